Background: an optimization exercise with open tools, aiming at small area. Do not read the settings as production practice. Only simulation tests tie the RTL to the original design; equivalence was not proved. The runs stand in the order in which they began. Some may have run side by side, so a run need not build on the results above it, and the first need not be the original design. The series may have gaps, and a smaller design here may also do less where the tests do not look. Power figures rest on the tool's default switching activity, not on a simulated workload.

File: run.sh
#!/bin/bash
# synth_recipe.tcl (not shown) runs the flow's synth.tcl, then flattens the netlist and writes it again
# the make line also repeats each setting of config.mk as NAME=value (left out here)
make -C /OpenROAD-flow-scripts/flow DESIGN_CONFIG=/design/flow/config.mk WORK_HOME=/design/flow/orfs CLKGATE_MAP_FILE= SYNTH_SCRIPT=/design/flow/synth_recipe.tcl finish
File: config.mk
export PLATFORM = sky130hd
export DESIGN_NAME = tt_um_htfab_caterpillar
export DESIGN_NICKNAME = tt_um_htfab_caterpillar
export VERILOG_FILES = /design/flow/design.v
export SDC_FILE = /design/flow/constraint.sdc
export NUM_CORES = 4
export LEC_CHECK = 0
export ABC_AREA = 1
export CAP_MARGIN = 20
export CORE_MARGIN = 2
export CORE_UTILIZATION = 40
export SLEW_MARGIN = 20
File: constraint.sdc
create_clock -name core_clock -period 15.0 [get_ports {clk}]
set_input_delay 3.0000 -clock core_clock [delete_from_list [all_inputs] [get_ports {clk}]]
set_output_delay 3.0000 -clock core_clock [all_outputs]
set_load 0.01 [all_outputs]
File: design.v
`default_nettype none
module tt_um_htfab_caterpillar(ui_in, uo_out, uio_in, uio_out, uio_oe, ena, clk, rst_n);
  input [7:0] ui_in;
  wire [7:0] ui_in;
  output [7:0] uo_out;
  wire [7:0] uo_out;
  input [7:0] uio_in;
  wire [7:0] uio_in;
  output [7:0] uio_out;
  wire [7:0] uio_out;
  output [7:0] uio_oe;
  wire [7:0] uio_oe;
  input ena;
  wire ena;
  input clk;
  wire clk;
  input rst_n;
  wire rst_n;
  wire [6:0] n0000;
  wire n0001;
  wire n0002;
  wire n0003;
  wire n0004;
  wire n0005;
  wire n0006;
  wire n0007;
  wire n0008;
  wire n0009;
  wire n0010;
  wire n0011;
  wire n0012;
  wire n0013;
  wire n0014;
  wire n0015;
  wire n0016;
  wire n0017;
  wire n0018;
  wire n0019;
  wire n0020;
  wire n0021;
  wire n0022;
  wire n0023;
  wire n0024;
  wire n0025;
  wire n0026;
  wire n0027;
  wire n0028;
  wire n0029;
  wire n0030;
  wire n0031;
  wire n0032;
  wire n0033;
  reg n0034;
  reg n0035;
  reg n0036;
  reg n0037;
  reg n0038;
  reg n0039;
  reg n0040;
  wire n0041;
  wire n0042;
  wire n0043;
  wire n0044;
  wire n0045;
  wire n0046;
  wire n0047;
  wire n0048;
  wire n0049;
  wire n0050;
  wire n0051;
  wire n0052;
  wire n0053;
  wire n0054;
  wire n0055;
  wire n0056;
  wire n0057;
  wire n0058;
  wire n0059;
  wire n0060;
  wire n0061;
  wire n0062;
  wire n0063;
  wire n0064;
  wire n0065;
  wire n0066;
  wire n0067;
  wire n0068;
  wire n0069;
  wire n0070;
  wire n0071;
  wire n0072;
  wire n0073;
  wire n0074;
  wire n0075;
  wire n0076;
  wire n0077;
  wire n0078;
  wire n0079;
  wire n0080;
  wire n0081;
  wire n0082;
  wire n0083;
  wire n0084;
  wire n0085;
  wire n0086;
  wire n0087;
  wire n0088;
  wire n0089;
  wire n0090;
  wire n0091;
  wire n0092;
  wire n0093;
  wire n0094;
  wire n0095;
  wire n0096;
  wire n0097;
  wire n0098;
  wire n0099;
  wire n0100;
  wire n0101;
  wire n0102;
  wire n0103;
  wire n0104;
  wire n0105;
  wire n0106;
  wire n0107;
  wire n0108;
  wire n0109;
  wire n0110;
  wire n0111;
  wire n0112;
  wire n0113;
  wire n0114;
  wire n0115;
  wire n0116;
  wire n0117;
  wire n0118;
  wire n0119;
  wire n0120;
  wire n0121;
  wire n0122;
  wire n0123;
  wire n0124;
  wire n0125;
  wire n0126;
  wire n0127;
  wire n0128;
  wire n0129;
  wire n0130;
  wire n0131;
  wire n0132;
  wire n0133;
  wire n0134;
  wire n0135;
  wire n0136;
  wire n0137;
  wire n0138;
  wire n0139;
  wire n0140;
  wire n0141;
  wire n0142;
  wire n0143;
  wire n0144;
  wire n0145;
  wire n0146;
  wire n0147;
  wire n0148;
  wire n0149;
  wire n0150;
  wire n0151;
  wire n0152;
  wire n0153;
  wire n0154;
  wire n0155;
  wire n0156;
  wire n0157;
  wire n0158;
  wire n0159;
  wire n0160;
  wire n0161;
  wire n0162;
  wire n0163;
  wire n0164;
  wire n0165;
  wire n0166;
  wire n0167;
  wire n0168;
  wire n0169;
  wire n0170;
  wire n0171;
  wire n0172;
  wire n0173;
  wire n0174;
  wire n0175;
  wire n0176;
  wire n0177;
  wire n0178;
  wire n0179;
  wire n0180;
  wire n0181;
  wire n0182;
  wire n0183;
  wire n0184;
  wire n0185;
  wire n0186;
  wire n0187;
  wire n0188;
  wire n0189;
  wire n0190;
  wire n0191;
  wire n0192;
  wire n0193;
  wire n0194;
  wire n0195;
  wire n0196;
  wire n0197;
  wire n0198;
  wire n0199;
  wire n0200;
  wire n0201;
  wire n0202;
  wire n0203;
  wire n0204;
  wire n0205;
  wire n0206;
  wire n0207;
  wire n0208;
  wire n0209;
  wire n0210;
  wire n0211;
  wire n0212;
  wire n0213;
  wire n0214;
  wire n0215;
  wire n0216;
  wire n0217;
  wire n0218;
  wire n0219;
  wire n0220;
  wire n0221;
  wire n0222;
  wire n0223;
  wire n0224;
  wire n0225;
  wire n0226;
  wire n0227;
  wire n0228;
  wire n0229;
  wire n0230;
  wire n0231;
  wire n0232;
  wire n0233;
  wire n0234;
  wire n0235;
  wire n0236;
  wire n0237;
  wire n0238;
  wire n0239;
  wire n0240;
  wire n0241;
  wire n0242;
  wire n0243;
  wire n0244;
  wire n0245;
  wire n0246;
  wire n0247;
  wire n0248;
  wire n0249;
  wire n0250;
  wire n0251;
  wire n0252;
  wire n0253;
  wire n0254;
  wire n0255;
  wire n0256;
  wire n0257;
  wire n0258;
  wire n0259;
  wire n0260;
  wire n0261;
  wire n0262;
  wire n0263;
  wire n0264;
  wire n0265;
  wire n0266;
  wire n0267;
  wire n0268;
  wire n0269;
  wire n0270;
  wire n0271;
  wire n0272;
  wire n0273;
  wire n0274;
  wire n0275;
  wire n0276;
  wire n0277;
  wire n0278;
  wire n0279;
  wire n0280;
  wire n0281;
  wire n0282;
  wire n0283;
  wire n0284;
  wire n0285;
  wire n0286;
  wire n0287;
  wire n0288;
  wire n0289;
  wire n0290;
  wire n0291;
  wire n0292;
  wire n0293;
  wire n0294;
  wire n0295;
  wire n0296;
  wire n0297;
  wire n0298;
  wire n0299;
  wire n0300;
  wire n0301;
  wire n0302;
  wire n0303;
  wire n0304;
  wire n0305;
  wire n0306;
  wire n0307;
  wire n0308;
  wire n0309;
  wire n0310;
  wire n0311;
  wire n0312;
  wire n0313;
  wire n0314;
  wire n0315;
  wire n0316;
  wire n0317;
  wire n0318;
  wire n0319;
  wire n0320;
  wire n0321;
  wire n0322;
  wire n0323;
  wire n0324;
  wire n0325;
  wire n0326;
  wire n0327;
  wire n0328;
  wire n0329;
  wire n0330;
  wire n0331;
  wire n0332;
  wire n0333;
  wire n0334;
  wire n0335;
  wire n0336;
  wire n0337;
  wire n0338;
  wire n0339;
  wire n0340;
  wire n0341;
  wire n0342;
  wire n0343;
  wire n0344;
  wire n0345;
  wire n0346;
  wire n0347;
  wire n0348;
  wire n0349;
  wire n0350;
  wire n0351;
  wire n0352;
  wire n0353;
  wire n0354;
  wire n0355;
  wire n0356;
  wire n0357;
  wire n0358;
  wire n0359;
  wire n0360;
  wire n0361;
  wire n0362;
  wire n0363;
  wire n0364;
  wire n0365;
  wire n0366;
  wire n0367;
  wire n0368;
  wire n0369;
  wire n0370;
  wire n0371;
  wire n0372;
  wire n0373;
  wire n0374;
  wire n0375;
  wire n0376;
  wire n0377;
  wire n0378;
  wire n0379;
  wire n0380;
  wire n0381;
  wire n0382;
  wire n0383;
  wire n0384;
  wire n0385;
  wire n0386;
  wire n0387;
  wire n0388;
  wire n0389;
  wire n0390;
  wire n0391;
  wire n0392;
  wire n0393;
  wire n0394;
  wire n0395;
  wire n0396;
  wire n0397;
  wire n0398;
  wire n0399;
  wire n0400;
  wire n0401;
  wire n0402;
  wire n0403;
  wire n0404;
  wire n0405;
  wire n0406;
  wire n0407;
  wire n0408;
  wire n0409;
  wire n0410;
  wire n0411;
  wire n0412;
  wire n0413;
  wire n0414;
  wire n0415;
  wire n0416;
  wire n0417;
  wire n0418;
  wire n0419;
  wire n0420;
  wire n0421;
  wire n0422;
  wire n0423;
  wire n0424;
  wire n0425;
  wire n0426;
  wire n0427;
  wire n0428;
  wire n0429;
  wire n0430;
  wire n0431;
  wire n0432;
  wire n0433;
  wire n0434;
  wire n0435;
  wire n0436;
  wire n0437;
  wire n0438;
  wire n0439;
  wire n0440;
  wire n0441;
  wire n0442;
  wire n0443;
  wire n0444;
  wire n0445;
  wire n0446;
  wire n0447;
  wire n0448;
  wire n0449;
  wire n0450;
  wire n0451;
  wire n0452;
  wire n0453;
  wire n0454;
  wire n0455;
  wire n0456;
  wire n0457;
  wire n0458;
  wire n0459;
  wire n0460;
  wire n0461;
  wire n0462;
  wire n0463;
  wire n0464;
  wire n0465;
  wire n0466;
  wire n0467;
  wire n0468;
  wire n0469;
  wire n0470;
  wire n0471;
  wire n0472;
  wire n0473;
  wire n0474;
  wire n0475;
  wire n0476;
  wire n0477;
  wire n0478;
  wire n0479;
  wire n0480;
  wire n0481;
  wire n0482;
  wire n0483;
  wire n0484;
  wire n0485;
  wire n0486;
  wire n0487;
  wire n0488;
  wire n0489;
  wire n0490;
  wire n0491;
  wire n0492;
  wire n0493;
  wire n0494;
  wire n0495;
  wire n0496;
  wire n0497;
  wire n0498;
  wire n0499;
  wire n0500;
  wire n0501;
  wire n0502;
  wire n0503;
  wire n0504;
  wire n0505;
  wire n0506;
  wire n0507;
  wire n0508;
  wire n0509;
  wire n0510;
  wire n0511;
  wire n0512;
  wire n0513;
  wire n0514;
  wire n0515;
  wire n0516;
  wire n0517;
  wire n0518;
  wire n0519;
  wire n0520;
  wire n0521;
  wire n0522;
  wire n0523;
  wire n0524;
  wire n0525;
  wire n0526;
  wire n0527;
  wire n0528;
  wire n0529;
  wire n0530;
  wire n0531;
  wire n0532;
  wire n0533;
  wire n0534;
  wire n0535;
  wire n0536;
  wire n0537;
  wire n0538;
  wire n0539;
  wire n0540;
  wire n0541;
  wire n0542;
  wire n0543;
  wire n0544;
  wire n0545;
  wire n0546;
  wire n0547;
  wire n0548;
  wire n0549;
  wire n0550;
  wire n0551;
  wire n0552;
  wire n0553;
  wire n0554;
  wire n0555;
  wire n0556;
  wire n0557;
  wire n0558;
  wire n0559;
  wire n0560;
  wire n0561;
  wire n0562;
  wire n0563;
  wire n0564;
  wire n0565;
  wire n0566;
  wire n0567;
  wire n0568;
  wire n0569;
  wire n0570;
  wire n0571;
  wire n0572;
  wire n0573;
  wire n0574;
  wire n0575;
  wire n0576;
  wire n0577;
  wire n0578;
  wire n0579;
  wire n0580;
  wire n0581;
  wire n0582;
  wire n0583;
  wire n0584;
  wire n0585;
  wire n0586;
  wire n0587;
  wire n0588;
  wire n0589;
  wire n0590;
  wire n0591;
  wire n0592;
  wire n0593;
  wire n0594;
  wire n0595;
  wire n0596;
  wire n0597;
  wire n0598;
  wire n0599;
  wire n0600;
  wire n0601;
  wire n0602;
  wire n0603;
  wire n0604;
  wire n0605;
  wire n0606;
  wire n0607;
  wire n0608;
  wire n0609;
  wire n0610;
  wire n0611;
  wire n0612;
  wire n0613;
  wire n0614;
  wire n0615;
  wire n0616;
  wire n0617;
  wire n0618;
  wire n0619;
  wire n0620;
  wire n0621;
  wire n0622;
  wire n0623;
  wire n0624;
  wire n0625;
  wire n0626;
  wire n0627;
  wire n0628;
  wire n0629;
  wire n0630;
  wire n0631;
  wire n0632;
  wire n0633;
  wire n0634;
  wire n0635;
  wire n0636;
  wire n0637;
  wire n0638;
  wire n0639;
  wire n0640;
  wire n0641;
  wire n0642;
  wire n0643;
  wire n0644;
  wire n0645;
  wire n0646;
  wire n0647;
  wire n0648;
  wire n0649;
  wire n0650;
  wire n0651;
  wire n0652;
  wire n0653;
  wire n0654;
  wire n0655;
  wire n0656;
  wire n0657;
  wire n0658;
  wire n0659;
  wire n0660;
  wire n0661;
  wire n0662;
  wire n0663;
  wire n0664;
  wire n0665;
  wire n0666;
  wire n0667;
  wire n0668;
  wire n0669;
  wire n0670;
  wire n0671;
  wire n0672;
  wire n0673;
  wire n0674;
  wire n0675;
  wire n0676;
  wire n0677;
  wire n0678;
  wire n0679;
  wire n0680;
  wire n0681;
  wire n0682;
  wire n0683;
  wire n0684;
  wire n0685;
  wire n0686;
  wire n0687;
  wire n0688;
  wire n0689;
  wire n0690;
  wire n0691;
  wire n0692;
  wire n0693;
  wire n0694;
  wire n0695;
  wire n0696;
  wire n0697;
  wire n0698;
  wire n0699;
  wire n0700;
  wire n0701;
  wire n0702;
  wire n0703;
  wire n0704;
  wire n0705;
  wire n0706;
  wire n0707;
  wire n0708;
  wire n0709;
  wire n0710;
  wire n0711;
  wire n0712;
  wire n0713;
  wire n0714;
  wire n0715;
  wire n0716;
  wire n0717;
  wire n0718;
  wire n0719;
  wire n0720;
  wire n0721;
  wire n0722;
  wire n0723;
  wire n0724;
  wire n0725;
  wire n0726;
  wire n0727;
  wire n0728;
  wire n0729;
  wire n0730;
  wire n0731;
  wire n0732;
  wire n0733;
  wire n0734;
  wire n0735;
  wire n0736;
  wire n0737;
  wire n0738;
  wire n0739;
  wire n0740;
  wire n0741;
  wire n0742;
  wire n0743;
  wire n0744;
  wire n0745;
  wire n0746;
  wire n0747;
  wire n0748;
  wire n0749;
  wire n0750;
  wire n0751;
  wire n0752;
  wire n0753;
  wire n0754;
  wire n0755;
  wire n0756;
  wire n0757;
  wire n0758;
  wire n0759;
  wire n0760;
  wire n0761;
  wire n0762;
  wire n0763;
  wire n0764;
  wire n0765;
  wire n0766;
  wire n0767;
  wire n0768;
  wire n0769;
  wire n0770;
  wire n0771;
  wire n0772;
  wire n0773;
  wire n0774;
  wire n0775;
  wire n0776;
  wire n0777;
  wire n0778;
  wire n0779;
  wire n0780;
  wire n0781;
  wire n0782;
  wire n0783;
  wire n0784;
  wire n0785;
  wire n0786;
  wire n0787;
  wire n0788;
  wire n0789;
  wire n0790;
  wire n0791;
  wire n0792;
  wire n0793;
  wire n0794;
  wire n0795;
  wire n0796;
  wire n0797;
  wire n0798;
  wire n0799;
  wire n0800;
  wire n0801;
  wire n0802;
  wire n0803;
  wire n0804;
  wire n0805;
  wire n0806;
  wire n0807;
  wire n0808;
  wire n0809;
  wire n0810;
  wire n0811;
  wire n0812;
  wire n0813;
  wire n0814;
  wire n0815;
  wire n0816;
  wire n0817;
  wire n0818;
  wire n0819;
  wire n0820;
  wire n0821;
  wire n0822;
  wire n0823;
  wire n0824;
  wire n0825;
  wire n0826;
  wire n0827;
  wire n0828;
  wire n0829;
  wire n0830;
  wire n0831;
  wire n0832;
  wire n0833;
  wire n0834;
  wire n0835;
  wire n0836;
  wire n0837;
  wire n0838;
  wire n0839;
  wire n0840;
  wire n0841;
  wire n0842;
  wire n0843;
  wire n0844;
  wire n0845;
  wire n0846;
  wire n0847;
  wire n0848;
  wire n0849;
  wire n0850;
  wire n0851;
  wire n0852;
  wire n0853;
  wire n0854;
  wire n0855;
  wire n0856;
  wire n0857;
  wire n0858;
  wire n0859;
  wire n0860;
  wire n0861;
  wire n0862;
  wire n0863;
  wire n0864;
  wire n0865;
  wire n0866;
  wire n0867;
  wire n0868;
  wire n0869;
  wire n0870;
  wire n0871;
  wire n0872;
  wire n0873;
  wire n0874;
  wire n0875;
  wire n0876;
  wire n0877;
  wire n0878;
  wire n0879;
  wire n0880;
  wire n0881;
  wire n0882;
  wire n0883;
  wire n0884;
  wire n0885;
  wire n0886;
  wire n0887;
  wire n0888;
  wire n0889;
  wire n0890;
  wire n0891;
  wire n0892;
  wire n0893;
  wire n0894;
  wire n0895;
  wire n0896;
  wire n0897;
  wire n0898;
  wire n0899;
  wire n0900;
  wire n0901;
  wire n0902;
  wire n0903;
  wire n0904;
  wire n0905;
  wire n0906;
  wire n0907;
  wire n0908;
  wire n0909;
  wire n0910;
  wire n0911;
  wire n0912;
  wire n0913;
  wire n0914;
  wire n0915;
  wire n0916;
  wire n0917;
  wire n0918;
  wire n0919;
  wire n0920;
  wire n0921;
  wire n0922;
  wire n0923;
  wire n0924;
  wire n0925;
  wire n0926;
  wire n0927;
  wire n0928;
  wire n0929;
  wire n0930;
  wire n0931;
  wire n0932;
  wire n0933;
  wire n0934;
  wire n0935;
  wire n0936;
  wire n0937;
  wire n0938;
  wire n0939;
  wire n0940;
  wire n0941;
  wire n0942;
  wire n0943;
  wire n0944;
  wire n0945;
  wire n0946;
  wire n0947;
  wire n0948;
  wire n0949;
  wire n0950;
  wire n0951;
  wire n0952;
  wire n0953;
  wire n0954;
  wire n0955;
  wire n0956;
  wire n0957;
  wire n0958;
  wire n0959;
  wire n0960;
  wire n0961;
  wire n0962;
  wire n0963;
  wire n0964;
  wire n0965;
  wire n0966;
  wire n0967;
  wire n0968;
  wire n0969;
  wire n0970;
  wire n0971;
  wire n0972;
  wire n0973;
  wire n0974;
  wire n0975;
  wire n0976;
  wire n0977;
  wire n0978;
  wire n0979;
  wire n0980;
  wire n0981;
  wire n0982;
  wire n0983;
  wire n0984;
  wire n0985;
  wire n0986;
  wire n0987;
  wire n0988;
  wire n0989;
  wire n0990;
  wire n0991;
  wire n0992;
  wire n0993;
  wire n0994;
  wire n0995;
  wire n0996;
  wire n0997;
  wire n0998;
  wire n0999;
  wire n1000;
  wire n1001;
  wire n1002;
  wire n1003;
  wire n1004;
  wire n1005;
  wire n1006;
  wire n1007;
  wire n1008;
  wire n1009;
  wire n1010;
  wire n1011;
  wire n1012;
  wire n1013;
  wire n1014;
  wire n1015;
  wire n1016;
  wire n1017;
  wire n1018;
  wire n1019;
  wire n1020;
  wire n1021;
  wire n1022;
  wire n1023;
  wire n1024;
  wire n1025;
  wire n1026;
  wire n1027;
  wire n1028;
  wire n1029;
  wire n1030;
  wire n1031;
  wire n1032;
  wire n1033;
  wire n1034;
  wire n1035;
  wire n1036;
  wire n1037;
  wire n1038;
  wire n1039;
  wire n1040;
  wire n1041;
  wire n1042;
  wire n1043;
  wire n1044;
  wire n1045;
  wire n1046;
  wire n1047;
  wire n1048;
  wire n1049;
  wire n1050;
  wire n1051;
  wire n1052;
  wire n1053;
  wire n1054;
  wire n1055;
  wire n1056;
  wire n1057;
  wire n1058;
  wire n1059;
  wire n1060;
  wire n1061;
  wire n1062;
  wire n1063;
  wire n1064;
  wire n1065;
  wire n1066;
  wire n1067;
  wire n1068;
  wire n1069;
  wire n1070;
  wire n1071;
  wire n1072;
  wire n1073;
  wire n1074;
  wire n1075;
  wire n1076;
  wire n1077;
  wire n1078;
  wire n1079;
  wire n1080;
  wire n1081;
  wire n1082;
  wire n1083;
  wire n1084;
  wire n1085;
  wire n1086;
  wire n1087;
  wire n1088;
  wire n1089;
  wire n1090;
  wire n1091;
  wire n1092;
  wire n1093;
  wire n1094;
  wire n1095;
  wire n1096;
  wire n1097;
  wire n1098;
  wire n1099;
  wire n1100;
  wire n1101;
  wire n1102;
  wire n1103;
  wire n1104;
  wire n1105;
  wire n1106;
  wire n1107;
  wire n1108;
  wire n1109;
  wire n1110;
  wire n1111;
  wire n1112;
  wire n1113;
  wire n1114;
  wire n1115;
  wire n1116;
  wire n1117;
  wire n1118;
  wire n1119;
  wire n1120;
  wire n1121;
  wire n1122;
  wire n1123;
  wire n1124;
  wire n1125;
  wire n1126;
  wire n1127;
  wire n1128;
  wire n1129;
  wire n1130;
  wire n1131;
  wire n1132;
  wire n1133;
  wire n1134;
  wire n1135;
  wire n1136;
  wire n1137;
  wire n1138;
  wire n1139;
  wire n1140;
  wire n1141;
  wire n1142;
  wire n1143;
  wire n1144;
  wire n1145;
  wire n1146;
  wire n1147;
  wire n1148;
  wire n1149;
  wire n1150;
  wire n1151;
  wire n1152;
  wire n1153;
  wire n1154;
  wire n1155;
  wire n1156;
  wire n1157;
  wire n1158;
  wire n1159;
  wire n1160;
  wire n1161;
  wire n1162;
  wire n1163;
  wire n1164;
  wire n1165;
  wire n1166;
  wire n1167;
  wire n1168;
  wire n1169;
  wire n1170;
  wire n1171;
  wire n1172;
  wire n1173;
  wire n1174;
  wire n1175;
  wire n1176;
  wire n1177;
  wire n1178;
  wire n1179;
  wire n1180;
  wire n1181;
  wire n1182;
  wire n1183;
  wire n1184;
  wire n1185;
  wire n1186;
  wire n1187;
  wire n1188;
  wire n1189;
  wire n1190;
  wire n1191;
  wire n1192;
  wire n1193;
  wire n1194;
  wire n1195;
  wire n1196;
  wire n1197;
  wire n1198;
  wire n1199;
  wire n1200;
  wire n1201;
  wire n1202;
  wire n1203;
  wire n1204;
  wire n1205;
  wire n1206;
  wire n1207;
  wire n1208;
  wire n1209;
  wire n1210;
  wire n1211;
  wire n1212;
  wire n1213;
  wire n1214;
  wire n1215;
  wire n1216;
  wire n1217;
  wire n1218;
  wire n1219;
  wire n1220;
  wire n1221;
  wire n1222;
  wire n1223;
  wire n1224;
  wire n1225;
  wire n1226;
  wire n1227;
  wire n1228;
  wire n1229;
  wire n1230;
  wire n1231;
  wire n1232;
  wire n1233;
  wire n1234;
  wire n1235;
  wire n1236;
  wire n1237;
  wire n1238;
  wire n1239;
  wire n1240;
  wire n1241;
  wire n1242;
  wire n1243;
  wire n1244;
  wire n1245;
  wire n1246;
  wire n1247;
  wire n1248;
  wire n1249;
  wire n1250;
  wire n1251;
  wire n1252;
  wire n1253;
  wire n1254;
  wire n1255;
  wire n1256;
  wire n1257;
  wire n1258;
  wire n1259;
  wire n1260;
  wire n1261;
  wire n1262;
  wire n1263;
  wire n1264;
  wire n1265;
  wire n1266;
  wire n1267;
  wire n1268;
  wire n1269;
  wire n1270;
  wire n1271;
  wire n1272;
  wire n1273;
  wire n1274;
  wire n1275;
  wire n1276;
  wire n1277;
  wire n1278;
  wire n1279;
  wire n1280;
  wire n1281;
  wire n1282;
  wire n1283;
  wire n1284;
  wire n1285;
  wire n1286;
  wire n1287;
  wire n1288;
  wire n1289;
  wire n1290;
  wire n1291;
  wire n1292;
  wire n1293;
  wire n1294;
  wire n1295;
  wire n1296;
  wire n1297;
  wire n1298;
  wire n1299;
  wire n1300;
  wire n1301;
  wire n1302;
  wire n1303;
  wire n1304;
  wire n1305;
  wire n1306;
  wire n1307;
  wire n1308;
  wire n1309;
  wire n1310;
  wire n1311;
  wire n1312;
  wire n1313;
  wire n1314;
  wire n1315;
  wire n1316;
  wire n1317;
  wire n1318;
  wire n1319;
  wire n1320;
  wire n1321;
  wire n1322;
  wire n1323;
  wire n1324;
  wire n1325;
  wire n1326;
  wire n1327;
  wire n1328;
  wire n1329;
  wire n1330;
  wire n1331;
  wire n1332;
  wire n1333;
  wire n1334;
  wire n1335;
  wire n1336;
  wire n1337;
  wire n1338;
  wire n1339;
  wire n1340;
  wire n1341;
  wire n1342;
  wire n1343;
  wire n1344;
  wire n1345;
  wire n1346;
  wire n1347;
  wire n1348;
  wire n1349;
  wire n1350;
  wire n1351;
  wire n1352;
  wire n1353;
  wire n1354;
  wire n1355;
  wire n1356;
  wire n1357;
  wire n1358;
  wire n1359;
  wire n1360;
  wire n1361;
  wire n1362;
  wire n1363;
  wire n1364;
  wire n1365;
  wire n1366;
  wire n1367;
  wire n1368;
  wire n1369;
  wire n1370;
  wire n1371;
  wire n1372;
  wire n1373;
  wire n1374;
  wire n1375;
  wire n1376;
  wire n1377;
  wire n1378;
  wire n1379;
  wire n1380;
  wire n1381;
  wire n1382;
  wire n1383;
  wire n1384;
  wire n1385;
  wire n1386;
  wire n1387;
  wire n1388;
  wire n1389;
  wire n1390;
  wire n1391;
  wire n1392;
  wire n1393;
  wire n1394;
  wire n1395;
  wire n1396;
  wire n1397;
  wire n1398;
  wire n1399;
  wire n1400;
  wire n1401;
  wire n1402;
  wire n1403;
  wire n1404;
  wire n1405;
  wire n1406;
  wire n1407;
  wire n1408;
  wire n1409;
  wire n1410;
  wire n1411;
  wire n1412;
  wire n1413;
  wire n1414;
  wire n1415;
  wire n1416;
  wire n1417;
  wire n1418;
  wire n1419;
  wire n1420;
  wire n1421;
  wire n1422;
  wire n1423;
  wire n1424;
  wire n1425;
  wire n1426;
  wire n1427;
  wire n1428;
  wire n1429;
  wire n1430;
  wire n1431;
  wire n1432;
  wire n1433;
  wire n1434;
  wire n1435;
  wire n1436;
  wire n1437;
  wire n1438;
  wire n1439;
  wire n1440;
  wire n1441;
  wire n1442;
  wire n1443;
  wire n1444;
  wire n1445;
  wire n1446;
  wire n1447;
  wire n1448;
  wire n1449;
  wire n1450;
  wire n1451;
  wire n1452;
  wire n1453;
  wire n1454;
  wire n1455;
  wire n1456;
  wire n1457;
  wire n1458;
  wire n1459;
  wire n1460;
  wire n1461;
  wire n1462;
  wire n1463;
  wire n1464;
  wire n1465;
  wire n1466;
  wire n1467;
  wire n1468;
  wire n1469;
  wire n1470;
  wire n1471;
  wire n1472;
  wire n1473;
  wire n1474;
  wire n1475;
  wire n1476;
  wire n1477;
  wire n1478;
  wire n1479;
  wire n1480;
  wire n1481;
  wire n1482;
  wire n1483;
  wire n1484;
  wire n1485;
  wire n1486;
  wire n1487;
  wire n1488;
  wire n1489;
  wire n1490;
  wire n1491;
  wire n1492;
  wire n1493;
  wire n1494;
  wire n1495;
  wire n1496;
  wire n1497;
  wire n1498;
  wire n1499;
  wire n1500;
  wire n1501;
  wire n1502;
  wire n1503;
  wire n1504;
  wire n1505;
  wire n1506;
  wire n1507;
  wire n1508;
  wire n1509;
  wire n1510;
  wire n1511;
  wire n1512;
  wire n1513;
  wire n1514;
  wire n1515;
  wire n1516;
  wire n1517;
  wire n1518;
  wire n1519;
  wire n1520;
  wire n1521;
  wire n1522;
  wire n1523;
  wire n1524;
  wire n1525;
  wire n1526;
  wire n1527;
  wire n1528;
  wire n1529;
  wire n1530;
  wire n1531;
  wire n1532;
  wire n1533;
  wire n1534;
  wire n1535;
  wire n1536;
  wire n1537;
  wire n1538;
  wire n1539;
  wire n1540;
  wire n1541;
  wire n1542;
  wire n1543;
  wire n1544;
  wire n1545;
  wire n1546;
  wire n1547;
  wire n1548;
  wire n1549;
  wire n1550;
  wire n1551;
  wire n1552;
  wire n1553;
  wire n1554;
  wire n1555;
  wire n1556;
  wire n1557;
  wire n1558;
  wire n1559;
  wire n1560;
  wire n1561;
  wire n1562;
  wire n1563;
  wire n1564;
  wire n1565;
  wire n1566;
  wire n1567;
  wire n1568;
  wire n1569;
  wire n1570;
  wire n1571;
  wire n1572;
  wire n1573;
  wire n1574;
  wire n1575;
  wire n1576;
  wire n1577;
  wire n1578;
  wire n1579;
  wire n1580;
  wire n1581;
  wire n1582;
  wire n1583;
  wire n1584;
  wire n1585;
  wire n1586;
  wire n1587;
  wire n1588;
  wire n1589;
  wire n1590;
  wire n1591;
  wire n1592;
  wire n1593;
  wire n1594;
  wire n1595;
  wire n1596;
  wire n1597;
  wire n1598;
  wire n1599;
  wire n1600;
  wire n1601;
  wire n1602;
  wire n1603;
  wire n1604;
  wire n1605;
  wire n1606;
  wire n1607;
  wire n1608;
  wire n1609;
  wire n1610;
  wire n1611;
  wire n1612;
  wire n1613;
  wire n1614;
  wire n1615;
  wire n1616;
  wire n1617;
  wire n1618;
  wire n1619;
  wire n1620;
  wire n1621;
  wire n1622;
  wire n1623;
  wire n1624;
  wire n1625;
  wire n1626;
  wire n1627;
  wire n1628;
  wire n1629;
  wire n1630;
  wire n1631;
  wire n1632;
  wire n1633;
  wire n1634;
  wire n1635;
  wire n1636;
  wire n1637;
  wire n1638;
  wire n1639;
  wire n1640;
  wire n1641;
  wire n1642;
  wire n1643;
  wire n1644;
  wire n1645;
  wire n1646;
  wire n1647;
  wire n1648;
  wire n1649;
  wire n1650;
  wire n1651;
  wire n1652;
  wire n1653;
  wire n1654;
  wire n1655;
  wire n1656;
  wire n1657;
  wire n1658;
  wire n1659;
  wire n1660;
  wire n1661;
  wire n1662;
  wire n1663;
  wire n1664;
  wire n1665;
  wire n1666;
  wire n1667;
  wire n1668;
  wire n1669;
  wire n1670;
  wire n1671;
  wire [7:0] n1672;
  wire [7:0] n1673;
  wire [8:0] n1674;
  wire [0:0] n1675;
  wire [0:0] n1676;
  wire [3:0] n1677;
  wire [1:0] n1678;
  wire [2:0] n1679;
  wire [4:0] n1680;
  wire [2:0] n1681;
  wire [6:0] n1682;
  wire [3:0] n1683;
  wire [1:0] n1684;
  wire [3:0] n1685;
  reg [1:0] active_tune;
  reg [3:0] button_state;
  reg challenge_mode;
  reg [3:0] challenge_num;
  reg [5:0] change_timer;
  reg [7:0] clk_div_counter;
  reg [1:0] cmd_color;
  reg cmd_erase;
  reg cmd_reset;
  reg cmd_update;
  reg [6:0] counter;
  reg [3:0] current_event;
  reg [4:0] current_level;
  reg digit;
  reg digit_started;
  reg display_graphical;
  reg [4:0] display_value;
  reg event_pending;
  reg [3:0] fb;
  reg [2:0] fsm_len ;
  reg [2:0] fsm_read_pos ;
  reg [1:0] fsm_seq_0 ;
  reg [1:0] fsm_seq_1 ;
  reg [1:0] fsm_seq_2 ;
  reg [1:0] fsm_seq_3 ;
  reg [1:0] fsm_seq_4 ;
  reg [1:0] fsm_seq_5 ;
  reg [1:0] fsm_seq_6 ;
  reg gate_200hz;
  reg [20:0] lfsr;
  reg long_press;
  wire [3:0] new_button_state;
  reg [3:0] next_note_id;
  reg [1:0] next_note_sel;
  reg [3:0] note_id;
  reg [1:0] note_sel;
  wire [3:0] pre_next_note_id;
  wire [1:0] pre_next_note_sel;
  reg random_target;
  reg [1:0] run0;
  reg [1:0] run1;
  reg [1:0] run2;
  reg [1:0] run3;
  reg saved_target;
  reg [6:0] segments_raw;
  reg [1:0] sequencer_state;
  reg [8:0] snd_counter;
  reg sound;
  reg [2:0] sound_mode;
  reg sound_on;
  reg [13:0] state;
  reg [1:0] tune;
  reg tune_on;
  assign n1034 = 4'h8 >> { challenge_num[0], challenge_num[1] };
  assign n1035 = 4'h1 >> { challenge_num[0], challenge_num[1] };
  assign n1036 = 4'h1 >> { n1035, n1034 };
  assign n1037 = 4'h1 >> { current_event[3], current_event[0] };
  assign n1038 = 4'h2 >> { n1037, event_pending };
  assign n1039 = 4'h1 >> current_event[3:2];
  assign n1040 = 4'h1 >> { current_event[0], current_event[1] };
  assign n1041 = 4'h1 >> { n1040, n1039 };
  assign n1042 = 4'h1 >> { current_event[0], current_event[2] };
  assign n1043 = 4'h4 >> { n1042, current_event[1] };
  assign n1044 = 4'h1 >> { n1043, n1041 };
  assign n1045 = 4'h1 >> { n1044, n1037 };
  assign n1046 = 4'h4 >> { current_event[0], current_event[1] };
  assign n1047 = 4'h1 >> { n1046, n1037 };
  assign n1048 = 4'h2 >> { n1047, n1044 };
  assign n1049 = 4'h1 >> { n1048, long_press };
  assign n1050 = 4'h4 >> { n1049, n1045 };
  assign n1051 = 4'h8 >> { n1050, n1038 };
  assign n1052 = 4'h8 >> { n1051, current_event[2] };
  assign n1053 = 4'h1 >> { n1052, state[6] };
  assign n1054 = 4'h2 >> { current_event[0], current_event[1] };
  assign n1055 = 4'h8 >> { n1054, event_pending };
  assign n1056 = 4'h8 >> { n1039, long_press };
  assign n1057 = 4'h8 >> { n1056, n1055 };
  assign n0075 = 4'he >> { n1057, state[2] };
  assign n1058 = 4'h1 >> { n0075, state[6] };
  assign n1059 = 4'h8 >> { challenge_num[3], challenge_num[1] };
  assign n1060 = 4'h8 >> { n1059, challenge_num[2] };
  assign n1061 = 4'h4 >> { n1060, state[6] };
  assign n1062 = 4'h1 >> { n1061, n1058 };
  assign n1063 = 4'h4 >> { n1062, n1053 };
  assign n1064 = 4'h8 >> { n1063, n1036 };
  assign n1065 = 4'h2 >> { n1052, state[2] };
  assign n1066 = 4'h4 >> { n1065, n1036 };
  assign n1683[1] = 4'he >> { n1066, n1064 };
  assign n1067 = 4'h8 >> { run2[0], run2[1] };
  assign n1068 = 4'h2 >> { button_state[2], ui_in[2] };
  assign n1069 = 4'h4 >> { button_state[2], ui_in[2] };
  assign n1070 = 4'h1 >> { n1069, n1068 };
  assign n1071 = 4'h2 >> { n1070, n1067 };
  assign n1072 = 4'h8 >> run0;
  assign n1073 = 4'h2 >> { button_state[0], ui_in[0] };
  assign n1074 = 4'h4 >> { button_state[0], ui_in[0] };
  assign n1075 = 4'h1 >> { n1074, n1073 };
  assign n1076 = 4'h2 >> { n1075, n1072 };
  assign n1077 = 4'h1 >> { n1076, n1071 };
  assign n1078 = 4'h8 >> run3;
  assign n1079 = 4'h2 >> { button_state[3], ui_in[3] };
  assign n1080 = 4'h4 >> { button_state[3], ui_in[3] };
  assign n1081 = 4'h1 >> { n1080, n1079 };
  assign n1082 = 4'h2 >> { n1081, n1078 };
  assign n1083 = 4'h8 >> run1;
  assign n1084 = 4'h2 >> { button_state[1], ui_in[1] };
  assign n1085 = 4'h4 >> { button_state[1], ui_in[1] };
  assign n1086 = 4'h1 >> { n1085, n1084 };
  assign n1087 = 4'h2 >> { n1086, n1083 };
  assign n1088 = 4'h1 >> { n1087, n1082 };
  assign n1089 = 4'h8 >> { n1088, n1077 };
  assign n1090 = 4'h8 >> change_timer[1:0];
  assign n1091 = 4'h8 >> { n1090, change_timer[2] };
  assign n1092 = 4'h8 >> { n1091, change_timer[3] };
  assign n1093 = 4'h1 >> { n1092, change_timer[4] };
  assign n1094 = 4'h8 >> { n1092, change_timer[4] };
  assign n1095 = 4'h1 >> { n1094, n1093 };
  assign n0091 = 4'h8 >> { n1095, n1089 };
  assign n1096 = 4'h1 >> { n1091, change_timer[3] };
  assign n1097 = 4'h1 >> { n1096, n1092 };
  assign n0090 = 4'h8 >> { n1097, n1089 };
  assign n1098 = 4'h1 >> { n1090, change_timer[2] };
  assign n1099 = 4'h1 >> { n1098, n1091 };
  assign n0089 = 4'h8 >> { n1099, n1089 };
  assign n1100 = 4'h1 >> change_timer[1:0];
  assign n1101 = 4'h1 >> { n1100, n1090 };
  assign n0088 = 4'h8 >> { n1101, n1089 };
  assign n0087 = 4'h4 >> { n1089, change_timer[0] };
  assign n1102 = 4'h1 >> { n1072, button_state[0] };
  assign n1103 = 4'h4 >> { n1072, ui_in[0] };
  assign new_button_state[0] = 4'h1 >> { n1103, n1102 };
  assign n1104 = 4'h1 >> { n1083, button_state[1] };
  assign n1105 = 4'h4 >> { n1083, ui_in[1] };
  assign new_button_state[1] = 4'h1 >> { n1105, n1104 };
  assign n1106 = 4'h1 >> { n1067, button_state[2] };
  assign n1107 = 4'h4 >> { n1067, ui_in[2] };
  assign new_button_state[2] = 4'h1 >> { n1107, n1106 };
  assign n1108 = 4'h1 >> { n1078, button_state[3] };
  assign n1109 = 4'h4 >> { n1078, ui_in[3] };
  assign new_button_state[3] = 4'h1 >> { n1109, n1108 };
  assign n1110 = 4'h1 >> new_button_state[3:2];
  assign n1111 = 4'h1 >> new_button_state[1:0];
  assign n0046 = 4'h8 >> { n1111, n1110 };
  assign n1112 = 4'h1 >> button_state[3:2];
  assign n1113 = 4'h1 >> button_state[1:0];
  assign n1114 = 4'h8 >> { n1113, n1112 };
  assign n1115 = 4'h2 >> { change_timer[1], change_timer[3] };
  assign n1116 = 4'h8 >> change_timer[5:4];
  assign n1117 = 4'h8 >> { n1116, change_timer[2] };
  assign n1118 = 4'h8 >> { n1117, n1115 };
  assign n1119 = 4'h4 >> { n1118, n1114 };
  assign n1120 = 4'h8 >> { n1119, n0087 };
  assign n1121 = 4'h8 >> { n1120, long_press };
  assign n1122 = 4'h1 >> { n0046, n1089 };
  assign n1123 = 4'h1 >> { n1122, n1121 };
  assign n1124 = 4'h2 >> { n1123, gate_200hz };
  assign n1125 = 4'h1 >> { n1121, new_button_state[2] };
  assign n1126 = 4'h2 >> { n1125, n1124 };
  assign n1127 = 4'h2 >> { n1124, event_pending };
  assign n1128 = 4'h2 >> { n1127, current_event[2] };
  assign n0085 = 4'he >> { n1128, n1126 };
  assign n1129 = 4'h1 >> { n1121, new_button_state[1] };
  assign n1130 = 4'h2 >> { n1129, n1124 };
  assign n1131 = 4'h2 >> { n1127, current_event[1] };
  assign n0084 = 4'he >> { n1131, n1130 };
  assign n1132 = 4'h1 >> { n1121, new_button_state[0] };
  assign n1133 = 4'h2 >> { n1132, n1124 };
  assign n1134 = 4'h2 >> { n1127, current_event[0] };
  assign n0083 = 4'he >> { n1134, n1133 };
  assign n1135 = 4'h4 >> { fsm_len [2], fsm_read_pos [2] };
  assign n1136 = 4'h2 >> { fsm_len [2], fsm_read_pos [2] };
  assign n1137 = 4'h4 >> { fsm_len [1], fsm_read_pos [1] };
  assign n1138 = 4'h2 >> { fsm_len [1], fsm_read_pos [1] };
  assign n1139 = 4'h4 >> { fsm_len [0], fsm_read_pos [0] };
  assign n1140 = 4'h4 >> { n1139, n1138 };
  assign n1141 = 4'h1 >> { n1140, n1137 };
  assign n1142 = 4'h1 >> { n1141, n1136 };
  assign n1143 = 4'h1 >> { n1142, n1135 };
  assign n1144 = 4'h2 >> { n1143, state[4] };
  assign n1145 = 4'h8 >> counter[4:3];
  assign n1146 = 4'h8 >> { n1145, counter[2] };
  assign n1147 = 4'h1 >> { counter[0], counter[1] };
  assign n1148 = 4'h2 >> { n1147, n1145 };
  assign n1149 = 4'h1 >> { counter[5], counter[6] };
  assign n1150 = 4'h4 >> { n1149, n1148 };
  assign n1151 = 4'h4 >> { n1150, n1146 };
  assign n1152 = 4'h2 >> { n1151, n1144 };
  assign n1153 = 4'h1 >> { fsm_read_pos [0], fsm_read_pos [1] };
  assign n1154 = 4'h4 >> { n1153, fsm_seq_0 [0] };
  assign n1155 = 4'h2 >> { fsm_read_pos [0], fsm_read_pos [1] };
  assign n1156 = 4'h4 >> { n1155, fsm_seq_2 [0] };
  assign n1157 = 4'h1 >> { n1156, n1154 };
  assign n1158 = 4'h8 >> { fsm_read_pos [0], fsm_read_pos [1] };
  assign n1159 = 4'h4 >> { n1158, fsm_seq_3 [0] };
  assign n1160 = 4'h4 >> { fsm_read_pos [0], fsm_read_pos [1] };
  assign n1161 = 4'h4 >> { n1160, fsm_seq_1 [0] };
  assign n1162 = 4'h1 >> { n1161, n1159 };
  assign n1163 = 4'h8 >> { n1162, n1157 };
  assign n1164 = 4'h1 >> { n1163, fsm_read_pos [2] };
  assign n1165 = 4'h8 >> { n1153, fsm_seq_4 [0] };
  assign n1166 = 4'h8 >> { fsm_seq_5 [0], fsm_read_pos [0] };
  assign n1167 = 4'h8 >> { fsm_seq_6 [0], fsm_read_pos [1] };
  assign n1168 = 4'h1 >> { n1167, n1166 };
  assign n1169 = 4'h8 >> { n1168, fsm_read_pos [2] };
  assign n1170 = 4'h4 >> { n1169, n1165 };
  assign n1171 = 4'h1 >> { n1170, n1164 };
  assign n1172 = 4'h8 >> { n1171, n1152 };
  assign n1173 = 4'h4 >> { n1153, fsm_seq_0 [1] };
  assign n1174 = 4'h4 >> { n1158, fsm_seq_3 [1] };
  assign n1175 = 4'h1 >> { n1174, n1173 };
  assign n1176 = 4'h4 >> { n1160, fsm_seq_1 [1] };
  assign n1177 = 4'h4 >> { n1155, fsm_seq_2 [1] };
  assign n1178 = 4'h1 >> { n1177, n1176 };
  assign n1179 = 4'h8 >> { n1178, n1175 };
  assign n1180 = 4'h1 >> { n1179, fsm_read_pos [2] };
  assign n1181 = 4'h8 >> { n1153, fsm_seq_4 [1] };
  assign n1182 = 4'h8 >> { fsm_seq_5 [1], fsm_read_pos [0] };
  assign n1183 = 4'h8 >> { fsm_seq_6 [1], fsm_read_pos [1] };
  assign n1184 = 4'h1 >> { n1183, n1182 };
  assign n1185 = 4'h8 >> { n1184, fsm_read_pos [2] };
  assign n1186 = 4'h4 >> { n1185, n1181 };
  assign n1187 = 4'h1 >> { n1186, n1180 };
  assign n1188 = 4'h8 >> { n1187, n1172 };
  assign n1189 = 4'h8 >> { fsm_len [1], fsm_len [2] };
  assign n1190 = 4'h8 >> { n1189, fsm_len [0] };
  assign n1191 = 4'h8 >> { n1190, state[0] };
  assign n1685[3] = 4'he >> { n1191, n1188 };
  assign n1192 = 4'h2 >> { challenge_num[0], state[6] };
  assign n1193 = 4'h8 >> { n1192, n1060 };
  assign n1684[1] = 4'he >> { n1193, state[2] };
  assign n1194 = 4'h1 >> { current_level[0], current_level[1] };
  assign n1195 = 4'h8 >> { n1194, n1053 };
  assign n1196 = 4'h8 >> { current_level[0], current_level[1] };
  assign n1197 = 4'h4 >> { n1196, n1053 };
  assign n1198 = 4'h1 >> { n1197, n1195 };
  assign n1199 = 4'h8 >> { n1198, current_level[3] };
  assign n1200 = 4'h1 >> current_level[3:2];
  assign n1201 = 4'h8 >> { n1200, current_level[4] };
  assign n1202 = 4'h8 >> { n1201, n1195 };
  assign n1203 = 4'h8 >> current_level[3:2];
  assign n1204 = 4'h8 >> { n1203, n1053 };
  assign n1205 = 4'h2 >> current_level[3:2];
  assign n1206 = 4'h8 >> { n1205, n1196 };
  assign n1207 = 4'h4 >> current_level[3:2];
  assign n1208 = 4'h1 >> { n1207, n1206 };
  assign n1209 = 4'h1 >> { n1208, n1053 };
  assign n1210 = 4'h1 >> { n1209, n1204 };
  assign n1211 = 4'h4 >> { n1210, n1202 };
  assign n0080 = 4'hb >> { n1211, n1199 };
  assign n1212 = 4'h2 >> { n1197, current_level[4] };
  assign n1213 = 4'h1 >> { n1195, current_level[4] };
  assign n1214 = 4'h1 >> { n1213, current_level[3] };
  assign n1215 = 4'h4 >> { n1214, n1212 };
  assign n1216 = 4'h4 >> { n1198, current_level[2] };
  assign n1217 = 4'h2 >> { n1198, current_level[2] };
  assign n1218 = 4'h1 >> { n1217, n1216 };
  assign n0079 = 4'h4 >> { n1218, n1215 };
  assign n1219 = 4'h1 >> { n1196, n1194 };
  assign n1220 = 4'h1 >> { n1219, n1053 };
  assign n1221 = 4'h8 >> { n1219, n1053 };
  assign n0078 = 4'h1 >> { n1221, n1220 };
  assign n1222 = 4'h8 >> { n1034, challenge_num[2] };
  assign n1223 = 4'h2 >> { n1222, challenge_num[3] };
  assign n1224 = 4'h4 >> { n1222, challenge_num[3] };
  assign n1225 = 4'h1 >> { n1224, n1223 };
  assign n1226 = 4'h2 >> { n1225, n1063 };
  assign n1227 = 4'h4 >> { n1035, challenge_num[2] };
  assign n1228 = 4'h8 >> { n1227, challenge_num[3] };
  assign n1229 = 4'h1 >> { n1227, challenge_num[3] };
  assign n1230 = 4'h1 >> { n1229, n1228 };
  assign n1231 = 4'h8 >> { n1230, n1065 };
  assign n1683[3] = 4'he >> { n1231, n1226 };
  assign n0060 = 4'h1 >> { sequencer_state[0], sequencer_state[1] };
  assign n1232 = 4'h1 >> { fsm_len [1], fsm_len [2] };
  assign n0042 = 4'hb >> { n1232, fsm_len [0] };
  assign n1233 = 4'h8 >> { counter[0], counter[1] };
  assign n1234 = 4'h8 >> { n1233, counter[2] };
  assign n1235 = 4'h4 >> { n0060, sound_mode[2] };
  assign n1236 = 4'h2 >> { sequencer_state[0], sequencer_state[1] };
  assign n1237 = 4'h4 >> { sequencer_state[0], sequencer_state[1] };
  assign n1678[1] = 4'he >> { n1237, n1236 };
  assign n1238 = 4'h4 >> { n1678[1], gate_200hz };
  assign n1239 = 4'h1 >> { n1238, n1235 };
  assign n1240 = 4'h2 >> { current_level[0], current_level[1] };
  assign n1241 = 4'h2 >> { fsm_seq_6 [1], fsm_seq_5 [1] };
  assign n1242 = 4'h4 >> { fsm_seq_6 [1], fsm_seq_5 [1] };
  assign n1243 = 4'h1 >> { n1242, n1241 };
  assign n1244 = 4'h2 >> { fsm_seq_6 [0], fsm_seq_5 [0] };
  assign n1245 = 4'h4 >> { fsm_seq_6 [0], fsm_seq_5 [0] };
  assign n1246 = 4'h1 >> { n1245, n1244 };
  assign n1247 = 4'h8 >> { n1246, n1243 };
  assign n1248 = 4'h2 >> { n1247, n1190 };
  assign n1249 = 4'h8 >> { fsm_seq_3 [0], fsm_seq_2 [0] };
  assign n1250 = 4'h1 >> { fsm_seq_3 [0], fsm_seq_2 [0] };
  assign n1251 = 4'h1 >> { n1250, n1249 };
  assign n1252 = 4'h8 >> { fsm_seq_3 [1], fsm_seq_2 [1] };
  assign n1253 = 4'h1 >> { fsm_seq_3 [1], fsm_seq_2 [1] };
  assign n1254 = 4'h1 >> { n1253, n1252 };
  assign n1255 = 4'h1 >> { n1254, n1251 };
  assign n1256 = 4'h8 >> { n1255, fsm_len [2] };
  assign n1257 = 4'h1 >> { fsm_seq_1 [1], fsm_seq_0 [1] };
  assign n1258 = 4'h8 >> { fsm_seq_1 [1], fsm_seq_0 [1] };
  assign n1259 = 4'h1 >> { n1258, n1257 };
  assign n1260 = 4'h4 >> { fsm_seq_1 [0], fsm_seq_0 [0] };
  assign n1261 = 4'h2 >> { fsm_seq_1 [0], fsm_seq_0 [0] };
  assign n1262 = 4'h1 >> { n1261, n1260 };
  assign n1263 = 4'h4 >> { n1262, n1259 };
  assign n1264 = 4'h1 >> { n1263, n1256 };
  assign n1265 = 4'h1 >> { fsm_seq_2 [0], fsm_seq_1 [0] };
  assign n1266 = 4'h8 >> { fsm_seq_2 [0], fsm_seq_1 [0] };
  assign n1267 = 4'h1 >> { n1266, n1265 };
  assign n1268 = 4'h8 >> { fsm_seq_2 [1], fsm_seq_1 [1] };
  assign n1269 = 4'h1 >> { fsm_seq_2 [1], fsm_seq_1 [1] };
  assign n1270 = 4'h1 >> { n1269, n1268 };
  assign n1271 = 4'h1 >> { n1270, n1267 };
  assign n1272 = 4'h8 >> { fsm_len [0], fsm_len [1] };
  assign n1273 = 4'h1 >> { n1272, fsm_len [2] };
  assign n1274 = 4'h2 >> { n1273, n1271 };
  assign n1275 = 4'h4 >> { n1274, n1264 };
  assign n1276 = 4'h2 >> { fsm_seq_5 [1], fsm_seq_4 [1] };
  assign n1277 = 4'h4 >> { fsm_seq_5 [1], fsm_seq_4 [1] };
  assign n1278 = 4'h1 >> { n1277, n1276 };
  assign n1279 = 4'h2 >> { fsm_seq_5 [0], fsm_seq_4 [0] };
  assign n1280 = 4'h4 >> { fsm_seq_5 [0], fsm_seq_4 [0] };
  assign n1281 = 4'h1 >> { n1280, n1279 };
  assign n1282 = 4'h8 >> { n1281, n1278 };
  assign n1283 = 4'h8 >> { n1282, n1189 };
  assign n1284 = 4'h2 >> { n1255, fsm_len [2] };
  assign n1285 = 4'h4 >> { n1284, n1283 };
  assign n1286 = 4'h1 >> { fsm_len [0], fsm_len [1] };
  assign n1287 = 4'h1 >> { fsm_seq_4 [0], fsm_seq_3 [0] };
  assign n1288 = 4'h8 >> { fsm_seq_4 [0], fsm_seq_3 [0] };
  assign n1289 = 4'h1 >> { n1288, n1287 };
  assign n1290 = 4'h4 >> { fsm_seq_4 [1], fsm_seq_3 [1] };
  assign n1291 = 4'h2 >> { fsm_seq_4 [1], fsm_seq_3 [1] };
  assign n1292 = 4'h1 >> { n1291, n1290 };
  assign n1293 = 4'h4 >> { n1292, n1289 };
  assign n1294 = 4'h4 >> { n1293, n1286 };
  assign n1295 = 4'h8 >> { n1294, fsm_len [2] };
  assign n1296 = 4'h4 >> { n1295, n1285 };
  assign n1297 = 4'h1 >> { n1296, n1275 };
  assign n1298 = 4'h2 >> { n1282, n1189 };
  assign n1299 = 4'h2 >> { n1294, n1284 };
  assign n1300 = 4'h1 >> { n1271, n1263 };
  assign n1301 = 4'h1 >> { n1300, n1299 };
  assign n1302 = 4'h2 >> { n1301, n1298 };
  assign n1303 = 4'h4 >> { n1302, n1297 };
  assign n1304 = 4'h1 >> { n1264, n1232 };
  assign n1305 = 4'h1 >> { n1304, n1274 };
  assign n1306 = 4'h1 >> { n1305, n1275 };
  assign n1307 = 4'h2 >> { n1286, fsm_len [2] };
  assign n1308 = 4'h1 >> { n1293, n1255 };
  assign n1309 = 4'h8 >> { n1308, n1307 };
  assign n1310 = 4'h4 >> { n1309, n1306 };
  assign n1311 = 4'h4 >> { n1307, n1293 };
  assign n1312 = 4'h1 >> { n1311, n1284 };
  assign n1313 = 4'h8 >> { n1271, n1263 };
  assign n1314 = 4'h1 >> { n1300, n1298 };
  assign n1315 = 4'h1 >> { n1314, n1313 };
  assign n1316 = 4'h1 >> { n1315, n1309 };
  assign n1317 = 4'h1 >> { n1316, n1312 };
  assign n1318 = 4'h4 >> { n1317, n1302 };
  assign n1319 = 4'h4 >> { n1318, n1310 };
  assign n1320 = 4'h1 >> { n1319, n1303 };
  assign n1321 = 4'h1 >> { n1320, n1248 };
  assign n1322 = 4'h2 >> { n1295, n1263 };
  assign n1323 = 4'h8 >> { n1322, n1256 };
  assign n1324 = 4'h2 >> { n1323, n1297 };
  assign n1325 = 4'h2 >> { n1324, n1248 };
  assign n1326 = 4'h8 >> { n1325, n1320 };
  assign n1327 = 4'h1 >> { n1326, n1321 };
  assign n1328 = 4'h8 >> { n1313, n1255 };
  assign n1329 = 4'h4 >> { n1328, n1298 };
  assign n1330 = 4'h1 >> { fsm_seq_5 [1], fsm_seq_2 [1] };
  assign n1331 = 4'h8 >> { fsm_seq_5 [1], fsm_seq_2 [1] };
  assign n1332 = 4'h1 >> { n1331, n1330 };
  assign n1333 = 4'h4 >> { fsm_seq_5 [0], fsm_seq_2 [0] };
  assign n1334 = 4'h2 >> { fsm_seq_5 [0], fsm_seq_2 [0] };
  assign n1335 = 4'h1 >> { n1334, n1333 };
  assign n1336 = 4'h4 >> { n1335, n1332 };
  assign n1337 = 4'h1 >> { fsm_seq_5 [1], fsm_seq_3 [1] };
  assign n1338 = 4'h8 >> { fsm_seq_5 [1], fsm_seq_3 [1] };
  assign n1339 = 4'h1 >> { n1338, n1337 };
  assign n1340 = 4'h4 >> { fsm_seq_5 [0], fsm_seq_3 [0] };
  assign n1341 = 4'h2 >> { fsm_seq_5 [0], fsm_seq_3 [0] };
  assign n1342 = 4'h1 >> { n1341, n1340 };
  assign n1343 = 4'h4 >> { n1342, n1339 };
  assign n1344 = 4'h1 >> { fsm_seq_5 [1], fsm_seq_0 [1] };
  assign n1345 = 4'h8 >> { fsm_seq_5 [1], fsm_seq_0 [1] };
  assign n1346 = 4'h1 >> { n1345, n1344 };
  assign n1347 = 4'h4 >> { fsm_seq_5 [0], fsm_seq_0 [0] };
  assign n1348 = 4'h2 >> { fsm_seq_5 [0], fsm_seq_0 [0] };
  assign n1349 = 4'h1 >> { n1348, n1347 };
  assign n1350 = 4'h4 >> { n1349, n1346 };
  assign n1351 = 4'h1 >> { fsm_seq_5 [1], fsm_seq_1 [1] };
  assign n1352 = 4'h8 >> { fsm_seq_5 [1], fsm_seq_1 [1] };
  assign n1353 = 4'h1 >> { n1352, n1351 };
  assign n1354 = 4'h4 >> { fsm_seq_5 [0], fsm_seq_1 [0] };
  assign n1355 = 4'h2 >> { fsm_seq_5 [0], fsm_seq_1 [0] };
  assign n1356 = 4'h1 >> { n1355, n1354 };
  assign n1357 = 4'h4 >> { n1356, n1353 };
  assign n1358 = 4'h4 >> { n1357, n1350 };
  assign n1359 = 4'h1 >> { n1358, n1343 };
  assign n1360 = 4'h1 >> { n1359, n1336 };
  assign n1361 = 4'h8 >> { n1359, n1336 };
  assign n1362 = 4'h1 >> { n1361, n1350 };
  assign n1363 = 4'h1 >> { n1362, n1357 };
  assign n1364 = 4'h1 >> { n1363, n1360 };
  assign n1365 = 4'h1 >> { fsm_seq_3 [1], fsm_seq_1 [1] };
  assign n1366 = 4'h8 >> { fsm_seq_3 [1], fsm_seq_1 [1] };
  assign n1367 = 4'h1 >> { n1366, n1365 };
  assign n1368 = 4'h4 >> { fsm_seq_3 [0], fsm_seq_1 [0] };
  assign n1369 = 4'h2 >> { fsm_seq_3 [0], fsm_seq_1 [0] };
  assign n1370 = 4'h1 >> { n1369, n1368 };
  assign n1371 = 4'h4 >> { n1370, n1367 };
  assign n1372 = 4'h1 >> { fsm_seq_2 [1], fsm_seq_0 [1] };
  assign n1373 = 4'h8 >> { fsm_seq_2 [1], fsm_seq_0 [1] };
  assign n1374 = 4'h1 >> { n1373, n1372 };
  assign n1375 = 4'h4 >> { fsm_seq_2 [0], fsm_seq_0 [0] };
  assign n1376 = 4'h2 >> { fsm_seq_2 [0], fsm_seq_0 [0] };
  assign n1377 = 4'h1 >> { n1376, n1375 };
  assign n1378 = 4'h4 >> { n1377, n1374 };
  assign n1379 = 4'h1 >> { n1378, n1371 };
  assign n1380 = 4'h2 >> { n1264, fsm_len [2] };
  assign n1381 = 4'h4 >> { n1380, n1379 };
  assign n1382 = 4'h8 >> { n1357, n1336 };
  assign n1383 = 4'h8 >> { n1357, n1350 };
  assign n1384 = 4'h8 >> { n1336, n1255 };
  assign n1385 = 4'h1 >> { n1384, n1383 };
  assign n1386 = 4'h8 >> { n1385, n1382 };
  assign n1387 = 4'h1 >> { n1385, n1382 };
  assign n1388 = 4'h1 >> { n1387, n1386 };
  assign n1389 = 4'h8 >> { n1388, n1283 };
  assign n1390 = 4'h8 >> { n1389, n1381 };
  assign n1391 = 4'h4 >> { n1390, n1364 };
  assign n1392 = 4'h1 >> { n1391, n1255 };
  assign n1393 = 4'h2 >> { n1315, n1293 };
  assign n1394 = 4'h4 >> { n1393, n1392 };
  assign n1395 = 4'h1 >> { n1394, n1329 };
  assign n1396 = 4'h8 >> { n1395, n1207 };
  assign n1397 = 4'h4 >> { n1396, n1327 };
  assign n1398 = 4'h4 >> fsm_seq_3 ;
  assign n1399 = 4'h8 >> { n1398, fsm_len [2] };
  assign n1400 = 4'h4 >> fsm_seq_4 ;
  assign n1401 = 4'h8 >> { n1400, n1307 };
  assign n1402 = 4'h1 >> { n1401, n1399 };
  assign n1403 = 4'h4 >> fsm_seq_0 ;
  assign n1404 = 4'h4 >> fsm_seq_1 ;
  assign n1405 = 4'h4 >> { n1404, n1232 };
  assign n1406 = 4'h1 >> { n1405, n1403 };
  assign n1407 = 4'h4 >> fsm_seq_2 ;
  assign n1408 = 4'h1 >> { n1407, n1263 };
  assign n1409 = 4'h1 >> { n1408, n1406 };
  assign n1410 = 4'h2 >> { n1407, n1406 };
  assign n1411 = 4'h4 >> { n1189, fsm_seq_5 [0] };
  assign n1412 = 4'h8 >> { n1411, fsm_seq_5 [1] };
  assign n1413 = 4'h4 >> { n1412, n1410 };
  assign n1414 = 4'h1 >> { n1413, n1409 };
  assign n1415 = 4'h8 >> { n1414, n1402 };
  assign n1416 = 4'h4 >> { n1407, n1273 };
  assign n1417 = 4'h2 >> { n1416, n1406 };
  assign n1418 = 4'h4 >> { n1417, n1412 };
  assign n1419 = 4'h4 >> { n1418, n1294 };
  assign n1420 = 4'h1 >> { n1419, n1415 };
  assign n1421 = 4'h4 >> { fsm_len [0], fsm_seq_6 [0] };
  assign n1422 = 4'h8 >> { n1421, fsm_seq_6 [1] };
  assign n1423 = 4'h8 >> { n1422, n1189 };
  assign n1424 = 4'h1 >> { n1412, n1313 };
  assign n1425 = 4'h2 >> { n1424, n1409 };
  assign n1426 = 4'h2 >> { n1425, n1402 };
  assign n1427 = 4'h4 >> { n1414, n1293 };
  assign n1428 = 4'h1 >> { n1427, n1426 };
  assign n1429 = 4'h4 >> { n1428, n1418 };
  assign n1430 = 4'h1 >> { n1429, n1423 };
  assign n1431 = 4'h4 >> { n1430, n1420 };
  assign n1432 = 4'h8 >> fsm_seq_5 ;
  assign n1433 = 4'h8 >> { n1432, n1189 };
  assign n1434 = 4'h8 >> fsm_seq_4 ;
  assign n1435 = 4'h8 >> { n1434, n1433 };
  assign n1436 = 4'h2 >> { n1232, fsm_seq_1 [0] };
  assign n1437 = 4'h8 >> { n1436, fsm_seq_1 [1] };
  assign n1438 = 4'h8 >> fsm_seq_0 ;
  assign n1439 = 4'h1 >> { n1438, n1437 };
  assign n1440 = 4'h2 >> { n1439, n1263 };
  assign n1441 = 4'h8 >> fsm_seq_3 ;
  assign n1442 = 4'h8 >> { n1441, fsm_len [2] };
  assign n1443 = 4'h8 >> fsm_seq_2 ;
  assign n1444 = 4'h4 >> { n1443, n1273 };
  assign n1445 = 4'h1 >> { n1444, n1442 };
  assign n1446 = 4'h4 >> { n1439, n1256 };
  assign n1447 = 4'h1 >> { n1446, n1445 };
  assign n1448 = 4'h1 >> { n1447, n1440 };
  assign n1449 = 4'h4 >> { n1448, n1435 };
  assign n1450 = 4'h2 >> { n1439, n0042 };
  assign n1451 = 4'h2 >> { n1450, n1445 };
  assign n1452 = 4'h8 >> { n1434, n1307 };
  assign n1453 = 4'h1 >> { n1452, n1433 };
  assign n1454 = 4'h1 >> { n1453, n1451 };
  assign n1455 = 4'h2 >> { n1454, n1449 };
  assign n1456 = 4'h4 >> { n1455, n1431 };
  assign n1457 = 4'h2 >> { n1430, n1420 };
  assign n1458 = 4'h8 >> { n1453, n1451 };
  assign n1459 = 4'h1 >> { n1458, n1457 };
  assign n1460 = 4'h4 >> { n1459, n1456 };
  assign n1461 = 4'h2 >> { n1455, n1431 };
  assign n1462 = 4'h8 >> { n1418, n1402 };
  assign n1463 = 4'h4 >> { n1450, n1264 };
  assign n1464 = 4'h4 >> { n1463, n1445 };
  assign n1465 = 4'h1 >> { n1464, n1454 };
  assign n1466 = 4'h1 >> { n1465, n1449 };
  assign n1467 = 4'h1 >> { n1466, n1462 };
  assign n1468 = 4'h4 >> { n1467, n1461 };
  assign n1469 = 4'h2 >> { n1468, n1460 };
  assign n1470 = 4'h8 >> { fsm_len [0], fsm_seq_6 [1] };
  assign n1471 = 4'h8 >> { n1470, fsm_seq_6 [0] };
  assign n1472 = 4'h8 >> { n1471, n1189 };
  assign n1473 = 4'h8 >> { n1453, n1395 };
  assign n1474 = 4'h1 >> { n1381, n1283 };
  assign n1475 = 4'h1 >> { n1474, n1391 };
  assign n1476 = 4'h4 >> { n1475, n1448 };
  assign n1477 = 4'h4 >> { n1476, n1473 };
  assign n1478 = 4'h1 >> { n1477, n1472 };
  assign n1479 = 4'h4 >> { n1478, n1469 };
  assign n1480 = 4'h4 >> { n1467, n1460 };
  assign n1481 = 4'h2 >> { n1480, n1205 };
  assign n1482 = 4'h4 >> { n1481, n1479 };
  assign n1483 = 4'h2 >> { n1263, fsm_len [2] };
  assign n1484 = 4'h1 >> { n1483, n1299 };
  assign n1485 = 4'h4 >> { fsm_len [0], fsm_len [2] };
  assign n1486 = 4'h1 >> { n1273, n1271 };
  assign n1487 = 4'h4 >> { n1486, n1256 };
  assign n1488 = 4'h1 >> { n1487, n1485 };
  assign n1489 = 4'h8 >> { n1488, n1484 };
  assign n1490 = 4'h4 >> { n1311, n1283 };
  assign n1491 = 4'h1 >> { n1490, n1248 };
  assign n1492 = 4'h8 >> { n1491, n1489 };
  assign n1493 = 4'h8 >> { n1247, n1190 };
  assign n1494 = 4'h8 >> { n1493, n1282 };
  assign n1495 = 4'h2 >> { n1494, n1297 };
  assign n1496 = 4'h8 >> { n1283, n1271 };
  assign n1497 = 4'h1 >> { n1496, n1495 };
  assign n1498 = 4'h1 >> { n1493, n1475 };
  assign n1499 = 4'h1 >> { n1498, n1395 };
  assign n1500 = 4'h2 >> { n1493, n1311 };
  assign n1501 = 4'h8 >> { n1500, n1283 };
  assign n1502 = 4'h4 >> { n1493, n1282 };
  assign n1503 = 4'h8 >> { n1294, n1285 };
  assign n1504 = 4'h1 >> { n1503, n1502 };
  assign n1505 = 4'h4 >> { n1504, n1501 };
  assign n1506 = 4'h4 >> { n1505, n1306 };
  assign n1507 = 4'h2 >> { n1505, n1306 };
  assign n1508 = 4'h8 >> { n1503, n1493 };
  assign n1509 = 4'h4 >> { n1323, n1271 };
  assign n1510 = 4'h1 >> { n1509, n1508 };
  assign n1511 = 4'h4 >> { n1510, n1507 };
  assign n1512 = 4'h4 >> { n1511, n1506 };
  assign n1513 = 4'h1 >> { n1512, n1499 };
  assign n1514 = 4'h4 >> { n1513, n1497 };
  assign n1515 = 4'h4 >> { n1510, n1303 };
  assign n1516 = 4'h2 >> { n1515, n1507 };
  assign n1517 = 4'h1 >> { n1516, n1511 };
  assign n1518 = 4'h1 >> { n1517, n1514 };
  assign n1519 = 4'h2 >> { n1518, n1492 };
  assign n1520 = 4'h4 >> { n1486, n1263 };
  assign n1521 = 4'h1 >> { n1520, n1248 };
  assign n1522 = 4'h2 >> { n1313, n1299 };
  assign n1523 = 4'h2 >> { n1522, n1521 };
  assign n1524 = 4'h1 >> { n1523, n1489 };
  assign n1525 = 4'h2 >> { n1493, n1298 };
  assign n1526 = 4'h4 >> { n1490, n1323 };
  assign n1527 = 4'h1 >> { n1526, n1525 };
  assign n1528 = 4'h1 >> { n1527, n1492 };
  assign n1529 = 4'h1 >> { n1528, n1524 };
  assign n1530 = 4'h8 >> { n1529, current_level[4] };
  assign n1531 = 4'h4 >> { n1530, n1519 };
  assign n1532 = 4'h1 >> { n1531, n1482 };
  assign n1533 = 4'h4 >> { n1532, n1397 };
  assign n1534 = 4'h2 >> { n1533, n1240 };
  assign n1535 = 4'h2 >> { n1472, n1458 };
  assign n1536 = 4'h4 >> { n1421, fsm_seq_6 [1] };
  assign n1537 = 4'h8 >> { n1536, n1189 };
  assign n1538 = 4'h1 >> fsm_seq_4 ;
  assign n1539 = 4'h8 >> { n1538, n1307 };
  assign n1540 = 4'h1 >> fsm_seq_3 ;
  assign n1541 = 4'h8 >> { n1540, fsm_len [2] };
  assign n1542 = 4'h8 >> { n1541, n1328 };
  assign n1543 = 4'h1 >> { n1542, n1539 };
  assign n1544 = 4'h4 >> { n1543, n1537 };
  assign n1545 = 4'h1 >> fsm_seq_1 ;
  assign n1546 = 4'h4 >> { n1545, n1232 };
  assign n1547 = 4'h1 >> fsm_seq_0 ;
  assign n1548 = 4'h1 >> { n1547, n1546 };
  assign n1549 = 4'h1 >> fsm_seq_2 ;
  assign n1550 = 4'h1 >> { n1549, n1541 };
  assign n1551 = 4'h1 >> { n1550, n1273 };
  assign n1552 = 4'h2 >> { n1551, n1548 };
  assign n1553 = 4'h4 >> { n1411, fsm_seq_5 [1] };
  assign n1554 = 4'h2 >> { n1553, n1552 };
  assign n1555 = 4'h8 >> { n1554, n1544 };
  assign n1556 = 4'h1 >> { n1555, n1535 };
  assign n1557 = 4'h8 >> { n1556, n1196 };
  assign n1558 = 4'h2 >> fsm_seq_3 ;
  assign n1559 = 4'h8 >> { n1558, n1284 };
  assign n1560 = 4'h2 >> fsm_seq_2 ;
  assign n1561 = 4'h8 >> { n1560, n1486 };
  assign n1562 = 4'h1 >> { n1561, n1559 };
  assign n1563 = 4'h2 >> fsm_seq_6 ;
  assign n1564 = 4'h8 >> { n1563, n1248 };
  assign n1565 = 4'h8 >> { n1298, fsm_seq_5 [0] };
  assign n1566 = 4'h4 >> { n1565, fsm_seq_5 [1] };
  assign n1567 = 4'h1 >> { n1566, n1564 };
  assign n1568 = 4'h8 >> { n1567, n1562 };
  assign n1569 = 4'h4 >> { n1436, fsm_seq_1 [1] };
  assign n1570 = 4'h2 >> fsm_seq_0 ;
  assign n1571 = 4'h8 >> { n1570, n0042 };
  assign n1572 = 4'h1 >> { n1571, n1569 };
  assign n1573 = 4'h8 >> { n1311, fsm_seq_4 [0] };
  assign n1574 = 4'h4 >> { n1573, fsm_seq_4 [1] };
  assign n1575 = 4'h2 >> { n1574, n1572 };
  assign n1576 = 4'h8 >> { n1575, n1568 };
  assign n1577 = 4'h8 >> { n1576, n1240 };
  assign n1578 = 4'h1 >> { n1577, n1557 };
  assign n1579 = 4'h8 >> { n1485, fsm_seq_2 [0] };
  assign n1580 = 4'h1 >> { fsm_len [0], fsm_len [2] };
  assign n1581 = 4'h8 >> { n1580, fsm_seq_1 [0] };
  assign n1582 = 4'h1 >> { n1581, n1579 };
  assign n1583 = 4'h4 >> { n1272, fsm_seq_6 [0] };
  assign n1584 = 4'h4 >> { fsm_len [0], fsm_len [1] };
  assign n1585 = 4'h4 >> { n1584, fsm_seq_4 [0] };
  assign n1586 = 4'h1 >> { n1585, n1583 };
  assign n1587 = 4'h2 >> { fsm_len [0], fsm_len [1] };
  assign n1588 = 4'h4 >> { n1587, fsm_seq_5 [0] };
  assign n1589 = 4'h4 >> { n1286, fsm_seq_3 [0] };
  assign n1590 = 4'h1 >> { n1589, n1588 };
  assign n1591 = 4'h8 >> { n1590, fsm_len [2] };
  assign n1592 = 4'h8 >> { n1591, n1586 };
  assign n1593 = 4'h2 >> { n1592, n1582 };
  assign n1594 = 4'h8 >> { n1593, fsm_seq_0 [0] };
  assign n1595 = 4'h1 >> { n1593, fsm_seq_0 [0] };
  assign n1596 = 4'h1 >> { n1595, n1594 };
  assign n1597 = 4'h4 >> { n1286, fsm_seq_3 [1] };
  assign n1598 = 4'h2 >> { fsm_len [0], fsm_seq_5 [1] };
  assign n1599 = 4'h2 >> { n1598, n1189 };
  assign n1600 = 4'h4 >> { n1599, n1470 };
  assign n1601 = 4'h4 >> { n1584, fsm_seq_4 [1] };
  assign n1602 = 4'h4 >> { n1580, fsm_seq_1 [1] };
  assign n1603 = 4'h1 >> { n1602, n1601 };
  assign n1604 = 4'h4 >> { n1485, fsm_seq_2 [1] };
  assign n1605 = 4'h2 >> { n1604, n1603 };
  assign n1606 = 4'h4 >> { n1605, n1600 };
  assign n1607 = 4'h4 >> { n1606, n1597 };
  assign n1608 = 4'h4 >> { n1607, fsm_seq_0 [1] };
  assign n1609 = 4'h2 >> { n1607, fsm_seq_0 [1] };
  assign n1610 = 4'h1 >> { n1609, n1608 };
  assign n1611 = 4'h8 >> { n1610, n1596 };
  assign n1612 = 4'h1 >> { n1611, n1232 };
  assign n1613 = 4'h4 >> { current_level[0], current_level[1] };
  assign n1614 = 4'h4 >> { n1613, n1612 };
  assign n1615 = 4'h1 >> { n1614, current_level[4] };
  assign n1616 = 4'h8 >> { n1615, n1578 };
  assign n1617 = 4'h4 >> { n1584, fsm_len [2] };
  assign n1618 = 4'h2 >> { n1617, n1514 };
  assign n1619 = 4'h2 >> { n1618, n1194 };
  assign n1620 = 4'h2 >> { n1619, n1200 };
  assign n1621 = 4'h4 >> { n1620, n1616 };
  assign n1622 = 4'h1 >> { n1549, n1540 };
  assign n1623 = 4'h8 >> { n1622, n1548 };
  assign n1624 = 4'h2 >> { n1623, n1553 };
  assign n1625 = 4'h2 >> { n1543, n1537 };
  assign n1626 = 4'h1 >> { n1625, n1624 };
  assign n1627 = 4'h1 >> { n1622, n1548 };
  assign n1628 = 4'h8 >> { n1547, n1545 };
  assign n1629 = 4'h8 >> { n1541, n1255 };
  assign n1630 = 4'h1 >> { n1629, n1628 };
  assign n1631 = 4'h4 >> { n1630, n1627 };
  assign n1632 = 4'h8 >> { n1631, n1525 };
  assign n1633 = 4'h1 >> { n1632, n1626 };
  assign n1634 = 4'h1 >> { n1631, n1544 };
  assign n1635 = 4'h4 >> { n1625, n1623 };
  assign n1636 = 4'h1 >> { n1635, n1634 };
  assign n1637 = 4'h4 >> { n1636, n1633 };
  assign n1638 = 4'h1 >> { n1550, n1548 };
  assign n1639 = 4'h4 >> { n1638, n1630 };
  assign n1640 = 4'h8 >> { n1639, n1637 };
  assign n1641 = 4'h1 >> { n1639, n1637 };
  assign n1642 = 4'h1 >> { n1641, n1640 };
  assign n1643 = 4'h2 >> { n1636, n1633 };
  assign n1644 = 4'h4 >> { n1613, n1273 };
  assign n1645 = 4'h4 >> { n1644, n1643 };
  assign n1646 = 4'h4 >> { n1645, n1642 };
  assign n1647 = 4'h8 >> { n1555, n1535 };
  assign n1648 = 4'h1 >> { n1647, n1556 };
  assign n1649 = 4'h4 >> { n1648, n1576 };
  assign n1650 = 4'h2 >> { n1648, n1576 };
  assign n1651 = 4'h1 >> { n1650, n1649 };
  assign n1652 = 4'h4 >> { n1462, n1423 };
  assign n1653 = 4'h2 >> { n1652, n1651 };
  assign n1654 = 4'h4 >> { n1652, n1651 };
  assign n1655 = 4'h1 >> { n1654, n1653 };
  assign n1656 = 4'h1 >> { n1649, n1556 };
  assign n1657 = 4'h2 >> { n1656, n1194 };
  assign n1658 = 4'h8 >> { n1657, n1655 };
  assign n1659 = 4'h1 >> { n1658, n1646 };
  assign n1660 = 4'h1 >> { n1659, current_level[3] };
  assign n1661 = 4'h1 >> { n1660, n1200 };
  assign n1662 = 4'h4 >> { n1661, current_level[4] };
  assign n1663 = 4'h1 >> { n1662, n1621 };
  assign n1664 = 4'h8 >> { n1517, n1194 };
  assign n1665 = 4'h4 >> { n1613, n1506 };
  assign n1666 = 4'h8 >> { n1665, n1495 };
  assign n1667 = 4'h4 >> { n1283, n1255 };
  assign n1668 = 4'h2 >> { n1667, n1322 };
  assign n1669 = 4'h4 >> { n1668, n1493 };
  assign n1670 = 4'h8 >> { n1313, n1294 };
  assign n1671 = 4'h4 >> { n1263, n1255 };
  assign n0104 = 4'h1 >> { n1493, n1490 };
  assign n0105 = 4'h1 >> { n0104, n1255 };
  assign n0106 = 4'h4 >> { n1491, n1298 };
  assign n0107 = 4'h1 >> { n0106, n0105 };
  assign n0108 = 4'h1 >> { n1500, n1299 };
  assign n0109 = 4'h2 >> { n0108, n1271 };
  assign n0110 = 4'h1 >> { n0109, n0107 };
  assign n0111 = 4'h4 >> { n0110, n1671 };
  assign n0112 = 4'h1 >> { n0111, n1670 };
  assign n0113 = 4'h4 >> { n0112, n1669 };
  assign n0114 = 4'h2 >> { n0113, n1240 };
  assign n0115 = 4'h1 >> { n0114, n1666 };
  assign n0116 = 4'h4 >> { n0115, n1664 };
  assign n0117 = 4'h8 >> { n0116, current_level[2] };
  assign n0118 = 4'h2 >> { n1525, n1492 };
  assign n0119 = 4'h8 >> { n0118, n1665 };
  assign n0120 = 4'h1 >> { n1536, n1471 };
  assign n0121 = 4'h1 >> fsm_seq_5 ;
  assign n0122 = 4'h1 >> { n0121, n1432 };
  assign n0123 = 4'h1 >> { n0122, n0120 };
  assign n0124 = 4'h1 >> { n1538, n1434 };
  assign n0125 = 4'h2 >> { n0124, n0123 };
  assign n0126 = 4'h1 >> { n1560, n1407 };
  assign n0127 = 4'h8 >> { n1572, n1406 };
  assign n0128 = 4'h8 >> { n0127, n0126 };
  assign n0129 = 4'h1 >> { n1558, n1398 };
  assign n0130 = 4'h4 >> { n1548, n1450 };
  assign n0131 = 4'h1 >> { n0127, n0126 };
  assign n0132 = 4'h1 >> { n0131, n0130 };
  assign n0133 = 4'h8 >> { n0132, n0129 };
  assign n0134 = 4'h1 >> { n0133, n0128 };
  assign n0135 = 4'h4 >> { n0134, n0125 };
  assign n0136 = 4'h8 >> { n0122, n0120 };
  assign n0137 = 4'h2 >> { n0136, n1189 };
  assign n0138 = 4'h8 >> { n0129, n0128 };
  assign n0139 = 4'h1 >> { n0138, n0125 };
  assign n0140 = 4'h4 >> { n0124, n0123 };
  assign n0141 = 4'h2 >> { n0140, n0139 };
  assign n0142 = 4'h1 >> { n0141, n0134 };
  assign n0143 = 4'h2 >> { n0142, n0137 };
  assign n0144 = 4'h4 >> { n0143, n0135 };
  assign n0145 = 4'h2 >> { n0124, n1307 };
  assign n0146 = 4'h1 >> { n0145, n0137 };
  assign n0147 = 4'h2 >> { n0140, n0137 };
  assign n0148 = 4'h1 >> { n0147, n0146 };
  assign n0149 = 4'h8 >> { n0148, n0138 };
  assign n0150 = 4'h1 >> { n0149, n0144 };
  assign n0151 = 4'h4 >> { n0130, n0126 };
  assign n0152 = 4'h1 >> { n0132, n0129 };
  assign n0153 = 4'h1 >> { n0152, n0151 };
  assign n0154 = 4'h8 >> { n0153, n1194 };
  assign n0155 = 4'h4 >> { n0154, n0150 };
  assign n0156 = 4'h1 >> { n0155, n0119 };
  assign n0157 = 4'h4 >> { n1574, n1572 };
  assign n0158 = 4'h1 >> { n1567, n1562 };
  assign n0159 = 4'h1 >> { n0158, n0157 };
  assign n0160 = 4'h1 >> { n1575, n1568 };
  assign n0161 = 4'h2 >> { n0160, n0159 };
  assign n0162 = 4'h4 >> { n0160, n0159 };
  assign n0163 = 4'h2 >> { n0162, n1196 };
  assign n0164 = 4'h4 >> { n0163, n0161 };
  assign n0165 = 4'h1 >> { n0164, current_level[2] };
  assign n0166 = 4'h8 >> { n0165, n0156 };
  assign n0167 = 4'h2 >> { n0166, current_level[3] };
  assign n0168 = 4'h4 >> { n0167, n0117 };
  assign n0169 = 4'h1 >> { n0168, n1663 };
  assign n0170 = 4'h8 >> { n1613, current_level[4] };
  assign n0171 = 4'h1 >> { fsm_seq_6 [1], fsm_seq_1 [1] };
  assign n0172 = 4'h8 >> { fsm_seq_6 [1], fsm_seq_1 [1] };
  assign n0173 = 4'h1 >> { n0172, n0171 };
  assign n0174 = 4'h4 >> { fsm_seq_6 [0], fsm_seq_1 [0] };
  assign n0175 = 4'h2 >> { fsm_seq_6 [0], fsm_seq_1 [0] };
  assign n0176 = 4'h1 >> { n0175, n0174 };
  assign n0177 = 4'h4 >> { n0176, n0173 };
  assign n0178 = 4'h1 >> { n0177, n1612 };
  assign n0179 = 4'h1 >> { fsm_seq_6 [1], fsm_seq_3 [1] };
  assign n0180 = 4'h8 >> { fsm_seq_6 [1], fsm_seq_3 [1] };
  assign n0181 = 4'h1 >> { n0180, n0179 };
  assign n0182 = 4'h4 >> { fsm_seq_6 [0], fsm_seq_3 [0] };
  assign n0183 = 4'h2 >> { fsm_seq_6 [0], fsm_seq_3 [0] };
  assign n0184 = 4'h1 >> { n0183, n0182 };
  assign n0185 = 4'h4 >> { n0184, n0181 };
  assign n0186 = 4'h8 >> { n0185, n1299 };
  assign n0187 = 4'h4 >> { fsm_seq_6 [1], fsm_seq_2 [1] };
  assign n0188 = 4'h4 >> { fsm_seq_6 [0], fsm_seq_2 [0] };
  assign n0189 = 4'h2 >> { fsm_seq_6 [0], fsm_seq_2 [0] };
  assign n0190 = 4'h2 >> { fsm_seq_6 [1], fsm_seq_2 [1] };
  assign n0191 = 4'h1 >> { n0190, n0189 };
  assign n0192 = 4'h4 >> { n0191, n0188 };
  assign n0193 = 4'h4 >> { n0192, n0187 };
  assign n0194 = 4'h8 >> { n0193, n1487 };
  assign n0195 = 4'h1 >> { fsm_seq_6 [1], fsm_seq_4 [1] };
  assign n0196 = 4'h8 >> { fsm_seq_6 [1], fsm_seq_4 [1] };
  assign n0197 = 4'h1 >> { n0196, n0195 };
  assign n0198 = 4'h8 >> { fsm_seq_6 [0], fsm_seq_4 [0] };
  assign n0199 = 4'h1 >> { fsm_seq_6 [0], fsm_seq_4 [0] };
  assign n0200 = 4'h1 >> { n0199, n0198 };
  assign n0201 = 4'h1 >> { n0200, n0197 };
  assign n0202 = 4'h4 >> { n0201, n0185 };
  assign n0203 = 4'h1 >> { n0202, n0194 };
  assign n0204 = 4'h4 >> { n0203, n0186 };
  assign n0205 = 4'h4 >> { n0177, n1271 };
  assign n0206 = 4'h8 >> { n0205, n1612 };
  assign n0207 = 4'h2 >> { n0206, n0204 };
  assign n0208 = 4'h4 >> { n0207, n0178 };
  assign n0209 = 4'h2 >> { n0208, n1248 };
  assign n0210 = 4'h1 >> { fsm_seq_4 [1], fsm_seq_1 [1] };
  assign n0211 = 4'h8 >> { fsm_seq_4 [1], fsm_seq_1 [1] };
  assign n0212 = 4'h1 >> { n0211, n0210 };
  assign n0213 = 4'h4 >> { fsm_seq_4 [0], fsm_seq_1 [0] };
  assign n0214 = 4'h2 >> { fsm_seq_4 [0], fsm_seq_1 [0] };
  assign n0215 = 4'h1 >> { n0214, n0213 };
  assign n0216 = 4'h4 >> { n0215, n0212 };
  assign n0217 = 4'h1 >> { fsm_seq_4 [1], fsm_seq_0 [1] };
  assign n0218 = 4'h8 >> { fsm_seq_4 [1], fsm_seq_0 [1] };
  assign n0219 = 4'h1 >> { n0218, n0217 };
  assign n0220 = 4'h4 >> { fsm_seq_4 [0], fsm_seq_0 [0] };
  assign n0221 = 4'h2 >> { fsm_seq_4 [0], fsm_seq_0 [0] };
  assign n0222 = 4'h1 >> { n0221, n0220 };
  assign n0223 = 4'h4 >> { n0222, n0219 };
  assign n0224 = 4'h1 >> { fsm_seq_4 [1], fsm_seq_2 [1] };
  assign n0225 = 4'h8 >> { fsm_seq_4 [1], fsm_seq_2 [1] };
  assign n0226 = 4'h1 >> { n0225, n0224 };
  assign n0227 = 4'h4 >> { fsm_seq_4 [0], fsm_seq_2 [0] };
  assign n0228 = 4'h2 >> { fsm_seq_4 [0], fsm_seq_2 [0] };
  assign n0229 = 4'h1 >> { n0228, n0227 };
  assign n0230 = 4'h4 >> { n0229, n0226 };
  assign n0231 = 4'h1 >> { n0230, n0223 };
  assign n0232 = 4'h4 >> { n0231, n0216 };
  assign n0233 = 4'h2 >> { n0231, n0216 };
  assign n0234 = 4'h1 >> { n0233, n1283 };
  assign n0235 = 4'h4 >> { n0234, n0232 };
  assign n0236 = 4'h8 >> { n0233, n1283 };
  assign n0237 = 4'h8 >> { n0236, n1514 };
  assign n0238 = 4'h1 >> { n0237, n0235 };
  assign n0239 = 4'h8 >> { n0238, n1311 };
  assign n0240 = 4'h8 >> { n0239, n1328 };
  assign n0241 = 4'h8 >> { n1487, n1378 };
  assign n0242 = 4'h2 >> { n0241, n1520 };
  assign n0243 = 4'h1 >> { fsm_seq_3 [1], fsm_seq_0 [1] };
  assign n0244 = 4'h8 >> { fsm_seq_3 [1], fsm_seq_0 [1] };
  assign n0245 = 4'h1 >> { n0244, n0243 };
  assign n0246 = 4'h4 >> { fsm_seq_3 [0], fsm_seq_0 [0] };
  assign n0247 = 4'h2 >> { fsm_seq_3 [0], fsm_seq_0 [0] };
  assign n0248 = 4'h1 >> { n0247, n0246 };
  assign n0249 = 4'h4 >> { n0248, n0245 };
  assign n0250 = 4'h8 >> { n0249, n1371 };
  assign n0251 = 4'h8 >> { n0250, n1503 };
  assign n0252 = 4'h1 >> { n0249, n1371 };
  assign n0253 = 4'h2 >> { n0252, n1299 };
  assign n0254 = 4'h4 >> { n0253, n0250 };
  assign n0255 = 4'h1 >> { n0254, n0251 };
  assign n0256 = 4'h8 >> { n0255, n1284 };
  assign n0257 = 4'h4 >> { n0256, n1313 };
  assign n0258 = 4'h1 >> { n0257, n0242 };
  assign n0259 = 4'h4 >> { n0258, n1329 };
  assign n0260 = 4'h4 >> { n0259, n0239 };
  assign n0261 = 4'h1 >> { n0260, n0240 };
  assign n0262 = 4'h1 >> { n1328, n1248 };
  assign n0263 = 4'h2 >> { n0262, n0261 };
  assign n0264 = 4'h4 >> { n0263, n0209 };
  assign n0265 = 4'h2 >> { n0264, n0170 };
  assign n0266 = 4'h8 >> { n0208, n1248 };
  assign n0267 = 4'h1 >> { n0266, n0261 };
  assign n0268 = 4'h4 >> { n1502, n1388 };
  assign n0269 = 4'h4 >> { n1525, n1364 };
  assign n0270 = 4'h1 >> { n0269, n0268 };
  assign n0271 = 4'h8 >> { n0270, n1298 };
  assign n0272 = 4'h8 >> { n0257, n0242 };
  assign n0273 = 4'h1 >> { n0272, n0239 };
  assign n0274 = 4'h1 >> { n0273, n0258 };
  assign n0275 = 4'h1 >> { n0274, n0271 };
  assign n0276 = 4'h2 >> { n0275, n1395 };
  assign n0277 = 4'h8 >> { n0276, n0267 };
  assign n0278 = 4'h1 >> { n0276, n0267 };
  assign n0279 = 4'h1 >> { n0278, n0277 };
  assign n0280 = 4'h2 >> { n0279, n0265 };
  assign n0281 = 4'h2 >> { n0280, n0169 };
  assign n0282 = 4'h4 >> { n0281, n1534 };
  assign n0283 = 4'h2 >> { n0238, n1311 };
  assign n0284 = 4'h8 >> { n1196, current_level[4] };
  assign n0285 = 4'h4 >> { n0284, n0241 };
  assign n0286 = 4'h8 >> { n0285, n0270 };
  assign n0287 = 4'h4 >> { n0255, n0209 };
  assign n0288 = 4'h8 >> { n0287, n0286 };
  assign n0289 = 4'h4 >> { n0288, n0283 };
  assign n0290 = 4'h8 >> { n1311, n1287 };
  assign n0291 = 4'h1 >> { n1548, n1406 };
  assign n0292 = 4'h2 >> { n0291, n1206 };
  assign n0293 = 4'h4 >> { n0292, n0290 };
  assign n0294 = 4'h4 >> { n1421, n1243 };
  assign n0295 = 4'h1 >> { n1278, fsm_seq_4 [0] };
  assign n0296 = 4'h1 >> { n0295, n0294 };
  assign n0297 = 4'h2 >> { n0296, n1411 };
  assign n0298 = 4'h8 >> { n1284, n1250 };
  assign n0299 = 4'h8 >> { n1486, n1265 };
  assign n0300 = 4'h1 >> { n0299, n0298 };
  assign n0301 = 4'h4 >> { n0300, n0297 };
  assign n0302 = 4'h8 >> { n0301, n0293 };
  assign n0303 = 4'h1 >> { n1475, fsm_len [0] };
  assign n0304 = 4'h1 >> { n0303, n1655 };
  assign n0305 = 4'h8 >> { n1203, n1196 };
  assign n0306 = 4'h2 >> { n0216, n1300 };
  assign n0307 = 4'h4 >> { n0306, n1357 };
  assign n0308 = 4'h4 >> { n0307, n1371 };
  assign n0309 = 4'h1 >> { n0239, n1364 };
  assign n0310 = 4'h1 >> { n0309, n1282 };
  assign n0311 = 4'h1 >> { n1350, n1263 };
  assign n0312 = 4'h1 >> { n0249, n0223 };
  assign n0313 = 4'h8 >> { n0312, n0311 };
  assign n0314 = 4'h1 >> { n0230, n1336 };
  assign n0315 = 4'h4 >> { n0314, n1255 };
  assign n0316 = 4'h4 >> { n0315, n1271 };
  assign n0317 = 4'h1 >> { n0316, n0313 };
  assign n0318 = 4'h1 >> { n0317, n1378 };
  assign n0319 = 4'h2 >> { n1343, n1308 };
  assign n0320 = 4'h8 >> { n0319, n0252 };
  assign n0321 = 4'h2 >> { n0320, n1587 };
  assign n0322 = 4'h4 >> { n0321, n0318 };
  assign n0323 = 4'h4 >> { n0322, n0310 };
  assign n0324 = 4'h4 >> { n0323, n0308 };
  assign n0325 = 4'h2 >> { n1462, fsm_len [1] };
  assign n0326 = 4'h1 >> { n0325, n1655 };
  assign n0327 = 4'h2 >> { n1656, fsm_len [2] };
  assign n0328 = 4'h4 >> { n0327, n0326 };
  assign n0329 = 4'h4 >> { n0328, n0324 };
  assign n0330 = 4'h2 >> { n0329, n0305 };
  assign n0331 = 4'h4 >> { n0330, n0304 };
  assign n0332 = 4'h1 >> { n0331, n0302 };
  assign n0333 = 4'h4 >> { n0332, n0289 };
  assign n0334 = 4'h8 >> { n0333, n0282 };
  assign n0335 = 4'h8 >> { n1584, n1371 };
  assign n0336 = 4'h8 >> { n0335, n0223 };
  assign n0337 = 4'h8 >> { n0230, n1357 };
  assign n0338 = 4'h8 >> { n0337, n1272 };
  assign n0339 = 4'h2 >> { n0338, fsm_len [2] };
  assign n0340 = 4'h1 >> { n0339, n1612 };
  assign n0341 = 4'h8 >> { n0249, n1271 };
  assign n0342 = 4'h8 >> { n0341, n1286 };
  assign n0343 = 4'h8 >> { n1200, n1194 };
  assign n0344 = 4'h1 >> { n0343, current_level[4] };
  assign n0345 = 4'h1 >> { n0344, n1201 };
  assign n0346 = 4'h8 >> { n0216, n1587 };
  assign n0347 = 4'h8 >> { n0346, n1350 };
  assign n0348 = 4'h8 >> { n0347, n1256 };
  assign n0349 = 4'h2 >> { n0348, n0345 };
  assign n0350 = 4'h4 >> { n0349, n0342 };
  assign n0351 = 4'h4 >> { n0350, n0340 };
  assign n0352 = 4'h4 >> { n0351, n0336 };
  assign n0353 = 4'h1 >> { n0352, n0334 };
  assign n0354 = 4'h4 >> { n0353, saved_target };
  assign n0355 = 4'h2 >> { n0353, saved_target };
  assign n0356 = 4'h1 >> { n0355, n0354 };
  assign n0357 = 4'h2 >> { n0356, state[3] };
  assign n0358 = 4'h4 >> { n0357, n1239 };
  assign n0359 = 4'h4 >> { n1147, counter[4] };
  assign n0360 = 4'h4 >> { n0359, counter[3] };
  assign n0361 = 4'h8 >> { counter[5], counter[6] };
  assign n0362 = 4'h8 >> { n0361, counter[2] };
  assign n0363 = 4'h8 >> { n0362, n0360 };
  assign n0070 = 4'h2 >> { n0363, n1236 };
  assign n0364 = 4'h4 >> { counter[4], counter[6] };
  assign n0365 = 4'h8 >> { counter[5], counter[1] };
  assign n0366 = 4'h1 >> { counter[2], counter[3] };
  assign n0367 = 4'h4 >> { n0366, counter[0] };
  assign n0368 = 4'h8 >> { n0367, n0365 };
  assign n0369 = 4'h8 >> { n0368, n0364 };
  assign n0370 = 4'h2 >> { n0369, n1237 };
  assign n0371 = 4'h8 >> { n1143, state[4] };
  assign n0372 = 4'h1 >> { state[7], state[4] };
  assign n0373 = 4'h8 >> { n0361, gate_200hz };
  assign n0374 = 4'h4 >> { n0366, counter[4] };
  assign n0375 = 4'h2 >> { n0374, n0373 };
  assign n0376 = 4'h1 >> { n0375, n0372 };
  assign n0377 = 4'h1 >> { n0376, n0371 };
  assign n0378 = 4'h2 >> { n0377, n1235 };
  assign n0379 = 4'h1 >> { n0378, n0370 };
  assign n0380 = 4'h4 >> { n0379, n0070 };
  assign n0381 = 4'h2 >> { n0380, gate_200hz };
  assign n0382 = 4'h1 >> { n0381, n0358 };
  assign n0383 = 4'h1 >> { n0382, n1234 };
  assign n0384 = 4'h8 >> { n0356, state[3] };
  assign n0385 = 4'h8 >> lfsr[1:0];
  assign n0386 = 4'h2 >> { n0385, lfsr[2] };
  assign n0387 = 4'h1 >> lfsr[1:0];
  assign n0388 = 4'h1 >> { n0387, lfsr[2] };
  assign n0389 = 4'h1 >> { n0388, n0386 };
  assign n0390 = 4'h8 >> { n0389, state[5] };
  assign n0391 = 4'h1 >> { n0390, n0384 };
  assign n0059 = 4'h1 >> { state[0], state[2] };
  assign n0392 = 4'h2 >> { current_event[1], current_event[2] };
  assign n0393 = 4'h8 >> { n0392, event_pending };
  assign n0394 = 4'h8 >> { n0393, n1037 };
  assign n0395 = 4'h1 >> { n0394, n0059 };
  assign n0396 = 4'h1 >> { state[11], state[8] };
  assign n0397 = 4'h4 >> { n0396, n0395 };
  assign n0398 = 4'h1 >> { state[12], state[5] };
  assign n0399 = 4'h4 >> { n0398, state[3] };
  assign n0400 = 4'h8 >> { n0399, n0396 };
  assign n0401 = 4'h4 >> { n0400, state[10] };
  assign n0402 = 4'h8 >> { n0401, n0059 };
  assign n0403 = 4'h8 >> { n0402, n0372 };
  assign n0016 = 4'he >> { n0372, gate_200hz };
  assign n0404 = 4'h4 >> { state[0], long_press };
  assign n0405 = 4'h1 >> { n0404, state[12] };
  assign n0406 = 4'h8 >> { n0405, n0016 };
  assign n0407 = 4'h4 >> { n0406, n0403 };
  assign n0408 = 4'h8 >> { n0407, n0397 };
  assign n0409 = 4'h8 >> { n0408, n0391 };
  assign n0410 = 4'h1 >> { n0409, n1239 };
  assign n0411 = 4'h1 >> { n0410, n0383 };
  assign n0412 = 4'h4 >> { n0381, n1145 };
  assign n0413 = 4'h2 >> { n0412, n0411 };
  assign n0414 = 4'h2 >> { n0413, counter[6] };
  assign n0415 = 4'h2 >> { n0364, counter[5] };
  assign n0416 = 4'h8 >> { n0381, n1234 };
  assign n0417 = 4'h8 >> { n0416, counter[3] };
  assign n0418 = 4'h4 >> { n0417, n1149 };
  assign n0419 = 4'h4 >> { n0418, n0415 };
  assign n1682[6] = 4'he >> { n0419, n0414 };
  assign n0027 = 4'h1 >> { n1678[1], n1235 };
  assign n0420 = 4'h8 >> { n0360, sequencer_state[1] };
  assign n0421 = 4'h8 >> { n0420, n0375 };
  assign n0422 = 4'h1 >> { n0421, n0027 };
  assign n0423 = 4'h4 >> { n1234, n1189 };
  assign n0424 = 4'h8 >> { n0423, fsm_len [0] };
  assign n0425 = 4'h8 >> { n0424, fsm_len [1] };
  assign n0426 = 4'h1 >> { n0425, fsm_len [2] };
  assign n0427 = 4'h2 >> { n0426, n0357 };
  assign n0428 = 4'h4 >> { n0401, n0372 };
  assign n0429 = 4'h2 >> { n0399, n0391 };
  assign n0430 = 4'h1 >> { n0429, n0428 };
  assign n0431 = 4'h2 >> { n0430, n0377 };
  assign n0432 = 4'h2 >> { n0431, fsm_read_pos [2] };
  assign n0433 = 4'h2 >> { n1153, fsm_read_pos [2] };
  assign n0434 = 4'h8 >> { n0433, state[12] };
  assign n0435 = 4'h8 >> { n0386, state[5] };
  assign n0436 = 4'h1 >> { n0435, n0434 };
  assign n0437 = 4'h4 >> { n0436, n0432 };
  assign n0438 = 4'h4 >> { n0437, n0427 };
  assign n0439 = 4'h2 >> { n0438, n0422 };
  assign n0440 = 4'h1 >> { n0420, n1144 };
  assign n0441 = 4'h2 >> { n0440, n0375 };
  assign n0442 = 4'h4 >> { n0441, n0027 };
  assign n0443 = 4'h4 >> { n1158, fsm_read_pos [2] };
  assign n0444 = 4'h2 >> { n1158, fsm_read_pos [2] };
  assign n0445 = 4'h1 >> { n0444, n0443 };
  assign n0446 = 4'h2 >> { n0445, n0442 };
  assign n1681[2] = 4'he >> { n0446, n0439 };
  assign n0447 = 4'h8 >> { n0305, current_level[4] };
  assign n0448 = 4'h1 >> { n0305, current_level[4] };
  assign n0449 = 4'h1 >> { n0448, n0447 };
  assign n1680[4] = 4'h8 >> { n0449, n1058 };
  assign n0450 = 4'h8 >> { n0394, long_press };
  assign n0451 = 4'h8 >> { current_event[3], event_pending };
  assign n0452 = 4'h4 >> { n0451, current_event[2] };
  assign n0453 = 4'h8 >> { n0452, n1054 };
  assign n0454 = 4'h4 >> { n0453, long_press };
  assign n0455 = 4'h8 >> { current_event[0], current_event[2] };
  assign n0456 = 4'h2 >> { n0392, long_press };
  assign n0457 = 4'h1 >> { n0456, n0455 };
  assign n0458 = 4'h2 >> { n0457, event_pending };
  assign n0459 = 4'h1 >> { n1042, long_press };
  assign n0460 = 4'h4 >> { n0459, current_event[1] };
  assign n0461 = 4'h4 >> { n0460, current_event[3] };
  assign n0462 = 4'h8 >> { n0461, n0458 };
  assign n0463 = 4'h1 >> { n0462, n0454 };
  assign n0464 = 4'h2 >> { n1057, state[0] };
  assign n0465 = 4'h8 >> { n0464, n0463 };
  assign n0466 = 4'h4 >> { n0465, n0450 };
  assign n0467 = 4'h8 >> { state[0], long_press };
  assign n0468 = 4'h8 >> { n0467, current_event[3] };
  assign n0469 = 4'h8 >> { n0468, n1043 };
  assign n0470 = 4'h8 >> { n0469, n0042 };
  assign n0471 = 4'h2 >> { n1050, event_pending };
  assign n0472 = 4'h8 >> { n1056, n1046 };
  assign n0473 = 4'h2 >> { n0472, n0471 };
  assign n0474 = 4'h2 >> { n0473, state[0] };
  assign n0475 = 4'h4 >> { n0404, n1190 };
  assign n0476 = 4'h4 >> { n0475, n1041 };
  assign n0477 = 4'h8 >> { n0476, n0471 };
  assign n0478 = 4'h1 >> { n0477, n0474 };
  assign n0479 = 4'h4 >> { n0478, n0470 };
  assign n0480 = 4'h8 >> { n0479, n0466 };
  assign n0481 = 4'h8 >> { state[13], sound_on };
  assign n0482 = 4'h8 >> { n0481, n0060 };
  assign n0483 = 4'h1 >> { n0482, n0480 };
  assign n1679[2] = 4'h2 >> { n0483, sound_on };
  assign n0071 = 4'h8 >> { n0060, sound_mode[0] };
  assign n0484 = 4'h4 >> { sound_mode[1], sound_mode[2] };
  assign n0485 = 4'h8 >> { n0484, uo_out[3] };
  assign n0486 = 4'h4 >> { sound_mode[0], sound_mode[2] };
  assign n0487 = 4'h8 >> { n0486, button_state[3] };
  assign n1677[3] = 4'he >> { n0487, n0485 };
  assign n0488 = 4'h2 >> { n0389, state[5] };
  assign n0489 = 4'h1 >> { n0488, n0357 };
  assign n0490 = 4'h2 >> { n0460, n0451 };
  assign n0491 = 4'h1 >> { n0490, n0458 };
  assign n0492 = 4'h8 >> { n0491, state[2] };
  assign n0493 = 4'h8 >> { n0492, n0452 };
  assign n0494 = 4'h1 >> { n1193, state[9] };
  assign n0495 = 4'h4 >> { n0494, n0493 };
  assign n0496 = 4'h8 >> { n0474, n1038 };
  assign n0497 = 4'h2 >> { n0496, n0495 };
  assign n1676 = 4'h7 >> { n0497, n0489 };
  assign n0498 = 4'h4 >> { n1153, fsm_read_pos [2] };
  assign n0499 = 4'h2 >> { n0498, state[12] };
  assign n1675 = 4'he >> { n0499, n0477 };
  assign n0500 = 4'h8 >> { n0477, n1042 };
  assign n0501 = 4'h2 >> { n0477, lfsr[0] };
  assign n0068 = 4'he >> { n0501, n0500 };
  assign n0502 = 4'h1 >> { fb[0], tune_on };
  assign n0503 = 4'h4 >> { n0502, fb[1] };
  assign n0504 = 4'h2 >> { note_sel[0], fb[3] };
  assign n0505 = 4'h2 >> { n0504, note_sel[1] };
  assign n0506 = 4'h4 >> { n0505, n0503 };
  assign n0507 = 4'h8 >> { tune_on, active_tune[0] };
  assign n0508 = 4'h8 >> { n0507, active_tune[1] };
  assign n0509 = 4'h1 >> { n0508, fb[1] };
  assign n0510 = 4'h1 >> { n0509, note_sel[1] };
  assign n0511 = 4'h4 >> { n0510, note_sel[0] };
  assign n0512 = 4'h1 >> fb[3:2];
  assign n0513 = 4'h1 >> { n0512, n0511 };
  assign pre_next_note_sel[1] = 4'h4 >> { n0513, n0506 };
  assign n0514 = 4'h2 >> { note_sel[1], fb[3] };
  assign n0515 = 4'h1 >> { n0514, n0502 };
  assign n0516 = 4'h4 >> fb[3:2];
  assign n0517 = 4'h1 >> { n0516, fb[1] };
  assign n0518 = 4'h1 >> { n0517, n0515 };
  assign n0519 = 4'h1 >> { n0518, n0504 };
  assign n0520 = 4'h2 >> { note_sel[1], fb[2] };
  assign n0521 = 4'h1 >> { n0520, n0519 };
  assign pre_next_note_sel[0] = 4'he >> { n0521, n0511 };
  assign n0522 = 4'h4 >> { active_tune[0], fsm_read_pos [0] };
  assign n0523 = 4'h1 >> { n0522, active_tune[1] };
  assign n0524 = 4'h1 >> { n1160, n1155 };
  assign n0525 = 4'h4 >> { n0524, fsm_read_pos [2] };
  assign n0526 = 4'h1 >> { n0525, active_tune[0] };
  assign n0527 = 4'h4 >> { n0526, n0433 };
  assign n0528 = 4'h1 >> { n0527, n0523 };
  assign n0529 = 4'h2 >> { pre_next_note_sel[0], tune_on };
  assign n0530 = 4'h4 >> { n0529, n0528 };
  assign pre_next_note_id[1] = 4'he >> { n0530, pre_next_note_sel[1] };
  assign n0531 = 4'h2 >> { pre_next_note_sel[1], fb[1] };
  assign n0532 = 4'h2 >> { n0531, pre_next_note_sel[0] };
  assign n0533 = 4'h2 >> { active_tune[0], fsm_read_pos [2] };
  assign n0534 = 4'h2 >> { n0523, tune_on };
  assign n0535 = 4'h4 >> { n0534, n0533 };
  assign n0536 = 4'h1 >> { pre_next_note_sel[0], pre_next_note_sel[1] };
  assign n0537 = 4'h4 >> { n0536, n0535 };
  assign pre_next_note_id[2] = 4'h1 >> { n0537, n0532 };
  assign n0538 = 4'h2 >> { pre_next_note_id[2], tune_on };
  assign pre_next_note_id[3] = 4'h4 >> { n0538, pre_next_note_id[1] };
  assign n0539 = 4'h1 >> { display_value[3], display_value[4] };
  assign n0540 = 4'h8 >> { display_value[0], display_value[1] };
  assign n0541 = 4'h8 >> { n0540, digit };
  assign n0542 = 4'h2 >> { n0541, n0539 };
  assign n0543 = 4'h1 >> { display_value[0], display_value[1] };
  assign n0544 = 4'h4 >> { n0543, digit };
  assign n0545 = 4'h2 >> { n0544, display_value[2] };
  assign n0546 = 4'h2 >> { n0545, n0542 };
  assign n0547 = 4'h2 >> { n0546, display_graphical };
  assign n0548 = 4'h1 >> { display_graphical, digit };
  assign n0549 = 4'h8 >> { n0548, n0039 };
  assign n0066 = 4'he >> { n0549, n0547 };
  assign n0550 = 4'h8 >> { n0548, n0038 };
  assign n0551 = 4'h1 >> { display_value[2], display_value[4] };
  assign n0552 = 4'h2 >> { n0551, display_graphical };
  assign n0553 = 4'h4 >> { n0552, n0539 };
  assign n0554 = 4'h2 >> display_value[3:2];
  assign n0555 = 4'h2 >> { n0539, digit };
  assign n0556 = 4'h8 >> { n0555, n0554 };
  assign n0557 = 4'h8 >> { n0556, n0543 };
  assign n0558 = 4'h1 >> { n0557, n0553 };
  assign n0559 = 4'h1 >> { display_value[0], digit };
  assign n0560 = 4'h1 >> { display_value[1], digit };
  assign n0561 = 4'h1 >> { n0560, n0543 };
  assign n0562 = 4'h8 >> { n0561, display_graphical };
  assign n0563 = 4'h8 >> { n0562, display_value[3] };
  assign n0564 = 4'h4 >> { n0563, n0559 };
  assign n0565 = 4'h2 >> { n0564, n0558 };
  assign n0065 = 4'hb >> { n0565, n0550 };
  assign n0566 = 4'h1 >> { n0561, display_value[4] };
  assign n0567 = 4'h1 >> { n0566, n0558 };
  assign n0568 = 4'h8 >> { n0548, n0037 };
  assign n0064 = 4'he >> { n0568, n0567 };
  assign n0569 = 4'h8 >> { n0548, n0036 };
  assign n0570 = 4'h1 >> display_value[3:2];
  assign n0571 = 4'h1 >> { display_value[1], display_value[2] };
  assign n0572 = 4'h1 >> { n0571, display_value[4] };
  assign n0573 = 4'h1 >> { n0572, n0570 };
  assign n0574 = 4'h2 >> { n0573, n0555 };
  assign n0575 = 4'h1 >> { n0574, n0553 };
  assign n0063 = 4'hb >> { n0575, n0569 };
  assign n0576 = 4'h8 >> { n0548, n0035 };
  assign n0577 = 4'h2 >> { n0570, display_graphical };
  assign n0578 = 4'h2 >> { n0577, n0558 };
  assign n0579 = 4'h4 >> { n0578, n0574 };
  assign n0580 = 4'h8 >> { n0560, n0539 };
  assign n0581 = 4'h1 >> { n0580, n0579 };
  assign n0062 = 4'he >> { n0581, n0576 };
  assign n0582 = 4'h8 >> { n0548, n0034 };
  assign n0583 = 4'h1 >> { n0582, n0562 };
  assign n0061 = 4'h7 >> { n0583, n0578 };
  assign n0584 = 4'h8 >> clk_div_counter[1:0];
  assign n0585 = 4'h8 >> { n0584, clk_div_counter[2] };
  assign n0586 = 4'h8 >> { n0585, clk_div_counter[3] };
  assign n0587 = 4'h8 >> { n0586, clk_div_counter[4] };
  assign n0588 = 4'h1 >> { n0586, clk_div_counter[4] };
  assign n1673[4] = 4'h1 >> { n0588, n0587 };
  assign n0589 = 4'h1 >> { n0587, clk_div_counter[5] };
  assign n0590 = 4'h8 >> { clk_div_counter[5], clk_div_counter[3] };
  assign n0591 = 4'h8 >> { n0590, clk_div_counter[4] };
  assign n0592 = 4'h8 >> { n0591, n0585 };
  assign n1673[5] = 4'h1 >> { n0592, n0589 };
  assign n0593 = 4'h1 >> clk_div_counter[1:0];
  assign n1673[1] = 4'h1 >> { n0593, n0584 };
  assign n0594 = 4'h1 >> { n0584, clk_div_counter[2] };
  assign n1673[2] = 4'h1 >> { n0594, n0585 };
  assign n0595 = 4'h8 >> { n0484, uo_out[2] };
  assign n0596 = 4'h8 >> { n0486, button_state[2] };
  assign n1677[2] = 4'he >> { n0596, n0595 };
  assign n0597 = 4'h1 >> { n0416, counter[3] };
  assign n0598 = 4'h8 >> { n0411, counter[3] };
  assign n1682[3] = 4'h1 >> { n0598, n0597 };
  assign n0599 = 4'h1 >> { n0417, counter[4] };
  assign n1682[4] = 4'h1 >> { n0599, n0413 };
  assign n0600 = 4'h8 >> snd_counter[1:0];
  assign n0601 = 4'h8 >> { n0600, snd_counter[2] };
  assign n0602 = 4'h8 >> { n0601, snd_counter[3] };
  assign n0603 = 4'h8 >> { n0602, snd_counter[4] };
  assign n0604 = 4'h8 >> { n0603, snd_counter[5] };
  assign n0605 = 4'h8 >> { n0604, snd_counter[6] };
  assign n0606 = 4'h8 >> { n0605, snd_counter[7] };
  assign n0607 = 4'h2 >> { n0606, snd_counter[8] };
  assign n0608 = 4'h4 >> { n0606, snd_counter[8] };
  assign n1674[8] = 4'he >> { n0608, n0607 };
  assign n0609 = 4'h2 >> { n0413, counter[5] };
  assign n0610 = 4'h8 >> { n0416, n1145 };
  assign n0611 = 4'h4 >> { n0610, counter[5] };
  assign n1682[5] = 4'he >> { n0611, n0609 };
  assign n0612 = 4'h1 >> { n0585, clk_div_counter[3] };
  assign n1673[3] = 4'h1 >> { n0612, n0586 };
  assign n0613 = 4'h2 >> { ui_in[4], digit };
  assign n0614 = 4'h4 >> { ui_in[4], digit };
  assign uo_out[5] = 4'he >> { n0614, n0613 };
  assign n0615 = 4'h2 >> { segments_raw[5], ui_in[4] };
  assign n0616 = 4'h4 >> { segments_raw[5], ui_in[4] };
  assign uio_out[5] = 4'he >> { n0616, n0615 };
  assign n0617 = 4'h2 >> { segments_raw[4], ui_in[4] };
  assign n0618 = 4'h4 >> { segments_raw[4], ui_in[4] };
  assign uio_out[4] = 4'he >> { n0618, n0617 };
  assign n0619 = 4'h2 >> { segments_raw[3], ui_in[4] };
  assign n0620 = 4'h4 >> { segments_raw[3], ui_in[4] };
  assign uio_out[3] = 4'he >> { n0620, n0619 };
  assign n0621 = 4'h2 >> { segments_raw[2], ui_in[4] };
  assign n0622 = 4'h4 >> { segments_raw[2], ui_in[4] };
  assign uio_out[2] = 4'he >> { n0622, n0621 };
  assign n0623 = 4'h2 >> { segments_raw[1], ui_in[4] };
  assign n0624 = 4'h4 >> { segments_raw[1], ui_in[4] };
  assign uio_out[1] = 4'he >> { n0624, n0623 };
  assign n0625 = 4'h2 >> { segments_raw[0], ui_in[4] };
  assign n0626 = 4'h4 >> { segments_raw[0], ui_in[4] };
  assign uio_out[0] = 4'he >> { n0626, n0625 };
  assign n0627 = 4'h2 >> { note_id[1], snd_counter[4] };
  assign n0628 = 4'h8 >> { note_id[0], note_id[1] };
  assign n0629 = 4'h8 >> note_id[3:2];
  assign n0630 = 4'h1 >> { n0629, n0628 };
  assign n0631 = 4'h8 >> { n0630, note_id[2] };
  assign n0632 = 4'h8 >> { n0630, note_id[0] };
  assign n0633 = 4'h1 >> { n0632, n0631 };
  assign n0634 = 4'h4 >> { n0633, n0627 };
  assign n0635 = 4'h1 >> { n0634, snd_counter[6] };
  assign n0636 = 4'h2 >> { n0631, snd_counter[2] };
  assign n0637 = 4'h4 >> { n0636, snd_counter[1] };
  assign n0638 = 4'h1 >> { n0637, snd_counter[8] };
  assign n0639 = 4'h4 >> { n0638, n0635 };
  assign n0640 = 4'h1 >> note_id[2:1];
  assign n0641 = 4'h8 >> { n0640, note_id[3] };
  assign n0642 = 4'h8 >> note_id[2:1];
  assign n0643 = 4'h2 >> { note_id[3], note_id[0] };
  assign n0644 = 4'h4 >> { n0643, n0642 };
  assign n0645 = 4'h1 >> { n0644, n0641 };
  assign n0646 = 4'h1 >> { note_id[3], note_id[0] };
  assign n0647 = 4'h4 >> { note_id[1], snd_counter[2] };
  assign n0648 = 4'h8 >> { n0647, n0646 };
  assign n0649 = 4'h2 >> { n0648, snd_counter[1] };
  assign n0650 = 4'h8 >> { n0649, n0645 };
  assign n0651 = 4'h2 >> { n0640, snd_counter[5] };
  assign n0652 = 4'h1 >> { note_id[1], snd_counter[4] };
  assign n0653 = 4'h1 >> { n0652, n0651 };
  assign n0654 = 4'h4 >> { n0640, snd_counter[5] };
  assign n0655 = 4'h2 >> { n0654, snd_counter[6] };
  assign n0656 = 4'h4 >> { n0655, n0653 };
  assign n0657 = 4'h1 >> { n0656, n0650 };
  assign n0658 = 4'h4 >> snd_counter[1:0];
  assign n0659 = 4'h2 >> { n0658, snd_counter[7] };
  assign n0660 = 4'h4 >> { snd_counter[0], snd_counter[2] };
  assign n0661 = 4'h8 >> { n0642, snd_counter[1] };
  assign n0662 = 4'h2 >> { n0661, n0660 };
  assign n0663 = 4'h1 >> { n0662, n0658 };
  assign n0664 = 4'h1 >> { n0663, snd_counter[7] };
  assign n0665 = 4'h1 >> { n0664, n0659 };
  assign n0666 = 4'h8 >> { n0665, n0657 };
  assign n0667 = 4'h8 >> { n0666, n0639 };
  assign n0668 = 4'h4 >> { n0643, note_id[2] };
  assign n0669 = 4'h1 >> { n0668, n0641 };
  assign n0670 = 4'h4 >> { n0669, snd_counter[6] };
  assign n0671 = 4'h1 >> { n0670, snd_counter[0] };
  assign n0672 = 4'h4 >> { n0646, note_id[1] };
  assign n0673 = 4'h1 >> { note_id[3], snd_counter[1] };
  assign n0674 = 4'h4 >> { n0673, n0628 };
  assign n0675 = 4'h8 >> { n0643, snd_counter[4] };
  assign n0676 = 4'h1 >> { n0643, snd_counter[4] };
  assign n0677 = 4'h1 >> { n0676, n0675 };
  assign n0678 = 4'h1 >> { n0677, n0674 };
  assign n0679 = 4'h1 >> { n0678, n0672 };
  assign n0680 = 4'h1 >> { n0679, n0671 };
  assign n0681 = 4'h1 >> { n0631, snd_counter[5] };
  assign n0682 = 4'h4 >> { n0640, note_id[0] };
  assign n0683 = 4'h2 >> { n0682, note_id[3] };
  assign n0684 = 4'h1 >> { n0683, n0672 };
  assign n0685 = 4'h4 >> { n0684, n0681 };
  assign n0686 = 4'h8 >> { n0685, snd_counter[3] };
  assign n0687 = 4'h1 >> { n0684, snd_counter[5] };
  assign n0688 = 4'h4 >> { n0687, snd_counter[3] };
  assign n0689 = 4'h1 >> { n0688, n0686 };
  assign n0690 = 4'h2 >> { n0689, n0680 };
  assign n0043 = 4'h7 >> { n0690, n0667 };
  assign n0691 = 4'h2 >> { n0524, n0442 };
  assign n0692 = 4'h1 >> { n0424, fsm_len [1] };
  assign n0693 = 4'h2 >> { n0425, n0357 };
  assign n0694 = 4'h4 >> { n0693, n0692 };
  assign n0695 = 4'h1 >> { fsm_read_pos [1], fsm_read_pos [2] };
  assign n0696 = 4'h2 >> { n0695, state[12] };
  assign n0697 = 4'h8 >> { n0696, n0524 };
  assign n0698 = 4'h8 >> { n0488, lfsr[1] };
  assign n0699 = 4'h1 >> { n0698, n0697 };
  assign n0700 = 4'h2 >> { n0431, fsm_read_pos [1] };
  assign n0701 = 4'h2 >> { n0700, n0699 };
  assign n0702 = 4'h4 >> { n0701, n0694 };
  assign n0703 = 4'h2 >> { n0702, n0422 };
  assign n1681[1] = 4'he >> { n0703, n0691 };
  assign n0704 = 4'h8 >> { n1196, current_level[2] };
  assign n0705 = 4'h2 >> { n0704, current_level[3] };
  assign n0706 = 4'h1 >> { n0705, n1206 };
  assign n0707 = 4'h2 >> { n0706, n1058 };
  assign n0708 = 4'h2 >> { n1225, state[6] };
  assign n0709 = 4'h8 >> { challenge_num[3], state[2] };
  assign n0710 = 4'h1 >> { n0709, n0708 };
  assign n1680[3] = 4'hb >> { n0710, n0707 };
  assign n0711 = 4'h2 >> { n0382, n1233 };
  assign n0712 = 4'h1 >> { n0711, counter[2] };
  assign n1682[2] = 4'h1 >> { n0712, n0411 };
  assign n0713 = 4'h2 >> run3;
  assign n0099 = 4'h1 >> { n0713, n1081 };
  assign n0714 = 4'h4 >> { run2[0], run2[1] };
  assign n0097 = 4'h1 >> { n0714, n1070 };
  assign n0715 = 4'h2 >> run1;
  assign n0095 = 4'h1 >> { n0715, n1086 };
  assign n0716 = 4'h2 >> run0;
  assign n0093 = 4'h1 >> { n0716, n1075 };
  assign n0717 = 4'h2 >> { n1171, n1152 };
  assign n0718 = 4'h8 >> { n0717, n1187 };
  assign n0719 = 4'h2 >> { n0042, state[0] };
  assign n1685[2] = 4'he >> { n0719, n0718 };
  assign n0720 = 4'h8 >> { challenge_num[2], state[2] };
  assign n0721 = 4'h1 >> { n1034, challenge_num[2] };
  assign n0722 = 4'h1 >> { n0721, n1222 };
  assign n0723 = 4'h8 >> { n0722, state[6] };
  assign n0724 = 4'h1 >> { n0723, n0720 };
  assign n0725 = 4'h1 >> { n1196, current_level[2] };
  assign n0726 = 4'h1 >> { n0725, n0704 };
  assign n0727 = 4'h8 >> { n0726, n1058 };
  assign n1680[2] = 4'hd >> { n0727, n0724 };
  assign n0728 = 4'h2 >> { n1035, challenge_num[2] };
  assign n0729 = 4'h1 >> { n0728, n1227 };
  assign n0730 = 4'h2 >> { n0729, n1065 };
  assign n0731 = 4'h8 >> { n0722, n1063 };
  assign n1683[2] = 4'he >> { n0731, n0730 };
  assign n0732 = 4'h8 >> { challenge_num[0], state[2] };
  assign n0733 = 4'h4 >> { n1058, current_level[0] };
  assign n0734 = 4'h1 >> { n0733, n1192 };
  assign n1680[0] = 4'hb >> { n0734, n0732 };
  assign n0735 = 4'h1 >> { n0382, counter[0] };
  assign n0736 = 4'h8 >> { n0410, counter[0] };
  assign n1682[0] = 4'he >> { n0736, n0735 };
  assign n0737 = 4'h8 >> { n0482, tune[0] };
  assign n0738 = 4'h1 >> { n0492, state[0] };
  assign n0739 = 4'h2 >> { n0738, sound_on };
  assign n1679[0] = 4'he >> { n0739, n0737 };
  assign n0740 = 4'h1 >> { n1587, n1584 };
  assign n0741 = 4'h2 >> { n1189, cmd_update };
  assign n0742 = 4'h8 >> { n0741, n0740 };
  assign n0743 = 4'h1 >> { n0740, cmd_update };
  assign n0048 = 4'h1 >> { n0743, n0742 };
  assign n0744 = 4'h4 >> { n0059, state[6] };
  assign n0021 = 4'h1 >> { n0744, n1193 };
  assign n0745 = 4'h4 >> { n0021, n1680[3] };
  assign n0746 = 4'h1 >> { n0021, display_value[3] };
  assign n0747 = 4'h1 >> { n0746, n0745 };
  assign n0748 = 4'h4 >> { n0021, n1680[4] };
  assign n0749 = 4'h1 >> { n0021, display_value[4] };
  assign n0750 = 4'h1 >> { n0749, n0748 };
  assign n0751 = 4'h2 >> { n0750, rst_n };
  assign n0752 = 4'h8 >> { n0751, n0747 };
  assign n0753 = 4'h4 >> { n0021, n1680[2] };
  assign n0754 = 4'h1 >> { n0021, display_value[2] };
  assign n0755 = 4'h1 >> { n0754, n0753 };
  assign n0756 = 4'h2 >> { n0755, n0752 };
  assign n0757 = 4'h2 >> { n0747, rst_n };
  assign n0758 = 4'h4 >> { n0757, n0755 };
  assign n0759 = 4'h8 >> { n0758, n0750 };
  assign n0760 = 4'h8 >> { n1219, n1058 };
  assign n0761 = 4'h8 >> { challenge_num[1], state[2] };
  assign n0762 = 4'h8 >> { n1036, state[6] };
  assign n0763 = 4'h1 >> { n0762, n0761 };
  assign n1680[1] = 4'hb >> { n0763, n0760 };
  assign n0764 = 4'h2 >> { n1680[1], n0021 };
  assign n0765 = 4'h1 >> { n0021, display_value[1] };
  assign n0766 = 4'h1 >> { n0765, n0764 };
  assign n0767 = 4'h1 >> { n0766, n0747 };
  assign n0768 = 4'h8 >> { n0750, rst_n };
  assign n0769 = 4'h8 >> { n0768, n0767 };
  assign n0770 = 4'h1 >> { n0769, n0756 };
  assign n0771 = 4'h4 >> { n0021, n1680[0] };
  assign n0772 = 4'h1 >> { n0021, display_value[0] };
  assign n0773 = 4'h1 >> { n0772, n0771 };
  assign n0774 = 4'h1 >> { n0773, n0770 };
  assign n0775 = 4'h1 >> { n0774, n0759 };
  assign n0776 = 4'h1 >> { n0758, n0752 };
  assign n0777 = 4'h4 >> { n0766, n0747 };
  assign n0778 = 4'h2 >> { n0766, n0747 };
  assign n0779 = 4'h1 >> { n0778, n0777 };
  assign n0780 = 4'h1 >> { n0779, n0776 };
  assign n0781 = 4'h8 >> { n0755, rst_n };
  assign n0782 = 4'h1 >> { n0777, n0773 };
  assign n0783 = 4'h2 >> { n0782, n0781 };
  assign n0784 = 4'h1 >> { n0783, n0780 };
  assign n0785 = 4'h1 >> { n0784, n0750 };
  assign n0000[0] = 4'hd >> { n0785, n0775 };
  assign n0786 = 4'h8 >> { n0000[0], n0756 };
  assign n0787 = 4'h8 >> { n0766, n0759 };
  assign n0788 = 4'h8 >> { n0755, n0751 };
  assign n0789 = 4'h2 >> { n0788, n0775 };
  assign n0790 = 4'h8 >> { n0788, n0779 };
  assign n0791 = 4'h1 >> { n0773, n0747 };
  assign n0792 = 4'h1 >> { n0791, n0790 };
  assign n0793 = 4'h1 >> { n0792, n0789 };
  assign n0794 = 4'h1 >> { n0793, n0787 };
  assign n0000[5] = 4'hb >> { n0794, n0786 };
  assign n0000[4] = 4'h4 >> { n0000[0], n0773 };
  assign n0795 = 4'h8 >> { n0484, uo_out[0] };
  assign n0796 = 4'h8 >> { n0486, button_state[0] };
  assign n1677[0] = 4'he >> { n0796, n0795 };
  assign n0797 = 4'h2 >> { n0779, n0773 };
  assign n0798 = 4'h2 >> { n0797, n0788 };
  assign n0799 = 4'h1 >> { n0798, n0780 };
  assign n0800 = 4'h2 >> { n0799, n0773 };
  assign n0000[3] = 4'he >> { n0800, n0000[4] };
  assign n0801 = 4'h4 >> { n0768, n0767 };
  assign n0802 = 4'h4 >> { n0801, n0758 };
  assign n0803 = 4'h2 >> { n0797, n0783 };
  assign n0804 = 4'h8 >> { n0782, n0758 };
  assign n0805 = 4'h1 >> { n0804, n0803 };
  assign n0000[1] = 4'h4 >> { n0805, n0802 };
  assign n0806 = 4'h4 >> { n0000[1], n0000[4] };
  assign n0000[2] = 4'he >> { n0806, n0000[5] };
  assign n0807 = 4'h1 >> { n0602, snd_counter[4] };
  assign n1674[4] = 4'h1 >> { n0807, n0603 };
  assign n0808 = 4'h8 >> { n0410, counter[1] };
  assign n0809 = 4'h1 >> { n1233, n1147 };
  assign n0810 = 4'h4 >> { n0809, n0382 };
  assign n1682[1] = 4'he >> { n0810, n0808 };
  assign n0811 = 4'h1 >> { n0604, snd_counter[6] };
  assign n1674[6] = 4'h1 >> { n0811, n0605 };
  assign n0812 = 4'h1 >> { n0603, snd_counter[5] };
  assign n1674[5] = 4'h1 >> { n0812, n0604 };
  assign n0813 = 4'h2 >> { n0431, fsm_read_pos [0] };
  assign n0814 = 4'h8 >> { n0488, lfsr[0] };
  assign n0815 = 4'h1 >> { n0423, fsm_len [0] };
  assign n0816 = 4'h1 >> { n0815, n0424 };
  assign n0817 = 4'h8 >> { n0816, n0357 };
  assign n0818 = 4'h1 >> { n0817, n0814 };
  assign n0819 = 4'h4 >> { n0818, n0813 };
  assign n0820 = 4'h2 >> { n0819, n0422 };
  assign n0821 = 4'h1 >> { n0696, n0441 };
  assign n0822 = 4'h1 >> { n0821, n0027 };
  assign n0823 = 4'h4 >> { n0822, fsm_read_pos [0] };
  assign n1681[0] = 4'he >> { n0823, n0820 };
  assign n0824 = 4'h8 >> { n0592, clk_div_counter[6] };
  assign n0825 = 4'h2 >> { n0824, clk_div_counter[7] };
  assign n0826 = 4'h4 >> { n0824, clk_div_counter[7] };
  assign n1673[7] = 4'he >> { n0826, n0825 };
  assign n0827 = 4'h8 >> { n0482, tune[1] };
  assign n0828 = 4'h1 >> { n0480, state[7] };
  assign n0829 = 4'h2 >> { n0828, sound_on };
  assign n1679[1] = 4'he >> { n0829, n0827 };
  assign n0830 = 4'h2 >> { n1193, state[6] };
  assign n1684[0] = 4'he >> { n0830, state[2] };
  assign n0831 = 4'h4 >> { n0522, active_tune[1] };
  assign n0832 = 4'h2 >> { active_tune[0], fsm_read_pos [0] };
  assign n0833 = 4'h1 >> { n0832, n0831 };
  assign n0834 = 4'h2 >> { n0833, tune_on };
  assign n0835 = 4'h1 >> { n0520, n0502 };
  assign n0836 = 4'h4 >> { n0835, pre_next_note_id[3] };
  assign n0837 = 4'h4 >> { n0836, n0834 };
  assign pre_next_note_id[0] = 4'he >> { n0837, pre_next_note_sel[0] };
  assign n0838 = 4'h1 >> { n0600, snd_counter[2] };
  assign n1674[2] = 4'h1 >> { n0838, n0601 };
  assign n0839 = 4'h8 >> { n0484, uo_out[1] };
  assign n0840 = 4'h8 >> { n0486, button_state[1] };
  assign n1677[1] = 4'he >> { n0840, n0839 };
  assign n0841 = 4'h1 >> { n0601, snd_counter[3] };
  assign n1674[3] = 4'h1 >> { n0841, n0602 };
  assign n0842 = 4'h2 >> { cmd_reset, cmd_update };
  assign n0843 = 4'h4 >> { n0842, fsm_len [2] };
  assign n0054 = 4'h8 >> { n0843, n1587 };
  assign n0844 = 4'h8 >> { n0842, fsm_len [2] };
  assign n0056 = 4'h8 >> { n0844, n1286 };
  assign n0053 = 4'h8 >> { n0842, n1617 };
  assign n0845 = 4'h2 >> { n0773, n0759 };
  assign n0000[6] = 4'hd >> { n0845, n0799 };
  assign n0846 = 4'h2 >> { n0499, n0489 };
  assign n0006 = 4'h2 >> { n0846, rst_n };
  assign n0847 = 4'h4 >> { state[13], sound_on };
  assign n0848 = 4'h8 >> { n0060, state[1] };
  assign n0849 = 4'h1 >> { n0848, n0847 };
  assign n0850 = 4'h2 >> { n0849, tune[0] };
  assign n0851 = 4'h4 >> { n0850, tune[1] };
  assign n0852 = 4'h2 >> { n0465, state[0] };
  assign n0853 = 4'h1 >> { n0852, n0851 };
  assign n0005 = 4'h2 >> { n0853, rst_n };
  assign n0003 = 4'h8 >> { n0384, rst_n };
  assign n0854 = 4'h4 >> { n1039, long_press };
  assign n0855 = 4'h8 >> { rst_n, event_pending };
  assign n0856 = 4'h8 >> { n0855, state[2] };
  assign n0857 = 4'h8 >> { n0856, n0854 };
  assign n0858 = 4'h8 >> { n0857, n1046 };
  assign n0859 = 4'h2 >> { n0858, n0353 };
  assign n0860 = 4'h8 >> { n0857, n1054 };
  assign n0861 = 4'h1 >> { n0860, n0353 };
  assign n0014 = 4'h1 >> { n0861, n0859 };
  assign n0002 = 4'h8 >> { rst_n, state[11] };
  assign n0862 = 4'h2 >> { n0375, state[7] };
  assign n0863 = 4'h2 >> { n0492, n0466 };
  assign n0864 = 4'h1 >> { n0863, n0738 };
  assign n0865 = 4'h8 >> { n0864, n0394 };
  assign n0866 = 4'h1 >> { n0865, n0862 };
  assign n0867 = 4'h4 >> { n0866, state[10] };
  assign n0013 = 4'h2 >> { n0867, rst_n };
  assign n0868 = 4'h4 >> { n0858, n0353 };
  assign n0869 = 4'h8 >> { n0860, n0353 };
  assign n0012 = 4'he >> { n0869, n0868 };
  assign n0870 = 4'h1 >> { n0390, state[8] };
  assign n0011 = 4'h2 >> { n0870, rst_n };
  assign n0871 = 4'h8 >> { n0375, state[7] };
  assign n0872 = 4'h2 >> { n1147, n1146 };
  assign n0873 = 4'h8 >> { n0872, n0373 };
  assign n0874 = 4'h8 >> { n0873, n0371 };
  assign n0875 = 4'h2 >> { n0874, state[4] };
  assign n0876 = 4'h1 >> { n0875, n0871 };
  assign n0010 = 4'h2 >> { n0876, rst_n };
  assign n0877 = 4'h8 >> { n0498, state[12] };
  assign n0001 = 4'h8 >> { n0877, rst_n };
  assign n0878 = 4'h2 >> { n0471, state[2] };
  assign n0879 = 4'h8 >> { n0874, challenge_mode };
  assign n0880 = 4'h8 >> { n0850, tune[1] };
  assign n0881 = 4'h1 >> { n0880, n0879 };
  assign n0882 = 4'h4 >> { n0881, n0878 };
  assign n0009 = 4'h2 >> { n0882, rst_n };
  assign n0883 = 4'h1 >> { n0481, state[1] };
  assign n0884 = 4'h2 >> { n0883, rst_n };
  assign n0008 = 4'h4 >> { n0884, n0060 };
  assign n0885 = 4'h1 >> { n0849, tune[0] };
  assign n0886 = 4'h4 >> { n0874, challenge_mode };
  assign n0887 = 4'h1 >> { n0886, n0885 };
  assign n0888 = 4'h2 >> { n0493, rst_n };
  assign n0889 = 4'h8 >> { n0888, n0887 };
  assign n0004 = 4'h7 >> { n0889, n0479 };
  assign n0890 = 4'h1 >> snd_counter[1:0];
  assign n1674[1] = 4'h1 >> { n0890, n0600 };
  assign n0891 = 4'h1 >> { n0605, snd_counter[7] };
  assign n1674[7] = 4'h1 >> { n0891, n0606 };
  assign n0058 = 4'h8 >> { n0844, n1587 };
  assign n0055 = 4'h8 >> { n0843, n1272 };
  assign n0892 = 4'h1 >> { n0042, cmd_update };
  assign n0893 = 4'h2 >> { n1273, cmd_update };
  assign n0894 = 4'h1 >> { n0893, n1307 };
  assign n0049 = 4'hb >> { n0894, n0892 };
  assign n0895 = 4'h8 >> { n0042, state[0] };
  assign n0896 = 4'h8 >> { n0895, n0353 };
  assign n0897 = 4'h2 >> { n1187, n1172 };
  assign n1685[1] = 4'he >> { n0897, n0896 };
  assign n0898 = 4'h4 >> { n0744, state[9] };
  assign n0899 = 4'h1 >> { n0898, state[13] };
  assign n0900 = 4'h1 >> { n0899, n0847 };
  assign n0901 = 4'h1 >> { n0900, n0864 };
  assign n0017 = 4'h8 >> { n0901, n0479 };
  assign n0902 = 4'h2 >> { n1051, state[0] };
  assign n0903 = 4'h1 >> { state[0], state[6] };
  assign n0904 = 4'h1 >> { n0903, n0902 };
  assign n0018 = 4'h4 >> { n0904, n0830 };
  assign n0905 = 4'h8 >> { n1094, change_timer[5] };
  assign n0906 = 4'h1 >> { n1094, change_timer[5] };
  assign n0907 = 4'h2 >> { n0906, n1089 };
  assign n0092 = 4'h4 >> { n0907, n0905 };
  assign n0908 = 4'h1 >> { n1121, new_button_state[3] };
  assign n0909 = 4'h2 >> { n0908, n1124 };
  assign n0910 = 4'h2 >> { n1127, current_event[3] };
  assign n0086 = 4'he >> { n0910, n0909 };
  assign n0911 = 4'h8 >> { note_id[3], note_id[0] };
  assign n0912 = 4'h1 >> { n0911, snd_counter[4] };
  assign n0913 = 4'h2 >> { n0912, snd_counter[0] };
  assign n0914 = 4'h1 >> { n0684, n0640 };
  assign n0915 = 4'h1 >> { n0914, n0913 };
  assign n0916 = 4'h4 >> { n0633, snd_counter[7] };
  assign n0917 = 4'h2 >> { n0633, snd_counter[7] };
  assign n0918 = 4'h1 >> { n0917, n0916 };
  assign n0919 = 4'h1 >> note_id[3:2];
  assign n0920 = 4'h4 >> { n0919, snd_counter[3] };
  assign n0921 = 4'h2 >> { n0920, snd_counter[8] };
  assign n0922 = 4'h1 >> { n0642, note_id[3] };
  assign n0923 = 4'h2 >> { n0922, snd_counter[3] };
  assign n0924 = 4'h4 >> { n0923, n0654 };
  assign n0925 = 4'h1 >> { n0924, n0921 };
  assign n0926 = 4'h2 >> { n0672, snd_counter[1] };
  assign n0927 = 4'h2 >> { snd_counter[8], snd_counter[2] };
  assign n0928 = 4'h4 >> { n0927, n0926 };
  assign n0929 = 4'h8 >> { n0673, note_id[1] };
  assign n0930 = 4'h1 >> { n0929, n0668 };
  assign n0931 = 4'h2 >> { n0682, snd_counter[6] };
  assign n0932 = 4'h8 >> { n0931, n0930 };
  assign n0933 = 4'h1 >> { n0932, n0928 };
  assign n0934 = 4'h8 >> { n0933, n0925 };
  assign n0935 = 4'h4 >> { n0934, n0918 };
  assign n0936 = 4'h1 >> { n0672, n0643 };
  assign n0937 = 4'h1 >> { n0936, snd_counter[5] };
  assign n0938 = 4'h2 >> { note_id[1], snd_counter[0] };
  assign n0939 = 4'h1 >> { n0938, snd_counter[5] };
  assign n0940 = 4'h1 >> { n0939, snd_counter[3] };
  assign n0941 = 4'h1 >> { n0940, n0660 };
  assign n0942 = 4'h8 >> { n0643, n0642 };
  assign n0943 = 4'h1 >> { n0942, n0941 };
  assign n0944 = 4'h1 >> { n0943, n0937 };
  assign n0945 = 4'h8 >> { note_id[3], snd_counter[1] };
  assign n0946 = 4'h1 >> { n0945, n0673 };
  assign n0947 = 4'h1 >> { n0946, n0640 };
  assign n0948 = 4'h1 >> { n0947, snd_counter[4] };
  assign n0949 = 4'h2 >> { n0672, n0631 };
  assign n0950 = 4'h1 >> { n0949, n0948 };
  assign n0951 = 4'h4 >> { n0950, snd_counter[6] };
  assign n0952 = 4'h2 >> { n0951, n0944 };
  assign n0953 = 4'h8 >> { n0952, n0935 };
  assign n0954 = 4'h4 >> { n0953, n0915 };
  assign n0955 = 4'h4 >> { n0682, note_id[3] };
  assign n0051 = 4'he >> { n0955, n0954 };
  assign n0031 = 4'hd >> { n0051, rst_n };
  assign n0956 = 4'h8 >> { n1120, gate_200hz };
  assign n0957 = 4'h4 >> { long_press, event_pending };
  assign n0082 = 4'he >> { n0957, n0956 };
  assign n0958 = 4'h2 >> { n0493, state[2] };
  assign n0959 = 4'h1 >> { n0898, n0830 };
  assign n0960 = 4'h4 >> { n0959, n0464 };
  assign n0019 = 4'h4 >> { n0960, n0958 };
  assign n0961 = 4'h1 >> { n0592, clk_div_counter[6] };
  assign n1673[6] = 4'h1 >> { n0961, n0824 };
  assign n0962 = 4'h2 >> { n1051, state[2] };
  assign n0963 = 4'h2 >> { n0962, n0021 };
  assign n0020 = 4'h4 >> { n0963, n0464 };
  assign n0052 = 4'h4 >> { n0842, n0042 };
  assign n0964 = 4'h8 >> { n0042, cmd_erase };
  assign n0965 = 4'h2 >> { n1190, cmd_update };
  assign n0015 = 4'he >> { n0965, n0964 };
  assign n0966 = 4'h4 >> { n1203, n1053 };
  assign n0967 = 4'h1 >> { n0966, n1200 };
  assign n0968 = 4'h1 >> { n0967, n1198 };
  assign n0969 = 4'h2 >> { n0968, current_level[4] };
  assign n0970 = 4'h4 >> { n0305, current_level[4] };
  assign n0971 = 4'h4 >> { n0970, n1053 };
  assign n0972 = 4'h8 >> { n0448, n1195 };
  assign n0973 = 4'h4 >> { n0972, n0967 };
  assign n0974 = 4'h1 >> { n0973, n0971 };
  assign n0081 = 4'hb >> { n0974, n0969 };
  assign n0975 = 4'h8 >> { n0594, clk_div_counter[6] };
  assign n0976 = 4'h8 >> { clk_div_counter[7], clk_div_counter[0] };
  assign n0977 = 4'h8 >> { n0976, n0591 };
  assign n0045 = 4'h8 >> { n0977, n0975 };
  assign n0030 = 4'hd >> { n0045, rst_n };
  assign n0978 = 4'h1 >> { state[9], state[6] };
  assign n0076 = 4'h4 >> { n0978, state[2] };
  assign n0979 = 4'h4 >> { n0895, n0353 };
  assign n0980 = 4'h4 >> { n0717, n1187 };
  assign n1685[0] = 4'he >> { n0980, n0979 };
  assign n0981 = 4'h2 >> { n0059, n1055 };
  assign n0022 = 4'h8 >> { n0981, n1050 };
  assign n0023 = 4'h4 >> { n0016, state[4] };
  assign n0982 = 4'h2 >> { n0454, n0401 };
  assign n0983 = 4'h1 >> { n0401, lfsr[0] };
  assign n0074 = 4'h1 >> { n0983, n0982 };
  assign n0984 = 4'h8 >> { n0463, state[0] };
  assign n0985 = 4'h8 >> { random_target, state[8] };
  assign n0986 = 4'h8 >> { n0401, state[0] };
  assign n0987 = 4'h1 >> { n0986, n0985 };
  assign n0024 = 4'h1 >> { n0987, n0984 };
  assign n0073 = 4'he >> { n0463, state[6] };
  assign n0072 = 4'h8 >> { n0060, sound_mode[1] };
  assign n0988 = 4'h1 >> { n0465, n1193 };
  assign n0025 = 4'h4 >> { n0988, n0903 };
  assign n0032 = 4'h8 >> { n0855, n0469 };
  assign n0989 = 4'h8 >> { n0477, n1039 };
  assign n0990 = 4'h1 >> { n0477, lfsr[1] };
  assign n0069 = 4'h1 >> { n0990, n0989 };
  assign n0991 = 4'h8 >> { n0366, n1149 };
  assign n0992 = 4'h8 >> { n0991, n0359 };
  assign n0993 = 4'h8 >> { fsm_read_pos [1], fsm_read_pos [2] };
  assign n0994 = 4'h2 >> { active_tune[0], active_tune[1] };
  assign n0995 = 4'h4 >> { n0994, n0993 };
  assign n0996 = 4'h4 >> { n0695, active_tune[1] };
  assign n0997 = 4'h1 >> { n0996, n0995 };
  assign n0998 = 4'h4 >> { n0997, n0498 };
  assign n0999 = 4'h2 >> { n0998, n0992 };
  assign n1000 = 4'h2 >> { n0999, n0070 };
  assign n1001 = 4'h8 >> { n1000, n0992 };
  assign n1002 = 4'h1 >> { n1001, sequencer_state[0] };
  assign n1003 = 4'h2 >> { n0370, gate_200hz };
  assign n1004 = 4'h4 >> { n1003, n1002 };
  assign n0026 = 4'he >> { n1004, n0027 };
  assign n0044 = 4'hd >> { n0051, snd_counter[0] };
  assign n1005 = 4'h2 >> { n1000, sequencer_state[1] };
  assign n0028 = 4'h4 >> { n1005, n1238 };
  assign n1006 = 4'h8 >> { n1118, change_timer[0] };
  assign n1007 = 4'h1 >> { n1006, n1114 };
  assign n1008 = 4'h2 >> { n1007, n1089 };
  assign n0029 = 4'h2 >> { n1008, gate_200hz };
  assign n1009 = 4'h2 >> { n1089, gate_200hz };
  assign n0033 = 4'h8 >> { n1009, rst_n };
  assign n1010 = 4'h1 >> { n0578, n0542 };
  assign n1011 = 4'h8 >> { n0548, n0040 };
  assign n0067 = 4'he >> { n1011, n1010 };
  assign n1012 = 4'h1 >> { digit_started, ui_in[4] };
  assign n1013 = 4'h8 >> { uo_out[5], digit_started };
  assign uo_out[6] = 4'h1 >> { n1013, n1012 };
  assign n1014 = 4'h2 >> { segments_raw[6], ui_in[4] };
  assign n1015 = 4'h4 >> { segments_raw[6], ui_in[4] };
  assign uio_out[6] = 4'he >> { n1015, n1014 };
  assign n1016 = 4'h2 >> { n0978, n0401 };
  assign n1017 = 4'h2 >> { n0491, state[2] };
  assign n1018 = 4'h1 >> { n1017, n1016 };
  assign n1019 = 4'h8 >> { n1018, n0483 };
  assign n0007 = 4'h2 >> { n1019, rst_n };
  assign n0057 = 4'h8 >> { n0844, n1584 };
  assign n1020 = 4'h1 >> challenge_num[3:2];
  assign n1021 = 4'h4 >> { n1020, challenge_num[1] };
  assign n1022 = 4'h2 >> { n1021, n1065 };
  assign n1023 = 4'h1 >> { n1022, n1063 };
  assign n1683[0] = 4'h1 >> { n1023, challenge_num[0] };
  assign n1024 = 4'h2 >> { lfsr[20], lfsr[18] };
  assign n1025 = 4'h4 >> { lfsr[20], lfsr[18] };
  assign n0103 = 4'he >> { n1025, n1024 };
  assign n1026 = 4'h2 >> { lfsr[19], lfsr[17] };
  assign n1027 = 4'h4 >> { lfsr[19], lfsr[17] };
  assign n0102 = 4'he >> { n1027, n1026 };
  assign n1028 = 4'h2 >> { lfsr[16], lfsr[18] };
  assign n1029 = 4'h4 >> { lfsr[16], lfsr[18] };
  assign n0101 = 4'he >> { n1029, n1028 };
  assign n1030 = 4'h1 >> run3;
  assign n0100 = 4'h1 >> { n1030, n1081 };
  assign n1031 = 4'h1 >> { run2[0], run2[1] };
  assign n0098 = 4'h1 >> { n1031, n1070 };
  assign n1032 = 4'h1 >> run1;
  assign n0096 = 4'h1 >> { n1032, n1086 };
  assign n1033 = 4'h1 >> run0;
  assign n0094 = 4'h1 >> { n1033, n1075 };
  assign n0077 = 2'h1 >> current_level[0];
  assign n0041 = 2'h1 >> sound_on;
  assign n0050 = 2'h1 >> digit;
  assign n1672[0] = 2'h1 >> clk_div_counter[0];
  assign n1678[0] = 2'h1 >> sequencer_state[0];
  assign n0047 = 2'h1 >> fsm_len [0];
  always @(posedge clk)
    if (n0058) fsm_seq_6 [0] <= cmd_color[0];
  always @(posedge clk)
    if (n0058) fsm_seq_6 [1] <= cmd_color[1];
  always @(posedge clk)
    if (n0057) fsm_seq_5 [0] <= cmd_color[0];
  always @(posedge clk)
    if (n0057) fsm_seq_5 [1] <= cmd_color[1];
  always @(posedge clk)
    if (n0056) fsm_seq_4 [0] <= cmd_color[0];
  always @(posedge clk)
    if (n0056) fsm_seq_4 [1] <= cmd_color[1];
  always @(posedge clk)
    if (n0055) fsm_seq_3 [0] <= cmd_color[0];
  always @(posedge clk)
    if (n0055) fsm_seq_3 [1] <= cmd_color[1];
  always @(posedge clk)
    if (n0054) fsm_seq_2 [0] <= cmd_color[0];
  always @(posedge clk)
    if (n0054) fsm_seq_2 [1] <= cmd_color[1];
  always @(posedge clk)
    if (n0053) fsm_seq_1 [0] <= cmd_color[0];
  always @(posedge clk)
    if (n0053) fsm_seq_1 [1] <= cmd_color[1];
  always @(posedge clk)
    if (n0052) fsm_seq_0 [0] <= cmd_color[0];
  always @(posedge clk)
    if (n0052) fsm_seq_0 [1] <= cmd_color[1];
  always @(posedge clk)
    if (!rst_n) fsm_read_pos [0] <= 1'h0;
    else fsm_read_pos [0] <= n1681[0];
  always @(posedge clk)
    if (!rst_n) fsm_read_pos [1] <= 1'h0;
    else fsm_read_pos [1] <= n1681[1];
  always @(posedge clk)
    if (!rst_n) fsm_read_pos [2] <= 1'h0;
    else fsm_read_pos [2] <= n1681[2];
  always @(posedge clk)
    if (!n0033) event_pending <= 1'h0;
    else event_pending <= n0046;
  always @(posedge clk)
    if (!rst_n) long_press <= 1'h0;
    else long_press <= n0082;
  always @(posedge clk)
    if (!rst_n) current_event[0] <= 1'h0;
    else current_event[0] <= n0083;
  always @(posedge clk)
    if (!rst_n) current_event[1] <= 1'h0;
    else current_event[1] <= n0084;
  always @(posedge clk)
    if (!rst_n) current_event[2] <= 1'h0;
    else current_event[2] <= n0085;
  always @(posedge clk)
    if (!rst_n) current_event[3] <= 1'h0;
    else current_event[3] <= n0086;
  always @(posedge clk)
    if (!rst_n) change_timer[0] <= 1'h0;
    else if (n0029) change_timer[0] <= n0087;
  always @(posedge clk)
    if (!rst_n) change_timer[1] <= 1'h0;
    else if (n0029) change_timer[1] <= n0088;
  always @(posedge clk)
    if (!rst_n) change_timer[2] <= 1'h0;
    else if (n0029) change_timer[2] <= n0089;
  always @(posedge clk)
    if (!rst_n) change_timer[3] <= 1'h0;
    else if (n0029) change_timer[3] <= n0090;
  always @(posedge clk)
    if (!rst_n) change_timer[4] <= 1'h0;
    else if (n0029) change_timer[4] <= n0091;
  always @(posedge clk)
    if (!rst_n) change_timer[5] <= 1'h0;
    else if (n0029) change_timer[5] <= n0092;
  always @(posedge clk)
    if (!rst_n) run3[0] <= 1'h0;
    else if (gate_200hz) run3[0] <= n0099;
  always @(posedge clk)
    if (!rst_n) run3[1] <= 1'h0;
    else if (gate_200hz) run3[1] <= n0100;
  always @(posedge clk)
    if (!rst_n) run2[0] <= 1'h0;
    else if (gate_200hz) run2[0] <= n0097;
  always @(posedge clk)
    if (!rst_n) run2[1] <= 1'h0;
    else if (gate_200hz) run2[1] <= n0098;
  always @(posedge clk)
    if (!rst_n) run1[0] <= 1'h0;
    else if (gate_200hz) run1[0] <= n0095;
  always @(posedge clk)
    if (!rst_n) run1[1] <= 1'h0;
    else if (gate_200hz) run1[1] <= n0096;
  always @(posedge clk)
    if (!rst_n) run0[0] <= 1'h0;
    else if (gate_200hz) run0[0] <= n0093;
  always @(posedge clk)
    if (!rst_n) run0[1] <= 1'h0;
    else if (gate_200hz) run0[1] <= n0094;
  always @(posedge clk)
    if (!rst_n) button_state[0] <= 1'h0;
    else if (gate_200hz) button_state[0] <= new_button_state[0];
  always @(posedge clk)
    if (!rst_n) button_state[1] <= 1'h0;
    else if (gate_200hz) button_state[1] <= new_button_state[1];
  always @(posedge clk)
    if (!rst_n) button_state[2] <= 1'h0;
    else if (gate_200hz) button_state[2] <= new_button_state[2];
  always @(posedge clk)
    if (!rst_n) button_state[3] <= 1'h0;
    else if (gate_200hz) button_state[3] <= new_button_state[3];
  always @(posedge clk)
    if (!rst_n) lfsr[0] <= 1'h1;
    else lfsr[0] <= n0101;
  always @(posedge clk)
    if (!rst_n) lfsr[1] <= 1'h1;
    else lfsr[1] <= n0102;
  always @(posedge clk)
    if (!rst_n) lfsr[2] <= 1'h1;
    else lfsr[2] <= n0103;
  always @(posedge clk)
    if (!rst_n) lfsr[3] <= 1'h1;
    else lfsr[3] <= lfsr[0];
  always @(posedge clk)
    if (!rst_n) lfsr[4] <= 1'h1;
    else lfsr[4] <= lfsr[1];
  always @(posedge clk)
    if (!rst_n) lfsr[5] <= 1'h1;
    else lfsr[5] <= lfsr[2];
  always @(posedge clk)
    if (!rst_n) lfsr[6] <= 1'h1;
    else lfsr[6] <= lfsr[3];
  always @(posedge clk)
    if (!rst_n) lfsr[7] <= 1'h1;
    else lfsr[7] <= lfsr[4];
  always @(posedge clk)
    if (!rst_n) lfsr[8] <= 1'h1;
    else lfsr[8] <= lfsr[5];
  always @(posedge clk)
    if (!rst_n) lfsr[9] <= 1'h1;
    else lfsr[9] <= lfsr[6];
  always @(posedge clk)
    if (!rst_n) lfsr[10] <= 1'h1;
    else lfsr[10] <= lfsr[7];
  always @(posedge clk)
    if (!rst_n) lfsr[11] <= 1'h1;
    else lfsr[11] <= lfsr[8];
  always @(posedge clk)
    if (!rst_n) lfsr[12] <= 1'h1;
    else lfsr[12] <= lfsr[9];
  always @(posedge clk)
    if (!rst_n) lfsr[13] <= 1'h1;
    else lfsr[13] <= lfsr[10];
  always @(posedge clk)
    if (!rst_n) lfsr[14] <= 1'h1;
    else lfsr[14] <= lfsr[11];
  always @(posedge clk)
    if (!rst_n) lfsr[15] <= 1'h1;
    else lfsr[15] <= lfsr[12];
  always @(posedge clk)
    if (!rst_n) lfsr[16] <= 1'h1;
    else lfsr[16] <= lfsr[13];
  always @(posedge clk)
    if (!rst_n) lfsr[17] <= 1'h1;
    else lfsr[17] <= lfsr[14];
  always @(posedge clk)
    if (!rst_n) lfsr[18] <= 1'h1;
    else lfsr[18] <= lfsr[15];
  always @(posedge clk)
    if (!rst_n) lfsr[19] <= 1'h1;
    else lfsr[19] <= lfsr[16];
  always @(posedge clk)
    if (!rst_n) lfsr[20] <= 1'h1;
    else lfsr[20] <= lfsr[17];
  always @(posedge clk)
    if (!rst_n) fb[0] <= 1'h0;
    else if (n0060) fb[0] <= n1677[0];
  always @(posedge clk)
    if (!rst_n) fb[1] <= 1'h0;
    else if (n0060) fb[1] <= n1677[1];
  always @(posedge clk)
    if (!rst_n) fb[2] <= 1'h0;
    else if (n0060) fb[2] <= n1677[2];
  always @(posedge clk)
    if (!rst_n) fb[3] <= 1'h0;
    else if (n0060) fb[3] <= n1677[3];
  always @(posedge clk)
    if (!rst_n) tune_on <= 1'h0;
    else if (n0028) tune_on <= n0070;
  always @(posedge clk)
    if (!rst_n) active_tune[0] <= 1'h0;
    else if (n0027) active_tune[0] <= n0071;
  always @(posedge clk)
    if (!rst_n) active_tune[1] <= 1'h0;
    else if (n0027) active_tune[1] <= n0072;
  always @(posedge clk)
    if (!rst_n) sequencer_state[0] <= 1'h0;
    else if (n0026) sequencer_state[0] <= n1678[0];
  always @(posedge clk)
    if (!rst_n) sequencer_state[1] <= 1'h0;
    else if (n0026) sequencer_state[1] <= n1678[1];
  always @(posedge clk)
    if (!rst_n) cmd_color[0] <= 1'h0;
    else cmd_color[0] <= n0068;
  always @(posedge clk)
    if (!rst_n) cmd_color[1] <= 1'h0;
    else cmd_color[1] <= n0069;
  always @(posedge clk)
    if (!n0032) cmd_erase <= 1'h0;
    else cmd_erase <= n0042;
  always @(posedge clk)
    if (!rst_n) cmd_update <= 1'h0;
    else cmd_update <= n1675;
  always @(posedge clk)
    if (!rst_n) cmd_reset <= 1'h1;
    else cmd_reset <= n1676;
  always @(posedge clk)
    if (!rst_n) random_target <= 1'h0;
    else if (n0025) random_target <= n0073;
  always @(posedge clk)
    if (!rst_n) saved_target <= 1'h0;
    else if (n0024) saved_target <= n0074;
  always @(posedge clk)
    if (!rst_n) sound_mode[0] <= 1'h0;
    else if (n0023) sound_mode[0] <= n1679[0];
  always @(posedge clk)
    if (!rst_n) sound_mode[1] <= 1'h0;
    else if (n0023) sound_mode[1] <= n1679[1];
  always @(posedge clk)
    if (!rst_n) sound_mode[2] <= 1'h0;
    else if (n0023) sound_mode[2] <= n1679[2];
  always @(posedge clk)
    if (!rst_n) sound_on <= 1'h1;
    else if (n0022) sound_on <= n0041;
  always @(posedge clk)
    if (!rst_n) display_graphical <= 1'h0;
    else if (!n0059) display_graphical <= n0075;
  always @(posedge clk)
    if (!rst_n) display_value[0] <= 1'h1;
    else if (n0021) display_value[0] <= n1680[0];
  always @(posedge clk)
    if (!rst_n) display_value[1] <= 1'h0;
    else if (n0021) display_value[1] <= n1680[1];
  always @(posedge clk)
    if (!rst_n) display_value[2] <= 1'h0;
    else if (n0021) display_value[2] <= n1680[2];
  always @(posedge clk)
    if (!rst_n) display_value[3] <= 1'h0;
    else if (n0021) display_value[3] <= n1680[3];
  always @(posedge clk)
    if (!rst_n) display_value[4] <= 1'h0;
    else if (n0021) display_value[4] <= n1680[4];
  always @(posedge clk)
    if (!rst_n) counter[0] <= 1'h0;
    else counter[0] <= n1682[0];
  always @(posedge clk)
    if (!rst_n) counter[1] <= 1'h0;
    else counter[1] <= n1682[1];
  always @(posedge clk)
    if (!rst_n) counter[2] <= 1'h0;
    else counter[2] <= n1682[2];
  always @(posedge clk)
    if (!rst_n) counter[3] <= 1'h0;
    else counter[3] <= n1682[3];
  always @(posedge clk)
    if (!rst_n) counter[4] <= 1'h0;
    else counter[4] <= n1682[4];
  always @(posedge clk)
    if (!rst_n) counter[5] <= 1'h0;
    else counter[5] <= n1682[5];
  always @(posedge clk)
    if (!rst_n) counter[6] <= 1'h0;
    else counter[6] <= n1682[6];
  always @(posedge clk)
    if (!rst_n) challenge_num[0] <= 1'h0;
    else if (n0020) challenge_num[0] <= n1683[0];
  always @(posedge clk)
    if (!rst_n) challenge_num[1] <= 1'h0;
    else if (n0020) challenge_num[1] <= n1683[1];
  always @(posedge clk)
    if (!rst_n) challenge_num[2] <= 1'h0;
    else if (n0020) challenge_num[2] <= n1683[2];
  always @(posedge clk)
    if (!rst_n) challenge_num[3] <= 1'h0;
    else if (n0020) challenge_num[3] <= n1683[3];
  always @(posedge clk)
    if (!rst_n) challenge_mode <= 1'h0;
    else if (n0019) challenge_mode <= n0076;
  always @(posedge clk)
    if (!rst_n) current_level[0] <= 1'h0;
    else if (n0018) current_level[0] <= n0077;
  always @(posedge clk)
    if (!rst_n) current_level[1] <= 1'h0;
    else if (n0018) current_level[1] <= n0078;
  always @(posedge clk)
    if (!rst_n) current_level[2] <= 1'h0;
    else if (n0018) current_level[2] <= n0079;
  always @(posedge clk)
    if (!rst_n) current_level[3] <= 1'h0;
    else if (n0018) current_level[3] <= n0080;
  always @(posedge clk)
    if (!rst_n) current_level[4] <= 1'h0;
    else if (n0018) current_level[4] <= n0081;
  always @(posedge clk)
    if (!rst_n) tune[0] <= 1'h0;
    else if (n0017) tune[0] <= n1684[0];
  always @(posedge clk)
    if (!rst_n) tune[1] <= 1'h0;
    else if (n0017) tune[1] <= n1684[1];
  reg uo_out_reg_0 ;
  always @(posedge clk)
    if (!rst_n) uo_out_reg_0  <= 1'h0;
    else if (n0016) uo_out_reg_0  <= n1685[0];
  assign uo_out[0] = uo_out_reg_0 ;
  reg uo_out_reg_1 ;
  always @(posedge clk)
    if (!rst_n) uo_out_reg_1  <= 1'h0;
    else if (n0016) uo_out_reg_1  <= n1685[1];
  assign uo_out[1] = uo_out_reg_1 ;
  reg uo_out_reg_2 ;
  always @(posedge clk)
    if (!rst_n) uo_out_reg_2  <= 1'h1;
    else if (n0016) uo_out_reg_2  <= n1685[2];
  assign uo_out[2] = uo_out_reg_2 ;
  reg uo_out_reg_3 ;
  always @(posedge clk)
    if (!rst_n) uo_out_reg_3  <= 1'h0;
    else if (n0016) uo_out_reg_3  <= n1685[3];
  assign uo_out[3] = uo_out_reg_3 ;
  always @(posedge clk)
    if (n0031) snd_counter[1] <= 1'h0;
    else snd_counter[1] <= n1674[1];
  always @(posedge clk)
    if (n0031) snd_counter[2] <= 1'h0;
    else snd_counter[2] <= n1674[2];
  always @(posedge clk)
    if (n0031) snd_counter[3] <= 1'h0;
    else snd_counter[3] <= n1674[3];
  always @(posedge clk)
    if (n0031) snd_counter[4] <= 1'h0;
    else snd_counter[4] <= n1674[4];
  always @(posedge clk)
    if (n0031) snd_counter[5] <= 1'h0;
    else snd_counter[5] <= n1674[5];
  always @(posedge clk)
    if (n0031) snd_counter[6] <= 1'h0;
    else snd_counter[6] <= n1674[6];
  always @(posedge clk)
    if (n0031) snd_counter[7] <= 1'h0;
    else snd_counter[7] <= n1674[7];
  always @(posedge clk)
    if (n0031) snd_counter[8] <= 1'h0;
    else snd_counter[8] <= n1674[8];
  always @(posedge clk)
    if (!rst_n) snd_counter[0] <= 1'h0;
    else snd_counter[0] <= n0044;
  always @(posedge clk)
    if (!rst_n) note_id[0] <= 1'h0;
    else if (n0051) note_id[0] <= next_note_id[0];
  always @(posedge clk)
    if (!rst_n) note_id[1] <= 1'h0;
    else if (n0051) note_id[1] <= next_note_id[1];
  always @(posedge clk)
    if (!rst_n) note_id[2] <= 1'h0;
    else if (n0051) note_id[2] <= next_note_id[2];
  always @(posedge clk)
    if (!rst_n) note_id[3] <= 1'h0;
    else if (n0051) note_id[3] <= next_note_id[3];
  always @(posedge clk)
    if (!rst_n) note_sel[0] <= 1'h0;
    else if (n0051) note_sel[0] <= next_note_sel[0];
  always @(posedge clk)
    if (!rst_n) note_sel[1] <= 1'h0;
    else if (n0051) note_sel[1] <= next_note_sel[1];
  always @(posedge clk)
    if (n0031) sound <= 1'h0;
    else if (!n0043) sound <= 1'h1;
  always @(posedge clk)
    if (!rst_n) next_note_id[0] <= 1'h0;
    else if (gate_200hz) next_note_id[0] <= pre_next_note_id[0];
  always @(posedge clk)
    if (!rst_n) next_note_id[1] <= 1'h0;
    else if (gate_200hz) next_note_id[1] <= pre_next_note_id[1];
  always @(posedge clk)
    if (!rst_n) next_note_id[2] <= 1'h0;
    else if (gate_200hz) next_note_id[2] <= pre_next_note_id[2];
  always @(posedge clk)
    if (!rst_n) next_note_id[3] <= 1'h0;
    else if (gate_200hz) next_note_id[3] <= pre_next_note_id[3];
  always @(posedge clk)
    if (!rst_n) next_note_sel[0] <= 1'h0;
    else if (gate_200hz) next_note_sel[0] <= pre_next_note_sel[0];
  always @(posedge clk)
    if (!rst_n) next_note_sel[1] <= 1'h0;
    else if (gate_200hz) next_note_sel[1] <= pre_next_note_sel[1];
  always @(posedge clk)
    if (!rst_n) segments_raw[0] <= 1'h0;
    else segments_raw[0] <= n0061;
  always @(posedge clk)
    if (!rst_n) segments_raw[1] <= 1'h0;
    else segments_raw[1] <= n0062;
  always @(posedge clk)
    if (!rst_n) segments_raw[2] <= 1'h0;
    else segments_raw[2] <= n0063;
  always @(posedge clk)
    if (!rst_n) segments_raw[3] <= 1'h0;
    else segments_raw[3] <= n0064;
  always @(posedge clk)
    if (!rst_n) segments_raw[4] <= 1'h0;
    else segments_raw[4] <= n0065;
  always @(posedge clk)
    if (!rst_n) segments_raw[5] <= 1'h0;
    else segments_raw[5] <= n0066;
  always @(posedge clk)
    if (!rst_n) segments_raw[6] <= 1'h0;
    else segments_raw[6] <= n0067;
  always @(posedge clk)
    if (!rst_n) digit <= 1'h0;
    else digit <= n0050;
  always @(posedge clk)
    if (cmd_reset) fsm_len [0] <= 1'h0;
    else if (n0015) fsm_len [0] <= n0047;
  always @(posedge clk)
    if (cmd_reset) fsm_len [1] <= 1'h0;
    else if (n0015) fsm_len [1] <= n0048;
  always @(posedge clk)
    if (cmd_reset) fsm_len [2] <= 1'h0;
    else if (n0015) fsm_len [2] <= n0049;
  always @(posedge clk)
    if (n0030) clk_div_counter[0] <= 1'h0;
    else clk_div_counter[0] <= n1672[0];
  always @(posedge clk)
    if (n0030) clk_div_counter[1] <= 1'h0;
    else clk_div_counter[1] <= n1673[1];
  always @(posedge clk)
    if (n0030) clk_div_counter[2] <= 1'h0;
    else clk_div_counter[2] <= n1673[2];
  always @(posedge clk)
    if (n0030) clk_div_counter[3] <= 1'h0;
    else clk_div_counter[3] <= n1673[3];
  always @(posedge clk)
    if (n0030) clk_div_counter[4] <= 1'h0;
    else clk_div_counter[4] <= n1673[4];
  always @(posedge clk)
    if (n0030) clk_div_counter[5] <= 1'h0;
    else clk_div_counter[5] <= n1673[5];
  always @(posedge clk)
    if (n0030) clk_div_counter[6] <= 1'h0;
    else clk_div_counter[6] <= n1673[6];
  always @(posedge clk)
    if (n0030) clk_div_counter[7] <= 1'h0;
    else clk_div_counter[7] <= n1673[7];
  always @(posedge clk)
    if (!rst_n) gate_200hz <= 1'h0;
    else gate_200hz <= n0045;
  always @(posedge clk)
    state[0] <= n0004;
  always @(posedge clk)
    state[1] <= n0008;
  always @(posedge clk)
    state[2] <= n0009;
  always @(posedge clk)
    state[3] <= n0001;
  always @(posedge clk)
    state[4] <= n0010;
  always @(posedge clk)
    state[5] <= n0011;
  always @(posedge clk)
    state[6] <= n0012;
  always @(posedge clk)
    state[7] <= n0013;
  always @(posedge clk)
    state[8] <= n0002;
  always @(posedge clk)
    state[9] <= n0014;
  always @(posedge clk)
    state[10] <= n0003;
  always @(posedge clk)
    state[11] <= n0005;
  always @(posedge clk)
    state[12] <= n0006;
  always @(posedge clk)
    state[13] <= n0007;
  always @(posedge clk)
    digit_started <= rst_n;
  always @(posedge clk)
    n0034 <= n0000[0];
  always @(posedge clk)
    n0035 <= n0000[1];
  always @(posedge clk)
    n0036 <= n0000[2];
  always @(posedge clk)
    n0037 <= n0000[3];
  always @(posedge clk)
    n0038 <= n0000[4];
  always @(posedge clk)
    n0039 <= n0000[5];
  always @(posedge clk)
    n0040 <= n0000[6];
  assign n1673[0] = n1672[0];
  assign n1672[7:1] = clk_div_counter[7:1];
  assign uio_oe = 8'hff;
  assign uio_out[7] = 1'h0;
  assign { uo_out[7], uo_out[4] } = { 1'h0, sound };
endmodule
==> flow_metrics.py, run 1 <==
metrics = {
    "status": {
        "run_status": "complete, no violations",
    },
    "logic_synthesis": {
        "ys_async_sr_fraction_pct": 0,
        "yosysSeqAreaShare_pct": 30.29,
        "synth_top_area_share_pct": 26.79,
        "synth-edff-count": 14,
        "yosys.area.top_type": "dfxtp_1",
        "synth.most_common_cell": "nand2_1",
        "synth.top_cells.by_area": "dfxtp_1, nand2_1, inv_1",
        "post_synth.cell_area_avg_um2": 6.548,
        "postSynth.topFlopCell": "dfxtp_1",
        "synth-warning-count": 1,
        "ys_top_cells_by_count": "nand2_1, inv_1, nor2_1",
        "syn_inst": 1837,
        "post_synthesis_sequential_element_count": 175,
        "cell_area_synth_mm2": 0.01203,
        "synth_cell_type_count": 67,
    },
    "pwr": {
        "power.share.switching_pct": 30.03,
        "power.internal_uw": 756.0,
        "p_seq_share_pct": 46.6,
        "power_frac_comb_pct": 13.6,
        "vdd_drop_max_mv": 0.05940,
        "power_spent_charging_and_discharging_nets_uw": 324.4,
        "total_leakage_power_uw": 0.005772,
        "power.density_mw_per_mm2": 83.21,
        "power.clock.fraction_pct": 39.8,
    },
    "worst_setup_path": {
        "worst-endpoint-arrival_ps": 4600,
        "cp_max_fo": 9,
        "critPathMaxStageDelay_ps": 750,
        "critical_path.slowest_cell": "clkdlybuf4s50_1",
        "r2r_start": "fsm_seq_4[0]$_DFFE_PP_",
        "crit_path_cell_trace": "clkdlybuf4s50_1 > xor2_1 > a21oi_1 > clkdlybuf4s50_1",
        "most_common_cell_on_crit_path": "clkdlybuf4s50_1",
        "cp-end-kind": "output pin",
        "reg2reg_slack_ps": 10010,
        "setup.worst_path.start": "ui_in[4]",
        "timing.rr.end": "counter[6]$_SDFFE_PN0P_",
        "start_kind": "input pin",
        "r2r.worst_path.cells": 30,
        "critical_path_class": "in -> out",
        "required_ps": 12000,
    },
    "routing": {
        "first_iter_violations": 1000,
        "route.detailed.wl_per_inst_um": 15.65,
        "wl_mm": 34.88,
        "route.vias.total": 11910,
        "drt-vias-per-instance": 5.343,
        "drc": 0,
        "drt-pass1-iter-count": 6,
        "final_antenna_net_count": 0,
    },
    "die": {
        "die_height_um": 177.4,
        "rows": 63,
        "design.core.area_mm2": 0.02964,
        "die_area_mm2": 0.03148,
        "ios": 43,
        "initial_utilization_pct": 40.59,
        "floorplan.die.width_um": 177.4,
    },
    "cells_and_area": {
        "finalNetCount": 1894,
        "syn_to_final_growth_pct": 7.936,
        "ant_diodes": 0,
        "final_cells": 2229,
        "final_layout_size_suffix_gt1_share_pct": 7.287,
    },
    "clock_tree": {
        "cts_max_path_buffers": 2,
        "tritoncts": "done",
        "cts.repair_timing.setup_buffer_count": 0,
        "clkSinkCount": 175,
        "postCtsResizedCells": 0,
        "cts_bufs_inserted": 17,
        "worstSkewPairLatency_ps": 440,
        "cts_hold_repair.buffers": 0,
        "cts-root-buf": "clkbuf_16",
        "clk_transition_reported_paths_ps": 80,
        "cts_htree_levels": 4,
    },
    "timing": {
        "min_period_ps": 7597,
        "rsz0062_at_grt": "false",
        "setup_tns_ps": 0,
        "max_slew.worst_pin.slew_ps": 836.3,
        "hold_viol_final": 0,
        "final-max-slew-violation-count": 0,
        "slew_headroom_pct": 43.36,
        "setup_viols_final": 0,
        "max_freq_ghz": 0.1316,
        "timing.clock.skew_ps": 14.85,
        "period_share_pct": 50.65,
    },
    "placement": {
        "gpl.final_weighted_congestion": 0.9517,
        "dp.final_hpwl_mm": 26.70,
        "numPortBuffers": 20,
        "placed_cells_incl_taps": 2197,
    },
    "min_path": {
        "hold_path_startpoint": "lfsr[3]$_SDFF_PN1_",
        "number_of_instances_on_the_worst_hold_path": 1,
        "min_path_type": "reg -> reg",
        "worst_hold_path.endpoint": "lfsr[6]$_SDFF_PN1_",
    },
    "global_routing": {
        "globalRouteTotalUtil_pct": 22.73,
        "globalRoute.totalOverflow": 0,
        "grt_pass1_vias": 11280,
        "grt_first_pass_wirelength_mm": 57.07,
        "grt_antenna_before_repair": 0,
        "grt_max_degree": 77,
    },
    "flow_run": {
        "max-cap-violations": 0,
    },
}
## how the worst max path moves through the flow
| stage | end | slack [ps] | cells past startpoint |
|---|---|---|---|
| 6_report | uo_out[6] | 7400 | 4 |
| 3_3_place_gp | uo_out[6] | 7400 | 4 |
| 3_5_place_dp | uo_out[6] | 7410 | 4 |
| 5_1_grt | uo_out[6] | 7290 | 4 |
| 2_1_floorplan | uo_out[6] | 8180 | 3 |
| 4_1_cts | uo_out[6] | 7400 | 4 |
## layer usage
metal	GRT usage (%)	wire, um	up-vias	share of wire [%]
met5	0	0	-	0
met4	7.821	851	0	2.4
met3	3.106	1859	60	5.3
met2	38.24	16100	321	46
met1	29.77	16070	5494	46
li1	-	-	6035	-
## worst max-delay path, delay by kind of cell
family | cells | cell delay (ps)
AO/OA/AOI/OAI | 1 | 150
XOR/XNOR | 1 | 150
buffers and inverters | 2 | 1300
## power groups by stage
stage | clock network (uW) | logic, uW | registers (uW)
after CTS | 440 | 147 | 503
after detailed placement | 0 | 146 | 514
final | 430 | 147 | 503
after global placement | 0 | 144 | 514
after global routing | 461 | 167 | 506
after floorplan | 0 | 110 | 508
## sequential cells by signal (all words and copies together), names as in the netlist, 4 cells and up
signal           cells
counter              7
clk_div_counter      8
current_event        4
button_state         4
display_value        5
fb                   4
snd_counter          9
next_note_id         4
note_id              4
challenge_num        4
state               14
lfsr                21
current_level        5
segments_raw         7
change_timer         6
## kinds of logic (layout without fill, tap and decap cells)
family	after synthesis	count (layout)	synth area share (%)
AO/OA/AOI/OAI	394	394	18.82
XOR/XNOR	28	28	2.226
adder cells (fa/ha/maj)	49	49	5.159
buffers and inverters	327	321	11.36
flip-flops	175	175	30.29
multiplexers	1	1	0.08322
other	2	10	0.06243
AND/OR/NAND/NOR	861	861	32.01
## stage by stage
stage | area [um2] | hold slack [ps] | setup WS (ps) | total power [uW] | utilization, %
6_report | 12980 | 404.1 | 7403 | 1080 | 43.81
5_1_grt | 12980 | 412.8 | 7291 | 1134 | 43.81
4_1_cts | 12980 | 407.0 | 7402 | 1090 | 43.81
3_5_place_dp | 12410 | 397.2 | 7408 | 659.5 | 41.87
3_3_place_gp | 12410 | 393.3 | 7405 | 657.8 | 41.87
2_1_floorplan | 12060 | 392.5 | 8175 | 618.4 | -
## cell usage in the layout, fill, tap and decap left out, drive strengths merged, types with 4 or more instances in the layout
master	instances
xnor2	9
a22oi	7
clkbuf	18
dfxtp	161
xor2	19
conb	10
nor3b	4
or2	21
a221oi	8
a31oi	25
nand4	24
o31ai	5
nor4	9
nor2	213
o22ai	13
o2111ai	4
clkinv	8
nand3	120
a211oi	9
inv	270
edfxtp	14
nor3	43
o211ai	9
nand2	421
ha	48
clkdlybuf4s50	19
a311oi	4
o21ai	144
a21oi	145
buf	5
## cell type report
| type | count | area, um2 |
|---|---|---|
| timing repair buffer | 24 | 225.2 |
| inverter | 265 | 1003 |
| multi-input combinational | 1343 | 7049 |
| clock buffer | 18 | 429.2 |
| sequential | 175 | 3643 |
| fill | 3194 | 16650 |
| tap | 390 | 488.0 |
| clock inverter | 14 | 145.1 |
--- run 2: outline of the changes from run 1 ---
design.v: 4002 -> 3954 lines; modules unchanged: 0
  tt_um_htfab_caterpillar: edited, 4001 -> 3953 lines, shown in part
==> module tt_um_htfab_caterpillar, changes in run 2, first 102 of 4223 lines <==
@@ -18,5 +18,5 @@
   wire [6:0] n0000;
-  wire n0001;
+  wire [1:0] n0001;
   wire n0002;
-  wire n0003;
+  wire [6:0] n0003;
   wire n0004;
@@ -51,9 +51,9 @@
   wire n0033;
-  reg n0034;
-  reg n0035;
-  reg n0036;
-  reg n0037;
-  reg n0038;
-  reg n0039;
-  reg n0040;
+  wire n0034;
+  wire n0035;
+  wire n0036;
+  wire n0037;
+  wire n0038;
+  wire n0039;
+  wire n0040;
   wire n0041;
@@ -64,9 +64,9 @@
   wire n0046;
-  wire n0047;
-  wire n0048;
-  wire n0049;
-  wire n0050;
-  wire n0051;
-  wire n0052;
-  wire n0053;
+  reg n0047;
+  reg n0048;
+  reg n0049;
+  reg n0050;
+  reg n0051;
+  reg n0052;
+  reg n0053;
   wire n0054;
@@ -1668,37 +1668,19 @@
   wire n1650;
-  wire n1651;
-  wire n1652;
-  wire n1653;
-  wire n1654;
-  wire n1655;
-  wire n1656;
-  wire n1657;
-  wire n1658;
-  wire n1659;
-  wire n1660;
-  wire n1661;
-  wire n1662;
-  wire n1663;
-  wire n1664;
-  wire n1665;
-  wire n1666;
-  wire n1667;
-  wire n1668;
-  wire n1669;
-  wire n1670;
-  wire n1671;
-  wire [7:0] n1672;
-  wire [7:0] n1673;
-  wire [8:0] n1674;
-  wire [0:0] n1675;
-  wire [0:0] n1676;
-  wire [3:0] n1677;
-  wire [1:0] n1678;
-  wire [2:0] n1679;
-  wire [4:0] n1680;
-  wire [2:0] n1681;
-  wire [6:0] n1682;
-  wire [3:0] n1683;
-  wire [1:0] n1684;
-  wire [3:0] n1685;
+  wire [7:0] n1651;
+  wire [7:0] n1652;
+  wire [5:0] n1653;
+  wire [5:0] n1654;
+  wire [8:0] n1655;
+  wire [8:0] n1656;
+  wire [0:0] n1657;
+  wire [0:0] n1658;
+  wire [3:0] n1659;
+  wire [1:0] n1660;
+  wire [2:0] n1661;
+  wire [5:0] n1662;
+  wire [2:0] n1663;
+  wire [6:0] n1664;
+  wire [3:0] n1665;
+  wire [1:0] n1666;
+  wire [3:0] n1667;
   reg [1:0] active_tune;
@@ -1715,3 +1697,2 @@
   reg [3:0] current_event;
-  reg [4:0] current_level;
   reg digit;
@@ -1719,3 +1700,3 @@
==> flow_metrics.py, run 2 <==
metrics = {
    "status": {
        "run_status": "complete, no violations",
    },
    "timing": {
        "min_period_ps": 7599,
        "setup_viols_final": 0,
        "timing.clock.skew_ps": 12.66,
        "max_freq_ghz": 0.1316,
        "final-max-slew-violation-count": 0,
        "period_share_pct": 50.66,
        "setup_tns_ps": 0,
        "slew_headroom_pct": 39.00,
        "hold_viol_final": 0,
        "worst_slack_ps": 7401,
        "max_slew.worst_pin.slew_ps": 903.6,
        "finalHoldWorstSlack_ps": 409.5,
        "rsz0062_at_grt": "false",
    },
    "routing": {
        "drt-pass1-iter-count": 6,
        "wl_mm": 33.51,
        "route.detailed.wl_per_inst_um": 16.12,
        "drc": 0,
        "final_antenna_net_count": 0,
        "first_iter_violations": 1119,
        "route.vias.total": 11280,
        "drt-vias-per-instance": 5.428,
    },
    "worst_setup_path": {
        "critical_path_class": "in -> out",
        "start_kind": "input pin",
        "required_ps": 12000,
        "worst-endpoint-arrival_ps": 4600,
        "cp-end-kind": "output pin",
        "cp_max_fo": 9,
    },
    "pwr": {
        "total_power_uw": 1106,
        "power.density_mw_per_mm2": 87.64,
        "vdd_drop_max_mv": 0.06582,
        "total_leakage_power_uw": 0.005582,
    },
    "cells_and_area": {
        "post_layout_instance_area_mm2": 0.01262,
        "final_layout_size_suffix_gt1_share_pct": 7.198,
        "largest_register_ff_count": 21,
        "finalNetCount": 1740,
        "biggestRegsByFlops": "lfsr: 21 flops, fsm_seqv: 14 flops, state: 14 flops",
        "layout.cells.most_common": "nand2_1",
        "most-common-layout-cells": "nand2_1, inv_1, nor2_1",
        "ant_diodes": 0,
        "syn_to_final_growth_pct": 9.155,
        "largest_register": "lfsr",
    },
    "clock_tree": {
        "clkSinkCount": 177,
        "postCtsResizedCells": 0,
        "cts_htree_levels": 4,
        "cts_bufs_inserted": 17,
        "tritoncts": "done",
        "cts.repair_timing.setup_buffer_count": 0,
        "cts_hold_repair.buffers": 0,
        "cts_max_path_buffers": 2,
        "clk_transition_reported_paths_ps": 80,
        "worstSkewPairLatency_ps": 440,
        "cts-root-buf": "clkbuf_16",
    },
    "logic_synthesis": {
        "syn_inst": 1683,
        "post_synthesis_sequential_element_count": 177,
        "synth_cell_type_count": 63,
        "yosysSeqAreaShare_pct": 34.20,
        "post_synth.cell_area_avg_um2": 6.870,
        "ys_async_sr_fraction_pct": 0,
        "synth.top_cells.by_area": "dfxtp_1, edfxtp_1, nand2_1",
        "yosys.area.top_type": "dfxtp_1",
        "ys_top_cells_by_count": "nand2_1, inv_1, nor2_1",
        "synth.most_common_cell": "nand2_1",
        "synth-edff-count": 41,
        "synth-warning-count": 1,
        "cell_area_synth_mm2": 0.01156,
        "postSynth.topFlopCell": "dfxtp_1",
        "synth_top_area_share_pct": 23.55,
    },
    "global_routing": {
        "globalRouteTotalUtil_pct": 22.38,
        "grt_pass1_vias": 10560,
        "grt_antenna_before_repair": 0,
        "globalRoute.totalOverflow": 0,
        "grt_first_pass_wirelength_mm": 54.74,
        "grt_max_degree": 48,
    },
    "placement": {
        "dp.final_hpwl_mm": 25.56,
        "gpl.final_weighted_congestion": 0.9767,
        "placed_area_mm2": 0.01202,
        "numPortBuffers": 20,
        "placement.setup.worst_slack_ps": 7366,
    },
    "die": {
        "initial_utilization_pct": 40.50,
        "rows": 62,
        "die_height_um": 174.0,
        "die_area_mm2": 0.03028,
        "ios": 43,
        "floorplan.die.width_um": 174.0,
        "design.core.area_mm2": 0.02855,
    },
    "flow_run": {
        "max-cap-violations": 0,
    },
    "min_path": {
        "min_path_type": "reg -> reg",
    },
}
[run 2: changes by cell type after synthesis, sizes merged, moves of 9 or more]
cell    before  now
a31oi       25   16
o21ai      144  126
edfxtp      14   41
nand2      421  332
nor3        43   57
buf         41   31
dfxtp      161  136
a21oi      145   98
ha          48   37
[run 2: per-layer routing]
| metal | vias up | track usage, % | wire (um) |
|---|---|---|---|
| li1 | 5588 | - | - |
| met1 | 5160 | 30.73 | 15150 |
| met2 | 463 | 35.64 | 14890 |
| met3 | 73 | 3.543 | 2520 |
| met4 | 0 | 7.983 | 954 |
| met5 | - | 0 | 0 |
[run 2: worst max-delay path, stage by stage]
cell and delay, ps:
clkdlybuf4s50_1 750, xor2_1 150, a21oi_1 150, clkdlybuf4s50_1 540
[run 2: path summary, 6_finish.rpt]
path | from | endpoint | slack [ps] | cells past startpoint
setup reg to reg | fsm_seqv[6]$_DFFE_PP_ | counter[6]$_SDFFE_PP1P_ | 8780 | 34
setup / recovery | ui_in[4] | uo_out[6] | 7400 | 4
hold / removal | lfsr[5]$_SDFF_PN1_ | lfsr[8]$_SDFF_PN1_ | 410 | 1
hold reg to reg | lfsr[5]$_SDFF_PN1_ | lfsr[8]$_SDFF_PN1_ | 410 | 1
[run 2: final cells by class]
type	count	area, um2
fillers	2979	15930
multi-input cells	1194	6334
flip-flops and latches	177	3954
inverters	269	1028
well taps	384	480.5
clock buffers	18	439.2
repair buffers	23	222.7
clock inverters	14	162.7
[run 2: through the flow]
stage          std cells  util (%)
2_1_floorplan       1691         -
3_3_place_gp        2047     42.10
5_1_grt             2079     44.21
3_5_place_dp        2047     42.10
6_report            2079     44.21
4_1_cts             2079     44.21
[run 2: where the power goes]
group	leakage, uW	internal, uW	switching [uW]	total (uW)
Clock	0.000301	243	209	452
Combinational	0.00379	46.0	80.9	127
Sequential	0.00149	506	20.9	527
Total	0.00558	795	311	1110
[run 2: cells by family after synthesis]
group,share of synthesized area [%]
compound gates,17.30
xor+xnor,2.640
fa+ha+maj,4.350
buf+inv,11.29
flops,34.20
other cells,0.06495
simple gates,30.16
==> run 3: changes to the inputs <==
--- a/config.mk
+++ b/config.mk
@@ -11,2 +11,3 @@
 export CORE_UTILIZATION = 40
+export CTS_BUF_LIST = sky130_fd_sc_hd__clkbuf_8
 export SLEW_MARGIN = 20
==> flow_metrics.py, run 3 <==
metrics = {
    "status": {
        "run_status": "complete, no violations",
    },
    "worst_setup_path": {
        "reg2reg_slack_ps": 8790,
        "crit_path_cell_trace": "clkdlybuf4s50_1 > xor2_1 > a21oi_1 > clkdlybuf4s50_1",
        "worst-path-buf-inv": 2,
        "r2r_start": "fsm_seqv[6]$_DFFE_PP_",
        "critical_path_class": "in -> out",
        "cp_max_fo": 9,
        "start_kind": "input pin",
        "r2r.worst_path.cells": 34,
        "timing.rr.end": "counter[6]$_SDFFE_PP1P_",
        "setup.worst_path.start": "ui_in[4]",
        "crit_path_max_delay_family": "buffers and inverters",
        "critical_path.slowest_cell": "clkdlybuf4s50_1",
        "cp-end-kind": "output pin",
        "required_ps": 12000,
        "worst-endpoint-arrival_ps": 4600,
        "most_common_cell_on_crit_path": "clkdlybuf4s50_1",
        "path_depth": 4,
        "critPathMaxStageDelay_ps": 750,
    },
    "placement": {
        "gpl.final_weighted_congestion": 0.9767,
        "dp.final_hpwl_mm": 25.56,
        "numPortBuffers": 20,
        "placed_area_mm2": 0.01202,
    },
    "cells_and_area": {
        "post_layout_instance_area_mm2": 0.01243,
        "sequential_cell_area_mm2": 0.003954,
        "layout.core_utilization_pct": 43.54,
        "syn_to_final_growth_pct": 7.499,
        "biggestRegsByFlops": "lfsr: 21 flops, fsm_seqv: 14 flops, state: 14 flops",
        "largest_register_ff_count": 21,
        "largest_register": "lfsr",
        "final_layout_size_suffix_gt1_share_pct": 7.198,
        "most-common-layout-cells": "nand2_1, inv_1, nor2_1",
        "finalNetCount": 1740,
        "n_fill_cell": 3002,
        "layout.cells.most_common": "nand2_1",
        "area_used_by_multi_input_combinational_logic_mm2": 0.006334,
        "ant_diodes": 0,
    },
    "die": {
        "design.core.area_mm2": 0.02855,
        "rows": 62,
        "initial_utilization_pct": 40.50,
        "die_height_um": 174.0,
        "floorplan.die.width_um": 174.0,
        "die_area_mm2": 0.03028,
        "ios": 43,
    },
    "global_routing": {
        "grt_pass1_vias": 10530,
        "grt_first_pass_wirelength_mm": 54.51,
        "globalRouteTotalUtil_pct": 22.35,
        "grt_antenna_before_repair": 0,
        "globalRoute.totalOverflow": 0,
        "grt_max_degree": 48,
    },
    "logic_synthesis": {
        "synth-edff-count": 41,
        "postSynth.topFlopCell": "dfxtp_1",
        "post_synth.cell_area_avg_um2": 6.870,
        "synth.top_cells.by_area": "dfxtp_1, edfxtp_1, nand2_1",
        "post_synthesis_sequential_element_count": 177,
        "synth.most_common_cell": "nand2_1",
        "synth_cell_type_count": 63,
        "syn_inst": 1683,
        "ys_async_sr_fraction_pct": 0,
        "synth-warning-count": 1,
        "cell_area_synth_mm2": 0.01156,
        "ys_top_cells_by_count": "nand2_1, inv_1, nor2_1",
        "yosys.area.top_type": "dfxtp_1",
        "yosysSeqAreaShare_pct": 34.20,
        "synth_top_area_share_pct": 23.55,
    },
    "min_path": {
        "hold_path_startpoint": "lfsr[5]$_SDFF_PN1_",
        "number_of_instances_on_the_worst_hold_path": 1,
        "min_path_type": "reg -> reg",
        "worst_hold_path.endpoint": "lfsr[8]$_SDFF_PN1_",
    },
    "routing": {
        "route.detailed.wl_per_inst_um": 16.07,
        "drt-vias-per-instance": 5.428,
        "final_antenna_net_count": 0,
        "drc": 0,
        "route.vias.total": 11280,
        "wl_mm": 33.42,
        "first_iter_violations": 1111,
        "drt-pass1-iter-count": 6,
    },
    "timing": {
        "hold_viol_final": 0,
        "final-max-slew-violation-count": 0,
        "timing.clock.skew_ps": 22.35,
        "max_freq_ghz": 0.1316,
        "period_share_pct": 50.66,
        "max_slew.worst_pin.slew_ps": 824.9,
        "min_period_ps": 7599,
        "setup_viols_final": 0,
        "rsz0062_at_grt": "false",
        "setup_tns_ps": 0,
        "slew_headroom_pct": 44.31,
    },
    "clock_tree": {
        "cts_bufs_inserted": 17,
        "cts_max_path_buffers": 2,
        "worstSkewPairLatency_ps": 490,
        "cts_htree_levels": 4,
        "tritoncts": "done",
        "cts-root-buf": "clkbuf_8",
        "postCtsResizedCells": 0,
        "clkSinkCount": 177,
        "cts_hold_repair.buffers": 0,
        "cts.repair_timing.setup_buffer_count": 0,
        "clk_transition_reported_paths_ps": 100,
    },
    "pwr": {
        "vdd_drop_max_mv": 0.05923,
        "power.density_mw_per_mm2": 80.05,
        "total_leakage_power_uw": 0.005495,
    },
    "flow_run": {
        "max-cap-violations": 0,
    },
}
-- run 3: cell counts after synthesis --
No cell type changed its count.
-- run 3: cell type report --
cell class,count,area share [%]
inverter,269,8.275
tap,384,3.866
multi-input combinational,1194,50.96
sequential,177,31.81
timing repair buffer,23,1.792
clock inverter,14,1.309
clock buffer,18,1.993
-- run 3: per-stage QoR --
stage | setup slack [ps] | cells | hold WS (ps) | power, uW
2_1_floorplan | 8175 | 1691 | 392.5 | 629.1
3_3_place_gp | 7365 | 2047 | 394.6 | 665.9
3_5_place_dp | 7366 | 2047 | 396.7 | 664.4
4_1_cts | 7364 | 2079 | 406.9 | 1008
5_1_grt | 7276 | 2079 | 421.1 | 1051
6_report | 7401 | 2079 | 404.8 | 994.9
-- run 3: kinds of logic (layout without fill, tap and decap cells) --
family          count (synthesis)  after routing  share of synthesized area, %
simple gates                  775            775                         30.16
flops                         177            177                         34.20
compound gates                336            336                         17.30
fa+ha+maj                      39             39                         4.350
other cells                     2             10                       0.06495
xor+xnor                       34             34                         2.640
buf+inv                       320            324                         11.29
-- run 3: worst reg2reg max path: cells and delay by family, from the launching register on --
family	cells	cell delay [ps]
and+or+nand+nor	17	2090
AOI/OAI and AO/OA	6	760
buffers and inverters	5	750
xor gates and xnor gates	1	140
DFF	1	610
adders and majority gates	5	1780
-- run 3: worst max path at each step --
stage                            to  slack, ps
final                     uo_out[6]       7400
after global routing      uo_out[6]       7280
after CTS                 uo_out[6]       7360
after detailed placement  uo_out[6]       7370
after global placement    uo_out[6]       7370
after floorplan           uo_out[6]       8180
-- run 3: where the power goes --
group	switching (uW)	internal (uW)
Clock	196	145
Sequential	20.8	506
Combinational	80.9	46.0
-- run 3: metal layers --
metal	GRT usage [%]	up-vias	wire [um]	part of all wire, %
met2	35.52	450	14770	44
met4	8.228	0	1058	3.2
met5	0	-	0	0
met1	30.53	5179	15150	45
li1	-	5577	-	-
met3	3.740	78	2437	7.3
==> run 4: changes to the inputs <==
--- a/config.mk
+++ b/config.mk
@@ -11,3 +11,3 @@
 export CORE_UTILIZATION = 40
-export CTS_BUF_LIST = sky130_fd_sc_hd__clkbuf_8
+export CTS_BUF_LIST = sky130_fd_sc_hd__clkbuf_4 sky130_fd_sc_hd__clkbuf_8
 export SLEW_MARGIN = 20
==> flow_metrics.py, run 4 <==
metrics = {
    "logic_synthesis": {
        "post_synthesis_sequential_element_count": 177,
        "synth.top_cells.by_area": "dfxtp_1, edfxtp_1, nand2_1",
        "ys_async_sr_fraction_pct": 0,
        "synth_cell_type_count": 63,
        "synth.most_common_cell": "nand2_1",
        "synth_top_area_share_pct": 23.55,
        "ys_top_cells_by_count": "nand2_1, inv_1, nor2_1",
        "postSynth.topFlopCell": "dfxtp_1",
        "yosysSeqAreaShare_pct": 34.20,
        "synth-warning-count": 1,
        "synth-edff-count": 41,
        "syn_inst": 1683,
        "cell_area_synth_mm2": 0.01156,
        "yosys.area.top_type": "dfxtp_1",
        "post_synth.cell_area_avg_um2": 6.870,
    },
    "flow_run": {
        "max-cap-violations": 0,
    },
    "timing": {
        "setup_viols_final": 0,
        "hold_viol_final": 0,
        "rsz0062_at_grt": "false",
        "period_share_pct": 50.66,
        "slew_headroom_pct": 44.31,
        "worst_slack_ps": 7401,
        "min_period_ps": 7599,
        "max_slew.worst_pin.slew_ps": 824.9,
        "setup_tns_ps": 0,
        "max_freq_ghz": 0.1316,
        "final-max-slew-violation-count": 0,
        "finalHoldWorstSlack_ps": 404.8,
        "timing.clock.skew_ps": 22.35,
    },
    "global_routing": {
        "met2_demand_to_capacity_share_in_global_routing_pct": 35.52,
        "grt_antenna_before_repair": 0,
        "grt_first_pass_wirelength_mm": 54.51,
        "grt_pass1_vias": 10530,
        "grt_max_degree": 48,
        "globalRoute.totalOverflow": 0,
        "grt_use_met3_pct": 3.740,
        "top_usage_layer": "met2",
        "met1_usage_pct": 30.53,
        "globalRouteTotalUtil_pct": 22.35,
    },
    "worst_setup_path": {
        "most_common_cell_on_crit_path": "clkdlybuf4s50_1",
        "worst-path-buf-inv": 2,
        "r2r_start": "fsm_seqv[6]$_DFFE_PP_",
        "cp_max_fo": 9,
        "crit_path_cell_trace": "clkdlybuf4s50_1 > xor2_1 > a21oi_1 > clkdlybuf4s50_1",
        "r2r.worst_path.cells": 34,
        "cp-end-kind": "output pin",
        "critPathMaxStageDelay_ps": 750,
        "crit_path_max_delay_family": "buffers and inverters",
        "start_kind": "input pin",
        "critical_path.slowest_cell": "clkdlybuf4s50_1",
        "timing.rr.end": "counter[6]$_SDFFE_PP1P_",
        "required_ps": 12000,
        "critical_path_class": "in -> out",
        "reg2reg_slack_ps": 8790,
        "worst-endpoint-arrival_ps": 4600,
    },
    "die": {
        "ios": 43,
        "die_height_um": 174.0,
        "die_area_mm2": 0.03028,
        "floorplan.die.width_um": 174.0,
        "design.core.area_mm2": 0.02855,
        "rows": 62,
        "initial_utilization_pct": 40.50,
    },
    "cells_and_area": {
        "ant_diodes": 0,
        "finalNetCount": 1740,
        "syn_to_final_growth_pct": 7.499,
        "layout.core_utilization_pct": 43.54,
        "most-common-layout-cells": "nand2_1, inv_1, nor2_1",
        "biggestRegsByFlops": "lfsr: 21 flops, fsm_seqv: 14 flops, state: 14 flops",
        "layout.cells.most_common": "nand2_1",
        "post_layout_instance_area_mm2": 0.01243,
        "largest_register": "lfsr",
        "largest_register_ff_count": 21,
        "final_layout_size_suffix_gt1_share_pct": 7.198,
    },
    "min_path": {
        "number_of_instances_on_the_worst_hold_path": 1,
        "hold_path_startpoint": "lfsr[5]$_SDFF_PN1_",
        "worst_hold_path.endpoint": "lfsr[8]$_SDFF_PN1_",
        "min_path_type": "reg -> reg",
    },
    "routing": {
        "first_iter_violations": 1111,
        "drt-vias-per-instance": 5.428,
        "drc": 0,
        "route.vias.total": 11280,
        "final_antenna_net_count": 0,
        "wl_mm": 33.42,
        "drt-pass1-iter-count": 6,
        "route.detailed.wl_per_inst_um": 16.07,
    },
    "status": {
        "run_status": "complete, no violations",
    },
    "placement": {
        "placement.setup.worst_slack_ps": 7366,
        "dp.final_hpwl_mm": 25.56,
        "numPortBuffers": 20,
        "placed_area_mm2": 0.01202,
        "gpl.final_weighted_congestion": 0.9767,
    },
    "clock_tree": {
        "postCtsResizedCells": 0,
        "cts_htree_levels": 4,
        "cts_bufs_inserted": 17,
        "worstSkewPairLatency_ps": 490,
        "clkSinkCount": 177,
        "cts_hold_repair.buffers": 0,
        "tritoncts": "done",
        "cts_max_path_buffers": 2,
        "clk_transition_reported_paths_ps": 100,
        "cts-root-buf": "clkbuf_8",
        "cts.repair_timing.setup_buffer_count": 0,
    },
    "pwr": {
        "total_leakage_power_uw": 0.005495,
        "power.density_mw_per_mm2": 80.05,
        "vdd_drop_max_mv": 0.05923,
    },
}
[run 4: cell counts after synthesis]
Identical to the previous run, type by type.
[run 4: worst max-delay path by stage]
stage / startpoint / end / slack (ps) / cells past startpoint
finish: ui_in[4] / uo_out[6] / 7400 / 4
global route: ui_in[4] / uo_out[6] / 7280 / 4
CTS: ui_in[4] / uo_out[6] / 7360 / 4
detailed placement: ui_in[4] / uo_out[6] / 7370 / 4
global placement: ui_in[4] / uo_out[6] / 7370 / 4
floorplan: ui_in[4] / uo_out[6] / 8180 / 3
[run 4: report_power, final]
part | internal [uW] | switching [uW] | total [uW] | leakage, uW
clock network | 145 | 196 | 341 | 0.000214
registers | 506 | 20.8 | 527 | 0.00149
logic | 46.0 | 80.9 | 127 | 0.00379
[run 4: layout make-up]
cell class / instances / area (um2)
fill: 3002 / 16120
multi-input combinational: 1194 / 6334
sequential: 177 / 3954
inverter: 269 / 1028
tap: 384 / 480.5
clock buffer: 18 / 247.7
timing repair buffer: 23 / 222.7
clock inverter: 14 / 162.7
[run 4: logic make-up after synthesis]
group	Yosys count	share of synthesized area [%]
buf+inv	320	11.29
flops	177	34.20
fa+ha+maj	39	4.350
simple gates	775	30.16
other cells	2	0.06495
xor+xnor	34	2.640
compound gates	336	17.30
[run 4: routing by layer]
layer / routed length (um) / share of wire [%] / vias up
li1: - / - / 5577
met1: 15150 / 45 / 5179
met2: 14770 / 44 / 450
met3: 2437 / 7.3 / 78
met4: 1058 / 3.2 / 0
met5: 0 / 0 / -
[run 4: stage by stage]
stage               total power [uW]  std cells
floorplan                      629.1       1691
global placement               665.9       2047
detailed placement             664.4       2047
CTS                             1008       2079
global route                    1051       2079
finish                         994.9       2079
==> run 5: changes to the inputs <==
--- a/config.mk
+++ b/config.mk
@@ -11,3 +11,5 @@
 export CORE_UTILIZATION = 40
-export CTS_BUF_LIST = sky130_fd_sc_hd__clkbuf_4 sky130_fd_sc_hd__clkbuf_8
+export CTS_BUF_LIST = sky130_fd_sc_hd__clkbuf_8
+export CTS_CLUSTER_DIAMETER = 80
+export CTS_CLUSTER_SIZE = 24
 export SLEW_MARGIN = 20
==> flow_metrics.py, run 5 <==
metrics = {
    "status": {
        "run_status": "complete, no violations",
    },
    "logic_synthesis": {
        "synth-edff-count": 41,
        "syn_inst": 1683,
        "cell_area_synth_mm2": 0.01156,
        "post_synth.cell_area_avg_um2": 6.870,
        "synth_top_area_share_pct": 23.55,
        "synth.top_cells.by_area": "dfxtp_1, edfxtp_1, nand2_1",
        "ys_top_cells_by_count": "nand2_1, inv_1, nor2_1",
        "ys_async_sr_fraction_pct": 0,
        "synth.most_common_cell": "nand2_1",
        "synth_cell_type_count": 63,
        "synth-warning-count": 1,
        "yosysSeqAreaShare_pct": 34.20,
        "yosys.area.top_type": "dfxtp_1",
        "post_synthesis_sequential_element_count": 177,
        "postSynth.topFlopCell": "dfxtp_1",
    },
    "worst_setup_path": {
        "start_kind": "input pin",
        "critical_path_class": "in -> out",
        "worst-endpoint-arrival_ps": 4600,
        "required_ps": 12000,
        "r2r.worst_path.cells": 34,
        "crit_path_cell_trace": "clkdlybuf4s50_1 > xor2_1 > a21oi_1 > clkdlybuf4s50_1",
        "reg2reg_slack_ps": 8790,
        "cp-end-kind": "output pin",
        "most_common_cell_on_crit_path": "clkdlybuf4s50_1",
        "crit_path_max_delay_family": "buffers and inverters",
        "critical_path.slowest_cell": "clkdlybuf4s50_1",
        "path_depth": 4,
        "cp_max_fo": 9,
        "worst-path-buf-inv": 2,
        "critPathMaxStageDelay_ps": 750,
    },
    "die": {
        "floorplan.die.width_um": 174.0,
        "initial_utilization_pct": 40.50,
        "rows": 62,
        "die_height_um": 174.0,
        "die_area_mm2": 0.03028,
        "ios": 43,
        "design.core.area_mm2": 0.02855,
    },
    "cells_and_area": {
        "ant_diodes": 0,
        "post_layout_instance_area_mm2": 0.01243,
        "finalNetCount": 1740,
        "biggestRegsByFlops": "lfsr: 21 flops, fsm_seqv: 14 flops, state: 14 flops",
        "layout.cells.most_common": "nand2_1",
        "largest_register_ff_count": 21,
        "largest_register": "lfsr",
        "most-common-layout-cells": "nand2_1, inv_1, nor2_1",
        "syn_to_final_growth_pct": 7.499,
        "final_layout_size_suffix_gt1_share_pct": 7.198,
    },
    "flow_run": {
        "max-cap-violations": 0,
    },
    "global_routing": {
        "globalRoute.totalOverflow": 0,
        "globalRouteTotalUtil_pct": 22.35,
        "grt_first_pass_wirelength_mm": 54.51,
        "grt_max_degree": 48,
        "grt_pass1_vias": 10530,
        "grt_antenna_before_repair": 0,
    },
    "routing": {
        "route.vias.total": 11280,
        "first_iter_violations": 1111,
        "drt-vias-per-instance": 5.428,
        "drc": 0,
        "wl_mm": 33.42,
        "route.detailed.wl_per_inst_um": 16.07,
        "drt-pass1-iter-count": 6,
        "final_antenna_net_count": 0,
    },
    "timing": {
        "timing.clock.skew_ps": 22.35,
        "period_share_pct": 50.66,
        "slew_headroom_pct": 44.31,
        "min_period_ps": 7599,
        "final-max-slew-violation-count": 0,
        "rsz0062_at_grt": "false",
        "setup_viols_final": 0,
        "max_freq_ghz": 0.1316,
        "setup_tns_ps": 0,
        "hold_viol_final": 0,
        "max_slew.worst_pin.slew_ps": 824.9,
    },
    "placement": {
        "placed_area_mm2": 0.01202,
        "numPortBuffers": 20,
        "dp.final_hpwl_mm": 25.56,
        "gpl.final_weighted_congestion": 0.9767,
    },
    "clock_tree": {
        "cts.repair_timing.setup_buffer_count": 0,
        "clkSinkCount": 177,
        "tritoncts": "done",
        "clk_transition_reported_paths_ps": 100,
        "cts_hold_repair.buffers": 0,
        "cts-root-buf": "clkbuf_8",
        "cts_max_path_buffers": 2,
        "worstSkewPairLatency_ps": 490,
        "cts_htree_levels": 4,
        "postCtsResizedCells": 0,
        "cts_bufs_inserted": 17,
    },
    "pwr": {
        "total_leakage_power_uw": 0.005495,
        "vdd_drop_max_mv": 0.05923,
        "power.density_mw_per_mm2": 80.05,
    },
    "min_path": {
        "min_path_type": "reg -> reg",
        "number_of_instances_on_the_worst_hold_path": 1,
    },
}
[run 5: cell counts after synthesis]
Identical to the previous run, type by type.
[run 5: cell type report]
cell class | count | area, um2
Inverter | 269 | 1028
Clock inverter | 14 | 162.7
Timing Repair Buffer | 23 | 222.7
Sequential cell | 177 | 3954
Fill cell | 3002 | 16120
Tap cell | 384 | 480.5
Multi-Input combinational cell | 1194 | 6334
Clock buffer | 18 | 247.7
[run 5: final timing paths]
check	start	end
worst max-delay path	ui_in[4]	uo_out[6]
worst min register to register	lfsr[5]$_SDFF_PN1_	lfsr[8]$_SDFF_PN1_
worst min-delay path	lfsr[5]$_SDFF_PN1_	lfsr[8]$_SDFF_PN1_
worst max register to register	fsm_seqv[6]$_DFFE_PP_	counter[6]$_SDFFE_PP1P_
[run 5: per-stage QoR]
stage               instances  util (%)  hold WS (ps)  setup slack [ps]  total power (uW)
floorplan                1691         -         392.5              8175             629.1
global placement         2047     42.10         394.6              7365             665.9
detailed placement       2047     42.10         396.7              7366             664.4
CTS                      2079     43.54         406.9              7364              1008
global route             2079     43.54         421.1              7276              1051
finish                   2079     43.54         404.8              7401             994.9
[run 5: cells by family after synthesis]
logic type      Yosys count  share of synthesized area, %
xor+xnor                 34                         2.640
compound gates          336                         17.30
simple gates            775                         30.16
flops                   177                         34.20
other cells               2                       0.06495
fa+ha+maj                39                         4.350
buf+inv                 320                         11.29
[run 5: metal layers]
| metal | vias to the layer above | routed length [um] | global-route usage [%] |
|---|---|---|---|
| met5 | - | 0 | 0 |
| met4 | 0 | 1058 | 8.228 |
| met3 | 78 | 2437 | 3.740 |
| met2 | 450 | 14770 | 35.52 |
| met1 | 5179 | 15150 | 30.53 |
| li1 | 5577 | - | - |
[run 5: power by group]
group          internal [uW]  switching (uW)
registers                506            20.8
logic                   46.0            80.9
clock network            145             196

separate check: timing with driven ports:
No port has a modelled driver above. Below, the same layouts with a new extraction and two added sets of constraints.
Step 1 assumes that a clkbuf_16 drives the clock port and a buf_2 every other input.
Step 2 moves the port delays by t, midway between the first and last clock arrival at a register: inputs arrive t later, outputs are due t later. That takes back most of the time a late clock gives input paths.
Three values: ideal, step 1, step 2; two values: the first two.
run | t (ns) | slack for setup (ns) | hold WS [ns] | latest minus earliest clock arrival (ns)
run 1 | 0.478 | 7.403 / 7.374 / 7.374 | 0.404 / 0.404 / 0.404 | 0.016 / 0.016
run 2 | 0.485 | 7.401 / 7.379 / 7.379 | 0.409 / 0.409 / 0.409 | 0.014 / 0.014
run 3 | 0.520 | 7.401 / 7.379 / 7.379 | 0.405 / 0.405 / 0.405 | 0.023 / 0.022
run 4 | 0.520 | 7.401 / 7.379 / 7.379 | 0.405 / 0.405 / 0.405 | 0.023 / 0.022
run 5 | 0.520 | 7.401 / 7.379 / 7.379 | 0.405 / 0.405 / 0.405 | 0.023 / 0.022
After both steps every run listed still meets setup and hold. For run 1, which loses most, drivers alone change the setup slack by -0.029 ns; drivers and shift together by -0.029 ns.
